From an optimization exercise on the open Yosys and OpenROAD flow, aimed at small area; shortcuts taken in it are not production practice. At most, simulation tests tie the RTL to the original design; equivalence was not proved. The runs stand in the order in which they began. Some may have run side by side, so a run need not build on the results above it, and the first need not be the original design. Some runs may be left out. An edit can pass the tests and still lose a function that they never use. Only the layout flow was run in runs 6 to 13 and 16; the RTL was not checked for function there. The clock input has no modelled driver; a real chip could not lean on it and would need a root buffer or a full tree. Power is estimated from default activity; no workload was simulated.

==> flow/constraint.sdc <==
create_clock -name core_clock -period 15.0 [get_ports {in_clk}]
set_input_delay 3.0000 -clock core_clock [delete_from_list [all_inputs] [get_ports {in_clk}]]
set_output_delay 3.0000 -clock core_clock [all_outputs]
set_load 0.01 [all_outputs]
==> flow/run.sh <==
#!/bin/bash
# synth_recipe.tcl (not shown) runs the flow's synth.tcl, then flattens the netlist and writes it again
# the make line also repeats each setting of config.mk as NAME=value (left out here)
make -C /OpenROAD-flow-scripts/flow DESIGN_CONFIG=/design/flow/config.mk WORK_HOME=/design/flow/orfs CLKGATE_MAP_FILE= SYNTH_SCRIPT=/design/flow/synth_recipe.tcl finish
==> flow/config.mk <==
export PLATFORM = sky130hd
export DESIGN_NAME = DP_project
export DESIGN_NICKNAME = DP_project
export VERILOG_FILES = /design/flow/design.v
export SDC_FILE = /design/flow/constraint.sdc
export NUM_CORES = 4
export LEC_CHECK = 0
export CAP_MARGIN = 20
export CORE_MARGIN = 2
export CORE_UTILIZATION = 40
export PLACE_DENSITY = 0.6
export SLEW_MARGIN = 20
==> flow/design.v <==
module DP_project(
    input [1:0] mode,
    input start, cancel, door_close, fill_water, drain_water, in_clk,
    output reg door_lock, fill_valve, drain_valve, motor_bled,
    output reg [3:0] mode_led,
    output reg [2:0] status,
    output reg [4:0] ps_led,
    output reg [6:0] lcd_out,
    output reg [7:0] lcd_an
    );
    localparam DIV = 9;
    reg [17:0] clk_counter, lcd_counter;
    reg motor, clk;
    reg wash_up, rinse_up, spin_up;
    reg wash_done, rinse_done, spin_done;
    reg [16:0]  washcount, rinsecount, spincount;
    reg [2:0] ps, ns;
    reg [1:0] mode_r;
    reg [1:0] step, step_n;
    reg [1:0] digit_display;
    reg [6:0] display1 [1:0];
    reg [3:0] lcd_bit [1:0];
    reg [4:0] display;
    reg door_lock_n, fill_valve_n, drain_valve_n, motor_n;
    reg wash_up_n, rinse_up_n, spin_up_n;
    reg [3:0] mode_led_n;
    reg [2:0] status_n;
    reg [4:0] ps_led_n;
    parameter idle = 3'b000,
              ready = 3'b001,
              wash = 3'b010,
              rinse = 3'b011,
              spin = 3'b100;
    wire tick = (clk_counter > DIV) && !clk;
    always @(*) motor_bled = motor;
    always@(posedge in_clk)
        begin
            if(cancel)
                begin
                clk <= 1'b0;
                clk_counter <= 0;
                end
            else if(clk_counter <= DIV)
                clk_counter <= clk_counter + 1'b1;
            else
                begin
                clk <= ~clk;
                clk_counter <= 1'b1;
                end
        end
    always@(posedge in_clk)
        begin
            if(cancel)
                begin
                ps <= idle;
                step <= 2'b00;
                mode_r <= 2'b00;
                door_lock <= 1'b0;
                fill_valve <= 1'b0;
                drain_valve <= 1'b0;
                motor <= 1'b0;
                wash_up <= 1'b0;
                rinse_up <= 1'b0;
                spin_up <= 1'b0;
                mode_led <= 4'b0000;
                status <= 3'b000;
                ps_led <= 5'b00000;
                end
            else if(tick)
                begin
                ps <= ns;
                step <= step_n;
                if(ps == idle)
                    mode_r <= mode;
                door_lock <= door_lock_n;
                fill_valve <= fill_valve_n;
                drain_valve <= drain_valve_n;
                motor <= motor_n;
                wash_up <= wash_up_n;
                rinse_up <= rinse_up_n;
                spin_up <= spin_up_n;
                mode_led <= mode_led_n;
                status <= status_n;
                ps_led <= ps_led_n;
                end
        end
    always@(*)
        begin
            ns = ps;
            step_n = step;
            door_lock_n = door_lock;
            fill_valve_n = fill_valve;
            drain_valve_n = drain_valve;
            motor_n = motor;
            wash_up_n = wash_up;
            rinse_up_n = rinse_up;
            spin_up_n = spin_up;
            mode_led_n = mode_led;
            status_n = status;
            ps_led_n = ps_led;
            case(ps)
                idle:
                    if(start && door_close)
                        begin
                        door_lock_n = 1'b1;
                        status_n = 3'b010;   
                        ns = ready;
                        end
                    else if(start && !door_close)
                        begin
                        status_n = 3'b001;   
                        ns = idle;
                        end
                    else
                        begin
                        status_n = 3'b100;   
                        case(mode)
                            2'b00 : mode_led_n = 4'b0001;
                            2'b01 : mode_led_n = 4'b0010;
                            2'b10 : mode_led_n = 4'b0100;
                            2'b11 : mode_led_n = 4'b1000;
                        endcase
                        ps_led_n = 5'b00001;
                        door_lock_n = 1'b0;
                        fill_valve_n = 1'b0;
                        drain_valve_n = 1'b0;
                        ns = idle;
                        step_n = 2'b00;
                        end
                 ready:
                    if(mode_r == 2'b00)
                        begin
                        ps_led_n = 5'b00010;
                        mode_led_n = 4'b0001;
                        step_n = 2'b00;
                        ns = wash;
                        end
                    else if(mode_r == 2'b01)
                        begin
                        ps_led_n = 5'b00010;
                        mode_led_n = 4'b0010;
                        step_n = 2'b00;
                        ns = wash;
                        end
                    else if(mode_r == 2'b10)
                        begin
                        ps_led_n = 5'b00010;
                        mode_led_n = 4'b0100;
                        step_n = 2'b00;
                        ns = rinse;
                        end
                    else
                        begin
                        ps_led_n = 5'b00010;
                        mode_led_n = 4'b1000;
                        step_n = 2'b00;
                        ns = spin;
                        end
                  wash:
                    begin
                        if(step_n == 2'b00)
                            begin
                            ps_led_n = 5'b00100;
                            fill_valve_n = 1'b1;
                            step_n = {1'b0, fill_water};
                            ns = wash;
                            end
                        else if(step_n == 2'b01)
                            begin
                            ps_led_n = 5'b00100;
                            fill_valve_n = 1'b0;
                            wash_up_n = 1'b1;
                            motor_n = 1'b1;
                            step_n = step_n + wash_done;
                            ns = wash;
                            end
                        else if(step_n == 2'b10)
                            begin
                            ps_led_n = 5'b00100;
                            motor_n = 1'b0;
                            wash_up_n = 1'b0;
                            drain_valve_n = 1'b1;
                            step_n = step_n + drain_water;
                            ns = wash;
                            end
                        else
                            begin
                            ps_led_n = 5'b00100;
                            drain_valve_n = 1'b0;
                            ns = rinse;
                            end
                    end
                  rinse:
                    begin
                        if(step_n == 2'b11 && !rinse_done)
                            step_n = 2'b00;
                        else if(step_n == 2'b00)
                            begin
                            ps_led_n = 5'b01000;
                            fill_valve_n = 1'b1;
                            step_n = {1'b0, fill_water};
                            ns = rinse;
                            end
                        else if(step_n == 2'b01)
                            begin
                            fill_valve_n = 1'b0;
                            rinse_up_n = 1'b1;
                            motor_n = 1'b1;
                            step_n = step_n + rinse_done;
                            ns = rinse;
                            end
                        else if(step_n == 2'b10)
                            begin
                            motor_n = 1'b0;
                            rinse_up_n = 1'b0;
                            drain_valve_n = 1'b1;
                            step_n = step_n + drain_water;
                            ns = rinse;
                            end
                        else
                            begin
                            drain_valve_n = 1'b0;
                            ns = spin;
                            end
                    end
                  spin:
                    if(!spin_done)
                        begin
                        ps_led_n = 5'b10000;
                        spin_up_n = 1'b1;
                        motor_n = 1'b1;
                        ns = spin;
                        end
                    else
                        begin
                        ps_led_n = 5'b10000;
                        spin_up_n = 1'b0;
                        motor_n = 1'b0;
                        door_lock_n = 1'b0;
                        ns = idle;
                        end
                  default:
                        ns = ps;
            endcase
        end
    always@(*)
        begin
            if(mode_r == 2'b00)
                wash_done = (washcount == 1500) ? 1'b1 : 1'b0;   
            else if(mode_r == 2'b01)
                wash_done = (washcount == 1250) ? 1'b1 : 1'b0;   
            else
                wash_done = 1'b0;
        end
    always@(*)
        begin
            if(mode_r == 2'b00)
                rinse_done = (rinsecount == 1500) ? 1'b1 : 1'b0;   
            else if(mode_r == 2'b01)
                rinse_done = (rinsecount == 1000) ? 1'b1 : 1'b0;   
            else if(mode_r == 2'b10)
                rinse_done = (rinsecount == 1500) ? 1'b1 : 1'b0;   
            else
                rinse_done = 1'b0;
        end
    always@(*)
        begin
            if(mode_r == 2'b00)
                spin_done = (spincount == 1000) ? 1'b1 : 1'b0;   
            else if(mode_r == 2'b01)
                spin_done = (spincount == 750) ? 1'b1 : 1'b0;   
            else
                spin_done = (spincount == 1000) ? 1'b1 : 1'b0;   
        end
    always@(posedge in_clk)
        begin
            if(cancel)
                begin
                washcount <= 0;
                rinsecount <= 0;
                spincount <= 0;
                display <= 0;
                end
            else if(tick)
                begin
                if(wash_done && ps == 3'b010)
                    washcount <= washcount;
                else if(wash_up)
                    washcount <= washcount + 1'b1;
                else
                    washcount <= 0;
                if(rinse_done && ps == 3'b011)
                    rinsecount <= rinsecount;
                else if(rinse_up)
                    rinsecount <= rinsecount + 1'b1;
                else
                    rinsecount <= 0;
                if(spin_done && ps == 3'b100)
                    spincount <= spincount;
                else if(spin_up)
                    spincount <= spincount + 1'b1;
                else
                    spincount <= 0;
                if(ps == 3'b000)
                    begin
                    case(mode)
                        2'b00 : display <= 16;
                        2'b01 : display <= 12;
                        2'b10 : display <= 10;
                        2'b11 : display <= 4;
                    endcase
                    end
                else if(wash_up)
                    begin
                    if((washcount % 250) == 0)
                        display <= display - 1'b1;
                    end
                else if(rinse_up)
                    begin
                    if((rinsecount % 250) == 0)
                        display <= display - 1'b1;
                    end
                else if(spin_up)
                    begin
                    if((spincount % 250) == 0)
                        display <= display - 1'b1;
                    end
                end
        end
    always@(posedge in_clk)
        begin
            if(cancel)
                begin
                lcd_counter <= 0;
                digit_display <= 0;
                lcd_bit[0] <= 4'b0000;
                lcd_bit[1] <= 4'b0000;
                display1[0] <= 7'b1111111;
                display1[1] <= 7'b1111111;
                lcd_an <= 8'b11111111;
                lcd_out <= 7'b1111111;
                end
            else
                begin
                if(lcd_counter <= DIV)
                    lcd_counter <= lcd_counter + 1'b1;
                else
                    begin
                    digit_display <= digit_display + 1'b1;
                    lcd_counter <= 1'b1;
                    end
                case(display)
                    0 : begin lcd_bit[0] <= 4'b0000; lcd_bit[1] <= 4'b0000; end
                    1 : begin lcd_bit[0] <= 4'b0001; lcd_bit[1] <= 4'b0000; end
                    2 : begin lcd_bit[0] <= 4'b0010; lcd_bit[1] <= 4'b0000; end
                    3 : begin lcd_bit[0] <= 4'b0011; lcd_bit[1] <= 4'b0000; end
                    4 : begin lcd_bit[0] <= 4'b0100; lcd_bit[1] <= 4'b0000; end
                    5 : begin lcd_bit[0] <= 4'b0101; lcd_bit[1] <= 4'b0000; end
                    6 : begin lcd_bit[0] <= 4'b0110; lcd_bit[1] <= 4'b0000; end
                    7 : begin lcd_bit[0] <= 4'b0111; lcd_bit[1] <= 4'b0000; end
                    8 : begin lcd_bit[0] <= 4'b1000; lcd_bit[1] <= 4'b0000; end
                    9 : begin lcd_bit[0] <= 4'b1001; lcd_bit[1] <= 4'b0000; end
                   10 : begin lcd_bit[0] <= 4'b0000; lcd_bit[1] <= 4'b0001; end
                   11 : begin lcd_bit[0] <= 4'b0001; lcd_bit[1] <= 4'b0001; end
                   12 : begin lcd_bit[0] <= 4'b0010; lcd_bit[1] <= 4'b0001; end
                   13 : begin lcd_bit[0] <= 4'b0011; lcd_bit[1] <= 4'b0001; end
                   14 : begin lcd_bit[0] <= 4'b0100; lcd_bit[1] <= 4'b0001; end
                   15 : begin lcd_bit[0] <= 4'b0101; lcd_bit[1] <= 4'b0001; end
                   16 : begin lcd_bit[0] <= 4'b0110; lcd_bit[1] <= 4'b0001; end
              default : begin lcd_bit[0] <= 4'b0000; lcd_bit[1] <= 4'b0000; end
                endcase
                if(digit_display[1] == 1'b0)
                    begin
                    case(lcd_bit[digit_display[0]])
                        0 : display1[digit_display[0]] <= 7'b1000000;
                        1 : display1[digit_display[0]] <= 7'b1111001;
                        2 : display1[digit_display[0]] <= 7'b0100100;
                        3 : display1[digit_display[0]] <= 7'b0110000;
                        4 : display1[digit_display[0]] <= 7'b0011001;
                        5 : display1[digit_display[0]] <= 7'b0010010;
                        6 : display1[digit_display[0]] <= 7'b0000010;
                        7 : display1[digit_display[0]] <= 7'b1111000;
                        8 : display1[digit_display[0]] <= 7'b0000000;
                        9 : display1[digit_display[0]] <= 7'b0010000;
                  default : display1[digit_display[0]] <= 7'b1111111;
                    endcase
                    end
                case(digit_display)
                    0 : begin
                        lcd_an <= 8'b11111110;
                        lcd_out <= display1[0];
                        end
                    1 : begin
                        lcd_an <= 8'b11111101;
                        lcd_out <= display1[1];
                        end
                    default : ;
                endcase
                end
        end
endmodule
==> results of run 1 <==
-- cell usage in the layout, fill, tap and decap left out, drive strengths merged, types with 23 or more instances in the layout --
cell and n:
mux2i 37, nand3 79, a31oi 29, a21oi 130, inv 73, dfxtp 135, nand2 169, o211ai 35
a21o 34, nand4 25, o21ai 121, ha 34, or2 23, nor2 237, nor4 31, nor3 81
xnor2 67, conb 35, clkdlybuf4s50 31, and3 32, a211oi 40
-- critical path: stages, from the launching register on --
cell       delay [ns]
dfxtp_1          0.80
o211a_1          0.36
a31oi_1          0.15
nor3_1           0.64
a21oi_2          0.24
mux2i_4          0.29
nor3_2           0.34
xor2_1           0.68
nand2_1          0.16
mux2i_1          0.82
a21oi_1          0.16
o32ai_2          0.33
nand3_1          0.31
or3_1            0.49
a21oi_1          0.30
nand2_1          0.11
mux2i_1          0.41
mux2_2           0.42
a211oi_2         0.27
o211ai_2         0.14
a31oi_1          0.23
a2111oi_2        0.08
o32ai_2          0.42
o31ai_1          0.18
nor4_4           0.23
nand2b_4         0.22
o31ai_1          0.06
-- report_power, final --
| group | leakage [nW] | switching (mW) | internal, mW | total [mW] |
|---|---|---|---|---|
| combinational | 4.30 | 0.0491 | 0.0377 | 0.0868 |
| clock | 0.286 | 0.197 | 0.222 | 0.419 |
| sequential | 1.23 | 0.0151 | 0.420 | 0.435 |
-- logic make-up (layout without fill, tap and decap cells) --
logic type               Yosys count  after routing  share of synthesized area [%]
other                              2             36                         0.0491
buffers and inverters            192            136                           5.75
adder cells (fa/ha/maj)           43             43                           3.38
AND/OR/NAND/NOR                  817            817                           27.3
flip-flops                       149            149                           20.4
multiplexers                      54             54                           3.88
XOR/XNOR                          90             90                           5.34
AO/OA/AOI/OAI                    674            674                           33.9
-- state kept, by name, indices dropped and copies added (netlist names), 2 cells and up --
| register | cells |
|---|---|
| clk_counter | 18 |
| lcd_counter | 18 |
| step | 2 |
| ps | 3 |
| mode_r | 2 |
| display | 5 |
| digit_display | 2 |
| display1 | 14 |
| washcount | 17 |
| lcd_out | 7 |
| lcd_an | 2 |
| spincount | 17 |
| lcd_bit | 5 |
| status | 3 |
| rinsecount | 17 |
| ps_led | 5 |
| mode_led | 4 |
-- final cells by class --
| cell class | count | area, µm² | area share [%] |
|---|---|---|---|
| timing repair buffer | 37 | 353 | 2.15 |
| inverter | 67 | 251 | 1.53 |
| clock buffer | 17 | 425 | 2.59 |
| sequential | 149 | 3120 | 19.0 |
| clock inverter | 15 | 161 | 0.984 |
| antenna | 1 | 2.50 | 0.0153 |
| tap | 511 | 639 | 3.90 |
| multi-input combinational | 1713 | 11400 | 69.8 |
-- worst paths after layout --
check	slack, ns	endpoint	depth (start not counted)
max reg2reg	5.98	display[1]	26
min	0.46	lcd_out[6]	2
min reg2reg	0.46	lcd_out[6]	2
max	5.98	display[1]	26
-- layer usage --
metal | vias up | track usage (%)
met5 | - | 0
met4 | 2 | 6.04
met3 | 55 | 2.97
met2 | 421 | 32.0
met1 | 7159 | 27.8
li1 | 7548 | -
==> results by group, run 1 <==
Timing
  • Max Transition Viols Final: 0
  • Highest achievable clock rate: 0.111 GHz
  • RSZ-0062 raised after global routing: no
  • Tmin final: 9.02 ns
  • Worst Skew: 0.0157 ns
  • Rel. slew slack: a little under a third
  • Setup TNS: 0 ns
  • Setup violations, final: 0
  • Setup ws final: 5.98 ns
  • Period utilisation layout: 60.2%
  • Slew @ Worst Pin: 1.02 ns
  • Hold WS: about 0.46 ns
  • Final Hold Viols: 0

Routing
  • Met2 routed WL: approximately 18000 µm
  • DRC Markers: 0
  • Met3 wire len: about 1900 µm
  • Post-route ant nets: 0
  • Pre-Repair DR Iteration Count: 5
  • Post-DR vias/cell: 6.05
  • DR vias: 15200
  • DR iter-0 viols: between 1000 and 1500
  • WL per Instance: between 15 and 20 µm
  • Uppermost routed layer: met5
  • Detailed Route WL: ~40000 µm
  • WL met1: 19200 µm

Setup path
  • Startpoint types: flop
  • Reg2Reg Launch Point: spincount[9]
  • Worst Setup SP: spincount[9]
  • Critical path class: reg -> reg
  • Max FO, Critical Path: 22
  • Worst EP required: 15.29 ns
  • Nature of the critical path endpoint: flop
  • Critical Path AT: 9.32 ns

Flow run
  • Max-Cap Viols: 0

Synth
  • Avg Inst Size Synth: 7.57 µm²
  • Synth top cells by count: nor2_1 (234), nand2_1 (168), dfxtp_1 (135)
  • Syn Std Cell Area: between 15000 and 20000 µm²
  • Cell variety after synth: 136
  • Yosys warnings: 2
  • Area contributors post-synth: dfxtp_1 (18%), nor2_1 (5.7%), nand2_1 (4.1%), a21oi_1 (3.9%), xnor2_1 (3.7%)
  • Synth Instances: 2021
  • Synth Flop Type: dfxtp_1
  • Register area share after synthesis: 20.4%
  • Yosys reg bits: approximately 150
  • Async SR Flop Fraction: 0%
  • Post-synth EDFFs: 14
  • Synth area leader: dfxtp_1
  • Post-synth top area share: 17.7%
  • Most numerous cell in the Yosys netlist: nor2_1

Global route
  • Initial antenna violation count: 2
  • Largest net degree at the start of global routing: 46
  • Vias in the first global route: 13600
  • First-pass GRT wire length: 67200 µm
  • Total GRT Usage: 20.1%
  • Grt ovf: 0

Power
  • Peak VDD IR: 78.9 µV
  • Tot Pwr: 0.941 mW
  • Leak pwr: between 5 and 6 nW
  • Pwr per Cell Area: 57.3 nW/µm²

Clock tree
  • TritonCTS buffer count: 17
  • Clock Latency Late Sink: 0.43 ns
  • CTS Sinks: 149
  • CTS clk-pin slew, worst paths: 0.07 ns
  • Post-CTS Setup Repair Bufs: 0
  • Clk buf depth: 2
  • Root Buffer: clkbuf_16
  • CTS resizes: 0
  • CTS Hold Buffers Added: 0
  • CTS tree: built
  • H-tree depth: 4

Outcome
  • Outcome: complete, no violations

Die
  • Die span in x: around 200 µm
  • Cell Rows: 71
  • Die area: 39800 µm²
  • Height of the chip: 200 µm
  • I/O pin count: 39
  • Floorplan core area: 37700 µm²
  • Starting density of the core: 40.6%

Worst hold path
  • Hold path startpoint: display1[1][6]
  • Min-delay worst type: reg -> reg

Layout
  • Finished Layout Cells: 2510
  • Layout area overhead: 7.22%
  • # fillers: 3820
  • Final #Nets: just over 2000
  • Share of layout cells above drive strength 1: 8.76%
  • Design area: approximately 16000 µm²
  • Post-layout util: 43.6%

Placed design
  • Worst slack, placed: slightly above 6 ns
  • GPL Wtd Cong: 0.908
  • DP Wirelength: 30200 µm
  • DP Cell Count: 2477
  • Port bufs: 32
  • Dpl cell area: approximately 16000 µm²
==> run 2, diff against run 1 <==
==> flow/design.v (replaced) <==
module DP_project(
    input [1:0] mode,
    input start, cancel, door_close, fill_water, drain_water, in_clk,
    output door_lock, fill_valve, drain_valve, motor_bled,
    output [3:0] mode_led,
    output [2:0] status,
    output [4:0] ps_led,
    output [6:0] lcd_out,
    output [7:0] lcd_an
    );
    localparam IDLE = 3'd0, READY = 3'd1, WASH = 3'd2, RINSE = 3'd3, SPIN = 3'd4;
    reg [3:0] c;
    reg [1:0] dd;
    reg       fp;        
    wire c10  = (c == 4'd10);
    wire tick = c10 && !dd[0];
    always @(posedge in_clk) begin
        if (cancel) begin
            c  <= 4'd0;
            dd <= 2'd0;
        end else if (c10) begin
            c  <= 4'd1;
            dd <= dd + 1'b1;
        end else
            c  <= c + 1'b1;
    end
    reg [2:0]  ps;
    reg [1:0]  step;
    reg        e;        
    reg        z;        
    reg        rd;       
    reg        motor;
    reg [1:0]  ml;       
    reg [1:0]  mode_r;   
    reg [10:0] t;        
    reg [4:0]  d;        
    reg [10:0] target;
    always @(*) begin
        case (ps)
            WASH:    target = mode_r[0] ? 11'd1250 : 11'd1500;
            RINSE:   target = (mode_r == 2'd1) ? 11'd1000 : 11'd1500;
            default: target = (mode_r == 2'd1) ? 11'd750 : 11'd1000;
        endcase
    end
    wire done = (t == target);
    reg [4:0] dload;
    always @(*) begin
        case (mode)
            2'd0: dload = 5'd16;
            2'd1: dload = 5'd12;
            2'd2: dload = 5'd10;
            default: dload = 5'd4;
        endcase
    end
    wire t250 = (t == 11'd0) || (t == 11'd250) || (t == 11'd500) || (t == 11'd750) ||
                (t == 11'd1000) || (t == 11'd1250) || (t == 11'd1500);
    always @(posedge in_clk) begin
        if (cancel) begin
            ps <= IDLE;
            step <= 2'd0;
            e <= 1'b0;
            z <= 1'b1;
            rd <= 1'b0;
            motor <= 1'b0;
            ml <= 2'd0;
            mode_r <= 2'd0;
            t <= 11'd0;
            d <= 5'd0;
        end else if (tick) begin
            if (!motor)
                t <= 11'd0;
            else if (!done)
                t <= t + 1'b1;
            if (ps == IDLE)
                d <= dload;
            else if (motor && t250)
                d <= d - 1'b1;
            case (ps)
                IDLE: begin
                    mode_r <= mode;
                    if (start && door_close) begin
                        ps <= READY;
                        rd <= 1'b0;
                    end else if (start) begin
                        rd <= 1'b1;
                    end else begin
                        e <= 1'b1;
                        z <= 1'b0;
                        rd <= 1'b0;
                        ml <= mode;
                    end
                end
                READY: begin
                    e <= 1'b0;
                    z <= 1'b0;
                    ml <= mode_r;
                    step <= 2'd0;
                    ps <= (mode_r[1] == 1'b0) ? WASH : (mode_r[0] ? SPIN : RINSE);
                end
                WASH, RINSE: begin
                    case (step)
                        2'd0: begin
                            e <= 1'b1;
                            step <= {1'b0, fill_water};
                        end
                        2'd1: begin
                            motor <= 1'b1;
                            if (done) step <= 2'd2;
                        end
                        2'd2: begin
                            motor <= 1'b0;
                            if (drain_water) step <= 2'd3;
                        end
                        default: begin
                            if (!e)
                                step <= 2'd0;
                            else begin
                                e <= 1'b0;
                                ps <= (ps == WASH) ? RINSE : SPIN;
                            end
                        end
                    endcase
                end
                default: begin  
                    if (!done) begin
                        e <= 1'b1;
                        motor <= 1'b1;
                    end else begin
                        e <= 1'b0;
                        motor <= 1'b0;
                        ps <= IDLE;
                    end
                end
            endcase
        end
    end
    wire st_idle  = (ps == IDLE);
    wire st_ready = (ps == READY);
    wire st_wash  = (ps == WASH);
    wire st_rinse = (ps == RINSE);
    wire st_spin  = (ps == SPIN);
    wire st_wr    = st_wash || st_rinse;
    assign door_lock   = !st_idle;
    assign motor_bled  = motor;
    assign fill_valve  = st_wr && ((step == 2'd0 && e) || (step == 2'd1 && !motor));
    assign drain_valve = st_wr && ((step == 2'd2 && !motor) || (step == 2'd3 && e));
    assign mode_led    = z ? 4'b0000 : (4'b0001 << ml);
    assign status      = !st_idle ? 3'b010 :
                         rd ? 3'b001 : e ? 3'b100 : z ? 3'b000 : 3'b010;
    reg [4:0] psl;
    always @(*) begin
        if (st_idle || st_ready)
            psl = z ? 5'b00000 : e ? 5'b00001 : 5'b10000;
        else if (st_wash)
            psl = e ? 5'b00100 : 5'b00010;
        else if (st_rinse)
            psl = e ? 5'b01000 : (mode_r == 2'd2 ? 5'b00010 : 5'b00100);
        else
            psl = e ? 5'b10000 : (mode_r == 2'd3 ? 5'b00010 : 5'b01000);
    end
    assign ps_led = psl;
    wire       ten = (d >= 5'd10) && (d <= 5'd16);
    wire [3:0] unit = (d <= 5'd9) ? d[3:0] : ten ? (d[3:0] - 4'd10) : 4'd0;
    reg [3:0] ustore;    
    reg       tb;        
    reg       tstore;    
    always @(posedge in_clk) begin
        if (cancel) begin
            ustore <= 4'd0;
            tb <= 1'b0;
            tstore <= 1'b0;
            fp <= 1'b1;
        end else if (tick) begin
            if (!dd[1]) begin
                ustore <= unit;
                tb <= ten;
            end else begin
                tstore <= ten;
                fp <= 1'b0;
            end
        end
    end
    reg [3:0] dig;
    reg       blank;
    reg [1:0] an;
    always @(*) begin
        blank = 1'b0;
        dig = 4'd0;
        an = 2'b01;
        if (c == 4'd0) begin
            blank = 1'b1;
            an = 2'b11;
        end else case (dd)
            2'd0: begin
                an = 2'b10;
                if (c == 4'd1) begin
                    blank = fp;
                    dig = {3'b000, tstore};
                    an = fp ? 2'b10 : 2'b01;
                end else if (c == 4'd2)
                    dig = ustore;
                else
                    dig = unit;
            end
            2'd1: begin
                if (c == 4'd1) begin
                    dig = ustore;
                    an = 2'b10;
                end else if (c == 4'd2) begin
                    blank = fp;
                    dig = {3'b000, tstore};
                end else if (c == 4'd3)
                    dig = {3'b000, tb};
                else
                    dig = {3'b000, ten};
            end
            2'd2: dig = {3'b000, ten};
            default: dig = {3'b000, tstore};
        endcase
    end
    reg [6:0] seg;
    always @(*) begin
        case (dig)
            4'd0: seg = 7'b1000000;
            4'd1: seg = 7'b1111001;
            4'd2: seg = 7'b0100100;
            4'd3: seg = 7'b0110000;
            4'd4: seg = 7'b0011001;
            4'd5: seg = 7'b0010010;
            4'd6: seg = 7'b0000010;
            4'd7: seg = 7'b1111000;
            4'd8: seg = 7'b0000000;
            default: seg = 7'b0010000;
        endcase
    end
    assign lcd_out = blank ? 7'b1111111 : seg;
    assign lcd_an  = {6'b111111, an};
endmodule
==> run 2 against run 1 <==
- first-iteration DRC count shrank 87%
- via count shrank 78%
- sequential cell count shrank 107
- clock-buffer cell count shrank 10
- largest cell class unchanged
==> results by group, run 2 <==
Outcome
  • Outcome: complete, no violations

Layout
  • Regs by FF count: t x11, d x5
  • Layout area overhead: 11.3%
  • Final #Nets: 514 (-75%)
  • Number of flip-flops under the largest register name: 11
  • Post-layout util: 45.9% (+2.3 points)
  • Most common cell after layout, fill and taps aside: dfxtp_1
  • Design area: 4000 µm² (-76%)
  • Share of layout cells above drive strength 1: 5.24% (-3.5 points)
  • # diodes: 0 (-1)
  • Finished Layout Cells: 585 (-77%)
  • Most frequent cells in the layout: dfxtp_1 (42), nor2_1 (41), nand2_1 (40), a21oi_1 (37), clkdlybuf4s50_1 (32)
  • Top reg by flops: t

Setup path
  • Worst-path cell chain: inv_1 -> ha_1 -> a21bo_2 -> a31oi_2 -> a2111oi_0 -> o21ai_1 -> inv_1 -> ha_1 -> inv_1 -> nand2b_1 -> a41oi_1 -> clkdlybuf4s50_1
  • Worst EP required: 12.00 ns (-3.29 ns)
  • Worst path buffer plus inverter count: 4 (+4)
  • Startpoint types: flop
  • CP top delay family: compound AO/OA/AOI/OAI gates
  • Worst Setup SP: d[1]
  • Reg2Reg Launch Point: c[0]
  • Crit-path max cell delay: 0.56 ns (-0.26 ns)
  • Nature of the critical path endpoint: output pin
  • Max FO, Critical Path: 10 (-55%)
  • Cell mode on critical path: inv_1
  • R2R Setup Slk: 12.41 ns (+6.43 ns)
  • CP max stage cell: clkdlybuf4s50_1
  • Critical path class: reg -> out
  • Worst r2r dst: t[8]
  • FF-to-FF path depth: 8 (-69%)
  • Critical Path AT: 3.41 ns (-5.91 ns)

Global route
  • Grt ovf: 0 (unchanged)
  • Total GRT Usage: 18.8% (-1.2 points)
  • Vias in the first global route: 3237 (-76%)
  • First-pass GRT wire length: 15500 µm (-77%)
  • Largest net degree at the start of global routing: 41 (-11%)
  • Initial antenna violation count: 0 (-2)

Worst hold path
  • Worst Hold Depth: 2 (unchanged)
  • Hold Crit Endpoint: t[10]
  • Min-delay worst type: reg -> reg
  • Hold path startpoint: t[10]

Synth
  • Synth Area in Compound Gates: 27.7% (-6.2 points)
  • Synth Area in Simple Gates: 26.8% (-0.44 points)
  • Synth Flop Type: dfxtp_1
  • Synth Instances: 465 (-77%)
  • Mux cell area share after synthesis: 2.54% (-1.3 points)
  • Area contributors post-synth: dfxtp_1 (23%), ha_1 (10%), a21oi_1 (5.2%), nor2_1 (4.3%), nand2_1 (4.2%)
  • Avg Inst Size Synth: 7.73 µm² (+2.0%)
  • Adder-Cell Fraction of Synth Area: 10.4% (+7.1 points)
  • Largest family of logic cells by synthesized area: compound AO/OA/AOI/OAI gates
  • Synth area leader: dfxtp_1
  • Post-synth top area share: 23.4% (+5.7 points)
  • Yosys warnings: 1 (-1)
  • Syn Std Cell Area: 3590 µm² (-77%)
  • Async SR Flop Fraction: 0% (unchanged)
  • Post-synth EDFFs: 0 (-14)
  • Yosys reg bits: 42 (-72%)
  • Synth Area in XOR/XNOR: 0.488% (-4.9 points)
  • Most numerous cell in the Yosys netlist: dfxtp_1
  • Synth top cells by count: dfxtp_1 (42), nor2_1 (41), nand2_1 (40)
  • Cell variety after synth: 78 (-43%)
  • Register area share after synthesis: 23.4% (+3.0 points)

Routing
  • DR vias: 3375 (-78%)
  • DR iter-0 viols: 134 (-87%)
  • Post-DR vias/cell: 5.77 (-4.6%)
  • Post-route ant nets: 0 (unchanged)
  • Detailed Route WL: 8920 µm (-78%)
  • DRC Markers: 0 (unchanged)
  • WL per Instance: 15.2 µm (-5.1%)
  • Pre-Repair DR Iteration Count: 4 (-1)

Clock tree
  • Root Buffer: clkbuf_8
  • CTS Hold Buffers Added: 0 (unchanged)
  • CTS resizes: 0 (unchanged)
  • CTS tree: built
  • CTS clk-pin slew, worst paths: 0.08 ns (about the same)
  • Clock Latency Late Sink: 0.30 ns (-0.13 ns)
  • Post-CTS Setup Repair Bufs: 0 (unchanged)
  • TritonCTS buffer count: 5 (-12)
  • Clk buf depth: 2 (unchanged)
  • H-tree depth: 2 (-2)
  • CTS Sinks: 42 (-72%)

Placed design
  • DP Wirelength: 6640 µm (-78%)
  • Port bufs: 32 (unchanged)
  • DP Cell Count: 577 (-77%)
  • GPL Wtd Cong: 0.852 (-6.2%)
  • Dpl cell area: 3890 µm² (-75%)

Die
  • Die span in x: 98.8 µm (-51%)
  • Height of the chip: 98.8 µm (-51%)
  • Starting density of the core: 41.2% (+0.57 points)
  • I/O pin count: 39 (unchanged)
  • Floorplan core area: 8720 µm² (-77%)
  • Cell Rows: 34 (-52%)
  • Die area: 9750 µm² (-76%)

Timing
  • Period utilisation layout: 42.8% (-17 points)
  • Tmin final: 6.41 ns (-2.61 ns)
  • Final Hold Viols: 0 (unchanged)
  • Setup violations, final: 0 (unchanged)
  • Slew @ Worst Pin: 0.565 ns (-0.452 ns)
  • Max Transition Viols Final: 0 (unchanged)
  • Worst Skew: 0.0103 ns (-0.00539 ns)
  • Highest achievable clock rate: 0.156 GHz (+41%)
  • Hold WS: 0.490 ns (+0.0284 ns)
  • RSZ-0062 raised after global routing: no
  • Setup TNS: 0 ns (unchanged)
  • Rel. slew slack: 62.2% (+32 points)

Power
  • Peak VDD IR: 25.1 µV (-68%)
  • Pwr per Cell Area: 59.6 nW/µm² (+3.9%)
  • Leak pwr: 1.43 nW (-75%)

Flow run
  • Max-Cap Viols: 0 (unchanged)
==> run 2: cell types whose count changed in the layout (fill, tap and decap cells not counted), sizes merged, moves of 70 or more <==
| cell | before | now |
|---|---|---|
| dfxtp | 135 | 42 |
| nand2 | 169 | 40 |
| nor2 | 237 | 41 |
| a21oi | 130 | 38 |
| nor3 | 81 | 11 |
| o21ai | 121 | 26 |
==> run 2: area by class of cell <==
| type | instances | area [µm²] |
|---|---|---|
| Fill cell | 906 | 4720 |
| Multi-Input combinational cell | 363 | 2460 |
| Clock buffer | 7 | 76.3 |
| Sequential cell | 42 | 841 |
| Tap cell | 108 | 135 |
| Clock inverter | 1 | 30.0 |
| Timing Repair Buffer | 35 | 343 |
| Inverter | 29 | 109 |
==> run 2: report_power, final <==
part	total, mW	internal (mW)	switching (mW)
sequential	0.113	0.112	0.00107
combinational	0.0349	0.0158	0.0191
clock	0.0901	0.0499	0.0402
==> run 2: worst max-delay path by stage <==
stage,to,cells past startpoint
after floorplan,lcd_out[4],11
after global placement,lcd_out[4],12
after detailed placement,lcd_out[4],12
after CTS,lcd_out[4],12
after global routing,lcd_out[4],12
final,lcd_out[4],12
==> run 2: stage by stage <==
| stage | power (mW) | setup WS, ns |
|---|---|---|
| floorplan | 0.138 | 9.67 |
| global placement | 0.151 | 9.00 |
| detailed placement | 0.151 | 8.90 |
| CTS | 0.241 | 8.56 |
| global route | 0.249 | 8.20 |
| finish | 0.238 | 8.59 |
==> run 2: cell families (layout without fill, tap and decap cells) <==
kind of cell | count (synthesis) | count (layout)
flops | 42 | 42
fa+ha+maj | 30 | 30
compound gates | 139 | 139
simple gates | 177 | 177
other cells | 1 | 6
xor+xnor | 2 | 2
mux | 9 | 9
buf+inv | 65 | 72
==> run 2: per-layer routing <==
layer | GRT usage, % | wire length (µm)
met2 | 31.9 | 4220
met1 | 24.7 | 4170
met4 | 5.90 | 146
met5 | 0 | 0
met3 | 2.70 | 376
==> run 2: worst reg2reg max path: cells and delay by family (launching register included) <==
kind / cells / cell delay [ns]
buf+inv: 1 / 0.10
flops: 1 / 0.36
compound gates: 1 / 0.14
simple gates: 5 / 1.60
fa+ha+maj: 1 / 0.35
==> run 3, diff against run 2 <==
--- a/flow/design.v
+++ b/flow/design.v
@@ -27,75 +27,73 @@
     reg [2:0]  ps;
     reg [1:0]  step;
     reg        e;        
-    reg        z;        
-    reg        rd;       
     reg        motor;
     reg [1:0]  ml;       
-    reg [1:0]  mode_r;   
-    reg [10:0] t;        
-    reg [4:0]  d;        
-    reg [10:0] target;
+    reg [7:0]  r;        
+    reg [4:0]  d;
+    wire st_idle  = (ps == IDLE);
+    wire st_ready = (ps == READY);
+    wire st_wash  = (ps == WASH);
+    wire st_rinse = (ps == RINSE);
+    wire st_spin  = (ps == SPIN);
+    wire st_wr    = st_wash || st_rinse;
+    reg [4:0] dend;
     always @(*) begin
         case (ps)
-            WASH:    target = mode_r[0] ? 11'd1250 : 11'd1500;
-            RINSE:   target = (mode_r == 2'd1) ? 11'd1000 : 11'd1500;
-            default: target = (mode_r == 2'd1) ? 11'd750 : 11'd1000;
-        endcase
-    end
-    wire done = (t == target);
+            WASH:    dend = ml[0] ? 5'd7 : 5'd16;
+            RINSE:   dend = ml[1] ? 5'd4 : (ml[0] ? 5'd1 : 5'd2);
+            default: dend = (ml == 2'd3) ? 5'd0 : (ml == 2'd2) ? 5'd30 : 5'd28;
+        endcase
+    end
+    wire r0   = (r == 8'd0);
+    wire done = r0 && (d == dend);
     reg [4:0] dload;
     always @(*) begin
         case (mode)
-            2'd0: dload = 5'd16;
-            2'd1: dload = 5'd12;
-            2'd2: dload = 5'd10;
+            2'd0: dload = 5'd22;
+            2'd1: dload = 5'd18;
+            2'd2: dload = 5'd16;
             default: dload = 5'd4;
         endcase
     end
-    wire t250 = (t == 11'd0) || (t == 11'd250) || (t == 11'd500) || (t == 11'd750) ||
-                (t == 11'd1000) || (t == 11'd1250) || (t == 11'd1500);
+    wire [4:0] ddec = (d == 5'd16) ? 5'd9 : d - 1'b1;
+    wire [1:0] dmode = {~d[1], d[2] ^ d[1]};
     always @(posedge in_clk) begin
         if (cancel) begin
             ps <= IDLE;
-            step <= 2'd0;
+            step <= 2'b10;
             e <= 1'b0;
-            z <= 1'b1;
-            rd <= 1'b0;
             motor <= 1'b0;
             ml <= 2'd0;
-            mode_r <= 2'd0;
-            t <= 11'd0;
+            r <= 8'd0;
             d <= 5'd0;
         end else if (tick) begin
-            if (!motor)
-                t <= 11'd0;
-            else if (!done)
-                t <= t + 1'b1;
-            if (ps == IDLE)
+            if (!motor || done || r == 8'd249)
+                r <= 8'd0;
+            else
+                r <= r + 1'b1;
+            if (st_idle)
                 d <= dload;
-            else if (motor && t250)
-                d <= d - 1'b1;
+            else if (motor && r0)
+                d <= ddec;
             case (ps)
                 IDLE: begin
-                    mode_r <= mode;
                     if (start && door_close) begin
                         ps <= READY;
-                        rd <= 1'b0;
+                        step[0] <= 1'b0;
                     end else if (start) begin
-                        rd <= 1'b1;
+                        step[0] <= 1'b1;
                     end else begin
                         e <= 1'b1;
-                        z <= 1'b0;
-                        rd <= 1'b0;
+                        step <= 2'b00;
                         ml <= mode;
                     end
                 end
                 READY: begin
                     e <= 1'b0;
-                    z <= 1'b0;
-                    ml <= mode_r;
-                    step <= 2'd0;
-                    ps <= (mode_r[1] == 1'b0) ? WASH : (mode_r[0] ? SPIN : RINSE);
+                    step <= 2'b00;
+                    ml <= dmode;
+                    ps <= (dmode[1] == 1'b0) ? WASH : (dmode[0] ? SPIN : RINSE);
                 end
                 WASH, RINSE: begin
                     case (step)
@@ -116,7 +114,7 @@
                                 step <= 2'd0;
                             else begin
                                 e <= 1'b0;
-                                ps <= (ps == WASH) ? RINSE : SPIN;
+                                ps <= st_wash ? RINSE : SPIN;
                             end
                         end
                     endcase
@@ -128,18 +126,15 @@
                     end else begin
                         e <= 1'b0;
                         motor <= 1'b0;
+                        step <= 2'b00;
                         ps <= IDLE;
                     end
                 end
             endcase
         end
     end
-    wire st_idle  = (ps == IDLE);
-    wire st_ready = (ps == READY);
-    wire st_wash  = (ps == WASH);
-    wire st_rinse = (ps == RINSE);
-    wire st_spin  = (ps == SPIN);
-    wire st_wr    = st_wash || st_rinse;
+    wire z  = (st_idle || st_ready) && step[1];
+    wire rd = st_idle && step[0];
     assign door_lock   = !st_idle;
     assign motor_bled  = motor;
     assign fill_valve  = st_wr && ((step == 2'd0 && e) || (step == 2'd1 && !motor));
@@ -154,13 +149,13 @@
         else if (st_wash)
             psl = e ? 5'b00100 : 5'b00010;
         else if (st_rinse)
-            psl = e ? 5'b01000 : (mode_r == 2'd2 ? 5'b00010 : 5'b00100);
+            psl = e ? 5'b01000 : (ml == 2'd2 ? 5'b00010 : 5'b00100);
         else
-            psl = e ? 5'b10000 : (mode_r == 2'd3 ? 5'b00010 : 5'b01000);
+            psl = e ? 5'b10000 : (ml == 2'd3 ? 5'b00010 : 5'b01000);
     end
     assign ps_led = psl;
-    wire       ten = (d >= 5'd10) && (d <= 5'd16);
-    wire [3:0] unit = (d <= 5'd9) ? d[3:0] : ten ? (d[3:0] - 4'd10) : 4'd0;
+    wire       ten  = d[4] && !d[3];
+    wire [3:0] unit = {d[3] && !d[4], d[2:0] & {3{!(d[4] && d[3])}}};
     reg [3:0] ustore;    
     reg       tb;        
     reg       tstore;    
==> flow/flow/run.sh (new file) <==
#!/bin/bash
bash standard.sh > standard_sh.log 2>&1
==> flow/standard.sh (new file) <==
#!/bin/bash
# synth_recipe.tcl (not shown) runs the flow's synth.tcl, then flattens the netlist and writes it again
# the make line also repeats each setting of config.mk as NAME=value (left out here)
make -C /OpenROAD-flow-scripts/flow DESIGN_CONFIG=/design/flow/config.mk WORK_HOME=/design/flow/orfs CLKGATE_MAP_FILE= SYNTH_SCRIPT=/design/flow/synth_recipe.tcl "${@:-finish}"
removed: flow/run.sh
==> run 3 against run 2 <==
- first-iteration DRC count increased by 13%
- worst setup slack better by 0.21 ns
- clock skew shrank 0.0061 ns
- via count is 15% lower
- clock power down 3.8%
- fmax is 3.4% higher
- register-to-register slack better by 0.06 ns
- non-clock buffer count fell by 1
- cell count is 10% lower
- combinational power grew 19%
- global-route usage is 0.11 points lower
- highest routed layer unchanged
==> results by group, run 3 <==
Die
  • Height of the chip: 91.2 µm (-7.7%)
  • Starting density of the core: 41.7% (+0.47 points)
  • I/O pin count: 39 (unchanged)
  • Floorplan core area: 7290 µm² (-16%)
  • Cell Rows: 31 (-8.8%)
  • Die area: 8310 µm² (-15%)
  • Die span in x: 91.2 µm (-7.7%)

Placed design
  • Worst slack, placed: 9.14 ns (+0.240 ns)
  • DP Wirelength: 5600 µm (-16%)
  • DP Cell Count: 516 (-11%)
  • GPL Wtd Cong: 0.798 (-6.4%)
  • Port bufs: 32 (unchanged)

Clock tree
  • Post-CTS Setup Repair Bufs: 0 (unchanged)
  • H-tree depth: 2 (unchanged)
  • Root Buffer: clkbuf_8
  • Clock Latency Late Sink: 0.28 ns (-0.02 ns)
  • CTS resizes: 0 (unchanged)
  • CTS Hold Buffers Added: 0 (unchanged)
  • Clk buf depth: 2 (unchanged)
  • CTS Sinks: 35 (-17%)
  • TritonCTS buffer count: 5 (unchanged)
  • CTS tree: built
  • CTS clk-pin slew, worst paths: 0.07 ns (about the same)

Setup path
  • FF-to-FF path depth: 6 (-2)
  • Reg2Reg Launch Point: ps[1]
  • Startpoint types: flop
  • Worst EP required: 12.00 ns (about the same)
  • R2R Setup Slk: 12.47 ns (+0.06 ns)
  • Critical path class: reg -> out
  • Nature of the critical path endpoint: output pin
  • Critical Path AT: 3.20 ns (-0.21 ns)
  • Max FO, Critical Path: 12 (+2)
  • Worst r2r dst: ps[1]

Synth
  • Adder-Cell Fraction of Synth Area: 11.5% (+1.1 points)
  • Synth area leader: dfxtp_1
  • Most numerous cell in the Yosys netlist: nand2_1
  • Synth Area in Simple Gates: 24.5% (-2.4 points)
  • Syn Std Cell Area: 3040 µm² (-15%)
  • Async SR Flop Fraction: 0% (unchanged)
  • Cell variety after synth: 65 (-17%)
  • Post-synth EDFFs: 0 (unchanged)
  • Synth Instances: 406 (-13%)
  • Area contributors post-synth: dfxtp_1 (23%), ha_1 (12%), a21oi_1 (5.4%), nand2_1 (4.9%), o21ai_0 (4.9%)
  • Mux cell area share after synthesis: 1.98% (-0.57 points)
  • Register area share after synthesis: 23.1% (-0.34 points)
  • Post-synth top area share: 23.1% (-0.34 points)
  • Synth top cells by count: nand2_1 (40), dfxtp_1 (35), a21oi_1 (33), nor2_1 (33), o21ai_0 (30)
  • Largest family of logic cells by synthesized area: compound AO/OA/AOI/OAI gates
  • Yosys reg bits: 35 (-17%)
  • Synth Flop Type: dfxtp_1
  • Synth Area in XOR/XNOR: 2.02% (+1.5 points)
  • Yosys warnings: 1 (unchanged)
  • Synth Area in Compound Gates: 28.8% (+1.1 points)
  • Avg Inst Size Synth: 7.48 µm² (-3.1%)

Routing
  • WL per Instance: 14.7 µm (-3.3%)
  • DRC Markers: 0 (unchanged)
  • Pre-Repair DR Iteration Count: 5 (+1)
  • DR vias: 2864 (-15%)
  • Detailed Route WL: 7720 µm (-13%)
  • Post-route ant nets: 0 (unchanged)
  • DR iter-0 viols: 151 (+13%)
  • Post-DR vias/cell: 5.47 (-5.3%)

Layout
  • Regs by FF count: r x8, d x5
  • Post-layout util: 47.9% (+2.0 points)
  • Number of flip-flops under the largest register name: 8 (-3)
  • Most common cell after layout, fill and taps aside: nand2_1
  • Most frequent cells in the layout: nand2_1 (40), dfxtp_1 (35), nor2_1 (33), a21oi_1 (33), clkdlybuf4s50_1 (32)
  • Share of layout cells above drive strength 1: 5.65% (+0.41 points)
  • Top reg by flops: r
  • # diodes: 0 (unchanged)
  • Layout area overhead: 14.9%
  • Final #Nets: 460 (-11%)
  • Finished Layout Cells: 524 (-10%)

Timing
  • Period utilisation layout: 41.4% (-1.4 points)
  • Setup TNS: 0 ns (unchanged)
  • Slew @ Worst Pin: 0.778 ns (+0.212 ns)
  • Tmin final: 6.20 ns (-0.211 ns)
  • Setup ws final: 8.80 ns (+0.211 ns)
  • Highest achievable clock rate: 0.161 GHz (+3.4%)
  • Worst Skew: 0.00422 ns (-0.00607 ns)
  • Setup violations, final: 0 (unchanged)
  • Rel. slew slack: 48.1% (-14 points)
  • RSZ-0062 raised after global routing: no
  • Max Transition Viols Final: 0 (unchanged)
  • Final Hold Viols: 0 (unchanged)

Worst hold path
  • Hold Crit Endpoint: tb
  • Hold path startpoint: tb
  • Min-delay worst type: reg -> reg
  • Worst Hold Depth: 2 (unchanged)

Power
  • Peak VDD IR: 34.8 µV (+38%)
  • Tot Pwr: 0.224 mW (-6.0%)
  • Leak pwr: 1.26 nW (-12%)
  • Pwr per Cell Area: 64.1 nW/µm² (+7.7%)

Global route
  • Vias in the first global route: 2620 (-19%)
  • Grt ovf: 0 (unchanged)
  • Largest net degree at the start of global routing: 35 (-15%)
  • First-pass GRT wire length: 12800 µm (-17%)
  • Initial antenna violation count: 0 (unchanged)
  • Total GRT Usage: 18.7% (-0.11 points)

Outcome
  • Outcome: complete, no violations

Flow run
  • Max-Cap Viols: 0 (unchanged)
## run 3: changes by cell type after synthesis, sizes merged, moves of 6 or more
cell	before	now
buf	19	12
dfxtp	42	35
nor2	41	34
and3	2	8
nand2b	15	9
nor3b	8	2
## run 3: final cells by class
cell class                 count  area [µm²]
tap                           99         124
fill                         765        3800
timing repair buffer          34         335
clock buffer                   5        68.8
multi-input combinational    320        2110
sequential                    35         701
clock inverter                 3        43.8
inverter                      28         105
## run 3: stage by stage
| step | hold slack, ns | area [µm²] |
|---|---|---|
| after floorplan | 0.445 | 3060 |
| after global placement | 0.465 | 3380 |
| after detailed placement | 0.477 | 3380 |
| after CTS | 0.490 | 3490 |
| after global routing | 0.520 | 3490 |
| final | 0.487 | 3490 |
## run 3: worst max-delay path, cell delays in order (launching register included)
cell             delay [ns]
dfxtp_1                0.42
inv_1                  0.12
ha_1                   0.33
nand3b_1               0.18
a21oi_1                0.28
a32oi_1                0.09
nor2_1                 0.24
inv_1                  0.11
ha_1                   0.24
o22ai_1                0.17
a21oi_1                0.06
o21ai_0                0.14
clkdlybuf4s50_1        0.55
## run 3: worst max path at each step
stage / from / endpoint / slack, ns / cells past startpoint
after detailed placement: dd[1] / lcd_out[3] / 9.14 / 12
after floorplan: dd[1] / lcd_out[3] / 9.66 / 12
after CTS: dd[1] / lcd_out[3] / 8.81 / 12
final: dd[1] / lcd_out[4] / 8.80 / 12
after global placement: dd[1] / lcd_out[3] / 9.19 / 11
after global routing: dd[1] / lcd_out[4] / 8.41 / 12
## run 3: cells by family after synthesis
group / count (synthesis)
multiplexers: 6
other: 1
XOR/XNOR: 7
buffers and inverters: 56
AO/OA/AOI/OAI: 130
AND/OR/NAND/NOR: 143
flip-flops: 35
adder cells (fa/ha/maj): 28
## run 3: report_power, final
group / total (mW) / leakage [nW] / switching [mW] / internal, mW
Combinational: 0.0417 / 0.923 / 0.0233 / 0.0184
Sequential: 0.0955 / 0.283 / 0.00174 / 0.0938
Clock: 0.0867 / 0.0581 / 0.0372 / 0.0495
## run 3: layer usage
metal	vias to the layer above	global-route usage, %	share of wire (%)	wire [µm]
met5	-	0	0	0
met2	68	31.4	47	3660
met4	0	3.79	0.61	47
met1	1306	25.5	47	3640
li1	1486	-	-	-
met3	4	2.82	4.8	373
==> run 4, diff against run 3 <==
==> flow/run.sh (new file) <==
#!/bin/bash
# synth_recipe.tcl (not shown) runs the flow's synth.tcl, then flattens the netlist and writes it again
# the make line also repeats each setting of config.mk as NAME=value (left out here)
make -C /OpenROAD-flow-scripts/flow DESIGN_CONFIG=/design/flow/config.mk WORK_HOME=/design/flow/orfs CLKGATE_MAP_FILE= SYNTH_SCRIPT=/design/flow/synth_recipe.tcl finish
--- a/flow/config.mk
+++ b/flow/config.mk
@@ -5,6 +5,7 @@
 export SDC_FILE = /design/flow/constraint.sdc
 export NUM_CORES = 4
 export LEC_CHECK = 0
+export ABC_AREA = 1
 export CAP_MARGIN = 20
 export CORE_MARGIN = 2
 export CORE_UTILIZATION = 40
removed: flow/flow/run.sh
removed: flow/standard.sh
==> run 4 against run 3 <==
- still clean on timing, DRC and antenna
- area after synthesis down 9.4%
- combinational power down 43%
- clock-buffer cell count up 1
- fmax up 6.6%
- via count down 6.3%
- critical path type unchanged
- largest cell class unchanged
==> results by group, run 4 <==
Setup path
  • Nature of the critical path endpoint: output pin
  • Startpoint types: flop
  • Max FO, Critical Path: 5 (-7)
  • Crit-path max cell delay: 0.51 ns (-0.04 ns)
  • Critical path class: reg -> out
  • Worst-path cell chain: inv_1 -> ha_1 -> nand2_1 -> inv_1 -> nand2_1 -> nor2_1 -> nor4_1 -> nand3_1 -> nand2_1 -> inv_1 -> ha_1 -> o21ai_0 -> o21ai_0 -> clkdlybuf4s50_1
  • Worst EP required: 12.00 ns (about the same)
  • Reg2Reg Launch Point: ps[2]
  • Worst path buffer plus inverter count: 4 (+1)
  • CP max stage cell: clkdlybuf4s50_1
  • Worst Setup SP: dd[0]
  • CP top delay family: buffers and inverters
  • Critical Path AT: 2.82 ns (-0.38 ns)

Timing
  • Highest achievable clock rate: 0.172 GHz (+6.6%)
  • Max Transition Viols Final: 0 (unchanged)
  • Setup violations, final: 0 (unchanged)
  • RSZ-0062 raised after global routing: no
  • Period utilisation layout: 38.8% (-2.6 points)
  • Slew @ Worst Pin: 0.789 ns (+0.0114 ns)
  • Final Hold Viols: 0 (unchanged)
  • Worst Skew: 0.00518 ns (+0.000954 ns)
  • Tmin final: 5.82 ns (-0.387 ns)
  • Setup TNS: 0 ns (unchanged)
  • Rel. slew slack: 47.2% (-0.87 points)

Synth
  • Post-synth top area share: 25.5% (+2.4 points)
  • Most numerous cell in the Yosys netlist: nand2_1
  • Synth Flop Type: dfxtp_1
  • Register area share after synthesis: 25.5% (+2.4 points)
  • Avg Inst Size Synth: 6.55 µm² (-12%)
  • Synth top cells by count: nand2_1 (79), inv_1 (68), nor2_1 (46)
  • Area contributors post-synth: dfxtp_1 (25%), ha_1 (13%), nand2_1 (11%), inv_1 (9.3%), nor2_1 (6.3%)
  • Synth area leader: dfxtp_1
  • Syn Std Cell Area: 2750 µm² (-9.4%)
  • Async SR Flop Fraction: 0% (unchanged)
  • Cell variety after synth: 39 (-40%)
  • Yosys warnings: 1 (unchanged)
  • Synth Instances: 420 (+3.4%)
  • Post-synth EDFFs: 0 (unchanged)
  • Yosys reg bits: 35 (unchanged)

Routing
  • WL per Instance: 12.3 µm (-16%)
  • DR iter-0 viols: 129 (-15%)
  • Pre-Repair DR Iteration Count: 4 (-1)
  • Post-DR vias/cell: 5.03 (-8.0%)
  • DRC Markers: 0 (unchanged)
  • Detailed Route WL: 6590 µm (-15%)
  • Post-route ant nets: 0 (unchanged)
  • DR vias: 2685 (-6.3%)

Clock tree
  • CTS Hold Buffers Added: 0 (unchanged)
  • Post-CTS Setup Repair Bufs: 0 (unchanged)
  • CTS tree: built
  • CTS clk-pin slew, worst paths: 0.07 ns (about the same)
  • CTS resizes: 0 (unchanged)
  • Clk buf depth: 2 (unchanged)
  • TritonCTS buffer count: 5 (unchanged)
  • Clock Latency Late Sink: 0.29 ns (about the same)
  • Root Buffer: clkbuf_8
  • CTS Sinks: 35 (unchanged)
  • H-tree depth: 2 (unchanged)

Global route
  • First-pass GRT wire length: 11300 µm (-12%)
  • Grt ovf: 0 (unchanged)
  • Grt met1 use: 25.3% (-0.17 points)
  • Vias in the first global route: 2506 (-4.4%)
  • Initial antenna violation count: 0 (unchanged)
  • Largest net degree at the start of global routing: 18 (-49%)
  • Met3 GRT Util: 2.84% (+0.022 points)
  • GR peak layer: met2
  • Met2 GRT Util: 29.5% (-1.9 points)
  • Total GRT Usage: 18.3% (-0.40 points)

Die
  • Starting density of the core: 41.0% (-0.69 points)
  • I/O pin count: 39 (unchanged)
  • Floorplan core area: 6720 µm² (-7.9%)
  • Die area: 7560 µm² (-9.0%)
  • Height of the chip: 87.0 µm (-4.6%)
  • Die span in x: 87.0 µm (-4.6%)
  • Cell Rows: 30 (-3.2%)

Power
  • Switching share of power: 26.8% (-0.98 points)
  • Seq pwr share: 50.5% (+7.8 points)
  • Peak VDD IR: 47.5 µV (+36%)
  • Net Switching: 0.0501 mW (-19%)
  • Pwr per Cell Area: 58.2 nW/µm² (-9.2%)
  • Logic pwr share: 12.7% (-5.9 points)
  • Tot Pwr: 0.187 mW (-16%)
  • Internal: 0.137 mW (-15%)
  • Clock power share: 36.8% (-1.9 points)
  • Leak pwr: 1.42 nW (+13%)

Placed design
  • Port bufs: 32 (unchanged)
  • DP Wirelength: 5090 µm (-9.2%)
  • GPL Wtd Cong: 0.874 (+9.5%)
  • DP Cell Count: 526 (+1.9%)

Layout
  • Final #Nets: 489 (+6.3%)
  • Share of layout cells above drive strength 1: 5.95% (+0.30 points)
  • Finished Layout Cells: 534 (+1.9%)
  • Regs by FF count: r x8, d x5
  • Most frequent cells in the layout: nand2_1 (79), inv_1 (68), nor2_1 (46), dfxtp_1 (35), o21ai_0 (34)
  • Most common cell after layout, fill and taps aside: nand2_1
  • Layout area overhead: 16.6%
  • Top reg by flops: r
  • # diodes: 0 (unchanged)
  • Number of flip-flops under the largest register name: 8 (unchanged)

Outcome
  • Outcome: complete, no violations

Flow run
  • Max-Cap Viols: 0 (unchanged)

Worst hold path
  • Hold path startpoint: tb
  • Min-delay worst type: reg -> reg
-- run 4: power groups by stage --
stage	clock network [mW]	registers, mW	logic (mW)
2_1_floorplan	0	0.0964	0.0143
3_3_place_gp	0	0.0965	0.0237
3_5_place_dp	0	0.0966	0.0239
4_1_cts	0.0711	0.0944	0.0240
5_1_grt	0.0744	0.0945	0.0271
6_report	0.0689	0.0944	0.0237
-- run 4: metrics by stage --
stage	utilization [%]	worst slack [ns]	hold WS [ns]	area, µm²
after global routing	47.8	8.84	0.487	3210
after global placement	46.5	9.57	0.455	3130
final	47.8	9.18	0.464	3210
after floorplan	-	10.12	0.430	2770
after detailed placement	46.5	9.49	0.458	3130
after CTS	47.8	9.17	0.470	3210
-- run 4: worst paths after layout --
path           endpoint  slack [ns]  cells past startpoint
max          lcd_out[6]        9.18                     14
min                  tb        0.46                      2
max reg2reg       ml[1]       12.93                      9
min reg2reg          tb        0.46                      2
-- run 4: cell families (layout without fill, tap and decap cells) --
| logic type | after synthesis | count (layout) | synth area share [%] |
|---|---|---|---|
| fa+ha+maj | 28 | 28 | 12.7 |
| flops | 35 | 35 | 25.5 |
| simple gates | 175 | 175 | 28.6 |
| xor+xnor | 5 | 5 | 1.59 |
| other cells | 1 | 6 | 0.136 |
| compound gates | 93 | 93 | 19.2 |
| buf+inv | 83 | 112 | 12.3 |
-- run 4: layer usage --
layer / wire [µm] / vias to the layer above
li1: - / 1430
met1: 3420 / 1222
met2: 2940 / 26
met3: 160 / 7
met4: 63 / 0
met5: 0 / -
-- run 4: cell type report --
| type | count | area [µm²] |
|---|---|---|
| Inverter | 72 | 273 |
| Sequential cell | 35 | 701 |
| Clock inverter | 2 | 12.5 |
| Multi-Input combinational cell | 307 | 1730 |
| Timing Repair Buffer | 32 | 320 |
| Fill cell | 700 | 3510 |
| Tap cell | 80 | 100 |
| Clock buffer | 6 | 72.6 |
-- run 4: tightest hold or removal path, delay by kind of cell, from the launching register on --
family           cells  cell delay [ns]
AO/OA/AOI/OAI        1             0.05
flip-flops           1             0.31
AND/OR/NAND/NOR      1             0.06
==> run 5, diff against run 4 <==
==> flow/flow/run.sh (new file) <==
#!/bin/bash
set -euo pipefail
here=$(pwd)
export MY_ABC_SCRIPT=$here/flow/area.abc
bash standard.sh ADDER_MAP_FILE= SYNTH_SCRIPT=$here/flow/my_synth.tcl synth > synth.log 2>&1
bash standard.sh ADDER_MAP_FILE= SYNTH_SCRIPT=$here/flow/my_synth.tcl finish > finish.log 2>&1
==> flow/flow/area.abc (new file) <==
strash
&get -n
&deepsyn -T 30
&put
strash
dch -f
map -a
topo
==> flow/flow/my_synth.tcl (new file) <==
# The standard flow's synthesis (synth_recipe.tcl) with one change: the final abc
# mapping runs an area-oriented script (flow/area.abc) in place of the
# platform's.
proc synth {args} { yosys synth -nofsm -noshare {*}$args }
proc abc {args} {
  set i [lsearch -exact $args -script]
  if {$i >= 0} {
    set args [lreplace $args [expr {$i+1}] [expr {$i+1}] $::env(MY_ABC_SCRIPT)]
  }
  yosys abc {*}$args
}
source $::env(SCRIPTS_DIR)/synth.tcl
# left out here: clear keep_hierarchy, flatten, clean up, hide names made inside functions, write 1_2_yosys.v
==> flow/standard.sh (new file) <==
#!/bin/bash
# synth_recipe.tcl (not shown) runs the flow's synth.tcl, then flattens the netlist and writes it again
# the make line also repeats each setting of config.mk as NAME=value (left out here)
make -C /OpenROAD-flow-scripts/flow DESIGN_CONFIG=/design/flow/config.mk WORK_HOME=/design/flow/orfs CLKGATE_MAP_FILE= SYNTH_SCRIPT=/design/flow/synth_recipe.tcl "${@:-finish}"
removed: flow/run.sh
==> run 5 against run 4 <==
- still clean
- highest routed layer unchanged
- sequential share of layout area is 6.4 points higher
- sequential power barely moved
- fmax decreased by 3.9%
- clock-buffer cell count is 1 lower
- first-iteration DRC count fell by 33%
==> results by group, run 5 <==
Outcome
  • Outcome: complete, no violations

Layout
  • Most common cell after layout, fill and taps aside: nor2_1
  • # diodes: 0 (unchanged)
  • Share of layout cells above drive strength 1: 3.27% (-2.7 points)
  • Top reg by flops: r
  • Regs by FF count: r x8, d x5
  • Number of flip-flops under the largest register name: 8 (unchanged)
  • Final #Nets: 374 (-24%)
  • Layout area overhead: 22.8%
  • Most frequent cells in the layout: nor2_1 (70), clkinv_1 (54), nand2_1 (49), o21ai_0 (36), dfxtp_1 (35)

Timing
  • Setup ws final: 8.95 ns (-0.236 ns)
  • RSZ-0062 raised after global routing: no
  • Period utilisation layout: 40.4% (+1.6 points)
  • Setup TNS: 0 ns (unchanged)
  • Tmin final: 6.05 ns (+0.236 ns)
  • Highest achievable clock rate: 0.165 GHz (-3.9%)
  • Final Hold Viols: 0 (unchanged)
  • Setup violations, final: 0 (unchanged)
  • Hold WS: 0.462 ns (-0.00202 ns)
  • Worst Skew: 0.00489 ns (-0.000288 ns)
  • Max Transition Viols Final: 0 (unchanged)

Placed design
  • Worst slack, placed: 9.25 ns (-0.242 ns)
  • Port bufs: 32 (unchanged)
  • DP Wirelength: 4270 µm (-16%)
  • GPL Wtd Cong: 0.863 (-1.2%)

Routing
  • WL per Instance: 12.2 µm (-1.1%)
  • DRC Markers: 0 (unchanged)
  • DR iter-0 viols: 87 (-33%)
  • Detailed Route WL: 5290 µm (-20%)
  • Post-DR vias/cell: 4.99 (-0.79%)
  • DR vias: 2165 (-19%)
  • Pre-Repair DR Iteration Count: 4 (unchanged)
  • Post-route ant nets: 0 (unchanged)

Power
  • Clock power share: 36.7% (about the same)
  • Leak pwr: 0.933 nW (-34%)
  • Internal: 0.134 mW (-1.8%)
  • Seq pwr share: 52.1% (+1.6 points)
  • Logic pwr share: 11.2% (-1.5 points)
  • Tot Pwr: 0.181 mW (-3.3%)
  • Switching share of power: 25.6% (-1.2 points)
  • Net Switching: 0.0463 mW (-7.6%)
  • Pwr per Cell Area: 72.7 nW/µm² (+25%)
  • Peak VDD IR: 53.3 µV (+12%)

Synth
  • Register area share after synthesis: 34.6% (+9.2 points)
  • Post-synth top area share: 34.6% (+9.2 points)
  • Yosys reg bits: 35 (unchanged)
  • Area contributors post-synth: dfxtp_1 (35%), nor2_1 (13%), clkinv_1 (10%), nand2_1 (9.1%), o21ai_0 (8.9%)
  • Synth Instances: 328 (-22%)
  • Synth Flop Type: dfxtp_1
  • Cell variety after synth: 24 (-38%)
  • Synth top cells by count: nor2_1 (70), clkinv_1 (54), nand2_1 (49)
  • Post-synth EDFFs: 0 (unchanged)
  • Yosys warnings: 1 (unchanged)
  • Most numerous cell in the Yosys netlist: nor2_1
  • Syn Std Cell Area: 2020 µm² (-26%)
  • Avg Inst Size Synth: 6.17 µm² (-5.8%)
  • Async SR Flop Fraction: 0% (unchanged)
  • Synth area leader: dfxtp_1

Clock tree
  • Clk buf depth: 2 (unchanged)
  • Post-CTS Setup Repair Bufs: 0 (unchanged)
  • H-tree depth: 2 (unchanged)
  • CTS Hold Buffers Added: 0 (unchanged)
  • TritonCTS buffer count: 5 (unchanged)
  • CTS clk-pin slew, worst paths: 0.07 ns (about the same)
  • CTS Sinks: 35 (unchanged)
  • CTS resizes: 0 (unchanged)
  • Root Buffer: clkbuf_8
  • Clock Latency Late Sink: 0.29 ns (about the same)
  • CTS tree: built

Die
  • I/O pin count: 39 (unchanged)
  • Die span in x: 75.1 µm (-14%)
  • Die area: 5650 µm² (-25%)
  • Starting density of the core: 42.0% (+1.1 points)
  • Floorplan core area: 4820 µm² (-28%)
  • Cell Rows: 25 (-17%)
  • Height of the chip: 75.1 µm (-14%)

Global route
  • Total GRT Usage: 20.4% (+2.1 points)
  • Grt ovf: 0 (unchanged)
  • Initial antenna violation count: 0 (unchanged)
  • First-pass GRT wire length: 8830 µm (-22%)
  • Vias in the first global route: 1936 (-23%)
  • Largest net degree at the start of global routing: 13 (-5)

Setup path
  • Critical path class: reg -> out
  • Reg2Reg Launch Point: c[1]
  • Worst path buffer plus inverter count: 6 (+2)
  • Critical Path AT: 3.05 ns (+0.23 ns)
  • Nature of the critical path endpoint: output pin
  • Worst Setup SP: c[1]
  • Crit-path max cell delay: 0.55 ns (+0.04 ns)
  • Max FO, Critical Path: 5 (unchanged)
  • Worst EP required: 12.00 ns (about the same)
  • CP top delay family: buffers and inverters
  • Worst-path cell chain: nand2_1 -> clkinv_1 -> nor2_1 -> clkinv_1 -> nor3_1 -> clkinv_1 -> o22ai_1 -> clkinv_1 -> nand2_1 -> a21oi_1 -> nor2_1 -> clkinv_1 -> o21ai_0 -> clkdlybuf4s50_1
  • CP max stage cell: clkdlybuf4s50_1
  • Cell mode on critical path: clkinv_1
  • Startpoint types: flop

Flow run
  • Max-Cap Viols: 0 (unchanged)

Worst hold path
  • Hold path startpoint: c[0]
  • Min-delay worst type: reg -> reg
run 5: cell type report:
cell class / count / area, µm²
clock buffers: 5 / 68.8
clock inverters: 3 / 15.0
fillers: 520 / 2330
inverters: 54 / 203
multi-input cells: 238 / 1090
flip-flops and latches: 35 / 701
well taps: 67 / 83.8
repair buffers: 32 / 320
run 5: worst reg2reg max path, delay by kind of cell, from the launching register on:
family,cells,cell delay [ns]
compound gates,2,0.25
buf+inv,3,0.51
flops,1,0.35
simple gates,10,1.75
run 5: power by group through the flow:
stage / clock network (mW) / registers (mW) / logic, mW
floorplan: 0 / 0.0961 / 0.0121
global placement: 0 / 0.0962 / 0.0203
detailed placement: 0 / 0.0963 / 0.0205
CTS: 0.0676 / 0.0941 / 0.0205
global route: 0.0718 / 0.0942 / 0.0231
finish: 0.0663 / 0.0941 / 0.0203
run 5: per-stage QoR:
step                      cell area [µm²]  cells  util, %
final                                2490    434     51.6
after global routing                 2490    434     51.6
after CTS                            2490    434     51.6
after detailed placement             2400    426     49.9
after global placement               2400    426     49.9
after floorplan                      2040    333        -
run 5: logic make-up (layout without fill, tap and decap cells):
logic type,Yosys count,in the layout,share of synthesized area [%]
AO/OA/AOI/OAI,81,81,22.2
XOR/XNOR,1,1,0.433
buffers and inverters,60,94,12.2
flip-flops,35,35,34.6
other,1,6,0.185
AND/OR/NAND/NOR,150,150,30.3
run 5: routing by layer:
| layer | up-vias | global-route usage, % | routed length [µm] |
|---|---|---|---|
| li1 | 1158 | - | - |
| met1 | 967 | 26.8 | 2520 |
| met2 | 36 | 34.5 | 2570 |
| met3 | 4 | 3.61 | 159 |
| met4 | 0 | 5.85 | 43 |
| met5 | - | 0 | 0 |
run 5: worst paths after layout:
check / end / slack [ns] / cells past startpoint
setup / recovery: lcd_out[2] / 8.95 / 14
hold / removal: c[0] / 0.46 / 1
setup reg to reg: r[7] / 12.09 / 15
hold reg to reg: c[0] / 0.46 / 1
==> run 6, diff against run 5 <==
--- a/flow/design.v
+++ b/flow/design.v
@@ -9,20 +9,20 @@
     output [7:0] lcd_an
     );
     localparam IDLE = 3'd0, READY = 3'd1, WASH = 3'd2, RINSE = 3'd3, SPIN = 3'd4;
-    reg [3:0] c;
-    reg [1:0] dd;
+    reg [3:0] k;
+    reg [1:0] s;
     reg       fp;        
-    wire c10  = (c == 4'd10);
-    wire tick = c10 && !dd[0];
+    wire k9   = k[3] && k[0];
+    wire tick = k[3] && !k[0] && !s[0];
     always @(posedge in_clk) begin
         if (cancel) begin
-            c  <= 4'd0;
-            dd <= 2'd0;
-        end else if (c10) begin
-            c  <= 4'd1;
-            dd <= dd + 1'b1;
+            k <= 4'd8;
+            s <= 2'd3;
+        end else if (k9) begin
+            k <= 4'd0;
+            s <= s + 1'b1;
         end else
-            c  <= c + 1'b1;
+            k <= k + 1'b1;
     end
     reg [2:0]  ps;
     reg [1:0]  step;
@@ -68,10 +68,10 @@
             r <= 8'd0;
             d <= 5'd0;
         end else if (tick) begin
-            if (!motor || done || r == 8'd249)
+            if (!motor || done || r == 8'd236)
                 r <= 8'd0;
             else
-                r <= r + 1'b1;
+                r <= {r[6:0], ~(r[7] ^ r[5] ^ r[4] ^ r[3])};
             if (st_idle)
                 d <= dload;
             else if (motor && r0)
@@ -156,63 +156,33 @@
     assign ps_led = psl;
     wire       ten  = d[4] && !d[3];
     wire [3:0] unit = {d[3] && !d[4], d[2:0] & {3{!(d[4] && d[3])}}};
-    reg [3:0] ustore;    
+    reg [3:0] ur;        
     reg       tb;        
-    reg       tstore;    
+    reg       tr;        
+    wire s0 = (s == 2'd0);
+    wire at00 = s0 && (k == 4'd0);
+    wire at08 = tick && !s[1];
+    wire at11 = (s == 2'd1) && (k == 4'd1);
     always @(posedge in_clk) begin
         if (cancel) begin
-            ustore <= 4'd0;
+            ur <= 4'd0;
             tb <= 1'b0;
-            tstore <= 1'b0;
+            tr <= 1'b0;
             fp <= 1'b1;
-        end else if (tick) begin
-            if (!dd[1]) begin
-                ustore <= unit;
+        end else begin
+            if (at00)
+                ur <= unit;
+            if (at08)
                 tb <= ten;
-            end else begin
-                tstore <= ten;
+            if (at11) begin
+                tr <= ten;
                 fp <= 1'b0;
             end
         end
     end
-    reg [3:0] dig;
-    reg       blank;
-    reg [1:0] an;
-    always @(*) begin
-        blank = 1'b0;
-        dig = 4'd0;
-        an = 2'b01;
-        if (c == 4'd0) begin
-            blank = 1'b1;
-            an = 2'b11;
-        end else case (dd)
-            2'd0: begin
-                an = 2'b10;
-                if (c == 4'd1) begin
-                    blank = fp;
-                    dig = {3'b000, tstore};
-                    an = fp ? 2'b10 : 2'b01;
-                end else if (c == 4'd2)
-                    dig = ustore;
-                else
-                    dig = unit;
-            end
-            2'd1: begin
-                if (c == 4'd1) begin
-                    dig = ustore;
-                    an = 2'b10;
-                end else if (c == 4'd2) begin
-                    blank = fp;
-                    dig = {3'b000, tstore};
-                end else if (c == 4'd3)
-                    dig = {3'b000, tb};
-                else
-                    dig = {3'b000, ten};
-            end
-            2'd2: dig = {3'b000, ten};
-            default: dig = {3'b000, tstore};
-        endcase
-    end
+    wire       blank = fp && ((s == 2'd3) || ((s == 2'd1) && (k == 4'd0)));
+    wire [3:0] dig = s0 ? ur : {3'b000, at11 ? tb : tr};
+    wire [1:0] an = {s0 || (fp && s == 2'd3), !(s0 || (fp && s == 2'd3 && k[0]))};
     reg [6:0] seg;
     always @(*) begin
         case (dig)
==> flow/flow/run.sh (replaced) <==
#!/bin/bash
set -euo pipefail
here=$(pwd)
export MY_ABC_SCRIPT=$here/flow/area.abc
args=(ADDER_MAP_FILE= SYNTH_SCRIPT=$here/flow/my_synth.tcl "BUFFER_PORTS_ARGS=-buffer_cell sky130_fd_sc_hd__buf_1")
bash standard.sh "${args[@]}" synth > synth.log 2>&1
bash standard.sh "${args[@]}" finish > finish.log 2>&1
==> flow/flow/area.abc (replaced) <==
strash
&get -n
&deepsyn -T 30
&put
strash
dch -f
amap
topo
==> run 6 against run 5 <==
- register-to-register slack got worse by 0.03 ns
- total power increased by 4.9%
- via count decreased by 7.7%
- area after synthesis decreased by 6.4%
- critical endpoint is now drain_valve
- first-iteration DRC count increased by 56%
- largest cell class unchanged
- worst hold slack improved by 0.017 ns
- clock power increased by 3.9%
- cell count decreased by 15%
- wire length decreased by 12%
- sequential cell count unchanged
- clock-buffer cell count increased by 1
- worst setup slack improved by 0.70 ns
==> results by group, run 6 <==
Timing
  • Rel. slew slack: 45.3%
  • Setup TNS: 0 ns (unchanged)
  • Worst Skew: 0.00540 ns (+0.000507 ns)
  • Tmin final: 5.35 ns (-0.704 ns)
  • Hold WS: 0.478 ns (+0.0167 ns)
  • Setup violations, final: 0 (unchanged)
  • Period utilisation layout: 35.7% (-4.7 points)
  • Highest achievable clock rate: 0.187 GHz (+13%)
  • Final Hold Viols: 0 (unchanged)
  • RSZ-0062 raised after global routing: no
  • Setup ws final: 9.65 ns (+0.704 ns)
  • Max Transition Viols Final: 0 (unchanged)
  • Slew @ Worst Pin: about 0.81 ns

Clock tree
  • Root Buffer: clkbuf_8
  • TritonCTS buffer count: 5 (unchanged)
  • CTS resizes: 0 (unchanged)
  • CTS clk-pin slew, worst paths: 0.07 ns (about the same)
  • Clk buf depth: 2 (unchanged)
  • CTS Sinks: 35 (unchanged)
  • CTS Hold Buffers Added: 0 (unchanged)
  • CTS tree: built
  • Clock Latency Late Sink: 0.28 ns (about the same)
  • H-tree depth: 2 (unchanged)
  • Post-CTS Setup Repair Bufs: 0 (unchanged)

Die
  • Die span in x: 72.8 µm (-3.1%)
  • Cell Rows: 25 (unchanged)
  • Floorplan core area: 4660 µm² (-3.2%)
  • I/O pin count: 39 (unchanged)
  • Die area: 5310 µm² (-6.0%)
  • Starting density of the core: 40.7% (-1.4 points)
  • Height of the chip: 72.8 µm (-3.1%)

Global route
  • Vias in the first global route: 1831 (-5.4%)
  • Grt ovf: 0 (unchanged)
  • Total GRT Usage: 19.1% (-1.3 points)
  • Largest net degree at the start of global routing: 13 (unchanged)
  • Initial antenna violation count: 0 (unchanged)
  • First-pass GRT wire length: 8020 µm (-9.1%)

Setup path
  • Critical Path AT: 2.35 ns (-0.70 ns)
  • Worst EP required: 12.00 ns (about the same)
  • Max FO, Critical Path: 6 (+1)
  • FF-to-FF path depth: 9 (-6)
  • Nature of the critical path endpoint: output pin
  • Startpoint types: flop
  • Critical path class: reg -> out

Layout
  • Final #Nets: 321 (-14%)
  • Most frequent cells in the layout: nor2_1 (51), clkinv_1 (49), dfxtp_1 (35), buf_1 (32), nand2_1 (27)
  • Layout area overhead: 13.1%
  • # diodes: 0 (unchanged)
  • Top reg by flops: r
  • Regs by FF count: r x8, d x5
  • Number of flip-flops under the largest register name: 8 (unchanged)
  • Most common cell after layout, fill and taps aside: nor2_1
  • Share of layout cells above drive strength 1: 2.24% (-1.0 points)
  • # fillers: 468 (-10%)
  • Post-layout util: 46.0% (-5.6 points)

Power
  • Peak VDD IR: 47.7 µV (-11%)
  • Leak pwr: 0.732 nW (-22%)
  • Pwr per Cell Area: 88.5 nW/µm² (+22%)

Synth
  • Cell variety after synth: 32 (+33%)
  • Post-synth EDFFs: 0 (unchanged)
  • Avg Inst Size Synth: 6.89 µm² (+12%)
  • Synth Flop Type: dfxtp_1
  • Syn Std Cell Area: 1900 µm² (-6.4%)
  • Most numerous cell in the Yosys netlist: nor2_1
  • Async SR Flop Fraction: 0% (unchanged)
  • Synth area leader: dfxtp_1
  • Synth Instances: 275 (-16%)
  • Register area share after synthesis: 37.0% (+2.4 points)
  • Yosys warnings: 1 (unchanged)
  • Synth top cells by count: nor2_1 (51), clkinv_1 (49), dfxtp_1 (35)
  • Post-synth top area share: 37.0% (+2.4 points)
  • Yosys reg bits: 35 (unchanged)
  • Area contributors post-synth: dfxtp_1 (37%), nor2_1 (10%), clkinv_1 (9.7%), o22ai_1 (5.9%), nand2_1 (5.3%)

Worst hold path
  • Worst Hold Depth: 2 (+1)
  • Min-delay worst type: reg -> reg

Outcome
  • Outcome: complete, no violations

Routing
  • DR vias: 1998 (-7.7%)
  • WL per Instance: 12.7 µm (+4.5%)
  • DR iter-0 viols: 136 (+56%)
  • Pre-Repair DR Iteration Count: 4 (unchanged)
  • Detailed Route WL: 4680 µm (-12%)
  • Post-route ant nets: 0 (unchanged)
  • Post-DR vias/cell: 5.44 (+9.1%)
  • DRC Markers: 0 (unchanged)

Flow run
  • Max-Cap Viols: 0 (unchanged)

Placed design
  • GPL Wtd Cong: 0.853 (-1.2%)
  • Port bufs: 32 (unchanged)
  • DP Wirelength: 3670 µm (-14%)
  • Worst slack, placed: 9.98 ns (+0.730 ns)
-- run 6: cell count changes after synthesis, sizes merged, moves of 3 or more --
cell,change
o21a,+6
o22ai,+8
o221ai,+4
a21oi,-11
nor2,-19
nand2,-22
nand3,-6
o21ai,-21
o32ai,+3
clkinv,-5
or3,+3
-- run 6: cell families (layout without fill, tap and decap cells) --
group | Yosys count | count (layout) | synth area share, %
compound gates | 75 | 75 | 26.3
simple gates | 109 | 109 | 24.4
buf+inv | 55 | 88 | 12.1
other cells | 1 | 6 | 0.198
flops | 35 | 35 | 37.0
-- run 6: final timing paths --
kind,from,endpoint,slack [ns]
worst max register to register,k[3],d[2],12.06
worst max-delay path,ps[1],drain_valve,9.65
worst min-delay path,r[1],r[1],0.48
worst min register to register,r[1],r[1],0.48
-- run 6: final cells by class --
cell class / instances / area [µm²] / area share (%)
clock buffers: 6 / 82.6 / 3.85
clock inverters: 1 / 5.00 / 0.233
inverters: 49 / 184 / 8.58
multi-input cells: 190 / 985 / 45.9
flip-flops and latches: 35 / 701 / 32.7
well taps: 54 / 67.6 / 3.15
repair buffers: 32 / 120 / 5.60
-- run 6: per-stage QoR --
step | cells | total power [mW] | cell area, µm²
after CTS | 367 | 0.191 | 2140
after floorplan | 280 | 0.116 | 1910
after global routing | 367 | 0.199 | 2140
after detailed placement | 360 | 0.123 | 2060
final | 367 | 0.190 | 2140
after global placement | 360 | 0.123 | 2060
-- run 6: where the power goes --
| group | switching, mW | internal, mW | total, mW |
|---|---|---|---|
| registers | 0.00245 | 0.0949 | 0.0974 |
| logic | 0.0155 | 0.00794 | 0.0234 |
| clock network | 0.0329 | 0.0360 | 0.0689 |
| total | 0.0508 | 0.139 | 0.190 |
-- run 6: metal layers --
| layer | global-route usage (%) | wire, µm | share of wire, % |
|---|---|---|---|
| met5 | 0 | 0 | 0 |
| met1 | 25.3 | 2260 | 48 |
| met3 | 5.11 | 254 | 5.4 |
| met4 | 7.41 | 53 | 1.1 |
| met2 | 29.7 | 2110 | 45 |
-- run 6: critical path: stages, from the launching register on --
cell and delay (ns):
dfxtp_1 0.33, clkinv_1 0.11, nor2_1 0.32, clkinv_1 0.26, nor3_1 0.53, clkinv_1 0.17
o22ai_1 0.18, buf_1 0.16
==> run 7, diff against run 6 <==
--- a/flow/config.mk
+++ b/flow/config.mk
@@ -9,5 +9,6 @@
 export CAP_MARGIN = 20
 export CORE_MARGIN = 2
 export CORE_UTILIZATION = 40
+export CTS_BUF_LIST = sky130_fd_sc_hd__clkbuf_4
 export PLACE_DENSITY = 0.6
 export SLEW_MARGIN = 20
==> run 7 against run 6 <==
- still clean
- clock power fell by 31%
- area after synthesis unchanged
- highest routed layer unchanged
- sequential power about the same
- die area did not move
==> results by group, run 7 <==
Clock tree
  • H-tree depth: 2 (unchanged)
  • Post-CTS Setup Repair Bufs: 0 (unchanged)
  • CTS clk-pin slew, worst paths: 0.11 ns (+0.04 ns)
  • CTS Hold Buffers Added: 0 (unchanged)
  • TritonCTS buffer count: 5 (unchanged)
  • Root Buffer: clkbuf_4
  • CTS resizes: 0 (unchanged)
  • CTS tree: built
  • Clock Latency Late Sink: 0.33 ns (+0.05 ns)
  • Clk buf depth: 2 (unchanged)
  • CTS Sinks: 35 (unchanged)

Layout
  • Most common cell after layout, fill and taps aside: nor2_1
  • Top reg by flops: r
  • Layout area overhead: 11.0%
  • Number of flip-flops under the largest register name: 8 (unchanged)
  • Regs by FF count: r x8, d x5
  • Final #Nets: 321 (unchanged)
  • Share of layout cells above drive strength 1: 1.92% (-0.32 points)
  • # diodes: 0 (unchanged)
  • Most frequent cells in the layout: nor2_1 (51), clkinv_1 (50), dfxtp_1 (35), buf_1 (32), nand2_1 (27)

Routing
  • Detailed Route WL: 4650 µm (-0.62%)
  • DRC Markers: 0 (unchanged)
  • DR vias: 1989 (-0.45%)
  • DR iter-0 viols: 113 (-17%)
  • Post-route ant nets: 0 (unchanged)
  • Pre-Repair DR Iteration Count: 4 (unchanged)
  • Post-DR vias/cell: 5.42 (-0.45%)
  • WL per Instance: 12.7 µm (-0.62%)

Die
  • Die span in x: 72.8 µm (unchanged)
  • Cell Rows: 25 (unchanged)
  • Die area: 5310 µm² (unchanged)
  • I/O pin count: 39 (unchanged)
  • Floorplan core area: 4660 µm² (unchanged)
  • Height of the chip: 72.8 µm (unchanged)
  • Starting density of the core: 40.7% (unchanged)

Flow run
  • Max-Cap Viols: 0 (unchanged)

Global route
  • Largest net degree at the start of global routing: 13 (unchanged)
  • Vias in the first global route: 1831 (unchanged)
  • Initial antenna violation count: 0 (unchanged)
  • First-pass GRT wire length: 8030 µm (about the same)
  • Total GRT Usage: 19.2% (+0.087 points)
  • Grt ovf: 0 (unchanged)

Synth
  • Async SR Flop Fraction: 0% (unchanged)
  • Syn Std Cell Area: 1900 µm² (unchanged)
  • Post-synth top area share: 37.0% (unchanged)
  • Synth top cells by count: nor2_1 (51), clkinv_1 (49), dfxtp_1 (35)
  • Area contributors post-synth: dfxtp_1 (37%), nor2_1 (10%), clkinv_1 (9.7%), o22ai_1 (5.9%), nand2_1 (5.3%)
  • Yosys reg bits: 35 (unchanged)
  • Post-synth EDFFs: 0 (unchanged)
  • Most numerous cell in the Yosys netlist: nor2_1
  • Register area share after synthesis: 37.0% (unchanged)
  • Yosys warnings: 1 (unchanged)
  • Synth Instances: 275 (unchanged)
  • Avg Inst Size Synth: 6.89 µm² (unchanged)
  • Cell variety after synth: 32 (unchanged)
  • Synth area leader: dfxtp_1
  • Synth Flop Type: dfxtp_1

Setup path
  • Nature of the critical path endpoint: output pin
  • Cell mode on critical path: clkinv_1
  • Critical path class: reg -> out
  • Crit-path max cell delay: 0.54 ns (about the same)
  • CP top delay family: simple AND/OR/NAND/NOR gates
  • CP max stage cell: nor3_1
  • Worst EP required: 12.00 ns (about the same)
  • Reg2Reg Launch Point: k[3]
  • Worst Setup SP: ps[1]
  • Max FO, Critical Path: 6 (unchanged)
  • Worst-path cell chain: clkinv_1 -> nor2_1 -> clkinv_1 -> nor3_1 -> clkinv_1 -> o22ai_1 -> buf_1
  • Startpoint types: flop
  • Critical Path AT: 2.42 ns (+0.07 ns)
  • Worst path buffer plus inverter count: 4 (unchanged)

Timing
  • Slew @ Worst Pin: 0.803 ns (-0.0107 ns)
  • Tmin final: 5.42 ns (+0.0734 ns)
  • Max Transition Viols Final: 0 (unchanged)
  • Final Hold Viols: 0 (unchanged)
  • Rel. slew slack: 46.0% (+0.72 points)
  • Hold WS: 0.484 ns (+0.00536 ns)
  • Highest achievable clock rate: 0.184 GHz (-1.4%)
  • Setup TNS: 0 ns (unchanged)
  • Setup violations, final: 0 (unchanged)
  • RSZ-0062 raised after global routing: no
  • Period utilisation layout: 36.1% (+0.49 points)
  • Worst Skew: 0.00613 ns (+0.000728 ns)

Worst hold path
  • Hold path startpoint: r[1]
  • Min-delay worst type: reg -> reg

Outcome
  • Outcome: complete, no violations

Placed design
  • GPL Wtd Cong: 0.853 (unchanged)
  • DP Wirelength: 3670 µm (unchanged)
  • Port bufs: 32 (unchanged)

Power
  • Peak VDD IR: 37.1 µV (-22%)
  • Pwr per Cell Area: 80.0 nW/µm² (-9.5%)
  • Leak pwr: 0.714 nW (-2.5%)
run 7: logic make-up after synthesis:
logic type	after synthesis	share of synthesized area, %
AOI/OAI and AO/OA	75	26.3
other	1	0.198
and+or+nand+nor	109	24.4
DFF	35	37.0
buffers and inverters	55	12.1
run 7: final timing paths:
path	slack [ns]	end	cells past startpoint
max	9.58	drain_valve	7
min	0.48	r[1]	2
max reg2reg	12.06	d[2]	9
min reg2reg	0.48	r[1]	2
run 7: metrics by stage:
step / setup WS [ns] / util [%] / total power [mW] / cells / area [µm²]
after floorplan: 10.18 / - / 0.116 / 280 / 1910
after global placement: 10.02 / 44.1 / 0.123 / 360 / 2060
after detailed placement: 9.98 / 44.1 / 0.123 / 360 / 2060
after CTS: 9.58 / 45.1 / 0.171 / 367 / 2100
after global routing: 9.31 / 45.1 / 0.178 / 367 / 2100
final: 9.58 / 45.1 / 0.168 / 367 / 2100
run 7: tightest hold or removal path, cell delays in order, from the launching register on:
cell	delay (ns)
dfxtp_1	0.32
clkinv_1	0.06
o22ai_1	0.07
run 7: metal layers:
layer  track usage (%)  routed length (µm)
met3              5.11                 275
met1              25.2                2200
met2              29.8                2100
met5                 0                   0
met4              8.02                  70
run 7: layout make-up:
type / count / area, µm²
repair buffers: 32 / 120
well taps: 54 / 67.6
fillers: 476 / 2560
flip-flops and latches: 35 / 701
clock buffers: 5 / 37.5
clock inverters: 2 / 8.76
multi-input cells: 190 / 985
inverters: 49 / 184
run 7: power breakdown:
group	switching [mW]	internal [mW]	leakage [nW]
clock	0.0309	0.0166	0.0285
combinational	0.0155	0.00794	0.402
sequential	0.00246	0.0949	0.283
==> run 8, diff against run 7 <==
--- a/flow/config.mk
+++ b/flow/config.mk
@@ -9,6 +9,8 @@
 export CAP_MARGIN = 20
 export CORE_MARGIN = 2
 export CORE_UTILIZATION = 40
-export CTS_BUF_LIST = sky130_fd_sc_hd__clkbuf_4
+export CTS_BUF_LIST = sky130_fd_sc_hd__clkbuf_16
+export CTS_CLUSTER_DIAMETER = 200
+export CTS_CLUSTER_SIZE = 50
 export PLACE_DENSITY = 0.6
 export SLEW_MARGIN = 20
==> run 8 against run 7 <==
- worst setup slack better by 0.013 ns
- total power increased by 29%
- first-iteration DRC count up 16%
- clock power grew 100%
- clock skew about the same
- area after synthesis did not move
- wire length increased by 1.1%
- still clean
- largest cell class unchanged
- fmax up 0.23%
- core utilization up 1.9 points
- cell count did not move
- sequential share of layout area fell by 1.3 points
==> results by group, run 8 <==
Global route
  • Vias in the first global route: 1832 (+0.055%)
  • Total GRT Usage: 19.4% (+0.17 points)
  • Grt ovf: 0 (unchanged)
  • Largest net degree at the start of global routing: 13 (unchanged)
  • First-pass GRT wire length: 8090 µm (+0.77%)
  • Initial antenna violation count: 0 (unchanged)

Setup path
  • Nature of the critical path endpoint: output pin
  • FF-to-FF path depth: 9 (unchanged)
  • Worst r2r dst: d[1]
  • Critical path class: reg -> out
  • Startpoint types: flop
  • Reg2Reg Launch Point: k[3]
  • Worst-path cell chain: clkinv_1 -> nor2_1 -> clkinv_1 -> nor3_1 -> clkinv_1 -> o22ai_1 -> buf_1
  • Worst Setup SP: ps[1]
  • R2R Setup Slk: 12.05 ns (about the same)
  • Cell mode on critical path: clkinv_1
  • Worst path buffer plus inverter count: 4 (unchanged)
  • CP max stage cell: nor3_1
  • Critical Path AT: 2.41 ns (about the same)
  • CP Depth: 7 (unchanged)
  • End of the critical path: drain_valve
  • CP top delay family: simple AND/OR/NAND/NOR gates
  • Max FO, Critical Path: 6 (unchanged)
  • Crit-path max cell delay: 0.58 ns (+0.04 ns)
  • Worst EP required: 12.00 ns (about the same)

Timing
  • Period utilisation layout: 36.1% (-0.084 points)
  • Hold WS: 0.477 ns (-0.00631 ns)
  • Max Transition Viols Final: 0 (unchanged)
  • Tmin final: 5.41 ns (-0.0127 ns)
  • Slew @ Worst Pin: 0.797 ns (-0.00638 ns)
  • RSZ-0062 raised after global routing: no
  • Setup violations, final: 0 (unchanged)
  • Setup ws final: 9.59 ns (+0.0127 ns)
  • Highest achievable clock rate: 0.185 GHz (+0.23%)
  • Rel. slew slack: 46.5% (+0.43 points)
  • Worst Skew: 0.00572 ns (-0.000404 ns)
  • Final Hold Viols: 0 (unchanged)
  • Setup TNS: 0 ns (unchanged)

Routing
  • WL per Instance: 12.8 µm (+1.1%)
  • DR vias: 1999 (+0.50%)
  • Post-route ant nets: 0 (unchanged)
  • Detailed Route WL: 4700 µm (+1.1%)
  • DRC Markers: 0 (unchanged)
  • DR iter-0 viols: 131 (+16%)
  • Post-DR vias/cell: 5.45 (+0.50%)
  • Pre-Repair DR Iteration Count: 4 (unchanged)

Clock tree
  • TritonCTS buffer count: 5 (unchanged)
  • Root Buffer: clkbuf_16
  • H-tree depth: 2 (unchanged)
  • Post-CTS Setup Repair Bufs: 0 (unchanged)
  • CTS tree: built
  • CTS Sinks: 35 (unchanged)
  • CTS clk-pin slew, worst paths: 0.05 ns (-0.06 ns)
  • CTS resizes: 0 (unchanged)
  • Clock Latency Late Sink: 0.28 ns (-0.05 ns)
  • Clk buf depth: 2 (unchanged)
  • CTS Hold Buffers Added: 0 (unchanged)

Die
  • Cell Rows: 25 (unchanged)
  • Die span in x: 72.8 µm (unchanged)
  • Height of the chip: 72.8 µm (unchanged)
  • I/O pin count: 39 (unchanged)
  • Starting density of the core: 40.7% (unchanged)
  • Die area: 5310 µm² (unchanged)
  • Floorplan core area: 4660 µm² (unchanged)

Synth
  • Mux cell area share after synthesis: 0% (unchanged)
  • Avg Inst Size Synth: 6.89 µm² (unchanged)
  • Yosys reg bits: 35 (unchanged)
  • Synth area leader: dfxtp_1
  • Adder-Cell Fraction of Synth Area: 0% (unchanged)
  • Largest family of logic cells by synthesized area: compound AO/OA/AOI/OAI gates
  • Synth Area in Simple Gates: 24.4% (unchanged)
  • Synth Flop Type: dfxtp_1
  • Syn Std Cell Area: 1900 µm² (unchanged)
  • Yosys warnings: 1 (unchanged)
  • Cell variety after synth: 32 (unchanged)
  • Async SR Flop Fraction: 0% (unchanged)
  • Synth Instances: 275 (unchanged)
  • Most numerous cell in the Yosys netlist: nor2_1
  • Area contributors post-synth: dfxtp_1 (37%), nor2_1 (10%), clkinv_1 (9.7%), o22ai_1 (5.9%), nand2_1 (5.3%)
  • Post-synth EDFFs: 0 (unchanged)
  • Synth Area in XOR/XNOR: 0% (unchanged)
  • Synth top cells by count: nor2_1 (51), clkinv_1 (49), dfxtp_1 (35)
  • Post-synth top area share: 37.0% (unchanged)
  • Synth Area in Compound Gates: 26.3% (unchanged)
  • Register area share after synthesis: 37.0% (unchanged)

Layout
  • Most common cell after layout, fill and taps aside: nor2_1
  • # diodes: 0 (unchanged)
  • Regs by FF count: r x8, d x5
  • Area taken by flip-flops and latches: 701 µm² (unchanged)
  • # fillers: 467 (-1.9%)
  • Final #Nets: 321 (unchanged)
  • Most frequent cells in the layout: nor2_1 (51), clkinv_1 (50), dfxtp_1 (35), buf_1 (32), nand2_1 (27)
  • Layout area overhead: 15.6%
  • Top reg by flops: r
  • Post-layout util: 47.0% (+1.9 points)
  • Number of flip-flops under the largest register name: 8 (unchanged)
  • Area of the multi-input gates: 985 µm² (unchanged)
  • Share of layout cells above drive strength 1: 1.92% (unchanged)

Power
  • Peak VDD IR: 72.9 µV (+96%)
  • Pwr per Cell Area: 98.8 nW/µm² (+23%)
  • Leak pwr: 0.752 nW (+5.4%)

Placed design
  • Port bufs: 32 (unchanged)
  • Worst slack, placed: 9.98 ns (unchanged)
  • DP Wirelength: 3670 µm (unchanged)
  • GPL Wtd Cong: 0.853 (unchanged)

Flow run
  • Max-Cap Viols: 0 (unchanged)

Worst hold path
  • Min-delay worst type: reg -> reg

Outcome
  • Outcome: complete, no violations
==> run 8: changes by cell type in the layout (fill, tap and decap cells not counted) <==
| cell | delta |
|---|---|
| clkbuf_4 | -5 |
| clkbuf_16 | +5 |
==> run 8: layout make-up <==
type | instances | area share, %
inverter | 49 | 8.40
sequential | 35 | 32.0
clock buffer | 5 | 5.71
timing repair buffer | 32 | 5.48
tap | 54 | 3.08
clock inverter | 2 | 0.400
multi-input combinational | 190 | 44.9
==> run 8: kinds of logic (layout without fill, tap and decap cells) <==
| family | count (synthesis) | after routing |
|---|---|---|
| simple gates | 109 | 109 |
| compound gates | 75 | 75 |
| buf+inv | 55 | 88 |
| flops | 35 | 35 |
| other cells | 1 | 6 |
==> run 8: worst min-delay path by stage <==
stage	startpoint	endpoint	slack, ns	cells past startpoint
after floorplan	tb	tb	0.44	2
after global placement	r[1]	r[1]	0.47	2
after detailed placement	r[1]	r[1]	0.47	2
after CTS	r[1]	r[1]	0.48	2
after global routing	r[7]	r[7]	0.51	2
final	r[1]	r[1]	0.48	2
==> run 8: power by group <==
part	total, mW	internal, mW	switching [mW]
clock	0.0956	0.0596	0.0360
combinational	0.0233	0.00794	0.0154
sequential	0.0975	0.0951	0.00242
total	0.216	0.163	0.0538
==> run 8: per-stage QoR <==
step                      area [µm²]  power, mW  std cells
final                           2190      0.216        367
after global routing            2190      0.227        367
after CTS                       2190      0.219        367
after detailed placement        2060      0.123        360
after global placement          2060      0.123        360
after floorplan                 1910      0.116        280
==> run 8: worst register-to-register path: cells and delay by family (launching register included) <==
family,cells,cell delay (ns)
AO/OA/AOI/OAI,2,0.45
buffers and inverters,3,0.61
flip-flops,1,0.32
AND/OR/NAND/NOR,4,1.43
==> run 8: layer usage <==
metal / up-vias / wire length, µm / global-route usage (%)
met2: 59 / 2140 / 30.0
met5: - / 0 / 0
met1: 908 / 2270 / 25.8
li1: 1026 / - / -
met3: 6 / 233 / 4.14
met4: 0 / 63 / 8.85
==> run 9, diff against run 8 <==
==> flow/flow/run.sh (replaced) <==
#!/bin/bash
set -euo pipefail
here=$(pwd)
export MY_ABC_SCRIPT=$here/flow/area.abc
args=(ADDER_MAP_FILE= SYNTH_SCRIPT=$here/flow/my_synth.tcl "BUFFER_PORTS_ARGS=-buffer_cell sky130_fd_sc_hd__buf_1" "CTS_ARGS=-sink_clustering_enable -repair_clock_nets -buf_list sky130_fd_sc_hd__clkbuf_4 -dont_use_dummy_load")
bash standard.sh "${args[@]}" synth > synth.log 2>&1
bash standard.sh "${args[@]}" finish > finish.log 2>&1
--- a/flow/config.mk
+++ b/flow/config.mk
@@ -9,8 +9,5 @@
 export CAP_MARGIN = 20
 export CORE_MARGIN = 2
 export CORE_UTILIZATION = 40
-export CTS_BUF_LIST = sky130_fd_sc_hd__clkbuf_16
-export CTS_CLUSTER_DIAMETER = 200
-export CTS_CLUSTER_SIZE = 50
 export PLACE_DENSITY = 0.6
 export SLEW_MARGIN = 20
==> run 9 against run 8 <==
- sequential cell count unchanged
- clock power decreased by 53%
- clock-buffer cell count unchanged
- die area unchanged
- non-clock buffer count unchanged
- register-to-register slack got worse by 0.03 ns
- total power decreased by 23%
- worst setup slack got worse by 0.012 ns
- sequential power about the same
- global-route usage decreased by 0.23 points
- critical path depth unchanged
- fmax decreased by 0.22%
==> results by group, run 9 <==
Outcome
  • Outcome: complete, no violations

Flow run
  • Max-Cap Viols: 0 (unchanged)

Synth
  • Synth top cells by count: nor2_1 (51), clkinv_1 (49), dfxtp_1 (35)
  • Synth Instances: 275 (unchanged)
  • Register area share after synthesis: 37.0% (unchanged)
  • Cell variety after synth: 32 (unchanged)
  • Area contributors post-synth: dfxtp_1 (37%), nor2_1 (10%), clkinv_1 (9.7%), o22ai_1 (5.9%), nand2_1 (5.3%)
  • Synth Area in Compound Gates: 26.3% (unchanged)
  • Yosys warnings: 1 (unchanged)
  • Most numerous cell in the Yosys netlist: nor2_1
  • Synth Area in Simple Gates: 24.4% (unchanged)
  • Post-synth EDFFs: 0 (unchanged)
  • Synth Flop Type: dfxtp_1
  • Adder-Cell Fraction of Synth Area: 0% (unchanged)
  • Largest family of logic cells by synthesized area: compound AO/OA/AOI/OAI gates
  • Yosys reg bits: 35 (unchanged)
  • Syn Std Cell Area: 1900 µm² (unchanged)
  • Mux cell area share after synthesis: 0% (unchanged)
  • Synth area leader: dfxtp_1
  • Post-synth top area share: 37.0% (unchanged)
  • Avg Inst Size Synth: 6.89 µm² (unchanged)
  • Async SR Flop Fraction: 0% (unchanged)
  • Synth Area in XOR/XNOR: 0% (unchanged)

Worst hold path
  • Hold path startpoint: r[1]
  • Worst Hold Depth: 2 (unchanged)
  • Hold Crit Endpoint: r[1]
  • Min-delay worst type: reg -> reg

Die
  • Height of the chip: 72.8 µm (unchanged)
  • Die area: 5310 µm² (unchanged)
  • Die span in x: 72.8 µm (unchanged)
  • Floorplan core area: 4660 µm² (unchanged)
  • Starting density of the core: 40.7% (unchanged)
  • Cell Rows: 25 (unchanged)
  • I/O pin count: 39 (unchanged)

Placed design
  • Port bufs: 32 (unchanged)
  • GPL Wtd Cong: 0.853 (unchanged)
  • DP Cell Count: 360 (unchanged)
  • DP Wirelength: 3670 µm (unchanged)

Timing
  • Slew @ Worst Pin: 0.840 ns (+0.0431 ns)
  • Max Transition Viols Final: 0 (unchanged)
  • Highest achievable clock rate: 0.184 GHz (-0.22%)
  • Worst Skew: 0.0148 ns (+0.00903 ns)
  • Rel. slew slack: 43.6% (-2.9 points)
  • Period utilisation layout: 36.1% (+0.080 points)
  • Setup violations, final: 0 (unchanged)
  • RSZ-0062 raised after global routing: no
  • Final Hold Viols: 0 (unchanged)
  • Tmin final: 5.42 ns (+0.0120 ns)
  • Setup TNS: 0 ns (unchanged)

Routing
  • Uppermost routed layer: met4
  • WL per Instance: 12.9 µm (+0.85%)
  • WL met1: 2270 µm (unchanged)
  • Met2 routed WL: 2170 µm (+1.6%)
  • DR vias: 1985 (-0.70%)
  • DR iter-0 viols: 136 (+3.8%)
  • Post-route ant nets: 0 (unchanged)
  • Pre-Repair DR Iteration Count: 4 (unchanged)
  • DRC Markers: 0 (unchanged)
  • Post-DR vias/cell: 5.44 (-0.16%)
  • Detailed Route WL: 4710 µm (+0.30%)
  • Met3 wire len: 250 µm (+7.3%)

Clock tree
  • CTS Hold Buffers Added: 0 (unchanged)
  • Clk buf depth: 2 (unchanged)
  • CTS resizes: 0 (unchanged)
  • Root Buffer: clkbuf_4
  • Clock Latency Late Sink: 0.34 ns (+0.06 ns)
  • CTS tree: built
  • CTS Sinks: 35 (unchanged)
  • H-tree depth: 2 (unchanged)
  • TritonCTS buffer count: 5 (unchanged)
  • Post-CTS Setup Repair Bufs: 0 (unchanged)
  • CTS clk-pin slew, worst paths: 0.11 ns (+0.06 ns)

Global route
  • Initial antenna violation count: 0 (unchanged)
  • First-pass GRT wire length: 8020 µm (-0.85%)
  • Vias in the first global route: 1829 (-0.16%)
  • Total GRT Usage: 19.1% (-0.23 points)
  • Largest net degree at the start of global routing: 13 (unchanged)
  • Grt ovf: 0 (unchanged)

Setup path
  • Cell mode on critical path: clkinv_1
  • Critical path class: reg -> out
  • Reg2Reg Launch Point: k[3]
  • FF-to-FF path depth: 9 (unchanged)
  • Crit-path max cell delay: 0.54 ns (-0.04 ns)
  • Nature of the critical path endpoint: output pin
  • Startpoint types: flop
  • Max FO, Critical Path: 6 (unchanged)
  • CP top delay family: simple AND/OR/NAND/NOR gates
  • Worst EP required: 12.00 ns (about the same)
  • Worst-path cell chain: clkinv_1 -> nor2_1 -> clkinv_1 -> nor3_1 -> clkinv_1 -> o22ai_1 -> buf_1
  • R2R Setup Slk: 12.02 ns (-0.03 ns)
  • Critical Path AT: 2.42 ns (about the same)
  • Worst r2r dst: d[1]
  • CP max stage cell: nor3_1
  • Worst path buffer plus inverter count: 4 (unchanged)

Layout
  • Final #Nets: 321 (unchanged)
  • Regs by FF count: r x8, d x5
  • Top reg by flops: r
  • # fillers: 478 (+2.4%)
  • Layout area overhead: 10.5%
  • Share of layout cells above drive strength 1: 1.61% (-0.31 points)
  • Most common cell after layout, fill and taps aside: nor2_1
  • Area taken by flip-flops and latches: 701 µm² (unchanged)
  • Number of flip-flops under the largest register name: 8 (unchanged)
  • Finished Layout Cells: 365 (-0.54%)
  • # diodes: 0 (unchanged)
  • Area of the multi-input gates: 985 µm² (unchanged)
  • Most frequent cells in the layout: nor2_1 (51), clkinv_1 (49), dfxtp_1 (35), buf_1 (32), nand2_1 (27)

Power
  • Peak VDD IR: 36.8 µV (-49%)
  • Pwr per Cell Area: 79.1 nW/µm² (-20%)
  • Leak pwr: 0.708 nW (-5.9%)
[run 9: changes by cell type in the layout (fill, tap and decap cells not counted)]
cell,before,now
clkinv_1,50,49
clkinv_2,1,0
clkbuf_16,5,0
clkbuf_4,0,5
[run 9: final cells by class]
cell class	count	share of cell area (%)
clock buffers	5	1.79
inverters	49	8.78
multi-input cells	190	47.0
flip-flops and latches	35	33.5
well taps	54	3.23
repair buffers	32	5.73
[run 9: worst min-delay path, cell delays in order (launching register included)]
cell	delay, ns
dfxtp_1	0.32
clkinv_1	0.06
o22ai_1	0.07
[run 9: stage by stage]
step	cell area [µm²]	hold slack, ns	worst slack, ns	power, mW	utilization [%]
floorplan	1910	0.444	10.18	0.116	-
global placement	2060	0.468	10.02	0.123	44.1
detailed placement	2060	0.471	9.98	0.123	44.1
CTS	2090	0.488	9.60	0.167	44.9
global route	2090	0.520	9.33	0.174	44.9
finish	2090	0.484	9.58	0.166	44.9
[run 9: report_power, final]
| part | leakage (nW) | total (mW) | internal [mW] | switching (mW) |
|---|---|---|---|---|
| clock | 0.0230 | 0.0449 | 0.0157 | 0.0292 |
| sequential | 0.283 | 0.0973 | 0.0949 | 0.00245 |
| combinational | 0.402 | 0.0234 | 0.00794 | 0.0155 |
| total | 0.708 | 0.166 | 0.118 | 0.0471 |
[run 9: cells by family (layout without fill, tap and decap cells)]
family                 Yosys count  in the layout
AO/OA/AOI/OAI                   75             75
buffers and inverters           55             86
flip-flops                      35             35
other                            1              6
AND/OR/NAND/NOR                109            109
[run 9: how the worst max path moves through the flow]
stage	startpoint	to	cells past startpoint
after floorplan	k[3]	lcd_out[0]	8
after global placement	ps[1]	drain_valve	7
after detailed placement	ps[1]	drain_valve	7
after CTS	ps[1]	drain_valve	7
after global routing	ps[1]	drain_valve	7
final	ps[1]	drain_valve	7
[run 9: routing by layer]
layer | up-vias | global-route usage (%)
li1 | 1023 | -
met1 | 910 | 25.0
met2 | 50 | 30.0
met3 | 2 | 5.25
met4 | 0 | 7.41
met5 | - | 0
==> run 10, diff against run 9 <==
==> flow/flow/run.sh (replaced) <==
#!/bin/bash
set -euo pipefail
here=$(pwd)
export MY_ABC_SCRIPT=$here/flow/area.abc
args=(ADDER_MAP_FILE= SYNTH_SCRIPT=$here/flow/my_synth.tcl "BUFFER_PORTS_ARGS=-buffer_cell sky130_fd_sc_hd__buf_1" "CTS_ARGS=-sink_clustering_enable -repair_clock_nets -buf_list sky130_fd_sc_hd__clkbuf_4 -sink_clustering_size 20 -sink_clustering_max_diameter 300 -dont_use_dummy_load")
bash standard.sh "${args[@]}" synth > synth.log 2>&1
bash standard.sh "${args[@]}" finish > finish.log 2>&1
==> run 10 against run 9 <==
- still clean on timing, DRC and antenna
- synthesized cell count is the same
- clock skew is the same
- critical path depth is the same
- via count is the same
- wire length is the same
- total power is the same
- register-to-register slack is essentially flat
- critical path type unchanged
- largest power group unchanged
==> results by group, run 10 <==
Synth
  • Synth top cells by count: nor2_1 (51), clkinv_1 (49), dfxtp_1 (35)
  • Yosys warnings: 1 (unchanged)
  • Yosys reg bits: 35 (unchanged)
  • Post-synth top area share: 37.0% (unchanged)
  • Cell variety after synth: 32 (unchanged)
  • Avg Inst Size Synth: 6.89 µm² (unchanged)
  • Register area share after synthesis: 37.0% (unchanged)
  • Post-synth EDFFs: 0 (unchanged)
  • Synth Flop Type: dfxtp_1
  • Synth Instances: 275 (unchanged)
  • Area contributors post-synth: dfxtp_1 (37%), nor2_1 (10%), clkinv_1 (9.7%), o22ai_1 (5.9%), nand2_1 (5.3%)
  • Synth area leader: dfxtp_1
  • Most numerous cell in the Yosys netlist: nor2_1
  • Syn Std Cell Area: 1900 µm² (unchanged)
  • Async SR Flop Fraction: 0% (unchanged)

Timing
  • Setup ws final: 9.58 ns (unchanged)
  • Max Transition Viols Final: 0 (unchanged)
  • Highest achievable clock rate: 0.184 GHz (unchanged)
  • Tmin final: 5.42 ns (unchanged)
  • Setup violations, final: 0 (unchanged)
  • Period utilisation layout: 36.1% (unchanged)
  • Final Hold Viols: 0 (unchanged)
  • Setup TNS: 0 ns (unchanged)
  • RSZ-0062 raised after global routing: no
  • Worst Skew: 0.0148 ns (unchanged)
  • Hold WS: 0.484 ns (unchanged)
  • Rel. slew slack: 43.6% (unchanged)
  • Slew @ Worst Pin: 0.840 ns (unchanged)

Clock tree
  • Clock Latency Late Sink: 0.34 ns (about the same)
  • CTS clk-pin slew, worst paths: 0.11 ns (about the same)
  • CTS Sinks: 35 (unchanged)
  • H-tree depth: 2 (unchanged)
  • Clk buf depth: 2 (unchanged)
  • Post-CTS Setup Repair Bufs: 0 (unchanged)
  • CTS resizes: 0 (unchanged)
  • CTS Hold Buffers Added: 0 (unchanged)
  • TritonCTS buffer count: 5 (unchanged)
  • CTS tree: built
  • Root Buffer: clkbuf_4

Layout
  • Layout area overhead: 10.5% (unchanged)
  • Post-layout util: 44.9% (unchanged)
  • # diodes: 0 (unchanged)
  • Number of flip-flops under the largest register name: 8 (unchanged)
  • Most common cell after layout, fill and taps aside: nor2_1
  • Design area: 2090 µm² (unchanged)
  • # fillers: 478 (unchanged)
  • Most frequent cells in the layout: nor2_1 (51), clkinv_1 (49), dfxtp_1 (35), buf_1 (32), nand2_1 (27)
  • Top reg by flops: r
  • Final #Nets: 321 (unchanged)
  • Share of layout cells above drive strength 1: 1.61% (unchanged)
  • Regs by FF count: r x8, d x5

Routing
  • Detailed Route WL: 4710 µm (unchanged)
  • WL per Instance: 12.9 µm (unchanged)
  • Pre-Repair DR Iteration Count: 4 (unchanged)
  • Post-DR vias/cell: 5.44 (unchanged)
  • DRC Markers: 0 (unchanged)
  • DR vias: 1985 (unchanged)
  • DR iter-0 viols: 136 (unchanged)
  • Post-route ant nets: 0 (unchanged)

Power
  • Leak pwr: 0.708 nW (unchanged)
  • Pwr per Cell Area: 79.1 nW/µm² (unchanged)
  • Peak VDD IR: 36.8 µV (unchanged)

Global route
  • First-pass GRT wire length: 8020 µm (unchanged)
  • Total GRT Usage: 19.1% (unchanged)
  • Vias in the first global route: 1829 (unchanged)
  • Grt ovf: 0 (unchanged)
  • Largest net degree at the start of global routing: 13 (unchanged)
  • Initial antenna violation count: 0 (unchanged)

Flow run
  • Max-Cap Viols: 0 (unchanged)

Die
  • Cell Rows: 25 (unchanged)
  • Height of the chip: 72.8 µm (unchanged)
  • Die span in x: 72.8 µm (unchanged)
  • Die area: 5310 µm² (unchanged)
  • Starting density of the core: 40.7% (unchanged)
  • Floorplan core area: 4660 µm² (unchanged)
  • I/O pin count: 39 (unchanged)

Placed design
  • DP Wirelength: 3670 µm (unchanged)
  • GPL Wtd Cong: 0.853 (unchanged)
  • Port bufs: 32 (unchanged)
  • Dpl cell area: 2060 µm² (unchanged)
  • Worst slack, placed: 9.98 ns (unchanged)

Worst hold path
  • Min-delay worst type: reg -> reg

Setup path
  • Nature of the critical path endpoint: output pin
  • Startpoint types: flop
  • Worst EP required: 12.00 ns (about the same)
  • Critical Path AT: 2.42 ns (about the same)
  • Max FO, Critical Path: 6 (unchanged)
  • R2R Setup Slk: 12.02 ns (about the same)
  • Critical path class: reg -> out

Outcome
  • Outcome: complete, no violations
[run 10: cell counts after synthesis]
Identical to the previous run, type by type.
[run 10: critical path, stage by stage, from the launching register on]
cell and delay, ns:
dfxtp_1 0.34, clkinv_1 0.10, nor2_1 0.32, clkinv_1 0.26, nor3_1 0.54, clkinv_1 0.19, o22ai_1 0.18, buf_1 0.16
[run 10: logic make-up (layout without fill, tap and decap cells)]
logic type	after synthesis	count (layout)	synth area share (%)
buffers and inverters	55	86	12.1
DFF	35	35	37.0
AOI/OAI and AO/OA	75	75	26.3
and+or+nand+nor	109	109	24.4
other	1	6	0.198
[run 10: final timing paths]
kind / startpoint / to / cells after the start
worst max-delay path: ps[1] / drain_valve / 7
worst min-delay path: r[1] / r[1] / 2
worst max register to register: k[3] / d[1] / 9
worst min register to register: r[1] / r[1] / 2
[run 10: layer usage]
| metal | track usage, % | up-vias | routed length [µm] |
|---|---|---|---|
| met5 | 0 | - | 0 |
| met1 | 25.0 | 910 | 2270 |
| li1 | - | 1023 | - |
| met2 | 30.0 | 50 | 2170 |
| met4 | 7.41 | 0 | 26 |
| met3 | 5.25 | 2 | 250 |
[run 10: area by class of cell]
type	instances	area (µm²)	area share (%)
Sequential cell	35	701	33.5
Clock buffer	5	37.5	1.79
Timing Repair Buffer	32	120	5.73
Multi-Input combinational cell	190	985	47.0
Inverter	49	184	8.78
Tap cell	54	67.6	3.23
[run 10: through the flow]
step                      std cells  power, mW
after floorplan                 280      0.116
after global placement          360      0.123
after detailed placement        360      0.123
after CTS                       365      0.167
after global routing            365      0.174
final                           365      0.166
[run 10: power breakdown]
group          switching (mW)  internal, mW
logic                  0.0155       0.00794
registers             0.00245        0.0949
clock network          0.0292        0.0157
total                  0.0471         0.118
==> run 11, diff against run 10 <==
==> flow/flow/run.sh (replaced) <==
#!/bin/bash
set -euo pipefail
here=$(pwd)
export MY_ABC_SCRIPT=$here/flow/area.abc
args=(ADDER_MAP_FILE= SYNTH_SCRIPT=$here/flow/my_synth.tcl "BUFFER_PORTS_ARGS=-buffer_cell sky130_fd_sc_hd__buf_1" "CTS_ARGS=-sink_clustering_enable -repair_clock_nets -buf_list sky130_fd_sc_hd__clkbuf_2 -root_buf sky130_fd_sc_hd__clkbuf_4 -sink_clustering_size 12 -sink_clustering_max_diameter 100 -dont_use_dummy_load")
bash standard.sh "${args[@]}" synth > synth.log 2>&1
bash standard.sh "${args[@]}" finish > finish.log 2>&1
==> run 11 against run 10 <==
- still clean
- sequential power is 0.6% higher
- cell area is 0.42% higher
- wire length is 0.51% higher
- sequential cell count stayed put
- worst hold slack worse by 0.019 ns
- largest cell class unchanged
- highest routed layer unchanged
==> results by group, run 11 <==
Global route
  • Grt ovf: 0 (unchanged)
  • Total GRT Usage: 19.2% (+0.073 points)
  • First-pass GRT wire length: 8030 µm (about the same)
  • Met3 GRT Util: 3.87% (-1.4 points)
  • Initial antenna violation count: 0 (unchanged)
  • Vias in the first global route: 1805 (-1.3%)
  • GR peak layer: met2
  • Largest net degree at the start of global routing: 15 (+2)
  • Grt met1 use: 25.0% (about the same)
  • Met2 GRT Util: 31.2% (+1.2 points)

Power
  • Pwr per Cell Area: 79.5 nW/µm² (+0.60%)
  • Peak VDD IR: 45.0 µV (+22%)
  • Leak pwr: 0.700 nW (-1.2%)
  • Tot Pwr: 0.167 mW (+1.0%)

Layout
  • Area of the multi-input gates: 982 µm² (-0.25%)
  • # fillers: 511 (+6.9%)
  • Regs by FF count: r x8, d x5
  • Final #Nets: 323 (+0.62%)
  • # diodes: 0 (unchanged)
  • Most frequent cells in the layout: clkinv_1 (52), nor2_1 (48), dfxtp_1 (35), buf_1 (32), nand2_1 (23)
  • Design area: 2100 µm² (+0.42%)
  • Share of layout cells above drive strength 1: 1.60% (-0.010 points)
  • Area taken by flip-flops and latches: 701 µm² (unchanged)
  • Most common cell after layout, fill and taps aside: clkinv_1
  • Number of flip-flops under the largest register name: 8 (unchanged)
  • Top reg by flops: r
  • Layout area overhead: 10.4% (about the same)

Synth
  • Yosys reg bits: 35 (unchanged)
  • Cell variety after synth: 34 (+6.3%)
  • Post-synth top area share: 36.8% (-0.17 points)
  • Adder-Cell Fraction of Synth Area: 0% (unchanged)
  • Synth Area in Compound Gates: 28.4% (+2.0 points)
  • Synth top cells by count: clkinv_1 (52), nor2_1 (48), dfxtp_1 (35)
  • Syn Std Cell Area: 1900 µm² (+0.46%)
  • Synth Flop Type: dfxtp_1
  • Async SR Flop Fraction: 0% (unchanged)
  • Register area share after synthesis: 36.8% (-0.17 points)
  • Synth Area in Simple Gates: 22.0% (-2.4 points)
  • Synth area leader: dfxtp_1
  • Mux cell area share after synthesis: 0% (unchanged)
  • Most numerous cell in the Yosys netlist: clkinv_1
  • Avg Inst Size Synth: 6.87 µm² (-0.26%)
  • Post-synth EDFFs: 0 (unchanged)
  • Synth Area in XOR/XNOR: 0% (unchanged)
  • Area contributors post-synth: dfxtp_1 (37%), clkinv_1 (10%), nor2_1 (9.5%), o21ai_0 (5.5%), o22ai_1 (5.3%)
  • Yosys warnings: 1 (unchanged)
  • Largest family of logic cells by synthesized area: compound AO/OA/AOI/OAI gates
  • Synth Instances: 277 (+0.73%)

Setup path
  • Worst EP required: 12.00 ns (about the same)
  • Critical path class: reg -> out
  • Reg2Reg Launch Point: d[2]
  • Max FO, Critical Path: 6 (unchanged)
  • R2R Setup Slk: 11.76 ns (-0.26 ns)
  • Critical Path AT: 2.46 ns (+0.04 ns)
  • Worst Setup SP: k[3]
  • Startpoint types: flop
  • Nature of the critical path endpoint: output pin

Timing
  • Setup TNS: 0 ns (unchanged)
  • Max Transition Viols Final: 0 (unchanged)
  • Setup violations, final: 0 (unchanged)
  • Tmin final: 5.46 ns (+0.0430 ns)
  • Final Hold Viols: 0 (unchanged)
  • Slew @ Worst Pin: 0.775 ns (-0.0648 ns)
  • Setup ws final: 9.54 ns (-0.0430 ns)
  • Worst Skew: 0.0193 ns (+0.00458 ns)
  • Highest achievable clock rate: 0.183 GHz (-0.79%)
  • Rel. slew slack: 47.9% (+4.4 points)
  • Period utilisation layout: 36.4% (+0.29 points)
  • RSZ-0062 raised after global routing: no

Clock tree
  • Clk buf depth: 2 (unchanged)
  • CTS tree: built
  • H-tree depth: 2 (unchanged)
  • Clock Latency Late Sink: 0.33 ns (about the same)
  • TritonCTS buffer count: 5 (unchanged)
  • Root Buffer: clkbuf_4
  • Post-CTS Setup Repair Bufs: 0 (unchanged)
  • CTS Hold Buffers Added: 0 (unchanged)
  • CTS Sinks: 35 (unchanged)
  • CTS clk-pin slew, worst paths: 0.11 ns (about the same)
  • CTS resizes: 0 (unchanged)

Routing
  • DR iter-0 viols: 71 (-48%)
  • WL per Instance: 12.9 µm (about the same)
  • DRC Markers: 0 (unchanged)
  • Post-DR vias/cell: 5.46 (+0.46%)
  • Post-route ant nets: 0 (unchanged)
  • Pre-Repair DR Iteration Count: 5 (+1)
  • DR vias: 2005 (+1.0%)
  • Detailed Route WL: 4740 µm (+0.51%)

Die
  • Starting density of the core: 40.9% (+0.19 points)
  • Height of the chip: 73 µm (+0.22%)
  • I/O pin count: 39 (unchanged)
  • Floorplan core area: 4660 µm² (unchanged)
  • Die span in x: 73 µm (+0.22%)
  • Cell Rows: 25 (unchanged)
  • Die area: 5330 µm² (+0.44%)

Placed design
  • DP Wirelength: 3660 µm (-0.20%)
  • Port bufs: 32 (unchanged)
  • Dpl cell area: 2070 µm² (+0.43%)
  • Worst slack, placed: 9.90 ns (-0.0769 ns)
  • GPL Wtd Cong: 0.837 (-1.8%)

Worst hold path
  • Min-delay worst type: reg -> reg
  • Hold path startpoint: ur[0]

Outcome
  • Outcome: complete, no violations

Flow run
  • Max-Cap Viols: 0 (unchanged)
## run 11: cell types whose count changed in the layout (fill, tap and decap cells not counted), sizes merged, moves of 3 or more
cell    before  now
clkinv      49   52
nand2       27   23
a21oi       10   15
nor2        51   48
o21ai       15   21
## run 11: cells by family after synthesis
| logic type | count (synthesis) |
|---|---|
| buffers and inverters | 58 |
| and+or+nand+nor | 99 |
| other | 1 |
| DFF | 35 |
| AOI/OAI and AO/OA | 84 |
## run 11: final timing paths
| check | to | depth (start not counted) |
|---|---|---|
| max reg2reg | ps[2] | 14 |
| min reg2reg | ur[0] | 2 |
| max | lcd_out[0] | 8 |
| min | ur[0] | 2 |
## run 11: area by class of cell
| class | count | share of cell area (%) |
|---|---|---|
| multi-input cells | 189 | 46.7 |
| repair buffers | 32 | 5.71 |
| inverters | 52 | 9.28 |
| well taps | 54 | 3.21 |
| flip-flops and latches | 35 | 33.3 |
| clock buffers | 5 | 1.78 |
## run 11: metal layers
metal	wire length, µm	part of all wire, %
met3	213	4.5
met4	92	1.9
met5	0	0
met2	2150	45
met1	2280	48
## run 11: worst max-delay path, stage by stage, from the launching register on
cell and delay [ns]:
dfxtp_1 0.37, or3_1 0.40, nor4_1 0.50, nor2_1 0.13, a31oi_1 0.24, nand2_1 0.10, o21ai_0 0.11, o21a_1 0.15
buf_1 0.15
## run 11: metrics by stage
step | util (%) | instances | hold WS (ns)
floorplan | - | 282 | 0.436
finish | 45.1 | 367 | 0.465
global route | 45.1 | 367 | 0.491
CTS | 45.1 | 367 | 0.466
global placement | 44.3 | 362 | 0.453
detailed placement | 44.3 | 362 | 0.452
## run 11: report_power, final
part,total (mW),leakage (nW),switching [mW],internal (mW)
clock,0.0440,0.0230,0.0283,0.0157
sequential,0.0979,0.284,0.00271,0.0951
combinational,0.0254,0.393,0.0171,0.00826
total,0.167,0.700,0.0482,0.119
==> run 12, diff against run 11 <==
==> flow/flow/run.sh (replaced) <==
#!/bin/bash
set -euo pipefail
here=$(pwd)
export MY_ABC_SCRIPT=$here/flow/area.abc
args=(ADDER_MAP_FILE= SYNTH_SCRIPT=$here/flow/my_synth.tcl "BUFFER_PORTS_ARGS=-buffer_cell sky130_fd_sc_hd__buf_1" "CTS_ARGS=-sink_clustering_enable -repair_clock_nets -buf_list sky130_fd_sc_hd__clkbuf_8 -sink_clustering_size 40 -sink_clustering_max_diameter 500 -dont_use_dummy_load")
bash standard.sh "${args[@]}" synth > synth.log 2>&1
bash standard.sh "${args[@]}" finish > finish.log 2>&1
==> run 12 against run 11 <==
- via count is 1.4% lower
- worst hold slack better by 0.0064 ns
- cell area is 0.59% higher
- critical path depth is 2 higher
- largest power group unchanged
==> results by group, run 12 <==
Global route
  • Grt ovf: 0 (unchanged)
  • Total GRT Usage: 19.5% (+0.28 points)
  • Initial antenna violation count: 0 (unchanged)
  • Largest net degree at the start of global routing: 16 (+1)
  • Vias in the first global route: 1808 (+0.17%)
  • First-pass GRT wire length: 8100 µm (+0.86%)

Clock tree
  • TritonCTS buffer count: 5 (unchanged)
  • CTS clk-pin slew, worst paths: 0.07 ns (-0.04 ns)
  • Clk buf depth: 2 (unchanged)
  • H-tree depth: 2 (unchanged)
  • CTS resizes: 0 (unchanged)
  • Clock Latency Late Sink: 0.29 ns (-0.04 ns)
  • CTS tree: built
  • CTS Sinks: 35 (unchanged)
  • Post-CTS Setup Repair Bufs: 0 (unchanged)
  • Root Buffer: clkbuf_8
  • CTS Hold Buffers Added: 0 (unchanged)

Setup path
  • Worst EP required: 12.00 ns (about the same)
  • R2R Setup Slk: 12.13 ns (+0.37 ns)
  • Worst-path cell chain: nor2_1 -> clkinv_1 -> nor4_1 -> a21oi_1 -> o41ai_1 -> a31oi_1 -> nand2b_1 -> o21ai_0 -> o21a_1 -> buf_1
  • CP max stage cell: nor4_1
  • Nature of the critical path endpoint: output pin
  • Critical path class: reg -> out
  • Worst path buffer plus inverter count: 2 (+1)
  • Max FO, Critical Path: 6 (unchanged)
  • Reg2Reg Launch Point: ps[1]
  • FF-to-FF path depth: 12 (-2)
  • Crit-path max cell delay: 0.49 ns (about the same)
  • Worst r2r dst: ps[2]
  • Critical Path AT: 2.38 ns (-0.08 ns)
  • Startpoint types: flop
  • CP top delay family: simple AND/OR/NAND/NOR gates

Synth
  • Avg Inst Size Synth: 6.84 µm² (-0.49%)
  • Syn Std Cell Area: 1890 µm² (-0.85%)
  • Post-synth EDFFs: 0 (unchanged)
  • Synth area leader: dfxtp_1
  • Synth Instances: 276 (-0.36%)
  • Synth top cells by count: clkinv_1 (47), nor2_1 (47), dfxtp_1 (35)
  • Register area share after synthesis: 37.1% (+0.32 points)
  • Yosys warnings: 1 (unchanged)
  • Synth Flop Type: dfxtp_1
  • Post-synth top area share: 37.1% (+0.32 points)
  • Async SR Flop Fraction: 0% (unchanged)
  • Yosys reg bits: 35 (unchanged)
  • Area contributors post-synth: dfxtp_1 (37%), clkinv_1 (9.3%), nor2_1 (9.3%), o22ai_1 (6.0%), nand2_1 (5.6%)
  • Cell variety after synth: 31 (-8.8%)

Worst hold path
  • Hold path startpoint: r[1]
  • Hold Crit Endpoint: r[2]
  • Worst Hold Depth: 2 (unchanged)
  • Min-delay worst type: reg -> reg

Routing
  • DRC Markers: 0 (unchanged)
  • Post-DR vias/cell: 5.43 (-0.63%)
  • DR iter-0 viols: 114 (+61%)
  • WL per Instance: 13.0 µm (+0.82%)
  • Post-route ant nets: 0 (unchanged)
  • Pre-Repair DR Iteration Count: 4 (-1)
  • Detailed Route WL: 4740 µm (unchanged)
  • DR vias: 1976 (-1.4%)

Power
  • Pwr per Cell Area: 92.5 nW/µm² (+16%)
  • Leak pwr: 0.727 nW (+3.9%)
  • Tot Pwr: 0.196 mW (+17%)
  • Peak VDD IR: 40.7 µV (-9.5%)

Layout
  • # diodes: 0 (unchanged)
  • Top reg by flops: r
  • Share of layout cells above drive strength 1: 1.60% (+0.0051 points)
  • Number of flip-flops under the largest register name: 8 (unchanged)
  • Layout area overhead: 12.1%
  • Most frequent cells in the layout: clkinv_1 (47), nor2_1 (47), dfxtp_1 (35), buf_1 (32), nand2_1 (28)
  • Design area: 2120 µm² (+0.59%)
  • # fillers: 495 (-3.1%)
  • Regs by FF count: r x8, d x5
  • Final #Nets: 322 (-0.31%)
  • Finished Layout Cells: 364 (-0.82%)
  • Post-layout util: 47.6% (+2.5 points)

Die
  • Height of the chip: 72.7 µm (-0.40%)
  • Starting density of the core: 42.5% (+1.6 points)
  • Cell Rows: 24 (-4.0%)
  • Floorplan core area: 4440 µm² (-4.6%)
  • I/O pin count: 39 (unchanged)
  • Die span in x: 72.7 µm (-0.40%)
  • Die area: 5290 µm² (-0.81%)

Timing
  • Final Hold Viols: 0 (unchanged)
  • Worst Skew: 0.00775 ns (-0.0116 ns)
  • Highest achievable clock rate: 0.186 GHz (+1.6%)
  • RSZ-0062 raised after global routing: no
  • Rel. slew slack: 58.8% (+11 points)
  • Setup ws final: 9.62 ns (+0.0874 ns)
  • Period utilisation layout: 35.8% (-0.58 points)
  • Setup violations, final: 0 (unchanged)
  • Tmin final: 5.38 ns (-0.0874 ns)
  • Setup TNS: 0 ns (unchanged)
  • Max Transition Viols Final: 0 (unchanged)
  • Hold WS: 0.471 ns (+0.00637 ns)
  • Slew @ Worst Pin: 0.612 ns (-0.163 ns)

Placed design
  • Port bufs: 32 (unchanged)
  • DP Cell Count: 359 (-0.83%)
  • DP Wirelength: 3630 µm (-0.78%)
  • Dpl cell area: 2050 µm² (-0.91%)
  • GPL Wtd Cong: 0.868 (+3.6%)
  • Worst slack, placed: 9.92 ns (+0.0163 ns)

Flow run
  • Max-Cap Viols: 0 (unchanged)

Outcome
  • Outcome: complete, no violations
run 12: cell families after synthesis:
family	count (synthesis)	synth area share, %
AOI/OAI and AO/OA	77	25.8
buffers and inverters	53	11.7
DFF	35	37.1
other	1	0.199
and+or+nand+nor	110	25.1
run 12: worst max-delay path by stage:
| stage | start | end | cells past startpoint |
|---|---|---|---|
| final | s[1] | lcd_out[0] | 10 |
| after detailed placement | s[1] | lcd_out[0] | 10 |
| after floorplan | s[1] | lcd_out[0] | 9 |
| after global routing | s[1] | lcd_out[0] | 10 |
| after CTS | s[1] | lcd_out[0] | 10 |
| after global placement | k[1] | lcd_out[0] | 10 |
run 12: area by class of cell:
class	instances	area [µm²]	share of cell area, %
repair buffers	32	120	5.68
well taps	52	65.1	3.08
flip-flops and latches	35	701	33.1
clock buffers	5	68.8	3.25
inverters	47	176	8.34
multi-input cells	193	985	46.5
run 12: tightest hold or removal path: stages, from the launching register on:
cell	delay, ns
dfxtp_1	0.30
clkinv_1	0.06
o22ai_1	0.07
run 12: routing by layer:
metal,vias up,wire (µm),GRT usage [%]
li1,1032,-,-
met1,871,2320,25.5
met2,63,2080,30.4
met3,10,258,4.70
met4,0,85,8.85
met5,-,0,0
run 12: where the power goes:
part           internal, mW  switching (mW)  leakage, nW  total, mW
Sequential           0.0959         0.00373        0.284     0.0996
Clock                0.0299          0.0312       0.0359     0.0611
Combinational        0.0113          0.0237        0.407     0.0351
Total                 0.137          0.0587        0.727      0.196
==> run 13, diff against run 12 <==
==> flow/flow/run.sh (replaced) <==
#!/bin/bash
set -euo pipefail
here=$(pwd)
export MY_ABC_SCRIPT=$here/flow/area.abc
args=(ADDER_MAP_FILE= SYNTH_SCRIPT=$here/flow/my_synth.tcl "BUFFER_PORTS_ARGS=-buffer_cell sky130_fd_sc_hd__buf_1" "CTS_ARGS=-sink_clustering_enable -repair_clock_nets -buf_list sky130_fd_sc_hd__clkbuf_4 -sink_clustering_size 40 -sink_clustering_max_diameter 500 -dont_use_dummy_load")
bash standard.sh "${args[@]}" synth > synth.log 2>&1
bash standard.sh "${args[@]}" finish > finish.log 2>&1
==> run 13 against run 12 <==
- still clean on timing, DRC and antenna
- total power is 15% lower
- sequential power is 2.3% lower
- wire length is 0.51% lower
- register-to-register slack worse by 0.11 ns
- first-iteration DRC count is 19% higher
- highest routed layer unchanged
==> results by group, run 13 <==
Outcome
  • Outcome: complete, no violations

Placed design
  • Dpl cell area: 2060 µm² (+0.49%)
  • DP Wirelength: 3670 µm (+0.99%)
  • GPL Wtd Cong: 0.853 (-1.7%)
  • Port bufs: 32 (unchanged)
  • Worst slack, placed: 9.98 ns (+0.0606 ns)

Routing
  • DR iter-0 viols: 136 (+19%)
  • Post-DR vias/cell: 5.44 (+0.18%)
  • Post-route ant nets: 0 (unchanged)
  • WL per Instance: 12.9 µm (-0.78%)
  • DRC Markers: 0 (unchanged)
  • DR vias: 1985 (+0.46%)
  • Detailed Route WL: 4710 µm (-0.51%)
  • Pre-Repair DR Iteration Count: 4 (unchanged)

Clock tree
  • Clock Latency Late Sink: 0.34 ns (+0.05 ns)
  • Root Buffer: clkbuf_4
  • TritonCTS buffer count: 5 (unchanged)
  • CTS tree: built
  • Post-CTS Setup Repair Bufs: 0 (unchanged)
  • Clk buf depth: 2 (unchanged)
  • CTS Hold Buffers Added: 0 (unchanged)
  • CTS clk-pin slew, worst paths: 0.11 ns (+0.04 ns)
  • CTS resizes: 0 (unchanged)
  • H-tree depth: 2 (unchanged)
  • CTS Sinks: 35 (unchanged)

Timing
  • Setup violations, final: 0 (unchanged)
  • Tmin final: 5.42 ns (+0.0444 ns)
  • Setup ws final: 9.58 ns (-0.0444 ns)
  • Max Transition Viols Final: 0 (unchanged)
  • Highest achievable clock rate: 0.184 GHz (-0.82%)
  • Period utilisation layout: 36.1% (+0.30 points)
  • Worst Skew: 0.0148 ns (+0.00700 ns)
  • Slew @ Worst Pin: 0.840 ns (+0.228 ns)
  • RSZ-0062 raised after global routing: no
  • Rel. slew slack: 43.6% (-15 points)
  • Setup TNS: 0 ns (unchanged)
  • Final Hold Viols: 0 (unchanged)

Synth
  • Area contributors post-synth: dfxtp_1 (37%), nor2_1 (10%), clkinv_1 (9.7%), o22ai_1 (5.9%), nand2_1 (5.3%)
  • Avg Inst Size Synth: 6.89 µm² (+0.76%)
  • Synth Flop Type: dfxtp_1
  • Post-synth EDFFs: 0 (unchanged)
  • Register area share after synthesis: 37.0% (-0.15 points)
  • Syn Std Cell Area: 1900 µm² (+0.40%)
  • Yosys reg bits: 35 (unchanged)
  • Post-synth top area share: 37.0% (-0.15 points)
  • Cell variety after synth: 32 (+3.2%)
  • Most numerous cell in the Yosys netlist: nor2_1
  • Synth top cells by count: nor2_1 (51), clkinv_1 (49), dfxtp_1 (35)
  • Async SR Flop Fraction: 0% (unchanged)
  • Synth Instances: 275 (-0.36%)
  • Yosys warnings: 1 (unchanged)
  • Synth area leader: dfxtp_1

Layout
  • Layout area overhead: 10.5%
  • # diodes: 0 (unchanged)
  • Regs by FF count: r x8, d x5
  • Share of layout cells above drive strength 1: 1.61% (+0.0052 points)
  • Design area: 2090 µm² (-1.0%)
  • Most common cell after layout, fill and taps aside: nor2_1
  • Most frequent cells in the layout: nor2_1 (51), clkinv_1 (49), dfxtp_1 (35), buf_1 (32), nand2_1 (27)
  • Area taken by flip-flops and latches: 701 µm² (unchanged)
  • Final #Nets: 321 (-0.31%)
  • Number of flip-flops under the largest register name: 8 (unchanged)
  • Top reg by flops: r
  • # fillers: 478 (-3.4%)
  • Area of the multi-input gates: 985 µm² (unchanged)

Die
  • Cell Rows: 25 (+4.2%)
  • Floorplan core area: 4660 µm² (+4.9%)
  • Die span in x: 72.8 µm (+0.19%)
  • Height of the chip: 72.8 µm (+0.19%)
  • Starting density of the core: 40.7% (-1.8 points)
  • Die area: 5310 µm² (+0.37%)
  • I/O pin count: 39 (unchanged)

Power
  • Peak VDD IR: 36.8 µV (-9.6%)
  • Seq pwr share: 58.8% (+7.9 points)
  • Tot Pwr: 0.166 mW (-15%)
  • Logic pwr share: 14.1% (-3.8 points)
  • Net Switching: 0.0471 mW (-20%)
  • Clock power share: 27.1% (-4.1 points)
  • Switching share of power: 28.4% (-1.5 points)
  • Leak pwr: 0.708 nW (-2.5%)
  • Internal: 0.118 mW (-14%)
  • Pwr per Cell Area: 79.1 nW/µm² (-15%)

Global route
  • Grt ovf: 0 (unchanged)
  • Total GRT Usage: 19.1% (-0.36 points)
  • Initial antenna violation count: 0 (unchanged)
  • Vias in the first global route: 1829 (+1.2%)
  • Largest net degree at the start of global routing: 13 (-3)
  • First-pass GRT wire length: 8020 µm (-0.94%)

Setup path
  • Nature of the critical path endpoint: output pin
  • Critical Path AT: 2.42 ns (+0.04 ns)
  • Max FO, Critical Path: 6 (unchanged)
  • Critical path class: reg -> out
  • Worst EP required: 12.00 ns (about the same)
  • Startpoint types: flop

Flow run
  • Max-Cap Viols: 0 (unchanged)

Worst hold path
  • Min-delay worst type: reg -> reg
run 13: changes by cell type in the layout (fill, tap and decap cells not counted), moves of 3 or more:
cell / previous run / this run
a21oi_1: 13 / 10
o21ai_0: 18 / 15
clkbuf_8: 5 / 0
nor2_1: 47 / 51
clkbuf_4: 0 / 5
run 13: metal layers:
layer | up-vias | part of all wire (%) | GRT usage [%]
met4 | 0 | 0.55 | 7.41
met1 | 910 | 48 | 25.0
met2 | 50 | 46 | 30.0
li1 | 1023 | - | -
met5 | - | 0 | 0
met3 | 2 | 5.3 | 5.25
run 13: critical path, cell delays in order (launching register included):
cell and delay (ns):
dfxtp_1 0.34, clkinv_1 0.10, nor2_1 0.32, clkinv_1 0.26, nor3_1 0.54, clkinv_1 0.19, o22ai_1 0.18, buf_1 0.16
run 13: layout make-up:
type,instances,share of cell area [%]
Sequential cell,35,33.5
Tap cell,54,3.23
Inverter,49,8.78
Multi-Input combinational cell,190,47.0
Clock buffer,5,1.79
Timing Repair Buffer,32,5.73
run 13: kinds of logic after synthesis:
logic type             Yosys count  synth area share, %
AO/OA/AOI/OAI                   75                 26.3
flip-flops                      35                 37.0
buffers and inverters           55                 12.1
AND/OR/NAND/NOR                109                 24.4
other                            1                0.198
run 13: power by group through the flow:
stage | Clock (mW) | Sequential, mW | Combinational, mW
finish | 0.0449 | 0.0973 | 0.0234
global route | 0.0499 | 0.0978 | 0.0267
CTS | 0.0465 | 0.0973 | 0.0234
detailed placement | 0 | 0.0994 | 0.0233
global placement | 0 | 0.0995 | 0.0233
floorplan | 0 | 0.0988 | 0.0173
run 13: worst paths after layout:
kind | slack (ns) | cells after the start | to | startpoint
setup / recovery | 9.58 | 7 | drain_valve | ps[1]
hold / removal | 0.48 | 2 | r[1] | r[1]
setup reg to reg | 12.02 | 9 | d[1] | k[3]
hold reg to reg | 0.48 | 2 | r[1] | r[1]
run 13: stage by stage:
step	instances	utilization, %	hold slack, ns
2_1_floorplan	280	-	0.444
3_3_place_gp	360	44.1	0.468
3_5_place_dp	360	44.1	0.471
4_1_cts	365	44.9	0.488
5_1_grt	365	44.9	0.520
6_report	365	44.9	0.484
==> run 14, diff against run 13 <==
--- a/flow/design.v
+++ b/flow/design.v
@@ -26,8 +26,7 @@
     end
     reg [2:0]  ps;
     reg [1:0]  step;
-    reg        e;        
-    reg        motor;
+    reg        x;
     reg [1:0]  ml;       
     reg [7:0]  r;        
     reg [4:0]  d;
@@ -37,6 +36,9 @@
     wire st_rinse = (ps == RINSE);
     wire st_spin  = (ps == SPIN);
     wire st_wr    = st_wash || st_rinse;
+    wire motor    = ((st_wr && (step[1] ^ step[0])) || st_spin) && x;
+    wire e        = st_wash  ? !(step == 2'd0 && !x) :
+                    st_rinse ? !(!x && (step[1] == step[0])) : x;
     reg [4:0] dend;
     always @(*) begin
         case (ps)
@@ -62,8 +64,7 @@
         if (cancel) begin
             ps <= IDLE;
             step <= 2'b10;
-            e <= 1'b0;
-            motor <= 1'b0;
+            x <= 1'b0;
             ml <= 2'd0;
             r <= 8'd0;
             d <= 5'd0;
@@ -84,13 +85,13 @@
                     end else if (start) begin
                         step[0] <= 1'b1;
                     end else begin
-                        e <= 1'b1;
+                        x <= 1'b1;
                         step <= 2'b00;
                         ml <= mode;
                     end
                 end
                 READY: begin
-                    e <= 1'b0;
+                    x <= 1'b0;
                     step <= 2'b00;
                     ml <= dmode;
                     ps <= (dmode[1] == 1'b0) ? WASH : (dmode[0] ? SPIN : RINSE);
@@ -98,22 +99,22 @@
                 WASH, RINSE: begin
                     case (step)
                         2'd0: begin
-                            e <= 1'b1;
+                            x <= !fill_water;
                             step <= {1'b0, fill_water};
                         end
                         2'd1: begin
-                            motor <= 1'b1;
+                            x <= 1'b1;
                             if (done) step <= 2'd2;
                         end
                         2'd2: begin
-                            motor <= 1'b0;
+                            x <= drain_water;
                             if (drain_water) step <= 2'd3;
                         end
                         default: begin
-                            if (!e)
+                            if (!x)
                                 step <= 2'd0;
                             else begin
-                                e <= 1'b0;
+                                x <= 1'b0;
                                 ps <= st_wash ? RINSE : SPIN;
                             end
                         end
@@ -121,11 +122,9 @@
                 end
                 default: begin  
                     if (!done) begin
-                        e <= 1'b1;
-                        motor <= 1'b1;
+                        x <= 1'b1;
                     end else begin
-                        e <= 1'b0;
-                        motor <= 1'b0;
+                        x <= 1'b0;
                         step <= 2'b00;
                         ps <= IDLE;
                     end
@@ -137,8 +136,8 @@
     wire rd = st_idle && step[0];
     assign door_lock   = !st_idle;
     assign motor_bled  = motor;
-    assign fill_valve  = st_wr && ((step == 2'd0 && e) || (step == 2'd1 && !motor));
-    assign drain_valve = st_wr && ((step == 2'd2 && !motor) || (step == 2'd3 && e));
+    assign fill_valve  = st_wr && ((step == 2'd0 && x) || (step == 2'd1 && !x));
+    assign drain_valve = st_wr && ((step == 2'd2 && !x) || (step == 2'd3 && x));
     assign mode_led    = z ? 4'b0000 : (4'b0001 << ml);
     assign status      = !st_idle ? 3'b010 :
                          rd ? 3'b001 : e ? 3'b100 : z ? 3'b000 : 3'b010;
==> flow/flow/run.sh (replaced) <==
#!/bin/bash
# The standard layout (standard.sh) with these changes:
#  - synthesis: no adder-cell extraction, and the final abc mapping uses an
#    area script, tried with several seeds, keeping the smallest netlist
#    (flow/my_synth.tcl, flow/area.abc); registers are untouched;
#  - every port still gets a buffer, of the smallest buffer cell (buf_1);
#  - clock tree of clkbuf_4 cells, without dummy loads.
# Each step writes its full output to its own log in this folder.
set -euo pipefail
here=$(pwd)
export MY_ABC_SCRIPT=$here/flow/area.abc
export MY_ABC_SEEDS="1 2 3 4"
args=(ADDER_MAP_FILE=
      SYNTH_SCRIPT=$here/flow/my_synth.tcl
      "BUFFER_PORTS_ARGS=-buffer_cell sky130_fd_sc_hd__buf_1"
      "CTS_ARGS=-sink_clustering_enable -repair_clock_nets -buf_list sky130_fd_sc_hd__clkbuf_4 -dont_use_dummy_load")
bash standard.sh "${args[@]}" synth > synth.log 2>&1
bash standard.sh "${args[@]}" finish > finish.log 2>&1
==> flow/flow/area.abc (replaced) <==
strash
&get -n
&deepsyn -T 25 -S @SEED@
&put
strash
dch -f
amap
topo
==> flow/flow/my_synth.tcl (replaced) <==
# The standard flow's synthesis (synth_recipe.tcl) with one change: the final abc
# mapping runs an area-oriented script (flow/area.abc) several times with
# different random seeds for its &deepsyn step, and keeps the smallest
# result by liberty cell area.
proc synth {args} { yosys synth -nofsm -noshare {*}$args }
proc abc {args} {
  set i [lsearch -exact $args -script]
  set lib [lindex $args [expr {[lsearch -exact $args -liberty] + 1}]]
  set seeds $::env(MY_ABC_SEEDS)
  set tmpl [read [open $::env(MY_ABC_SCRIPT)]]
  yosys design -save preabc
  set best -1
  set bestseed [lindex $seeds 0]
  foreach seed $seeds {
    set f $::env(OBJECTS_DIR)/area_s$seed.abc
    set fh [open $f w]
    puts $fh [string map [list @SEED@ $seed] $tmpl]
    close $fh
    set a [lreplace $args [expr {$i+1}] [expr {$i+1}] $f]
    yosys design -load preabc
    yosys abc {*}$a
    yosys tee -q -o $::env(OBJECTS_DIR)/area_s$seed.txt stat -liberty $lib
    set fh [open $::env(OBJECTS_DIR)/area_s$seed.txt r]
    set txt [read $fh]
    close $fh
    regexp {Chip area for module[^:]*:\s*([0-9.]+)} $txt -> area
    puts "abc seed $seed: area $area"
    if {$best < 0 || $area < $best} {
      set best $area
      set bestseed $seed
      yosys design -save bestabc
    }
  }
  puts "abc: keeping seed $bestseed, area $best"
  yosys design -load bestabc
}
source $::env(SCRIPTS_DIR)/synth.tcl
# left out here: clear keep_hierarchy, flatten, clean up, hide names made inside functions, write 1_2_yosys.v
==> run 14 against run 13 <==
- still clean on timing, DRC and antenna
- area after synthesis down 1.2%
- fmax rose by 3.9%
- core utilization increased by 1.6 points
- register-to-register slack improved by 0.09 ns
- critical path depth up 4
- total power is 1.4% higher
- critical path type unchanged
- largest cell class unchanged
==> results by group, run 14 <==
Outcome
  • Outcome: complete, no violations

Layout
  • Number of flip-flops under the largest register name: 8 (unchanged)
  • Layout area overhead: 10.5% (about the same)
  • Top reg by flops: r
  • Finished Layout Cells: 364 (-0.27%)
  • Regs by FF count: r x8, d x5
  • Most common cell after layout, fill and taps aside: clkinv_1
  • # fillers: 503 (+5.2%)
  • Share of layout cells above drive strength 1: 1.60% (-0.0052 points)
  • Final #Nets: 322 (+0.31%)
  • # diodes: 0 (unchanged)
  • Design area: 2070 µm² (-1.2%)
  • Most frequent cells in the layout: clkinv_1 (47), nor2_1 (46), dfxtp_1 (34), buf_1 (32), nand2_1 (29)
  • Post-layout util: 46.6% (+1.6 points)

Placed design
  • DP Cell Count: 359 (-0.28%)
  • GPL Wtd Cong: 0.843 (-1.1%)
  • Port bufs: 32 (unchanged)
  • Dpl cell area: 2030 µm² (-1.2%)
  • DP Wirelength: 3530 µm (-3.7%)

Clock tree
  • Root Buffer: clkbuf_4
  • CTS clk-pin slew, worst paths: 0.11 ns (about the same)
  • Post-CTS Setup Repair Bufs: 0 (unchanged)
  • CTS Hold Buffers Added: 0 (unchanged)
  • TritonCTS buffer count: 5 (unchanged)
  • Clk buf depth: 2 (unchanged)
  • H-tree depth: 2 (unchanged)
  • CTS tree: built
  • Clock Latency Late Sink: 0.34 ns (about the same)
  • CTS Sinks: 34 (-2.9%)
  • CTS resizes: 0 (unchanged)

Synth
  • Post-synth EDFFs: 0 (unchanged)
  • Area contributors post-synth: dfxtp_1 (36%), clkinv_1 (9.4%), nor2_1 (9.2%), o21ai_0 (5.9%), nand2_1 (5.8%)
  • Yosys reg bits: 34 (-2.9%)
  • Most numerous cell in the Yosys netlist: clkinv_1
  • Synth area leader: dfxtp_1
  • Yosys warnings: 1 (unchanged)
  • Syn Std Cell Area: 1870 µm² (-1.2%)
  • Post-synth top area share: 36.3% (-0.62 points)
  • Synth Instances: 276 (+0.36%)
  • Avg Inst Size Synth: 6.79 µm² (-1.5%)
  • Synth top cells by count: clkinv_1 (47), nor2_1 (46), dfxtp_1 (34)
  • Async SR Flop Fraction: 0% (unchanged)
  • Register area share after synthesis: 36.3% (-0.62 points)
  • Cell variety after synth: 32 (unchanged)
  • Synth Flop Type: dfxtp_1

Die
  • Die span in x: 72.4 µm (-0.56%)
  • Height of the chip: 72.4 µm (-0.56%)
  • Die area: 5250 µm² (-1.1%)
  • Cell Rows: 24 (-4.0%)
  • Floorplan core area: 4440 µm² (-4.6%)
  • Starting density of the core: 42.1% (+1.5 points)
  • I/O pin count: 39 (unchanged)

Power
  • Logic pwr share: 16.9% (+2.8 points)
  • Tot Pwr: 0.168 mW (+1.4%)
  • Switching share of power: 29.7% (+1.3 points)
  • Leak pwr: 0.711 nW (+0.36%)
  • Seq pwr share: 57.1% (-1.7 points)
  • Internal: 0.118 mW (-0.46%)
  • Peak VDD IR: 42.1 µV (+14%)
  • Net Switching: 0.0499 mW (+6.0%)
  • Clock power share: 26.0% (-1.1 points)
  • Pwr per Cell Area: 81.1 nW/µm² (+2.6%)

Setup path
  • Critical Path AT: 2.22 ns (-0.20 ns)
  • Worst EP required: 12.00 ns (about the same)
  • Nature of the critical path endpoint: output pin
  • Startpoint types: flop
  • Critical path class: reg -> out
  • Max FO, Critical Path: 4 (-2)

Timing
  • Final Hold Viols: 0 (unchanged)
  • Worst Skew: 0.0226 ns (+0.00782 ns)
  • Rel. slew slack: 57.7% (+14 points)
  • Max Transition Viols Final: 0 (unchanged)
  • Tmin final: 5.22 ns (-0.203 ns)
  • Setup violations, final: 0 (unchanged)
  • RSZ-0062 raised after global routing: no
  • Period utilisation layout: 34.8% (-1.4 points)
  • Highest achievable clock rate: 0.192 GHz (+3.9%)
  • Setup TNS: 0 ns (unchanged)
  • Slew @ Worst Pin: 0.635 ns (-0.205 ns)

Global route
  • Initial antenna violation count: 0 (unchanged)
  • Vias in the first global route: 1753 (-4.2%)
  • Largest net degree at the start of global routing: 14 (+1)
  • Grt ovf: 0 (unchanged)
  • First-pass GRT wire length: 7870 µm (-1.9%)
  • Total GRT Usage: 18.5% (-0.63 points)

Routing
  • WL per Instance: 12.4 µm (-3.6%)
  • Detailed Route WL: 4530 µm (-3.8%)
  • DR vias: 1960 (-1.3%)
  • Post-route ant nets: 0 (unchanged)
  • Post-DR vias/cell: 5.38 (-0.99%)
  • DR iter-0 viols: 92 (-32%)
  • DRC Markers: 0 (unchanged)
  • Pre-Repair DR Iteration Count: 4 (unchanged)

Flow run
  • Max-Cap Viols: 0 (unchanged)

Worst hold path
  • Min-delay worst type: reg -> reg
==> run 14: logic make-up (layout without fill, tap and decap cells) <==
kind of cell | count (synthesis) | in the layout | share of synthesized area, %
simple gates | 105 | 105 | 23.6
other cells | 1 | 6 | 0.200
compound gates | 83 | 83 | 28.0
buf+inv | 53 | 84 | 11.8
flops | 34 | 34 | 36.3
==> run 14: layout make-up <==
cell class | instances | area (µm²) | share of cell area [%]
clock buffers | 5 | 37.5 | 1.81
inverters | 47 | 176 | 8.52
multi-input cells | 194 | 990 | 47.8
flip-flops and latches | 34 | 681 | 32.9
well taps | 52 | 65.1 | 3.14
repair buffers | 32 | 120 | 5.80
==> run 14: routing by layer <==
| metal | up-vias | track usage [%] | wire length (µm) |
|---|---|---|---|
| met4 | 0 | 4.94 | 50 |
| met1 | 904 | 25.8 | 2270 |
| li1 | 1028 | - | - |
| met2 | 21 | 29.2 | 2090 |
| met3 | 7 | 3.75 | 117 |
| met5 | - | 0 | 0 |
==> run 14: path summary, 6_finish.rpt <==
check	startpoint	endpoint	slack, ns	cells past startpoint
setup / recovery	k[3]	lcd_out[0]	9.78	11
hold / removal	r[0]	r[1]	0.47	2
setup reg to reg	ps[0]	ps[0]	12.11	13
hold reg to reg	r[0]	r[1]	0.47	2
==> run 14: worst max-delay path, stage by stage, from the launching register on <==
cell and delay [ns]:
dfxtp_1 0.34, or2_0 0.24, nor3_1 0.22, nor2_1 0.09, nand3_1 0.14, clkinv_1 0.11
a22oi_1 0.17, nor2_1 0.06, nor2_1 0.18, o31ai_1 0.12, o21a_1 0.12, buf_1 0.12
==> run 14: power by group through the flow <==
| stage | clock, mW | combinational [mW] | sequential [mW] |
|---|---|---|---|
| after floorplan | 0 | 0.0213 | 0.0971 |
| after detailed placement | 0 | 0.0283 | 0.0979 |
| after CTS | 0.0456 | 0.0284 | 0.0958 |
| final | 0.0436 | 0.0284 | 0.0958 |
| after global routing | 0.0502 | 0.0322 | 0.0964 |
| after global placement | 0 | 0.0284 | 0.0979 |
==> run 14: per-stage QoR <==
step,hold slack [ns],setup slack [ns]
6_report,0.470,9.78
5_1_grt,0.499,9.53
4_1_cts,0.467,9.77
3_5_place_dp,0.466,10.10
3_3_place_gp,0.464,10.14
2_1_floorplan,0.442,10.22
==> run 15, diff against run 14 <==
--- a/flow/design.v
+++ b/flow/design.v
@@ -12,17 +12,20 @@
     reg [3:0] k;
     reg [1:0] s;
     reg       fp;        
-    wire k9   = k[3] && k[0];
-    wire tick = k[3] && !k[0] && !s[0];
+    wire k0   = !k[0] && !k[2];
+    wire k1   = !k[1] && !k[3];
+    wire k8   = !k[0] && !k[3];
+    wire k9   = !k[0] && !k[1] && k[2];
+    wire tick = k8 && !s[0];
     always @(posedge in_clk) begin
         if (cancel) begin
-            k <= 4'd8;
+            k <= 4'b0110;
             s <= 2'd3;
-        end else if (k9) begin
-            k <= 4'd0;
-            s <= s + 1'b1;
-        end else
-            k <= k + 1'b1;
+        end else begin
+            k <= {k[2:0], k[0] ^ k[3] ^ (!k[1] && k[2])};
+            if (k9)
+                s <= s + 1'b1;
+        end
     end
     reg [2:0]  ps;
     reg [1:0]  step;
@@ -39,16 +42,16 @@
     wire motor    = ((st_wr && (step[1] ^ step[0])) || st_spin) && x;
     wire e        = st_wash  ? !(step == 2'd0 && !x) :
                     st_rinse ? !(!x && (step[1] == step[0])) : x;
-    reg [4:0] dend;
+    reg [2:0] dend;
     always @(*) begin
         case (ps)
-            WASH:    dend = ml[0] ? 5'd7 : 5'd16;
-            RINSE:   dend = ml[1] ? 5'd4 : (ml[0] ? 5'd1 : 5'd2);
-            default: dend = (ml == 2'd3) ? 5'd0 : (ml == 2'd2) ? 5'd30 : 5'd28;
+            WASH:    dend = ml[0] ? 3'b111 : 3'b000;
+            RINSE:   dend = ml[1] ? 3'b100 : (ml[0] ? 3'b001 : 3'b010);
+            default: dend = (ml == 2'd3) ? 3'b000 : (ml == 2'd2) ? 3'b110 : 3'b100;
         endcase
     end
     wire r0   = (r == 8'd0);
-    wire done = r0 && (d == dend);
+    wire done = r0 && (d[2:0] == dend);
     reg [4:0] dload;
     always @(*) begin
         case (mode)
@@ -69,10 +72,10 @@
             r <= 8'd0;
             d <= 5'd0;
         end else if (tick) begin
-            if (!motor || done || r == 8'd236)
+            if (!motor || done)
                 r <= 8'd0;
             else
-                r <= {r[6:0], ~(r[7] ^ r[5] ^ r[4] ^ r[3])};
+                r <= {r[6:0], ~(r[7] ^ r[5] ^ r[0] ^ (r[4] & r[3]))};
             if (st_idle)
                 d <= dload;
             else if (motor && r0)
@@ -159,9 +162,9 @@
     reg       tb;        
     reg       tr;        
     wire s0 = (s == 2'd0);
-    wire at00 = s0 && (k == 4'd0);
+    wire at00 = s0 && k0;
     wire at08 = tick && !s[1];
-    wire at11 = (s == 2'd1) && (k == 4'd1);
+    wire at11 = (s == 2'd1) && k1;
     always @(posedge in_clk) begin
         if (cancel) begin
             ur <= 4'd0;
@@ -179,24 +182,18 @@
             end
         end
     end
-    wire       blank = fp && ((s == 2'd3) || ((s == 2'd1) && (k == 4'd0)));
+    wire       blank = fp && ((s == 2'd3) || ((s == 2'd1) && k0));
     wire [3:0] dig = s0 ? ur : {3'b000, at11 ? tb : tr};
-    wire [1:0] an = {s0 || (fp && s == 2'd3), !(s0 || (fp && s == 2'd3 && k[0]))};
-    reg [6:0] seg;
-    always @(*) begin
-        case (dig)
-            4'd0: seg = 7'b1000000;
-            4'd1: seg = 7'b1111001;
-            4'd2: seg = 7'b0100100;
-            4'd3: seg = 7'b0110000;
-            4'd4: seg = 7'b0011001;
-            4'd5: seg = 7'b0010010;
-            4'd6: seg = 7'b0000010;
-            4'd7: seg = 7'b1111000;
-            4'd8: seg = 7'b0000000;
-            default: seg = 7'b0010000;
-        endcase
-    end
+    wire [1:0] an = {s0 || (fp && s == 2'd3), !(s0 || (fp && s == 2'd3 && k[3]))};
+    wire A = dig[3], B = dig[2], C = dig[1], D = dig[0];
+    wire sa = A | C | (B & D) | (!B & !D);
+    wire sb = !B | (!C & !D) | (C & D);
+    wire sc = B | !C | D;
+    wire sd = A | (!B & !D) | (!B & C) | (C & !D) | (B & !C & D);
+    wire se = (!B & !D) | (C & !D);
+    wire sf = A | (!C & !D) | (B & !C) | (B & !D);
+    wire sg = A | (!B & C) | (B & !C) | (C & !D);
+    wire [6:0] seg = ~{sg, sf, se, sd, sc, sb, sa};
     assign lcd_out = blank ? 7'b1111111 : seg;
     assign lcd_an  = {6'b111111, an};
 endmodule
--- a/flow/flow/run.sh
+++ b/flow/flow/run.sh
@@ -9,7 +9,7 @@
 set -euo pipefail
 here=$(pwd)
 export MY_ABC_SCRIPT=$here/flow/area.abc
-export MY_ABC_SEEDS="1 2 3 4"
+export MY_ABC_SEEDS="1 2 3 4 5 6"
 args=(ADDER_MAP_FILE=
       SYNTH_SCRIPT=$here/flow/my_synth.tcl
       "BUFFER_PORTS_ARGS=-buffer_cell sky130_fd_sc_hd__buf_1"
==> run 15 against run 14 <==
- fmax decreased by 0.24%
- worst setup slack got worse by 0.012 ns
- combinational power about the same
- total power about the same
- clock power about the same
- wire length increased by 1.4%
- clock-buffer cell count unchanged
- global-route usage increased by 0.28 points
- cell area decreased by 2.4%
==> results by group, run 15 <==
Outcome
  • Outcome: complete, no violations

Setup path
  • Max FO, Critical Path: 6 (+2)
  • Worst r2r dst: ps[0]
  • Crit-path max cell delay: 0.51 ns (+0.17 ns)
  • Critical path class: reg -> out
  • Reg2Reg Launch Point: d[2]
  • Cell mode on critical path: nor2_1
  • Worst Setup SP: s[0]
  • R2R Setup Slk: 12.18 ns (+0.07 ns)
  • FF-to-FF path depth: 12 (-1)
  • Worst-path cell chain: nor2_1 -> nor4_1 -> nand2_1 -> a41oi_1 -> clkinv_1 -> nor2_1 -> o21a_1 -> buf_1
  • Startpoint types: flop
  • Critical Path AT: 2.23 ns (about the same)
  • Worst EP required: 12.00 ns (about the same)
  • End of the critical path: lcd_out[0]
  • Nature of the critical path endpoint: output pin
  • CP max stage cell: nor4_1

Routing
  • WL per Instance: 13.1 µm (+5.1%)
  • Pre-Repair DR Iteration Count: 4 (unchanged)
  • Post-route ant nets: 0 (unchanged)
  • DR iter-0 viols: 103 (+12%)
  • Detailed Route WL: 4590 µm (+1.4%)
  • Post-DR vias/cell: 5.48 (+1.8%)
  • DRC Markers: 0 (unchanged)
  • DR vias: 1924 (-1.8%)

Layout
  • Most common cell after layout, fill and taps aside: nor2_1
  • Final #Nets: 309 (-4.0%)
  • # fillers: 469 (-6.8%)
  • Most frequent cells in the layout: nor2_1 (52), clkinv_1 (42), dfxtp_1 (34), buf_1 (32), nand2_1 (22)
  • Regs by FF count: r x8, d x5
  • Top reg by flops: r
  • Number of flip-flops under the largest register name: 8 (unchanged)
  • Layout area overhead: 10.8%
  • Design area: 2020 µm² (-2.4%)
  • Share of layout cells above drive strength 1: 1.67% (+0.070 points)
  • Finished Layout Cells: 351 (-3.6%)
  • # diodes: 0 (unchanged)

Worst hold path
  • Worst Hold Depth: 2 (unchanged)
  • Min-delay worst type: reg -> reg

Power
  • Leak pwr: 0.711 nW (about the same)
  • Pwr per Cell Area: 83.1 nW/µm² (+2.5%)
  • Peak VDD IR: 34.1 µV (-19%)
  • Tot Pwr: 0.168 mW (about the same)

Clock tree
  • H-tree depth: 2 (unchanged)
  • TritonCTS buffer count: 5 (unchanged)
  • CTS Hold Buffers Added: 0 (unchanged)
  • Clk buf depth: 2 (unchanged)
  • CTS tree: built
  • CTS resizes: 0 (unchanged)
  • Root Buffer: clkbuf_4
  • CTS Sinks: 34 (unchanged)
  • Clock Latency Late Sink: 0.33 ns (about the same)
  • CTS clk-pin slew, worst paths: 0.10 ns (about the same)
  • Post-CTS Setup Repair Bufs: 0 (unchanged)

Synth
  • Synth Instances: 263 (-4.7%)
  • Area contributors post-synth: dfxtp_1 (37%), nor2_1 (11%), clkinv_1 (8.6%), o22ai_1 (5.5%), a21oi_1 (4.7%)
  • Yosys reg bits: 34 (unchanged)
  • Most numerous cell in the Yosys netlist: nor2_1
  • Register area share after synthesis: 37.3% (+1.0 points)
  • Yosys warnings: 1 (unchanged)
  • Post-synth top area share: 37.3% (+1.0 points)
  • Syn Std Cell Area: 1820 µm² (-2.7%)
  • Async SR Flop Fraction: 0% (unchanged)
  • Synth Flop Type: dfxtp_1
  • Synth area leader: dfxtp_1
  • Avg Inst Size Synth: 6.93 µm² (+2.1%)
  • Post-synth EDFFs: 0 (unchanged)
  • Cell variety after synth: 34 (+6.3%)
  • Synth top cells by count: nor2_1 (52), clkinv_1 (42), dfxtp_1 (34)

Timing
  • Final Hold Viols: 0 (unchanged)
  • Rel. slew slack: 45.3% (-12 points)
  • Slew @ Worst Pin: 0.814 ns (+0.179 ns)
  • Worst Skew: 0.0189 ns (-0.00366 ns)
  • Setup TNS: 0 ns (unchanged)
  • Setup violations, final: 0 (unchanged)
  • Tmin final: 5.23 ns (+0.0124 ns)
  • Period utilisation layout: 34.9% (+0.082 points)
  • Hold WS: 0.448 ns (-0.0213 ns)
  • RSZ-0062 raised after global routing: no
  • Max Transition Viols Final: 0 (unchanged)
  • Highest achievable clock rate: 0.191 GHz (-0.24%)

Global route
  • Grt ovf: 0 (unchanged)
  • First-pass GRT wire length: 7760 µm (-1.4%)
  • Total GRT Usage: 18.8% (+0.28 points)
  • Vias in the first global route: 1755 (+0.11%)
  • Initial antenna violation count: 0 (unchanged)
  • Largest net degree at the start of global routing: 13 (-1)

Die
  • Die span in x: 71.5 µm (-1.3%)
  • Cell Rows: 24 (unchanged)
  • Floorplan core area: 4380 µm² (-1.4%)
  • Starting density of the core: 41.6% (-0.56 points)
  • Height of the chip: 71.5 µm (-1.3%)
  • Die area: 5110 µm² (-2.5%)
  • I/O pin count: 39 (unchanged)

Placed design
  • Port bufs: 32 (unchanged)
  • Dpl cell area: 1980 µm² (-2.5%)
  • DP Wirelength: 3520 µm (-0.32%)
  • GPL Wtd Cong: 0.853 (+1.2%)
  • DP Cell Count: 346 (-3.6%)

Flow run
  • Max-Cap Viols: 0 (unchanged)
==> run 15: cell count changes after synthesis, moves of 3 or more <==
| cell | before | now |
|---|---|---|
| nand2_1 | 29 | 22 |
| a31o_1 | 4 | 1 |
| nor4_1 | 0 | 4 |
| o31ai_1 | 4 | 0 |
| nor2_1 | 46 | 52 |
| nand3_1 | 7 | 2 |
| o21ai_0 | 22 | 15 |
| nor3_1 | 16 | 13 |
| clkinv_1 | 47 | 42 |
| o21a_1 | 1 | 4 |
| and3_1 | 0 | 3 |
==> run 15: through the flow <==
stage	utilization (%)	worst slack [ns]
floorplan	-	10.07
global placement	45.2	10.14
detailed placement	45.2	10.09
CTS	46.1	9.73
global route	46.1	9.56
finish	46.1	9.77
==> run 15: final cells by class <==
cell class / count / area (µm²) / share of cell area (%)
Sequential cell: 34 / 681 / 33.7
Timing Repair Buffer: 32 / 120 / 5.95
Inverter: 42 / 158 / 7.81
Multi-Input combinational cell: 186 / 958 / 47.5
Tap cell: 52 / 65.1 / 3.22
Clock buffer: 5 / 37.5 / 1.86
==> run 15: logic make-up after synthesis <==
| group | count (synthesis) | share of synthesized area [%] |
|---|---|---|
| flops | 34 | 37.3 |
| simple gates | 104 | 24.6 |
| buf+inv | 48 | 11.1 |
| other cells | 1 | 0.206 |
| compound gates | 76 | 26.8 |
==> run 15: report_power, final <==
part | leakage [nW] | switching, mW | internal, mW | total [mW]
Clock | 0.0230 | 0.0279 | 0.0156 | 0.0436
Sequential | 0.276 | 0.00265 | 0.0930 | 0.0956
Combinational | 0.412 | 0.0194 | 0.00931 | 0.0287
Total | 0.711 | 0.0500 | 0.118 | 0.168
==> run 15: critical path: cells and delay by family (launching register included) <==
| kind | cells | cell delay (ns) |
|---|---|---|
| DFF | 1 | 0.38 |
| AOI/OAI and AO/OA | 2 | 0.40 |
| and+or+nand+nor | 4 | 0.88 |
| buffers and inverters | 2 | 0.26 |
==> run 15: how the worst min path moves through the flow <==
stage	from	end	slack, ns
after global placement	k[2]	k[3]	0.44
after detailed placement	k[2]	k[3]	0.44
after CTS	k[2]	k[3]	0.45
final	k[2]	k[3]	0.45
after floorplan	k[2]	k[3]	0.41
after global routing	k[2]	k[3]	0.49
==> run 15: layer usage <==
layer  share of wire [%]  up-vias  GRT usage (%)
met5                   0        -              0
met4                 1.9        0           7.34
met3                 5.0        9           3.80
met2                  46       52           29.7
met1                  47      862           25.2
li1                    -     1001              -
==> run 16, diff against run 15 <==
--- a/flow/design.v
+++ b/flow/design.v
@@ -31,7 +31,7 @@
     reg [1:0]  step;
     reg        x;
     reg [1:0]  ml;       
-    reg [7:0]  r;        
+    reg [7:0]  rn;       
     reg [4:0]  d;
     wire st_idle  = (ps == IDLE);
     wire st_ready = (ps == READY);
@@ -50,6 +50,7 @@
             default: dend = (ml == 2'd3) ? 3'b000 : (ml == 2'd2) ? 3'b110 : 3'b100;
         endcase
     end
+    wire [7:0] r = ~rn;
     wire r0   = (r == 8'd0);
     wire done = r0 && (d[2:0] == dend);
     reg [4:0] dload;
@@ -69,13 +70,13 @@
             step <= 2'b10;
             x <= 1'b0;
             ml <= 2'd0;
-            r <= 8'd0;
+            rn <= 8'hff;
             d <= 5'd0;
         end else if (tick) begin
             if (!motor || done)
-                r <= 8'd0;
+                rn <= 8'hff;
             else
-                r <= {r[6:0], ~(r[7] ^ r[5] ^ r[0] ^ (r[4] & r[3]))};
+                rn <= ~{r[6:0], ~(r[7] ^ r[5] ^ r[0] ^ (r[4] & r[3]))};
             if (st_idle)
                 d <= dload;
             else if (motor && r0)
@@ -84,7 +85,6 @@
                 IDLE: begin
                     if (start && door_close) begin
                         ps <= READY;
-                        step[0] <= 1'b0;
                     end else if (start) begin
                         step[0] <= 1'b1;
                     end else begin
--- a/flow/flow/run.sh
+++ b/flow/flow/run.sh
@@ -12,6 +12,7 @@
 export MY_ABC_SEEDS="1 2 3 4 5 6"
 args=(ADDER_MAP_FILE=
       SYNTH_SCRIPT=$here/flow/my_synth.tcl
+      SKIP_REPAIR_TIE_FANOUT=1
       "BUFFER_PORTS_ARGS=-buffer_cell sky130_fd_sc_hd__buf_1"
       "CTS_ARGS=-sink_clustering_enable -repair_clock_nets -buf_list sky130_fd_sc_hd__clkbuf_4 -dont_use_dummy_load")
 bash standard.sh "${args[@]}" synth > synth.log 2>&1
==> run 16 against run 15 <==
- sequential power rose by 0.7%
- die area decreased by 0.91%
- area after synthesis down 0.96%
- register-to-register slack worse by 0.33 ns
- core utilization fell by 0.52 points
- wire length down 6.2%
- worst hold slack hardly changed
- global-route usage shrank 0.64 points
- cell count shrank 3.7%
- non-clock buffer count stayed put
- highest routed layer unchanged
==> results by group, run 16 <==
Outcome
  • Outcome: complete, no violations

Die
  • Starting density of the core: 41.5% (-0.12 points)
  • I/O pin count: 39 (unchanged)
  • Die span in x: 71.2 µm (-0.45%)
  • Cell Rows: 24 (unchanged)
  • Die area: 5070 µm² (-0.91%)
  • Floorplan core area: 4350 µm² (-0.68%)
  • Height of the chip: 71.2 µm (-0.45%)

Setup path
  • Nature of the critical path endpoint: output pin
  • Cell mode on critical path: nor2_1
  • Startpoint types: flop
  • Critical path class: reg -> out
  • Crit-path max cell delay: 0.36 ns (-0.15 ns)
  • Worst EP required: 12.00 ns (about the same)
  • Worst-path cell chain: clkinv_1 -> nor2_1 -> clkinv_1 -> a21oi_1 -> o21ai_0 -> o211ai_1 -> nor2_1 -> nor2_1 -> a211oi_1 -> or2_0 -> nor2_1 -> buf_1
  • Critical Path AT: 2.51 ns (+0.28 ns)
  • Max FO, Critical Path: 4 (-2)
  • CP max stage cell: dfxtp_1

Layout
  • # fillers: 448 (-4.5%)
  • Final #Nets: 296 (-4.2%)
  • Regs by FF count: rn x8, d x5
  • Layout area overhead: 9.84%
  • Most frequent cells in the layout: nor2_1 (50), clkinv_1 (37), dfxtp_1 (34), buf_1 (32), o21ai_0 (24)
  • # diodes: 0 (unchanged)
  • Top reg by flops: rn
  • Share of layout cells above drive strength 1: 1.75% (+0.076 points)
  • Area of the multi-input gates: 941 µm² (-1.8%)
  • Number of flip-flops under the largest register name: 8 (unchanged)
  • Area taken by flip-flops and latches: 681 µm² (unchanged)
  • Finished Layout Cells: 338 (-3.7%)
  • Most common cell after layout, fill and taps aside: nor2_1

Clock tree
  • Root Buffer: clkbuf_4
  • CTS Sinks: 34 (unchanged)
  • Post-CTS Setup Repair Bufs: 0 (unchanged)
  • CTS Hold Buffers Added: 0 (unchanged)
  • TritonCTS buffer count: 5 (unchanged)
  • Clk buf depth: 2 (unchanged)
  • CTS resizes: 0 (unchanged)
  • CTS tree: built
  • CTS clk-pin slew, worst paths: 0.10 ns (about the same)
  • Clock Latency Late Sink: 0.34 ns (about the same)
  • H-tree depth: 2 (unchanged)

Synth
  • Synth Flop Type: dfxtp_1
  • Yosys reg bits: 34 (unchanged)
  • Area contributors post-synth: dfxtp_1 (38%), nor2_1 (10%), clkinv_1 (7.7%), o21ai_0 (6.7%), nand2_1 (4.4%)
  • Async SR Flop Fraction: 0% (unchanged)
  • Cell variety after synth: 32 (-5.9%)
  • Avg Inst Size Synth: 7.08 µm² (+2.1%)
  • Yosys warnings: 1 (unchanged)
  • Most numerous cell in the Yosys netlist: nor2_1
  • Synth Instances: 255 (-3.0%)
  • Register area share after synthesis: 37.7% (+0.36 points)
  • Post-synth top area share: 37.7% (+0.36 points)
  • Synth area leader: dfxtp_1
  • Syn Std Cell Area: 1810 µm² (-0.96%)
  • Post-synth EDFFs: 0 (unchanged)
  • Synth top cells by count: nor2_1 (50), clkinv_1 (37), dfxtp_1 (34)

Routing
  • Detailed Route WL: 4310 µm (-6.2%)
  • WL per Instance: 12.7 µm (-2.6%)
  • Pre-Repair DR Iteration Count: 4 (unchanged)
  • Post-DR vias/cell: 5.37 (-2.0%)
  • Post-route ant nets: 0 (unchanged)
  • DRC Markers: 0 (unchanged)
  • DR vias: 1815 (-5.7%)
  • DR iter-0 viols: 106 (+2.9%)

Timing
  • Worst Skew: 0.0222 ns (+0.00327 ns)
  • Period utilisation layout: 36.7% (+1.8 points)
  • Max Transition Viols Final: 0 (unchanged)
  • RSZ-0062 raised after global routing: no
  • Slew @ Worst Pin: 0.796 ns (-0.0181 ns)
  • Setup TNS: 0 ns (unchanged)
  • Setup violations, final: 0 (unchanged)
  • Tmin final: 5.51 ns (+0.275 ns)
  • Final Hold Viols: 0 (unchanged)
  • Highest achievable clock rate: 0.182 GHz (-5.0%)
  • Rel. slew slack: 46.5% (+1.2 points)

Placed design
  • Port bufs: 32 (unchanged)
  • GPL Wtd Cong: 0.847 (-0.76%)
  • DP Cell Count: 333 (-3.8%)
  • DP Wirelength: 3260 µm (-7.3%)

Global route
  • Vias in the first global route: 1662 (-5.3%)
  • First-pass GRT wire length: 7420 µm (-4.4%)
  • Initial antenna violation count: 0 (unchanged)
  • Largest net degree at the start of global routing: 16 (+3)
  • Total GRT Usage: 18.1% (-0.64 points)
  • Grt ovf: 0 (unchanged)

Power
  • Peak VDD IR: 40.6 µV (+19%)
  • Leak pwr: 0.666 nW (-6.3%)
  • Pwr per Cell Area: 85.0 nW/µm² (+2.2%)

Worst hold path
  • Min-delay worst type: reg -> reg

Flow run
  • Max-Cap Viols: 0 (unchanged)
[run 16: changes by cell type in the layout (fill, tap and decap cells not counted), sizes merged, moves of 3 or more]
cell    previous run  this run
conb               6         1
a211oi             2         6
a21oi             17        11
o22a               1         8
o21a               4         1
o22ai             16         6
o21ai             15        24
clkinv            42        37
[run 16: cells by family after synthesis]
group	after synthesis	synth area share, %
compound gates	76	27.7
flops	34	37.7
buf+inv	43	10.2
simple gates	101	24.2
other cells	1	0.208
[run 16: routing by layer]
metal | vias up | share of wire [%] | global-route usage (%)
li1 | 957 | - | -
met1 | 820 | 50 | 24.4
met2 | 33 | 44 | 28.8
met3 | 5 | 4.4 | 4.42
met4 | 0 | 0.91 | 5.45
met5 | - | 0 | 0
[run 16: metrics by stage]
step           setup slack, ns  hold slack (ns)  area, µm²  total power, mW  util (%)
3_5_place_dp              9.89            0.437       1950            0.127      44.7
4_1_cts                   9.52            0.451       1980            0.170      45.5
5_1_grt                   9.24            0.480       1980            0.177      45.5
6_report                  9.49            0.448       1980            0.169      45.5
3_3_place_gp              9.99            0.435       1950            0.127      44.7
2_1_floorplan            10.18            0.415       1810            0.119         -
[run 16: path summary, 6_finish.rpt]
check                            from        end  slack, ns  cells after the start
worst max-delay path            ps[1]  ps_led[1]       9.49                     12
worst min-delay path             k[2]       k[3]       0.45                      2
worst max register to register   s[0]    step[0]      11.85                      8
worst min register to register   k[2]       k[3]       0.45                      2
[run 16: where the power goes]
| group | leakage (nW) | switching [mW] | internal (mW) |
|---|---|---|---|
| clock | 0.0230 | 0.0280 | 0.0157 |
| combinational | 0.367 | 0.0193 | 0.00923 |
| sequential | 0.276 | 0.00315 | 0.0932 |
[run 16: final cells by class]
| type | count | area share (%) |
|---|---|---|
| Inverter | 37 | 7.00 |
| Multi-Input combinational cell | 178 | 47.4 |
| Clock buffer | 5 | 1.89 |
| Tap cell | 52 | 3.28 |
| Sequential cell | 34 | 34.3 |
| Timing Repair Buffer | 32 | 6.06 |
[run 16: worst max-delay path, delay by kind of cell, from the launching register on]
kind | cells | cell delay [ns]
flops | 1 | 0.36
compound gates | 4 | 0.61
simple gates | 5 | 0.75
buf+inv | 3 | 0.48
==> run 17, diff against run 16 <==
--- a/flow/design.v
+++ b/flow/design.v
@@ -8,7 +8,7 @@
     output [6:0] lcd_out,
     output [7:0] lcd_an
     );
-    localparam IDLE = 3'd0, READY = 3'd1, WASH = 3'd2, RINSE = 3'd3, SPIN = 3'd4;
+    localparam IDLE = 2'd0, SPIN = 2'd1, WASH = 2'd2, RINSE = 2'd3;
     reg [3:0] k;
     reg [1:0] s;
     reg       fp;        
@@ -27,17 +27,17 @@
                 s <= s + 1'b1;
         end
     end
-    reg [2:0]  ps;
+    reg [1:0]  ps;
     reg [1:0]  step;
     reg        x;
     reg [1:0]  ml;       
     reg [7:0]  rn;       
     reg [4:0]  d;
     wire st_idle  = (ps == IDLE);
-    wire st_ready = (ps == READY);
+    wire st_ready = (ps == SPIN) && step[0];
     wire st_wash  = (ps == WASH);
     wire st_rinse = (ps == RINSE);
-    wire st_spin  = (ps == SPIN);
+    wire st_spin  = (ps == SPIN) && !step[0];
     wire st_wr    = st_wash || st_rinse;
     wire motor    = ((st_wr && (step[1] ^ step[0])) || st_spin) && x;
     wire e        = st_wash  ? !(step == 2'd0 && !x) :
@@ -84,7 +84,8 @@
             case (ps)
                 IDLE: begin
                     if (start && door_close) begin
-                        ps <= READY;
+                        ps <= SPIN;
+                        step[0] <= 1'b1;
                     end else if (start) begin
                         step[0] <= 1'b1;
                     end else begin
@@ -93,44 +94,47 @@
                         ml <= mode;
                     end
                 end
-                READY: begin
-                    x <= 1'b0;
-                    step <= 2'b00;
-                    ml <= dmode;
-                    ps <= (dmode[1] == 1'b0) ? WASH : (dmode[0] ? SPIN : RINSE);
-                end
-                WASH, RINSE: begin
-                    case (step)
-                        2'd0: begin
-                            x <= !fill_water;
-                            step <= {1'b0, fill_water};
-                        end
-                        2'd1: begin
-                            x <= 1'b1;
-                            if (done) step <= 2'd2;
-                        end
-                        2'd2: begin
-                            x <= drain_water;
-                            if (drain_water) step <= 2'd3;
-                        end
-                        default: begin
-                            if (!x)
-                                step <= 2'd0;
-                            else begin
-                                x <= 1'b0;
-                                ps <= st_wash ? RINSE : SPIN;
-                            end
-                        end
-                    endcase
-                end
-                default: begin  
-                    if (!done) begin
+                SPIN: begin
+                    if (step[0]) begin  
+                        x <= 1'b0;
+                        step <= 2'b00;
+                        ml <= dmode;
+                        ps <= (dmode[1] == 1'b0) ? WASH : (dmode[0] ? SPIN : RINSE);
+                    end else if (!done) begin
                         x <= 1'b1;
                     end else begin
                         x <= 1'b0;
                         step <= 2'b00;
                         ps <= IDLE;
                     end
+                end
+                default: begin  
+                    case (step)
+                        2'd0: begin
+                            x <= !fill_water;
+                            step <= {1'b0, fill_water};
+                        end
+                        2'd1: begin
+                            x <= 1'b1;
+                            if (done) step <= 2'd2;
+                        end
+                        2'd2: begin
+                            x <= drain_water;
+                            if (drain_water) step <= 2'd3;
+                        end
+                        default: begin
+                            if (!x)
+                                step <= 2'd0;
+                            else if (st_wash) begin
+                                x <= 1'b0;
+                                ps <= RINSE;
+                            end else begin
+                                x <= 1'b0;
+                                step <= 2'b00;
+                                ps <= SPIN;
+                            end
+                        end
+                    endcase
                 end
             endcase
         end
--- a/flow/flow/run.sh
+++ b/flow/flow/run.sh
@@ -4,7 +4,8 @@
 #    area script, tried with several seeds, keeping the smallest netlist
 #    (flow/my_synth.tcl, flow/area.abc); registers are untouched;
 #  - every port still gets a buffer, of the smallest buffer cell (buf_1);
-#  - clock tree of clkbuf_4 cells, without dummy loads.
+#  - clock tree of clkbuf_4 cells, without dummy loads;
+#  - the constant outputs share one tie cell (no tie fanout repair).
 # Each step writes its full output to its own log in this folder.
 set -euo pipefail
 here=$(pwd)
==> run 17 against run 16 <==
- still clean on timing, DRC and antenna
- combinational power is 3% higher
- sequential share of layout area is 0.32 points lower
- clock-buffer cell count stayed put
- total power is 1.7% lower
- cell area is 2.0% lower
- clock skew is 0.0088 ns lower
- critical path depth is 4 lower
- register-to-register slack better by 0.30 ns
- largest cell class unchanged
- highest routed layer unchanged
==> results by group, run 17 <==
Die
  • Die span in x: 70.4 µm (-1.1%)
  • I/O pin count: 39 (unchanged)
  • Floorplan core area: 4290 µm² (-1.4%)
  • Height of the chip: 70.4 µm (-1.1%)
  • Die area: 4960 µm² (-2.1%)
  • Starting density of the core: 41.1% (-0.35 points)
  • Cell Rows: 24 (unchanged)

Synth
  • Post-synth top area share: 37.4% (-0.28 points)
  • Async SR Flop Fraction: 0% (unchanged)
  • Synth area leader: dfxtp_1
  • Avg Inst Size Synth: 7.24 µm² (+2.2%)
  • Yosys warnings: 1 (unchanged)
  • Syn Std Cell Area: 1770 µm² (-2.2%)
  • Yosys reg bits: 33 (-2.9%)
  • Synth Instances: 244 (-4.3%)
  • Synth Flop Type: dfxtp_1
  • Register area share after synthesis: 37.4% (-0.28 points)
  • Post-synth EDFFs: 0 (unchanged)
  • Most numerous cell in the Yosys netlist: nor2_1
  • Cell variety after synth: 31 (-3.1%)
  • Synth top cells by count: nor2_1 (39), clkinv_1 (38), dfxtp_1 (33)
  • Area contributors post-synth: dfxtp_1 (37%), nor2_1 (8.3%), clkinv_1 (8.1%), o21ai_0 (6.2%), nand2_1 (4.5%)

Routing
  • DRC Markers: 0 (unchanged)
  • DR vias: 1766 (-2.7%)
  • DR iter-0 viols: 65 (-39%)
  • WL per Instance: 12.7 µm (-0.74%)
  • Post-DR vias/cell: 5.40 (+0.57%)
  • Detailed Route WL: 4140 µm (-4.0%)
  • Post-route ant nets: 0 (unchanged)
  • Pre-Repair DR Iteration Count: 4 (unchanged)

Clock tree
  • Post-CTS Setup Repair Bufs: 0 (unchanged)
  • CTS tree: built
  • H-tree depth: 2 (unchanged)
  • Root Buffer: clkbuf_4
  • CTS clk-pin slew, worst paths: 0.09 ns (about the same)
  • Clock Latency Late Sink: 0.33 ns (about the same)
  • CTS Hold Buffers Added: 0 (unchanged)
  • CTS resizes: 0 (unchanged)
  • TritonCTS buffer count: 5 (unchanged)
  • CTS Sinks: 33 (-2.9%)
  • Clk buf depth: 2 (unchanged)

Placed design
  • GPL Wtd Cong: 0.867 (+2.4%)
  • Port bufs: 32 (unchanged)
  • DP Wirelength: 3160 µm (-3.1%)
  • Worst slack, placed: 9.90 ns (+0.0120 ns)
  • DP Cell Count: 322 (-3.3%)

Global route
  • Total GRT Usage: 18.0% (-0.18 points)
  • Initial antenna violation count: 0 (unchanged)
  • First-pass GRT wire length: 7250 µm (-2.3%)
  • Grt ovf: 0 (unchanged)
  • Vias in the first global route: 1607 (-3.3%)
  • Largest net degree at the start of global routing: 14 (-2)

Timing
  • RSZ-0062 raised after global routing: no
  • Highest achievable clock rate: 0.182 GHz (+0.18%)
  • Setup TNS: 0 ns (unchanged)
  • Period utilisation layout: 36.6% (-0.068 points)
  • Setup ws final: 9.50 ns (+0.0102 ns)
  • Setup violations, final: 0 (unchanged)
  • Worst Skew: 0.0133 ns (-0.00885 ns)
  • Slew @ Worst Pin: 0.613 ns (-0.183 ns)
  • Max Transition Viols Final: 0 (unchanged)
  • Rel. slew slack: 58.7% (+12 points)
  • Final Hold Viols: 0 (unchanged)
  • Tmin final: 5.50 ns (-0.0102 ns)

Power
  • Leak pwr: 0.644 nW (-3.4%)
  • Pwr per Cell Area: 85.3 nW/µm² (+0.36%)
  • Peak VDD IR: 48.3 µV (+19%)
  • Tot Pwr: 0.166 mW (-1.7%)
  • Seq pwr share: 56.4% (-0.8 points)
  • Clock power share: 25.9% (about the same)
  • Net Switching: 0.0496 mW (-1.7%)
  • Switching share of power: 29.9% (about the same)
  • Logic pwr share: 17.7% (+0.8 points)
  • Internal: 0.116 mW (-1.6%)

Layout
  • Share of layout cells above drive strength 1: 1.82% (+0.070 points)
  • Finished Layout Cells: 327 (-3.3%)
  • Post-layout util: 45.3% (-0.30 points)
  • Number of flip-flops under the largest register name: 8 (unchanged)
  • Regs by FF count: rn x8, d x5
  • Layout area overhead: 10.1%
  • Final #Nets: 285 (-3.7%)
  • Most common cell after layout, fill and taps aside: nor2_1
  • Top reg by flops: rn
  • # diodes: 0 (unchanged)
  • Most frequent cells in the layout: nor2_1 (39), clkinv_1 (38), dfxtp_1 (33), buf_1 (32), o21ai_0 (22)

Worst hold path
  • Worst Hold Depth: 2 (unchanged)
  • Min-delay worst type: reg -> reg
  • Hold path startpoint: k[2]

Setup path
  • Startpoint types: flop
  • FF-to-FF path depth: 12 (+4)
  • Max FO, Critical Path: 9 (+5)
  • Critical Path AT: 2.50 ns (about the same)
  • R2R Setup Slk: 12.15 ns (+0.30 ns)
  • Nature of the critical path endpoint: output pin
  • Worst EP required: 12.00 ns (about the same)
  • Reg2Reg Launch Point: ps[1]
  • Critical path class: reg -> out
  • Worst Setup SP: s[1]

Outcome
  • Outcome: complete, no violations

Flow run
  • Max-Cap Viols: 0 (unchanged)
-- run 17: cell count changes after synthesis, moves of 3 or more --
cell / change
a211oi_1: -3
nor2_1: -11
o221ai_1: +3
o21a_1: +4
o31ai_1: +4
o22ai_1: +3
nor3_1: -5
-- run 17: logic make-up (layout without fill, tap and decap cells) --
group | count (synthesis) | in the layout | share of synthesized area (%)
and+or+nand+nor | 84 | 84 | 20.8
AOI/OAI and AO/OA | 82 | 82 | 30.9
buffers and inverters | 44 | 75 | 10.6
DFF | 33 | 33 | 37.4
other | 1 | 1 | 0.212
-- run 17: path summary, 6_finish.rpt --
check,endpoint
worst max-delay path,lcd_out[0]
worst min-delay path,k[3]
worst max register to register,ps[0]
worst min register to register,k[3]
-- run 17: per-layer routing --
metal  GRT usage [%]  vias to the layer above  share of wire [%]
met5               0                        -                  0
met4            5.13                        0                1.3
met3            4.62                        6                5.2
met2            26.9                       47                 44
met1            25.3                      788                 50
li1                -                      925                  -
-- run 17: power groups by stage --
stage | sequential (mW) | clock (mW) | combinational, mW
CTS | 0.0935 | 0.0444 | 0.0294
floorplan | 0.0947 | 0 | 0.0219
global placement | 0.0954 | 0 | 0.0294
finish | 0.0935 | 0.0429 | 0.0294
detailed placement | 0.0955 | 0 | 0.0293
global route | 0.0941 | 0.0481 | 0.0334
-- run 17: layout make-up --
cell class | count | area [µm²]
Clock buffer | 5 | 37.5
Fill cell | 448 | 2350
Inverter | 38 | 143
Multi-Input combinational cell | 167 | 917
Sequential cell | 33 | 661
Tap cell | 52 | 65.1
Timing Repair Buffer | 32 | 120
-- run 17: worst max-delay path, stage by stage, from the launching register on --
cell and delay (ns):
dfxtp_1 0.41, nor2_1 0.16, nor4_1 0.51, nor2b_1 0.11, a2111oi_0 0.47, a31oi_1 0.13, o21a_1 0.16, o21a_1 0.10
buf_1 0.12
-- run 17: through the flow --
stage	hold WS (ns)	cell area, µm²
2_1_floorplan	0.410	1770
3_3_place_gp	0.438	1910
3_5_place_dp	0.433	1910
4_1_cts	0.450	1940
5_1_grt	0.478	1940
6_report	0.448	1940
==> run 18, diff against run 17 <==
==> flow/flow/run.sh (replaced) <==
#!/bin/bash
# The standard layout (standard.sh) with these changes:
#  - synthesis: no adder-cell extraction, and the final abc mapping uses an
#    area script, tried with several seeds, keeping the smallest netlist
#    (flow/my_synth.tcl, flow/area.abc); registers are untouched;
#  - every port still gets a buffer, of the smallest buffer cell (buf_1);
#  - clock tree of clkbuf_4 cells, without dummy loads.
# Each step writes its full output to its own log in this folder.
set -euo pipefail
here=$(pwd)
export MY_ABC_SCRIPT=$here/flow/area.abc
export MY_ABC_SEEDS="1 2 3 4 5 6"
args=(ADDER_MAP_FILE=
      SYNTH_SCRIPT=$here/flow/my_synth.tcl
      "BUFFER_PORTS_ARGS=-buffer_cell sky130_fd_sc_hd__buf_1"
      "CTS_ARGS=-sink_clustering_enable -repair_clock_nets -buf_list sky130_fd_sc_hd__clkbuf_4 -dont_use_dummy_load")
bash standard.sh "${args[@]}" synth > synth.log 2>&1
bash standard.sh "${args[@]}" finish > finish.log 2>&1
==> run 18 against run 17 <==
- sequential cell count did not move
- largest cell class unchanged
- sequential power barely moved
- still clean on timing, DRC and antenna
- core utilization rose by 0.44 points
- highest routed layer unchanged
- cell count rose by 1.5%
- largest power group unchanged
==> results by group, run 18 <==
Clock tree
  • CTS resizes: 0 (unchanged)
  • Post-CTS Setup Repair Bufs: 0 (unchanged)
  • CTS Hold Buffers Added: 0 (unchanged)
  • CTS Sinks: 33 (unchanged)
  • H-tree depth: 2 (unchanged)
  • Root Buffer: clkbuf_4
  • TritonCTS buffer count: 5 (unchanged)
  • CTS tree: built
  • CTS clk-pin slew, worst paths: 0.09 ns (about the same)
  • Clock Latency Late Sink: 0.33 ns (about the same)
  • Clk buf depth: 2 (unchanged)

Timing
  • Setup violations, final: 0 (unchanged)
  • Slew @ Worst Pin: 0.578 ns (-0.0350 ns)
  • Period utilisation layout: 36.9% (+0.30 points)
  • Highest achievable clock rate: 0.181 GHz (-0.80%)
  • Final Hold Viols: 0 (unchanged)
  • Worst Skew: 0.0108 ns (-0.00253 ns)
  • Setup TNS: 0 ns (unchanged)
  • Tmin final: 5.54 ns (+0.0446 ns)
  • Max Transition Viols Final: 0 (unchanged)
  • RSZ-0062 raised after global routing: no
  • Rel. slew slack: 60.5% (+1.8 points)

Setup path
  • Max FO, Critical Path: 9 (unchanged)
  • Startpoint types: flop
  • Reg2Reg Launch Point: ps[0]
  • Critical path class: reg -> out
  • Nature of the critical path endpoint: output pin
  • Worst EP required: 12.00 ns (about the same)
  • Worst Setup SP: s[1]
  • Critical Path AT: 2.54 ns (+0.04 ns)

Placed design
  • DP Cell Count: 327 (+1.6%)
  • DP Wirelength: 3150 µm (-0.48%)
  • GPL Wtd Cong: 0.792 (-8.7%)
  • Port bufs: 32 (unchanged)

Global route
  • Met3 GRT Util: 3.90% (-0.72 points)
  • Grt ovf: 0 (unchanged)
  • Total GRT Usage: 17.4% (-0.54 points)
  • Vias in the first global route: 1571 (-2.2%)
  • Grt met1 use: 23.9% (-1.4 points)
  • Initial antenna violation count: 0 (unchanged)
  • Met2 GRT Util: 27.6% (+0.63 points)
  • First-pass GRT wire length: 7130 µm (-1.6%)
  • Largest net degree at the start of global routing: 14 (unchanged)
  • GR peak layer: met2

Layout
  • Area of the multi-input gates: 936 µm² (+2.0%)
  • Area taken by flip-flops and latches: 661 µm² (unchanged)
  • Most common cell after layout, fill and taps aside: nor2_1
  • Final #Nets: 290 (+1.8%)
  • # diodes: 0 (unchanged)
  • Top reg by flops: rn
  • Layout area overhead: 11.1%
  • Finished Layout Cells: 332 (+1.5%)
  • Most frequent cells in the layout: nor2_1 (39), clkinv_1 (38), dfxtp_1 (33), buf_1 (32), o21ai_0 (22)
  • # fillers: 474 (+5.8%)
  • Regs by FF count: rn x8, d x5
  • Share of layout cells above drive strength 1: 1.79% (-0.032 points)
  • Number of flip-flops under the largest register name: 8 (unchanged)

Synth
  • Post-synth EDFFs: 0 (unchanged)
  • Yosys warnings: 1 (unchanged)
  • Area contributors post-synth: dfxtp_1 (37%), nor2_1 (8.3%), clkinv_1 (8.1%), o21ai_0 (6.2%), nand2_1 (4.5%)
  • Yosys reg bits: 33 (unchanged)
  • Avg Inst Size Synth: 7.24 µm² (unchanged)
  • Post-synth top area share: 37.4% (unchanged)
  • Synth top cells by count: nor2_1 (39), clkinv_1 (38), dfxtp_1 (33)
  • Cell variety after synth: 31 (unchanged)
  • Synth area leader: dfxtp_1
  • Register area share after synthesis: 37.4% (unchanged)
  • Synth Instances: 244 (unchanged)
  • Most numerous cell in the Yosys netlist: nor2_1
  • Syn Std Cell Area: 1770 µm² (unchanged)
  • Async SR Flop Fraction: 0% (unchanged)
  • Synth Flop Type: dfxtp_1

Die
  • Floorplan core area: 4290 µm² (unchanged)
  • Starting density of the core: 41.1% (unchanged)
  • Die span in x: 70.4 µm (unchanged)
  • I/O pin count: 39 (unchanged)
  • Die area: 4960 µm² (unchanged)
  • Cell Rows: 24 (unchanged)
  • Height of the chip: 70.4 µm (unchanged)

Outcome
  • Outcome: complete, no violations

Flow run
  • Max-Cap Viols: 0 (unchanged)

Power
  • Peak VDD IR: 40.5 µV (-16%)
  • Leak pwr: 0.660 nW (+2.5%)
  • Pwr per Cell Area: 84.3 nW/µm² (-1.2%)

Worst hold path
  • Min-delay worst type: reg -> reg
  • Hold path startpoint: k[2]

Routing
  • Post-DR vias/cell: 5.27 (-2.5%)
  • Detailed Route WL: 4080 µm (-1.3%)
  • DR iter-0 viols: 54 (-17%)
  • DRC Markers: 0 (unchanged)
  • DR vias: 1749 (-0.96%)
  • Pre-Repair DR Iteration Count: 4 (unchanged)
  • WL per Instance: 12.3 µm (-2.8%)
  • Post-route ant nets: 0 (unchanged)
-- run 18: final timing paths --
path	end	slack, ns	cells past startpoint
setup / recovery	lcd_out[0]	9.46	8
hold / removal	k[3]	0.44	2
setup reg to reg	d[4]	12.14	13
hold reg to reg	k[3]	0.44	2
-- run 18: per-stage QoR --
step / hold WS, ns / area (µm²) / power [mW] / utilization, % / setup slack (ns)
2_1_floorplan: 0.410 / 1780 / 0.117 / - / 10.10
3_3_place_gp: 0.440 / 1920 / 0.125 / 44.8 / 9.95
3_5_place_dp: 0.427 / 1920 / 0.125 / 44.8 / 9.85
4_1_cts: 0.443 / 1960 / 0.168 / 45.7 / 9.48
5_1_grt: 0.486 / 1960 / 0.175 / 45.7 / 9.19
6_report: 0.440 / 1960 / 0.165 / 45.7 / 9.46
-- run 18: critical path, cell delays in order (launching register included) --
cell and delay, ns:
dfxtp_1 0.41, nor2_1 0.17, nor4_1 0.54, nor2b_1 0.12, a2111oi_0 0.47, a31oi_1 0.12
o21a_1 0.16, o21a_1 0.11, buf_1 0.12
-- run 18: cell type report --
| cell class | instances | share of cell area, % |
|---|---|---|
| well taps | 52 | 3.32 |
| flip-flops and latches | 33 | 33.7 |
| clock buffers | 5 | 1.91 |
| inverters | 38 | 7.27 |
| multi-input cells | 172 | 47.7 |
| repair buffers | 32 | 6.12 |
-- run 18: cells by family after synthesis --
kind of cell	count (synthesis)	share of synthesized area, %
AND/OR/NAND/NOR	84	20.8
AO/OA/AOI/OAI	82	30.9
buffers and inverters	44	10.6
flip-flops	33	37.4
other	1	0.212
-- run 18: power by group --
group	internal, mW	switching, mW
registers	0.0905	0.00295
logic	0.00998	0.0194
clock network	0.0156	0.0269
-- run 18: routing by layer --
layer / vias up / share of wire (%)
met2: 40 / 44
met4: 0 / 1.2
met1: 773 / 50
met5: - / 0
met3: 6 / 4.4
li1: 930 / -
==> run 19, diff against run 18 <==
--- a/flow/design.v
+++ b/flow/design.v
@@ -39,9 +39,9 @@
     wire st_rinse = (ps == RINSE);
     wire st_spin  = (ps == SPIN) && !step[0];
     wire st_wr    = st_wash || st_rinse;
-    wire motor    = ((st_wr && (step[1] ^ step[0])) || st_spin) && x;
-    wire e        = st_wash  ? !(step == 2'd0 && !x) :
-                    st_rinse ? !(!x && (step[1] == step[0])) : x;
+    wire motor    = ((st_wr && step[0]) || st_spin) && x;
+    wire e        = st_wash  ? !(step == 2'b00 && !x) :
+                    st_rinse ? !(!x && !step[0]) : x;
     reg [2:0] dend;
     always @(*) begin
         case (ps)
@@ -114,17 +114,17 @@
                             x <= !fill_water;
                             step <= {1'b0, fill_water};
                         end
-                        2'd1: begin
+                        2'b01: begin
                             x <= 1'b1;
-                            if (done) step <= 2'd2;
-                        end
-                        2'd2: begin
+                            if (done) step <= 2'b11;
+                        end
+                        2'b11: begin
                             x <= drain_water;
-                            if (drain_water) step <= 2'd3;
+                            if (drain_water) step <= 2'b10;
                         end
                         default: begin
                             if (!x)
-                                step <= 2'd0;
+                                step <= 2'b00;
                             else if (st_wash) begin
                                 x <= 1'b0;
                                 ps <= RINSE;
@@ -143,8 +143,8 @@
     wire rd = st_idle && step[0];
     assign door_lock   = !st_idle;
     assign motor_bled  = motor;
-    assign fill_valve  = st_wr && ((step == 2'd0 && x) || (step == 2'd1 && !x));
-    assign drain_valve = st_wr && ((step == 2'd2 && !x) || (step == 2'd3 && x));
+    assign fill_valve  = st_wr && !step[1] && (step[0] ^ x);
+    assign drain_valve = st_wr && step[1] && (step[0] ^ x);
     assign mode_led    = z ? 4'b0000 : (4'b0001 << ml);
     assign status      = !st_idle ? 3'b010 :
                          rd ? 3'b001 : e ? 3'b100 : z ? 3'b000 : 3'b010;
@@ -155,7 +155,7 @@
         else if (st_wash)
             psl = e ? 5'b00100 : 5'b00010;
         else if (st_rinse)
-            psl = e ? 5'b01000 : (ml == 2'd2 ? 5'b00010 : 5'b00100);
+            psl = e ? 5'b01000 : (ml[1] ? 5'b00010 : 5'b00100);   
         else
             psl = e ? 5'b10000 : (ml == 2'd3 ? 5'b00010 : 5'b01000);
     end
--- a/flow/flow/run.sh
+++ b/flow/flow/run.sh
@@ -4,7 +4,8 @@
 #    area script, tried with several seeds, keeping the smallest netlist
 #    (flow/my_synth.tcl, flow/area.abc); registers are untouched;
 #  - every port still gets a buffer, of the smallest buffer cell (buf_1);
-#  - clock tree of clkbuf_4 cells, without dummy loads.
+#  - clock tree of clkbuf_4 cells, without dummy loads;
+#  - the constant outputs share one tie cell (no tie fanout repair).
 # Each step writes its full output to its own log in this folder.
 set -euo pipefail
 here=$(pwd)
@@ -12,6 +13,7 @@
 export MY_ABC_SEEDS="1 2 3 4 5 6"
 args=(ADDER_MAP_FILE=
       SYNTH_SCRIPT=$here/flow/my_synth.tcl
+      SKIP_REPAIR_TIE_FANOUT=1
       "BUFFER_PORTS_ARGS=-buffer_cell sky130_fd_sc_hd__buf_1"
       "CTS_ARGS=-sink_clustering_enable -repair_clock_nets -buf_list sky130_fd_sc_hd__clkbuf_4 -dont_use_dummy_load")
 bash standard.sh "${args[@]}" synth > synth.log 2>&1
==> run 19 against run 18 <==
- worst setup slack gained 0.22 ns
- fmax grew 4.1%
- die area shrank 2.7%
- cell area shrank 3.3%
- sequential cell count is the same
- clock-buffer cell count is the same
- first-iteration DRC count grew 130%
- critical path type unchanged
==> results by group, run 19 <==
Outcome
  • Outcome: complete, no violations

Timing
  • Hold WS: 0.447 ns (+0.00643 ns)
  • Tmin final: 5.32 ns (-0.219 ns)
  • Final Hold Viols: 0 (unchanged)
  • Slew @ Worst Pin: 0.803 ns (+0.226 ns)
  • RSZ-0062 raised after global routing: no
  • Highest achievable clock rate: 0.188 GHz (+4.1%)
  • Worst Skew: 0.0158 ns (+0.00497 ns)
  • Rel. slew slack: 46.5% (-14 points)
  • Max Transition Viols Final: 0 (unchanged)
  • Setup TNS: 0 ns (unchanged)
  • Period utilisation layout: 35.5% (-1.5 points)
  • Setup violations, final: 0 (unchanged)

Setup path
  • Worst EP required: 12.00 ns (about the same)
  • Worst r2r dst: d[2]
  • Startpoint types: flop
  • FF-to-FF path depth: 13 (unchanged)
  • Reg2Reg Launch Point: ps[0]
  • Critical path class: reg -> out
  • R2R Setup Slk: 11.66 ns (-0.48 ns)
  • Critical Path AT: 2.32 ns (-0.22 ns)
  • Nature of the critical path endpoint: output pin
  • Max FO, Critical Path: 6 (-3)

Layout
  • Most common cell after layout, fill and taps aside: nor2_1
  • Most frequent cells in the layout: nor2_1 (44), clkinv_1 (33), dfxtp_1 (33), buf_1 (32)
  • # fillers: 439 (-7.4%)
  • Final #Nets: 283 (-2.4%)
  • Finished Layout Cells: 323 (-2.7%)
  • Post-layout util: 46.8% (+1.1 points)
  • # diodes: 0 (unchanged)
  • Area taken by flip-flops and latches: 661 µm² (unchanged)
  • Area of the multi-input gates: 886 µm² (-5.3%)
  • Regs by FF count: rn x8, d x5
  • Number of flip-flops under the largest register name: 8 (unchanged)
  • Top reg by flops: rn
  • Layout area overhead: 10.6%
  • Share of layout cells above drive strength 1: 2.20% (+0.41 points)

Routing
  • Met2 routed WL: 1800 µm (unchanged)
  • DR iter-0 viols: 125 (+130%)
  • WL met1: 1970 µm (-4.3%)
  • WL per Instance: 12.4 µm (+0.87%)
  • Post-DR vias/cell: 5.36 (+1.7%)
  • DRC Markers: 0 (unchanged)
  • Post-route ant nets: 0 (unchanged)
  • DR vias: 1731 (-1.0%)
  • Uppermost routed layer: met4
  • Detailed Route WL: 4010 µm (-1.9%)
  • Pre-Repair DR Iteration Count: 4 (unchanged)
  • Met3 wire len: 212 µm (+19%)

Clock tree
  • CTS clk-pin slew, worst paths: 0.08 ns (about the same)
  • CTS Sinks: 33 (unchanged)
  • CTS resizes: 0 (unchanged)
  • CTS tree: built
  • Root Buffer: clkbuf_4
  • CTS Hold Buffers Added: 0 (unchanged)
  • Post-CTS Setup Repair Bufs: 0 (unchanged)
  • Clk buf depth: 2 (unchanged)
  • Clock Latency Late Sink: 0.33 ns (about the same)
  • H-tree depth: 2 (unchanged)
  • TritonCTS buffer count: 5 (unchanged)

Die
  • Floorplan core area: 4060 µm² (-5.5%)
  • Height of the chip: 69.5 µm (-1.3%)
  • Die area: 4830 µm² (-2.7%)
  • Starting density of the core: 42.3% (+1.2 points)
  • Die span in x: 69.5 µm (-1.3%)
  • I/O pin count: 39 (unchanged)
  • Cell Rows: 23 (-4.2%)

Global route
  • First-pass GRT wire length: 6820 µm (-4.3%)
  • Total GRT Usage: 17.1% (-0.30 points)
  • Grt ovf: 0 (unchanged)
  • Vias in the first global route: 1548 (-1.5%)
  • Largest net degree at the start of global routing: 19 (+5)
  • Initial antenna violation count: 0 (unchanged)

Power
  • Peak VDD IR: 59.7 µV (+48%)
  • Leak pwr: 0.656 nW (-0.52%)
  • Pwr per Cell Area: 91.2 nW/µm² (+8.2%)
  • Tot Pwr: 0.173 mW (+4.7%)

Synth
  • Async SR Flop Fraction: 0% (unchanged)
  • Post-synth top area share: 38.5% (+1.1 points)
  • Synth Flop Type: dfxtp_1
  • Cell variety after synth: 31 (unchanged)
  • Synth top cells by count: nor2_1 (44), clkinv_1 (33), dfxtp_1 (33)
  • Yosys reg bits: 33 (unchanged)
  • Post-synth EDFFs: 0 (unchanged)
  • Synth Instances: 241 (-1.2%)
  • Synth area leader: dfxtp_1
  • Syn Std Cell Area: 1720 µm² (-2.8%)
  • Register area share after synthesis: 38.5% (+1.1 points)
  • Yosys warnings: 1 (unchanged)
  • Area contributors post-synth: dfxtp_1 (39%), nor2_1 (9.6%), clkinv_1 (7.2%), a21oi_1 (6.1%), nor3_1 (5.3%)
  • Avg Inst Size Synth: 7.12 µm² (-1.6%)
  • Most numerous cell in the Yosys netlist: nor2_1

Worst hold path
  • Min-delay worst type: reg -> reg
  • Worst Hold Depth: 2 (unchanged)
  • Hold path startpoint: k[2]
  • Hold Crit Endpoint: k[3]

Placed design
  • Port bufs: 32 (unchanged)
  • DP Cell Count: 318 (-2.8%)
  • DP Wirelength: 3100 µm (-1.4%)
  • GPL Wtd Cong: 0.929 (+17%)

Flow run
  • Max-Cap Viols: 0 (unchanged)
-- run 19: cell count changes in the layout (fill, tap and decap cells not counted), moves of 3 or more --
cell	delta
a21oi_1	+9
a221oi_1	+4
a22oi_1	-3
clkinv_1	-5
conb_1	-5
nor2_1	+5
nor3_1	+10
o21ai_0	-11
o221ai_1	-3
o31ai_1	-5
-- run 19: worst max path at each step --
stage | end | depth (start not counted) | startpoint | slack [ns]
after detailed placement | lcd_out[0] | 8 | s[0] | 10.04
final | lcd_out[0] | 8 | s[0] | 9.68
after CTS | lcd_out[0] | 8 | s[0] | 9.67
after global placement | lcd_out[0] | 8 | s[0] | 10.13
after floorplan | lcd_out[0] | 7 | s[0] | 10.08
after global routing | lcd_out[0] | 8 | s[0] | 9.28
-- run 19: routing by layer --
layer	vias to the layer above	GRT usage [%]
met5	-	0
met4	0	4.79
met3	2	5.52
met2	31	26.4
met1	774	23.0
li1	924	-
-- run 19: worst max-delay path, cell delays in order (launching register included) --
cell	delay (ns)
dfxtp_1	0.36
clkinv_1	0.15
nor4_1	0.52
nand2_1	0.11
a41oi_1	0.31
clkinv_1	0.13
nor2_1	0.15
o21a_1	0.13
buf_1	0.14
-- run 19: kinds of logic after synthesis --
group | count (synthesis) | synth area share, %
buffers and inverters | 39 | 9.85
AO/OA/AOI/OAI | 68 | 26.0
flip-flops | 33 | 38.5
other | 1 | 0.219
AND/OR/NAND/NOR | 100 | 25.5
-- run 19: cell type report --
| cell class | count | area share [%] |
|---|---|---|
| Multi-Input combinational cell | 169 | 46.7 |
| Sequential cell | 33 | 34.8 |
| Timing Repair Buffer | 33 | 6.72 |
| Inverter | 33 | 6.53 |
| Tap cell | 50 | 3.30 |
| Clock buffer | 5 | 1.98 |
-- run 19: power by group --
| part | internal [mW] | switching, mW |
|---|---|---|
| registers | 0.0912 | 0.00395 |
| clock network | 0.0156 | 0.0255 |
| logic | 0.0123 | 0.0245 |
-- run 19: through the flow --
| step | area [µm²] | worst slack (ns) |
|---|---|---|
| finish | 1900 | 9.68 |
| global placement | 1860 | 10.13 |
| floorplan | 1720 | 10.08 |
| CTS | 1900 | 9.67 |
| global route | 1900 | 9.28 |
| detailed placement | 1860 | 10.04 |
==> run 20, diff against run 19 <==
--- a/flow/flow/run.sh
+++ b/flow/flow/run.sh
@@ -10,11 +10,11 @@
 set -euo pipefail
 here=$(pwd)
 export MY_ABC_SCRIPT=$here/flow/area.abc
-export MY_ABC_SEEDS="1 2 3 4 5 6"
+export MY_ABC_SEEDS="3"
 args=(ADDER_MAP_FILE=
       SYNTH_SCRIPT=$here/flow/my_synth.tcl
       SKIP_REPAIR_TIE_FANOUT=1
       "BUFFER_PORTS_ARGS=-buffer_cell sky130_fd_sc_hd__buf_1"
-      "CTS_ARGS=-sink_clustering_enable -repair_clock_nets -buf_list sky130_fd_sc_hd__clkbuf_4 -dont_use_dummy_load")
+      "CTS_ARGS=-sink_clustering_enable -repair_clock_nets -buf_list sky130_fd_sc_hd__clkbuf_4 -dont_use_dummy_load -sink_clustering_size 16 -sink_clustering_max_diameter 1000 -sink_clustering_levels 1")
 bash standard.sh "${args[@]}" synth > synth.log 2>&1
 bash standard.sh "${args[@]}" finish > finish.log 2>&1
==> run 20 against run 19 <==
- sequential share of layout area down 0.32 points
- combinational power up 7.9%
- fmax up 0.28%
- register-to-register slack better by 0.44 ns
- synthesized cell count up 0.83%
- cell count up 0.31%
- worst hold slack better by 0.0069 ns
- clock skew up 0.0017 ns
- via count up 1.6%
- sequential power up 0.6%
- non-clock buffer count down 1
- wire length up 3.2%
- highest routed layer unchanged
==> results by group, run 20 <==
Clock tree
  • Clk buf depth: 2 (unchanged)
  • CTS Hold Buffers Added: 0 (unchanged)
  • CTS clk-pin slew, worst paths: 0.10 ns (+0.02 ns)
  • CTS Sinks: 33 (unchanged)
  • TritonCTS buffer count: 5 (unchanged)
  • Post-CTS Setup Repair Bufs: 0 (unchanged)
  • Root Buffer: clkbuf_4
  • CTS tree: built
  • H-tree depth: 2 (unchanged)
  • Clock Latency Late Sink: 0.33 ns (about the same)
  • CTS resizes: 0 (unchanged)

Power
  • Tot Pwr: 0.178 mW (+2.6%)
  • Internal: 0.120 mW (+0.31%)
  • Leak pwr: 0.658 nW (+0.25%)
  • Net Switching: 0.0581 mW (+7.6%)
  • Clock power share: 23.7% (about the same)
  • Peak VDD IR: 37.1 µV (-38%)
  • Switching share of power: 32.7% (+1.5 points)
  • Pwr per Cell Area: 92.7 nW/µm² (+1.6%)
  • Logic pwr share: 22.4% (+1.1 points)
  • Seq pwr share: 53.9% (-1.1 points)

Synth
  • Synth Flop Type: dfxtp_1
  • Area contributors post-synth: dfxtp_1 (38%), nor2_1 (8.4%), clkinv_1 (7.3%), o21ai_0 (6.3%), nand2_1 (5.2%)
  • Synth area leader: dfxtp_1
  • Synth top cells by count: nor2_1 (39), clkinv_1 (34), dfxtp_1 (33)
  • Avg Inst Size Synth: 7.16 µm² (+0.62%)
  • Register area share after synthesis: 38.0% (-0.55 points)
  • Cell variety after synth: 32 (+3.2%)
  • Synth Instances: 243 (+0.83%)
  • Post-synth EDFFs: 0 (unchanged)
  • Yosys warnings: 1 (unchanged)
  • Async SR Flop Fraction: 0% (unchanged)
  • Most numerous cell in the Yosys netlist: nor2_1
  • Post-synth top area share: 38.0% (-0.55 points)
  • Syn Std Cell Area: 1740 µm² (+1.5%)
  • Yosys reg bits: 33 (unchanged)

Die
  • Die span in x: 70.0 µm (+0.68%)
  • Starting density of the core: 42.6% (+0.31 points)
  • Die area: 4890 µm² (+1.4%)
  • Cell Rows: 23 (unchanged)
  • Floorplan core area: 4090 µm² (+0.71%)
  • I/O pin count: 39 (unchanged)
  • Height of the chip: 70.0 µm (+0.68%)

Placed design
  • Dpl cell area: 1880 µm² (+0.94%)
  • GPL Wtd Cong: 0.920 (-0.95%)
  • Port bufs: 32 (unchanged)
  • DP Wirelength: 3100 µm (about the same)
  • Worst slack, placed: 9.99 ns (-0.0530 ns)

Layout
  • Design area: 1920 µm² (+0.92%)
  • Regs by FF count: rn x8, d x5
  • # diodes: 0 (unchanged)
  • Final #Nets: 284 (+0.35%)
  • Share of layout cells above drive strength 1: 1.82% (-0.37 points)
  • Layout area overhead: 10.1%
  • Most common cell after layout, fill and taps aside: nor2_1
  • Post-layout util: 46.9% (+0.099 points)
  • Most frequent cells in the layout: nor2_1 (39), clkinv_1 (34), dfxtp_1 (33), buf_1 (32), nand2_1 (24)
  • Number of flip-flops under the largest register name: 8 (unchanged)
  • Top reg by flops: rn

Flow run
  • Max-Cap Viols: 0 (unchanged)

Outcome
  • Outcome: complete, no violations

Global route
  • Vias in the first global route: 1612 (+4.1%)
  • GR peak layer: met2
  • Total GRT Usage: 17.9% (+0.78 points)
  • Initial antenna violation count: 0 (unchanged)
  • Grt met1 use: 23.2% (+0.27 points)
  • Grt ovf: 0 (unchanged)
  • Met2 GRT Util: 28.5% (+2.1 points)
  • First-pass GRT wire length: 7160 µm (+4.9%)
  • Met3 GRT Util: 3.61% (-1.9 points)
  • Largest net degree at the start of global routing: 15 (-4)

Worst hold path
  • Worst Hold Depth: 2 (unchanged)
  • Min-delay worst type: reg -> reg

Routing
  • Post-DR vias/cell: 5.43 (+1.3%)
  • Pre-Repair DR Iteration Count: 4 (unchanged)
  • DR iter-0 viols: 134 (+7.2%)
  • WL per Instance: 12.8 µm (+2.9%)
  • Detailed Route WL: 4140 µm (+3.2%)
  • DRC Markers: 0 (unchanged)
  • Post-route ant nets: 0 (unchanged)
  • DR vias: 1759 (+1.6%)

Timing
  • Setup violations, final: 0 (unchanged)
  • RSZ-0062 raised after global routing: no
  • Period utilisation layout: 35.4% (-0.099 points)
  • Setup ws final: 9.69 ns (+0.0148 ns)
  • Final Hold Viols: 0 (unchanged)
  • Max Transition Viols Final: 0 (unchanged)
  • Tmin final: 5.31 ns (-0.0148 ns)
  • Worst Skew: 0.0175 ns (+0.00172 ns)
  • Rel. slew slack: 59.1% (+13 points)
  • Setup TNS: 0 ns (unchanged)
  • Slew @ Worst Pin: 0.613 ns (-0.190 ns)
  • Highest achievable clock rate: 0.188 GHz (+0.28%)

Setup path
  • Nature of the critical path endpoint: output pin
  • Critical Path AT: 2.31 ns (about the same)
  • FF-to-FF path depth: 12 (-1)
  • Startpoint types: flop
  • Worst EP required: 12.00 ns (about the same)
  • Max FO, Critical Path: 5 (-1)
  • Critical path class: reg -> out
-- run 20: cell count changes after synthesis, sizes merged, moves of 4 or more --
cell,before,now
a21oi,21,17
a31oi,2,7
nor2,44,39
nor3,18,10
a221oi,4,0
o21a,5,1
a22oi,0,4
o21ai,11,22
-- run 20: logic make-up (layout without fill, tap and decap cells) --
family	after synthesis	count (layout)	synth area share (%)
AND/OR/NAND/NOR	88	88	21.8
AO/OA/AOI/OAI	81	81	30.1
buffers and inverters	40	71	9.92
flip-flops	33	33	38.0
other	1	1	0.215
-- run 20: per-stage QoR --
stage	cells	hold slack, ns
5_1_grt	324	0.475
3_3_place_gp	319	0.444
6_report	324	0.454
2_1_floorplan	243	0.415
4_1_cts	324	0.458
3_5_place_dp	319	0.443
-- run 20: final timing paths --
check / start / endpoint / slack, ns
max: s[0] / lcd_out[3] / 9.69
min: k[2] / k[3] / 0.45
max reg2reg: ps[0] / d[1] / 12.10
min reg2reg: k[2] / k[3] / 0.45
-- run 20: layout make-up --
class | instances | area, µm²
Clock buffer | 5 | 37.5
Fill cell | 443 | 2170
Inverter | 34 | 128
Multi-Input combinational cell | 170 | 907
Sequential cell | 33 | 661
Tap cell | 50 | 62.6
Timing Repair Buffer | 32 | 120
-- run 20: layer usage --
| metal | vias up | share of wire [%] |
|---|---|---|
| met4 | 0 | 0.80 |
| met1 | 770 | 47 |
| met3 | 5 | 6.6 |
| li1 | 926 | - |
| met2 | 58 | 45 |
| met5 | - | 0 |
-- run 20: power groups by stage --
stage                     clock (mW)  combinational [mW]  sequential (mW)
after detailed placement           0              0.0397           0.0975
final                         0.0422              0.0397           0.0957
after floorplan                    0              0.0295           0.0964
after global placement             0              0.0398           0.0977
after CTS                     0.0457              0.0398           0.0956
after global routing          0.0492              0.0458           0.0966
-- run 20: critical path, stage by stage (launching register included) --
cell and delay (ns):
dfxtp_1 0.39, clkinv_1 0.15, nor4_1 0.52, nand2b_1 0.20, a31oi_1 0.12, nor2_1 0.15, clkinv_1 0.09, o21ai_0 0.11
o21ai_0 0.12, buf_1 0.14
==> run 21, diff against run 20 <==
--- a/flow/flow/run.sh
+++ b/flow/flow/run.sh
@@ -15,6 +15,6 @@
       SYNTH_SCRIPT=$here/flow/my_synth.tcl
       SKIP_REPAIR_TIE_FANOUT=1
       "BUFFER_PORTS_ARGS=-buffer_cell sky130_fd_sc_hd__buf_1"
-      "CTS_ARGS=-sink_clustering_enable -repair_clock_nets -buf_list sky130_fd_sc_hd__clkbuf_4 -dont_use_dummy_load -sink_clustering_size 16 -sink_clustering_max_diameter 1000 -sink_clustering_levels 1")
+      "CTS_ARGS=-repair_clock_nets -buf_list sky130_fd_sc_hd__clkbuf_4 -dont_use_dummy_load")
 bash standard.sh "${args[@]}" synth > synth.log 2>&1
 bash standard.sh "${args[@]}" finish > finish.log 2>&1
==> run 21 against run 20 <==
- fmax unchanged
- first-iteration DRC count did not move
- area after synthesis did not move
- register-to-register slack hardly changed
- sequential power about the same
- synthesized cell count unchanged
- wire length did not move
- still clean on timing, DRC and antenna
- total power stayed put
- combinational power about the same
- sequential cell count unchanged
- die area did not move
==> results by group, run 21 <==
Synth
  • Async SR Flop Fraction: 0% (unchanged)
  • Post-synth EDFFs: 0 (unchanged)
  • Post-synth top area share: 38.0% (unchanged)
  • Register area share after synthesis: 38.0% (unchanged)
  • Avg Inst Size Synth: 7.16 µm² (unchanged)
  • Area contributors post-synth: dfxtp_1 (38%), nor2_1 (8.4%), clkinv_1 (7.3%), o21ai_0 (6.3%), nand2_1 (5.2%)
  • Most numerous cell in the Yosys netlist: nor2_1
  • Synth area leader: dfxtp_1
  • Synth Flop Type: dfxtp_1
  • Syn Std Cell Area: 1740 µm² (unchanged)
  • Cell variety after synth: 32 (unchanged)
  • Synth Instances: 243 (unchanged)
  • Yosys warnings: 1 (unchanged)
  • Synth top cells by count: nor2_1 (39), clkinv_1 (34), dfxtp_1 (33)
  • Yosys reg bits: 33 (unchanged)

Power
  • Clock power share: 23.7% (about the same)
  • Peak VDD IR: 37.1 µV (unchanged)
  • Logic pwr share: 22.4% (about the same)
  • Internal: 0.120 mW (unchanged)
  • Pwr per Cell Area: 92.7 nW/µm² (unchanged)
  • Net Switching: 0.0581 mW (unchanged)
  • Seq pwr share: 53.9% (about the same)
  • Leak pwr: 0.658 nW (unchanged)
  • Switching share of power: 32.7% (unchanged)

Timing
  • Worst Skew: 0.0175 ns (unchanged)
  • Final Hold Viols: 0 (unchanged)
  • Setup TNS: 0 ns (unchanged)
  • Highest achievable clock rate: 0.188 GHz (unchanged)
  • Setup violations, final: 0 (unchanged)
  • Slew @ Worst Pin: 0.613 ns (unchanged)
  • Rel. slew slack: 59.1% (unchanged)
  • Tmin final: 5.31 ns (unchanged)
  • Hold WS: 0.454 ns (unchanged)
  • Max Transition Viols Final: 0 (unchanged)
  • Period utilisation layout: 35.4% (unchanged)
  • RSZ-0062 raised after global routing: no

Routing
  • DR vias: 1759 (unchanged)
  • Post-route ant nets: 0 (unchanged)
  • Detailed Route WL: 4140 µm (unchanged)
  • Post-DR vias/cell: 5.43 (unchanged)
  • DR iter-0 viols: 134 (unchanged)
  • WL per Instance: 12.8 µm (unchanged)
  • DRC Markers: 0 (unchanged)
  • Pre-Repair DR Iteration Count: 4 (unchanged)

Layout
  • Most common cell after layout, fill and taps aside: nor2_1
  • Top reg by flops: rn
  • # diodes: 0 (unchanged)
  • Share of layout cells above drive strength 1: 1.82% (unchanged)
  • Finished Layout Cells: 324 (unchanged)
  • Post-layout util: 46.9% (unchanged)
  • Number of flip-flops under the largest register name: 8 (unchanged)
  • Most frequent cells in the layout: nor2_1 (39), clkinv_1 (34), dfxtp_1 (33), buf_1 (32), nand2_1 (24)
  • Final #Nets: 284 (unchanged)
  • Layout area overhead: 10.1% (unchanged)
  • Regs by FF count: rn x8, d x5

Global route
  • Grt ovf: 0 (unchanged)
  • First-pass GRT wire length: 7160 µm (unchanged)
  • Vias in the first global route: 1612 (unchanged)
  • Initial antenna violation count: 0 (unchanged)
  • Largest net degree at the start of global routing: 15 (unchanged)
  • Total GRT Usage: 17.9% (unchanged)

Setup path
  • Nature of the critical path endpoint: output pin
  • Critical path class: reg -> out
  • FF-to-FF path depth: 12 (unchanged)
  • Max FO, Critical Path: 5 (unchanged)
  • Startpoint types: flop
  • Worst EP required: 12.00 ns (about the same)
  • Critical Path AT: 2.31 ns (about the same)

Die
  • Die area: 4890 µm² (unchanged)
  • Floorplan core area: 4090 µm² (unchanged)
  • Die span in x: 70.0 µm (unchanged)
  • Height of the chip: 70.0 µm (unchanged)
  • I/O pin count: 39 (unchanged)
  • Cell Rows: 23 (unchanged)
  • Starting density of the core: 42.6% (unchanged)

Placed design
  • DP Cell Count: 319 (unchanged)
  • GPL Wtd Cong: 0.920 (unchanged)
  • DP Wirelength: 3100 µm (unchanged)
  • Port bufs: 32 (unchanged)

Clock tree
  • TritonCTS buffer count: 5 (unchanged)
  • CTS Hold Buffers Added: 0 (unchanged)
  • CTS clk-pin slew, worst paths: 0.10 ns (about the same)
  • H-tree depth: 2 (unchanged)
  • CTS resizes: 0 (unchanged)
  • CTS tree: built
  • Clk buf depth: 2 (unchanged)
  • Root Buffer: clkbuf_4
  • Clock Latency Late Sink: 0.33 ns (about the same)
  • Post-CTS Setup Repair Bufs: 0 (unchanged)
  • CTS Sinks: 33 (unchanged)

Flow run
  • Max-Cap Viols: 0 (unchanged)

Worst hold path
  • Min-delay worst type: reg -> reg
  • Worst Hold Depth: 2 (unchanged)

Outcome
  • Outcome: complete, no violations
## run 21: metal layers
layer | part of all wire [%] | track usage, % | wire [µm] | vias up
li1 | - | - | - | 926
met1 | 47 | 23.2 | 1950 | 770
met2 | 45 | 28.5 | 1880 | 58
met3 | 6.6 | 3.61 | 271 | 5
met4 | 0.80 | 8.33 | 33 | 0
met5 | 0 | 0 | 0 | -
## run 21: worst paths after layout
kind | from | to | slack (ns)
worst max register to register | ps[0] | d[1] | 12.10
worst min register to register | k[2] | k[3] | 0.45
worst min-delay path | k[2] | k[3] | 0.45
worst max-delay path | s[0] | lcd_out[3] | 9.69
## run 21: kinds of logic (layout without fill, tap and decap cells)
family | count (synthesis) | in the layout | synth area share [%]
AND/OR/NAND/NOR | 88 | 88 | 21.8
AO/OA/AOI/OAI | 81 | 81 | 30.1
buffers and inverters | 40 | 71 | 9.92
flip-flops | 33 | 33 | 38.0
other | 1 | 1 | 0.215
## run 21: cell type report
type	instances	area, µm²
inverters	34	128
repair buffers	32	120
multi-input cells	170	907
clock buffers	5	37.5
fillers	443	2170
well taps	50	62.6
flip-flops and latches	33	661
## run 21: metrics by stage
stage	cell area, µm²	worst slack [ns]	total power [mW]
2_1_floorplan	1740	10.14	0.126
3_3_place_gp	1880	9.98	0.138
3_5_place_dp	1880	9.99	0.137
4_1_cts	1920	9.66	0.181
5_1_grt	1920	9.37	0.192
6_report	1920	9.69	0.178
## run 21: critical path: stages, from the launching register on
cell	delay (ns)
dfxtp_1	0.39
clkinv_1	0.15
nor4_1	0.52
nand2b_1	0.20
a31oi_1	0.12
nor2_1	0.15
clkinv_1	0.09
o21ai_0	0.11
o21ai_0	0.12
buf_1	0.14
## run 21: power by group through the flow
stage	Combinational (mW)	Clock (mW)	Sequential, mW
after floorplan	0.0295	0	0.0964
after global placement	0.0398	0	0.0977
after detailed placement	0.0397	0	0.0975
after CTS	0.0398	0.0457	0.0956
after global routing	0.0458	0.0492	0.0966
final	0.0397	0.0422	0.0957
==> run 22, diff against run 21 <==
--- a/flow/flow/run.sh
+++ b/flow/flow/run.sh
@@ -14,7 +14,8 @@
 args=(ADDER_MAP_FILE=
       SYNTH_SCRIPT=$here/flow/my_synth.tcl
       SKIP_REPAIR_TIE_FANOUT=1
+      POST_CTS_TCL=$here/flow/post_cts.tcl
       "BUFFER_PORTS_ARGS=-buffer_cell sky130_fd_sc_hd__buf_1"
-      "CTS_ARGS=-repair_clock_nets -buf_list sky130_fd_sc_hd__clkbuf_4 -dont_use_dummy_load")
+      "CTS_ARGS=-sink_clustering_enable -repair_clock_nets -buf_list sky130_fd_sc_hd__clkbuf_4 -dont_use_dummy_load")
 bash standard.sh "${args[@]}" synth > synth.log 2>&1
 bash standard.sh "${args[@]}" finish > finish.log 2>&1
==> flow/flow/post_cts.tcl (new file) <==
set block [ord::get_db_block]
set port_net [[$block findBTerm in_clk] getNet]
set loads [$port_net getITerms]
if { [llength $loads] == 1 } {
  set root [[lindex $loads 0] getInst]
  set root_out ""
  foreach it [$root getITerms] {
    if { [$it isOutputSignal] } { set root_out [$it getNet] }
  }
  if { $root_out ne "" } {
    set sinks [$root_out getITerms]
    set ok 1
    set bufs {}
    foreach it $sinks {
      if { [$it isOutputSignal] } { continue }
      set inst [$it getInst]
      if { ![string match "sky130_fd_sc_hd__clkbuf_*" [[$inst getMaster] getName]] } { set ok 0 }
      lappend bufs $it
    }
    if { $ok && [llength $bufs] > 0 && [llength $bufs] <= 4 && [llength [$root_out getBTerms]] == 0 } {
      foreach it $bufs {
        $it disconnect
        $it connect $port_net
      }
      [lindex $loads 0] disconnect
      odb::dbInst_destroy $root
      odb::dbNet_destroy $root_out
      puts "post_cts: removed root clock buffer, clock port drives [llength $bufs] clock buffers"
    } else {
      puts "post_cts: clock tree left as built"
    }
  }
}
==> run 22 against run 21 <==
- critical endpoint unchanged
- cell count increased by 1.5%
- clock power fell by 18%
- still clean on timing, DRC and antenna
- critical path type unchanged
- sequential power is 1% lower
- cell area grew 0.52%
- non-clock buffer count unchanged
==> results by group, run 22 <==
Timing
  • Highest achievable clock rate: 0.193 GHz (+2.3%)
  • RSZ-0062 raised after global routing: no
  • Setup TNS: 0 ns (unchanged)
  • Worst Skew: 0.0227 ns (+0.00516 ns)
  • Slew @ Worst Pin: 0.875 ns (+0.262 ns)
  • Period utilisation layout: 34.6% (-0.79 points)
  • Rel. slew slack: 41.2% (-18 points)
  • Setup violations, final: 0 (unchanged)
  • Tmin final: 5.19 ns (-0.119 ns)
  • Max Transition Viols Final: 0 (unchanged)
  • Final Hold Viols: 0 (unchanged)
  • Hold WS: 0.455 ns (+0.00167 ns)

Worst hold path
  • Min-delay worst type: reg -> reg

Setup path
  • Cell mode on critical path: o21ai_0
  • Nature of the critical path endpoint: output pin
  • Startpoint types: flop
  • Crit-path max cell delay: 0.35 ns (-0.17 ns)
  • Critical path class: reg -> out
  • Worst-path cell chain: nor2_1 -> clkinv_1 -> o31ai_1 -> o21ai_0 -> o21ai_0 -> o21bai_1 -> o21ai_0 -> buf_1
  • CP max stage cell: dfxtp_1
  • Worst EP required: 12.00 ns (about the same)
  • Critical Path AT: 2.19 ns (-0.12 ns)
  • Max FO, Critical Path: 7 (+2)

Routing
  • Pre-Repair DR Iteration Count: 4 (unchanged)
  • Post-route ant nets: 0 (unchanged)
  • WL per Instance: 12.6 µm (-1.2%)
  • DR vias: 1757 (-0.11%)
  • DRC Markers: 0 (unchanged)
  • Detailed Route WL: 4150 µm (+0.29%)
  • DR iter-0 viols: 101 (-25%)
  • Post-DR vias/cell: 5.34 (-1.6%)

Synth
  • Yosys warnings: 1 (unchanged)
  • Yosys reg bits: 33 (unchanged)
  • Synth Area in Compound Gates: 30.4% (+0.31 points)
  • Adder-Cell Fraction of Synth Area: 0% (unchanged)
  • Area contributors post-synth: dfxtp_1 (38%), nor2_1 (9.4%), o21ai_0 (8.0%), clkinv_1 (7.5%), a21oi_1 (4.0%)
  • Most numerous cell in the Yosys netlist: nor2_1
  • Largest family of logic cells by synthesized area: compound AO/OA/AOI/OAI gates
  • Cell variety after synth: 34 (+6.3%)
  • Register area share after synthesis: 37.6% (-0.32 points)
  • Avg Inst Size Synth: 7.11 µm² (-0.77%)
  • Synth area leader: dfxtp_1
  • Synth top cells by count: nor2_1 (44), clkinv_1 (35), dfxtp_1 (33)
  • Post-synth top area share: 37.6% (-0.32 points)
  • Synth Area in XOR/XNOR: 0% (unchanged)
  • Synth Area in Simple Gates: 21.7% (-0.12 points)
  • Synth Instances: 247 (+1.6%)
  • Syn Std Cell Area: 1760 µm² (+0.86%)
  • Post-synth EDFFs: 0 (unchanged)
  • Synth Flop Type: dfxtp_1
  • Async SR Flop Fraction: 0% (unchanged)
  • Mux cell area share after synthesis: 0% (unchanged)

Die
  • Height of the chip: 70.2 µm (+0.41%)
  • I/O pin count: 39 (unchanged)
  • Cell Rows: 24 (+4.3%)
  • Floorplan core area: 4290 µm² (+5.1%)
  • Die area: 4930 µm² (+0.82%)
  • Starting density of the core: 40.9% (-1.7 points)
  • Die span in x: 70.2 µm (+0.41%)

Power
  • Clock power share: 20.5% (-3.2 points)
  • Internal: 0.116 mW (-2.9%)
  • Switching share of power: 30.9% (-1.8 points)
  • Seq pwr share: 56.3% (+2.4 points)
  • Peak VDD IR: 30.9 µV (-17%)
  • Logic pwr share: 23.1% (+0.7 points)
  • Net Switching: 0.0519 mW (-11%)
  • Pwr per Cell Area: 87.2 nW/µm² (-5.9%)
  • Leak pwr: 0.651 nW (-1.1%)

Clock tree
  • CTS Sinks: 33 (unchanged)
  • Clock Latency Late Sink: 0.16 ns (-0.17 ns)
  • CTS clk-pin slew, worst paths: 0.10 ns (about the same)

Placed design
  • DP Wirelength: 3160 µm (+1.8%)
  • Port bufs: 32 (unchanged)
  • GPL Wtd Cong: 0.867 (-5.8%)

Layout
  • Layout area overhead: 9.69%
  • Number of flip-flops under the largest register name: 8 (unchanged)
  • Share of layout cells above drive strength 1: 1.44% (-0.38 points)
  • Most common cell after layout, fill and taps aside: nor2_1
  • Most frequent cells in the layout: nor2_1 (44), clkinv_1 (35), dfxtp_1 (33), buf_1 (32), o21ai_0 (28)
  • Final #Nets: 287 (+1.1%)
  • # diodes: 0 (unchanged)
  • Regs by FF count: rn x8, d x5
  • Top reg by flops: rn

Outcome
  • Outcome: complete, no violations

Global route
  • Largest net degree at the start of global routing: 14 (-1)
  • First-pass GRT wire length: 6930 µm (-3.1%)
  • GR peak layer: met2
  • Met2 GRT Util: 27.0% (-1.4 points)
  • Grt ovf: 0 (unchanged)
  • Grt met1 use: 23.0% (-0.25 points)
  • Met3 GRT Util: 4.33% (+0.72 points)
  • Initial antenna violation count: 0 (unchanged)
  • Vias in the first global route: 1549 (-3.9%)
  • Total GRT Usage: 17.1% (-0.79 points)

Flow run
  • Max-Cap Viols: 0 (unchanged)
==> run 22: worst paths after layout <==
check | end | slack (ns) | from | depth (start not counted)
min reg2reg | k[3] | 0.46 | k[2] | 2
min | k[3] | 0.46 | k[2] | 2
max | lcd_out[3] | 9.81 | s[1] | 8
max reg2reg | d[1] | 12.24 | ps[1] | 11
==> run 22: metal layers <==
metal / vias to the layer above / routed length (µm)
met4: 0 / 52
li1: 929 / -
met1: 765 / 1980
met5: - / 0
met2: 57 / 1840
met3: 6 / 275
==> run 22: cells by family after synthesis <==
family,Yosys count
flip-flops,33
AO/OA/AOI/OAI,84
buffers and inverters,41
AND/OR/NAND/NOR,88
other,1
==> run 22: through the flow <==
stage / total power, mW / instance area, µm² / worst slack, ns / instances / util [%]
2_1_floorplan: 0.125 / 1760 / 10.06 / 247 / -
3_5_place_dp: 0.135 / 1900 / 10.03 / 325 / 44.1
3_3_place_gp: 0.135 / 1900 / 10.07 / 325 / 44.1
6_report: 0.168 / 1930 / 9.81 / 329 / 44.8
5_1_grt: 0.179 / 1930 / 9.44 / 329 / 44.8
==> run 22: critical path: cells and delay by family, from the launching register on <==
family | cells | cell delay [ns]
flops | 1 | 0.35
buf+inv | 2 | 0.38
compound gates | 5 | 0.97
simple gates | 1 | 0.33
==> run 22: layout make-up <==
| class | count | area [µm²] |
|---|---|---|
| Fill cell | 462 | 2370 |
| Multi-Input combinational cell | 173 | 918 |
| Sequential cell | 33 | 661 |
| Inverter | 35 | 131 |
| Timing Repair Buffer | 32 | 120 |
| Tap cell | 52 | 65.1 |
| Clock buffer | 4 | 30.0 |
==> run 22: power groups by stage <==
stage | Combinational [mW] | Clock (mW) | Sequential (mW)
after floorplan | 0.0290 | 0 | 0.0955
after global placement | 0.0387 | 0 | 0.0967
after detailed placement | 0.0387 | 0 | 0.0967
after global routing | 0.0442 | 0.0394 | 0.0953
final | 0.0389 | 0.0345 | 0.0946
==> run 23, diff against run 22 <==
--- a/flow/flow/run.sh
+++ b/flow/flow/run.sh
@@ -5,12 +5,11 @@
 #    (flow/my_synth.tcl, flow/area.abc); registers are untouched;
 #  - every port still gets a buffer, of the smallest buffer cell (buf_1);
 #  - clock tree of clkbuf_4 cells, without dummy loads;
-#  - the constant outputs share one tie cell (no tie fanout repair).
-# Each step writes its full output to its own log in this folder.
+#  - the constant outputs share one tie cell (no tie fanout repair);
 set -euo pipefail
 here=$(pwd)
 export MY_ABC_SCRIPT=$here/flow/area.abc
-export MY_ABC_SEEDS="3"
+export MY_ABC_SEEDS="1 2 3 4 5 6 7 8"
 args=(ADDER_MAP_FILE=
       SYNTH_SCRIPT=$here/flow/my_synth.tcl
       SKIP_REPAIR_TIE_FANOUT=1
==> flow/flow/area.abc (replaced) <==
strash
&get -n
&deepsyn -T 30 -S @SEED@
&put
strash
dch -f
amap
topo
==> run 23 against run 22 <==
- sequential cell count is the same
- sequential share of layout area rose by 0.64 points
- via count decreased by 1.9%
- cell area is 1.8% lower
- clock skew shrank 0.0092 ns
- wire length decreased by 4.4%
- core utilization increased by 1.7 points
- clock-buffer cell count is the same
- combinational power fell by 5%
- critical endpoint is now lcd_out[0]
- highest routed layer unchanged
==> results by group, run 23 <==
Global route
  • First-pass GRT wire length: 6790 µm (-2.1%)
  • GR peak layer: met2
  • Grt ovf: 0 (unchanged)
  • Vias in the first global route: 1548 (-0.065%)
  • Met2 GRT Util: 26.3% (-0.76 points)
  • Met3 GRT Util: 5.09% (+0.76 points)
  • Total GRT Usage: 16.9% (-0.17 points)
  • Grt met1 use: 23.0% (about the same)
  • Largest net degree at the start of global routing: 19 (+5)
  • Initial antenna violation count: 0 (unchanged)

Setup path
  • Crit-path max cell delay: 0.52 ns (+0.17 ns)
  • Worst-path cell chain: clkinv_1 -> nor4_1 -> nand2_1 -> a41oi_1 -> clkinv_1 -> nor2_1 -> o21a_1 -> buf_1
  • Startpoint types: flop
  • Worst EP required: 12.00 ns (about the same)
  • FF-to-FF path depth: 13 (+2)
  • Cell mode on critical path: clkinv_1
  • Critical Path AT: 2.15 ns (-0.04 ns)
  • CP max stage cell: nor4_1
  • Worst r2r dst: d[2]
  • R2R Setup Slk: 11.66 ns (-0.58 ns)
  • Critical path class: reg -> out
  • Nature of the critical path endpoint: output pin
  • Reg2Reg Launch Point: ps[0]
  • Max FO, Critical Path: 6 (-1)

Clock tree
  • CTS clk-pin slew, worst paths: 0.08 ns (-0.02 ns)
  • CTS Sinks: 33 (unchanged)
  • Clock Latency Late Sink: 0.16 ns (about the same)

Synth
  • Post-synth EDFFs: 0 (unchanged)
  • Yosys warnings: 1 (unchanged)
  • Most numerous cell in the Yosys netlist: nor2_1
  • Area contributors post-synth: dfxtp_1 (39%), nor2_1 (9.6%), clkinv_1 (7.2%), a21oi_1 (6.1%), nor3_1 (5.3%)
  • Synth Flop Type: dfxtp_1
  • Post-synth top area share: 38.5% (+0.88 points)
  • Cell variety after synth: 31 (-8.8%)
  • Syn Std Cell Area: 1720 µm² (-2.3%)
  • Yosys reg bits: 33 (unchanged)
  • Async SR Flop Fraction: 0% (unchanged)
  • Avg Inst Size Synth: 7.12 µm² (+0.15%)
  • Synth Instances: 241 (-2.4%)
  • Synth area leader: dfxtp_1
  • Synth top cells by count: nor2_1 (44), clkinv_1 (33), dfxtp_1 (33)
  • Register area share after synthesis: 38.5% (+0.88 points)

Outcome
  • Outcome: complete, no violations

Die
  • Floorplan core area: 4060 µm² (-5.5%)
  • Cell Rows: 23 (-4.2%)
  • Height of the chip: 69.5 µm (-1.1%)
  • Die area: 4830 µm² (-2.2%)
  • Die span in x: 69.5 µm (-1.1%)
  • I/O pin count: 39 (unchanged)
  • Starting density of the core: 42.3% (+1.4 points)

Timing
  • RSZ-0062 raised after global routing: no
  • Setup TNS: 0 ns (unchanged)
  • Hold WS: 0.447 ns (-0.00855 ns)
  • Period utilisation layout: 34.3% (-0.25 points)
  • Setup violations, final: 0 (unchanged)
  • Worst Skew: 0.0135 ns (-0.00915 ns)
  • Rel. slew slack: 46.0% (+4.8 points)
  • Final Hold Viols: 0 (unchanged)
  • Max Transition Viols Final: 0 (unchanged)
  • Tmin final: 5.15 ns (-0.0378 ns)
  • Slew @ Worst Pin: 0.810 ns (-0.0648 ns)
  • Highest achievable clock rate: 0.194 GHz (+0.74%)

Layout
  • Final #Nets: 282 (-1.7%)
  • Number of flip-flops under the largest register name: 8 (unchanged)
  • Design area: 1890 µm² (-1.8%)
  • Layout area overhead: 10.2%
  • # diodes: 0 (unchanged)
  • Share of layout cells above drive strength 1: 1.84% (+0.39 points)
  • Regs by FF count: rn x8, d x5
  • Most frequent cells in the layout: nor2_1 (44), clkinv_1 (33), dfxtp_1 (33), buf_1 (32)
  • Most common cell after layout, fill and taps aside: nor2_1
  • Top reg by flops: rn

Worst hold path
  • Hold path startpoint: k[2]
  • Worst Hold Depth: 2 (unchanged)
  • Min-delay worst type: reg -> reg
  • Hold Crit Endpoint: k[3]

Routing
  • Detailed Route WL: 3960 µm (-4.4%)
  • Post-DR vias/cell: 5.35 (+0.20%)
  • DR iter-0 viols: 106 (+5.0%)
  • Pre-Repair DR Iteration Count: 4 (unchanged)
  • DR vias: 1723 (-1.9%)
  • WL per Instance: 12.3 µm (-2.3%)
  • Post-route ant nets: 0 (unchanged)
  • DRC Markers: 0 (unchanged)

Placed design
  • GPL Wtd Cong: 0.929 (+7.1%)
  • Dpl cell area: 1860 µm² (-1.8%)
  • Port bufs: 32 (unchanged)
  • DP Wirelength: 3100 µm (-1.7%)

Flow run
  • Max-Cap Viols: 0 (unchanged)

Power
  • Peak VDD IR: 58.9 µV (+90%)
  • Leak pwr: 0.652 nW (+0.18%)
  • Pwr per Cell Area: 87.4 nW/µm² (+0.20%)
==> run 23: changes by cell type after synthesis, moves of 4 or more <==
cell / previous run / this run
a21oi_1: 14 / 21
nor3_1: 8 / 18
nand3_1: 8 / 4
nand2_1: 17 / 21
a31oi_1: 7 / 2
o21ai_0: 28 / 11
==> run 23: critical path: cells and delay by family, from the launching register on <==
family	cells	cell delay (ns)
compound gates	2	0.44
flops	1	0.36
buf+inv	3	0.42
simple gates	3	0.78
==> run 23: routing by layer <==
layer / vias up / part of all wire [%]
met1: 770 / 49
met3: 3 / 4.5
met4: 0 / 0.91
met2: 28 / 45
met5: - / 0
li1: 922 / -
==> run 23: area by class of cell <==
cell class                 instances  area (µm²)
clock buffer                       4        30.0
fill                             440        2170
inverter                          33         124
multi-input combinational        169         886
sequential                        33         661
tap                               50        62.6
timing repair buffer              33         128
==> run 23: cells by family (layout without fill, tap and decap cells) <==
kind of cell | after synthesis | after routing | synth area share (%)
AOI/OAI and AO/OA | 68 | 68 | 26.0
buffers and inverters | 39 | 70 | 9.85
DFF | 33 | 33 | 38.5
other | 1 | 1 | 0.219
and+or+nand+nor | 100 | 100 | 25.5
==> run 23: stage by stage <==
step           utilization [%]  cells  power (mW)  worst slack (ns)
2_1_floorplan                -    241       0.123             10.08
3_3_place_gp              45.9    318       0.134             10.13
3_5_place_dp              45.9    318       0.134             10.04
5_1_grt                   46.6    322       0.176              9.46
6_report                  46.6    322       0.165              9.85
==> run 23: worst max-delay path by stage <==
stage	start	endpoint	slack, ns
after floorplan	s[0]	lcd_out[0]	10.08
after global placement	s[0]	lcd_out[0]	10.13
after detailed placement	s[0]	lcd_out[0]	10.04
after global routing	s[0]	lcd_out[0]	9.46
final	s[0]	lcd_out[0]	9.85
==> run 23: where the power goes <==
part	total (mW)	internal, mW	switching, mW	leakage (nW)
Combinational	0.0369	0.0123	0.0245	0.365
Sequential	0.0951	0.0912	0.00395	0.269
Clock	0.0333	0.0127	0.0205	0.0184
Total	0.165	0.116	0.0490	0.652
==> run 24, diff against run 23 <==
--- a/flow/flow/run.sh
+++ b/flow/flow/run.sh
@@ -9,7 +9,7 @@
 set -euo pipefail
 here=$(pwd)
 export MY_ABC_SCRIPT=$here/flow/area.abc
-export MY_ABC_SEEDS="1 2 3 4 5 6 7 8"
+export MY_ABC_SEEDS="3"
 args=(ADDER_MAP_FILE=
       SYNTH_SCRIPT=$here/flow/my_synth.tcl
       SKIP_REPAIR_TIE_FANOUT=1
==> flow/flow/post_cts.tcl (replaced) <==
# After clock tree synthesis:
# 2. Then, while a leaf clock buffer's registers can be shared among the
#    other leaf buffers with each driving at most 12 registers, move each
#    of its registers to the nearest other leaf buffer and remove it.
# Every register still gets its clock through exactly one clock buffer.
set block [ord::get_db_block]
set port_net [[$block findBTerm in_clk] getNet]

proc out_net {inst} {
  foreach it [$inst getITerms] {
    if { [$it isOutputSignal] } { return [$it getNet] }
  }
  return ""
}
proc is_clkbuf {inst} {
  return [string match "sky130_fd_sc_hd__clkbuf_*" [[$inst getMaster] getName]]
}
proc sinks_of {net} {
  set r {}
  foreach it [$net getITerms] {
    if { ![$it isOutputSignal] } { lappend r $it }
  }
  return $r
}

set loads [sinks_of $port_net]
if { [llength $loads] == 1 && [is_clkbuf [[lindex $loads 0] getInst]] } {
  set root [[lindex $loads 0] getInst]
  set root_out [out_net $root]
  set bufs [sinks_of $root_out]
  set ok [expr {[llength [$root_out getBTerms]] == 0 && [llength $bufs] <= 4}]
  foreach it $bufs { if { ![is_clkbuf [$it getInst]] } { set ok 0 } }
  if { $ok } {
    foreach it $bufs { $it disconnect; $it connect $port_net }
    [lindex $loads 0] disconnect
    odb::dbInst_destroy $root
    odb::dbNet_destroy $root_out
    puts "post_cts: removed root clock buffer"
  }
}

set maxload 12
while {1} {
  set leaves {}
  set total 0
  foreach it [sinks_of $port_net] {
    set inst [$it getInst]
    if { ![is_clkbuf $inst] } { set leaves {}; break }
    set n [out_net $inst]
    foreach s [sinks_of $n] {
      if { [is_clkbuf [$s getInst]] } { set leaves {}; break }
    }
    lappend leaves $inst
    incr total [llength [sinks_of $n]]
  }
  if { [llength $leaves] < 2 } { break }
  if { $total > $maxload * ([llength $leaves] - 1) } { break }
  # remove the leaf with the fewest registers
  set victim ""
  set vn 1000000
  foreach l $leaves {
    set c [llength [sinks_of [out_net $l]]]
    if { $c < $vn } { set vn $c; set victim $l }
  }
  set others {}
  foreach l $leaves { if { $l ne $victim } { lappend others $l } }
  set count [dict create]
  foreach l $others { dict set count [$l getName] [llength [sinks_of [out_net $l]]] }
  set vnet [out_net $victim]
  set moved 1
  foreach s [sinks_of $vnet] {
    set loc [[$s getInst] getLocation]
    set best ""
    set bd 1e18
    foreach l $others {
      if { [dict get $count [$l getName]] >= $maxload } { continue }
      set ll [$l getLocation]
      set dd [expr {abs([lindex $ll 0]-[lindex $loc 0]) + abs([lindex $ll 1]-[lindex $loc 1])}]
      if { $dd < $bd } { set bd $dd; set best $l }
    }
    if { $best eq "" } { set moved 0; break }
    $s disconnect
    $s connect [out_net $best]
    dict incr count [$best getName]
  }
  if { !$moved } { puts "post_cts: could not share a leaf's registers"; break }
  foreach it [$victim getITerms] { if { [$it getNet] ne "NULL" } { $it disconnect } }
  odb::dbInst_destroy $victim
  odb::dbNet_destroy $vnet
  puts "post_cts: removed leaf clock buffer, [llength $others] left"
}
==> run 24 against run 23 <==
- clock-buffer cell count decreased by 1
- still clean on timing, DRC and antenna
- total power grew 1.7%
- worst setup slack worse by 0.0070 ns
- die area up 1.4%
- wire length rose by 3.3%
- register-to-register slack gained 0.43 ns
- sequential cell count unchanged
- critical path type unchanged
- first-iteration DRC count is 29% higher
- cell count did not move
- area after synthesis increased by 1.5%
- worst hold slack improved by 0.010 ns
==> results by group, run 24 <==
Routing
  • Post-DR vias/cell: 5.47 (+2.1%)
  • DR vias: 1760 (+2.1%)
  • Pre-Repair DR Iteration Count: 4 (unchanged)
  • Detailed Route WL: 4090 µm (+3.3%)
  • DRC Markers: 0 (unchanged)
  • WL per Instance: 12.7 µm (+3.3%)
  • DR iter-0 viols: 137 (+29%)
  • Post-route ant nets: 0 (unchanged)

Timing
  • Setup violations, final: 0 (unchanged)
  • Rel. slew slack: 59.3% (+13 points)
  • Setup ws final: 9.84 ns (-0.00702 ns)
  • RSZ-0062 raised after global routing: no
  • Max Transition Viols Final: 0 (unchanged)
  • Period utilisation layout: 34.4% (+0.047 points)
  • Worst Skew: 0.0124 ns (-0.00107 ns)
  • Setup TNS: 0 ns (unchanged)
  • Highest achievable clock rate: 0.194 GHz (-0.14%)
  • Slew @ Worst Pin: 0.611 ns (-0.199 ns)
  • Tmin final: 5.16 ns (+0.00702 ns)
  • Final Hold Viols: 0 (unchanged)

Layout
  • Post-layout util: 46.5% (-0.083 points)
  • Top reg by flops: rn
  • # diodes: 0 (unchanged)
  • Most common cell after layout, fill and taps aside: nor2_1
  • Number of flip-flops under the largest register name: 8 (unchanged)
  • Most frequent cells in the layout: nor2_1 (39), clkinv_1 (34), dfxtp_1 (33), buf_1 (32), nand2_1 (24)
  • Layout area overhead: 9.20%
  • Regs by FF count: rn x8, d x5
  • Share of layout cells above drive strength 1: 1.10% (-0.74 points)
  • Final #Nets: 282 (unchanged)
  • Design area: 1900 µm² (+0.53%)

Setup path
  • Critical Path AT: 2.16 ns (about the same)
  • Nature of the critical path endpoint: output pin
  • CP top delay family: simple AND/OR/NAND/NOR gates
  • Worst path buffer plus inverter count: 3 (unchanged)
  • R2R Setup Slk: 12.09 ns (+0.43 ns)
  • Startpoint types: flop
  • Critical path class: reg -> out
  • CP max stage cell: nor4_1
  • Crit-path max cell delay: 0.52 ns (about the same)
  • Max FO, Critical Path: 5 (-1)
  • Worst EP required: 12.00 ns (about the same)
  • Worst-path cell chain: clkinv_1 -> nor4_1 -> nand2b_1 -> a31oi_1 -> nor2_1 -> clkinv_1 -> o21ai_0 -> o21ai_0 -> buf_1

Synth
  • Area contributors post-synth: dfxtp_1 (38%), nor2_1 (8.4%), clkinv_1 (7.3%), o21ai_0 (6.3%), nand2_1 (5.2%)
  • Post-synth EDFFs: 0 (unchanged)
  • Synth top cells by count: nor2_1 (39), clkinv_1 (34), dfxtp_1 (33)
  • Synth Flop Type: dfxtp_1
  • Yosys reg bits: 33 (unchanged)
  • Synth Instances: 243 (+0.83%)
  • Post-synth top area share: 38.0% (-0.55 points)
  • Async SR Flop Fraction: 0% (unchanged)
  • Synth area leader: dfxtp_1
  • Most numerous cell in the Yosys netlist: nor2_1
  • Register area share after synthesis: 38.0% (-0.55 points)
  • Syn Std Cell Area: 1740 µm² (+1.5%)
  • Cell variety after synth: 32 (+3.2%)
  • Avg Inst Size Synth: 7.16 µm² (+0.62%)
  • Yosys warnings: 1 (unchanged)

Global route
  • Largest net degree at the start of global routing: 15 (-4)
  • Total GRT Usage: 17.4% (+0.51 points)
  • Initial antenna violation count: 0 (unchanged)
  • First-pass GRT wire length: 7130 µm (+5.1%)
  • Vias in the first global route: 1605 (+3.7%)
  • Grt ovf: 0 (unchanged)

Power
  • Tot Pwr: 0.168 mW (+1.7%)
  • Peak VDD IR: 31.9 µV (-46%)
  • Leak pwr: 0.649 nW (-0.45%)
  • Pwr per Cell Area: 88.4 nW/µm² (+1.2%)

Die
  • Cell Rows: 23 (unchanged)
  • Die area: 4890 µm² (+1.4%)
  • Floorplan core area: 4090 µm² (+0.71%)
  • Starting density of the core: 42.6% (+0.31 points)
  • Height of the chip: 70.0 µm (+0.68%)
  • Die span in x: 70.0 µm (+0.68%)
  • I/O pin count: 39 (unchanged)

Worst hold path
  • Min-delay worst type: reg -> reg

Placed design
  • Worst slack, placed: 9.99 ns (-0.0530 ns)
  • Port bufs: 32 (unchanged)
  • DP Wirelength: 3100 µm (about the same)
  • Dpl cell area: 1880 µm² (+0.94%)
  • GPL Wtd Cong: 0.920 (-0.95%)

Clock tree
  • CTS Sinks: 33 (unchanged)
  • CTS clk-pin slew, worst paths: 0.12 ns (+0.04 ns)
  • Clock Latency Late Sink: 0.18 ns (+0.02 ns)

Outcome
  • Outcome: complete, no violations

Flow run
  • Max-Cap Viols: 0 (unchanged)
## run 24: metrics by stage
stage | cells | hold slack [ns]
2_1_floorplan | 243 | 0.415
3_3_place_gp | 319 | 0.444
3_5_place_dp | 319 | 0.443
5_1_grt | 322 | 0.476
6_report | 322 | 0.457
## run 24: logic make-up after synthesis
| group | after synthesis | synth area share (%) |
|---|---|---|
| buffers and inverters | 40 | 9.92 |
| AND/OR/NAND/NOR | 88 | 21.8 |
| flip-flops | 33 | 38.0 |
| other | 1 | 0.215 |
| AO/OA/AOI/OAI | 81 | 30.1 |
## run 24: routing by layer
layer | wire length [µm] | part of all wire [%] | global-route usage (%) | vias up
li1 | - | - | - | 916
met4 | 19 | 0.46 | 6.41 | 0
met2 | 1870 | 46 | 27.8 | 52
met1 | 2010 | 49 | 23.8 | 790
met5 | 0 | 0 | 0 | -
met3 | 201 | 4.9 | 2.74 | 2
## run 24: power breakdown
part / total [mW] / internal (mW) / switching [mW]
clock: 0.0326 / 0.00963 / 0.0230
combinational: 0.0397 / 0.0128 / 0.0269
sequential: 0.0957 / 0.0911 / 0.00465
## run 24: worst register-to-register path, delay by kind of cell (launching register included)
| kind | cells | cell delay (ns) |
|---|---|---|
| buffers and inverters | 3 | 0.56 |
| flip-flops | 1 | 0.58 |
| AND/OR/NAND/NOR | 7 | 1.34 |
| AO/OA/AOI/OAI | 2 | 0.30 |
## run 24: layout make-up
cell class	count	area, µm²
Clock buffer	3	22.5
Fill cell	445	2190
Inverter	34	128
Multi-Input combinational cell	170	907
Sequential cell	33	661
Tap cell	50	62.6
Timing Repair Buffer	32	120
## run 24: worst paths after layout
kind / startpoint / endpoint / cells past startpoint
setup / recovery: s[0] / lcd_out[3] / 9
hold / removal: k[2] / k[3] / 2
setup reg to reg: ps[0] / d[1] / 12
hold reg to reg: k[2] / k[3] / 2

## separate check: timing with driven ports
No port has a modelled driver above. Below, the same layouts with a new extraction and two added sets of constraints. Step 1: set_driving_cell puts a clkbuf_16 on in_clk and a buf_2 on each other input, an assumption about the parent block. Step 2, shift: input delay + t, output delay - t, t = (earliest + latest rising clock arrival at the registers) / 2. This alone moves slack from input paths to output paths. a / b / c = ideal / step 1 / step 2; a / b = the first two.
| run | t (ns) | setup slack, ns | hold WS [ns] | slew at the worst register clock pin (ns) |
|---|---|---|---|---|
| run 1 | 0.468 | 5.975 / 5.975 / 5.975 | 0.462 / 0.462 / 0.462 | 0.08 / 0.08 |
| run 2 | 0.323 | 8.586 / 8.555 / 8.878 | 0.490 / 0.490 / 0.490 | 0.08 / 0.08 |
| run 3 | 0.311 | 8.796 / 8.767 / 9.078 | 0.487 / 0.487 / 0.487 | 0.08 / 0.08 |
| run 4 | 0.318 | 9.183 / 9.154 / 9.471 | 0.464 / 0.464 / 0.464 | 0.08 / 0.08 |
| run 5 | 0.309 | 8.947 / 8.923 / 9.232 | 0.462 / 0.462 / 0.462 | 0.07 / 0.07 |
| run 6 | 0.307 | 9.652 / 9.625 / 9.932 | 0.478 / 0.478 / 0.478 | 0.07 / 0.07 |
| run 7 | 0.357 | 9.578 / 9.553 / 9.910 | 0.484 / 0.484 / 0.484 | 0.11 / 0.11 |
| run 8 | 0.305 | 9.591 / 9.559 / 9.864 | 0.477 / 0.477 / 0.477 | 0.05 / 0.05 |
| run 9 | 0.354 | 9.579 / 9.554 / 9.909 | 0.484 / 0.484 / 0.484 | 0.11 / 0.11 |
| run 10 | 0.354 | 9.579 / 9.554 / 9.909 | 0.484 / 0.484 / 0.484 | 0.11 / 0.11 |
| run 11 | 0.345 | 9.536 / 9.509 / 9.853 | 0.465 / 0.465 / 0.465 | 0.11 / 0.11 |
| run 12 | 0.310 | 9.623 / 9.595 / 9.905 | 0.471 / 0.471 / 0.471 | 0.07 / 0.07 |
| run 13 | 0.354 | 9.579 / 9.554 / 9.909 | 0.484 / 0.484 / 0.484 | 0.11 / 0.11 |
| run 14 | 0.351 | 9.782 / 9.757 / 10.102 | 0.470 / 0.470 / 0.470 | 0.11 / 0.11 |
| run 15 | 0.352 | 9.770 / 9.742 / 10.093 | 0.448 / 0.448 / 0.448 | 0.10 / 0.10 |
| run 16 | 0.351 | 9.494 / 9.469 / 9.820 | 0.448 / 0.448 / 0.448 | 0.11 / 0.11 |
| run 17 | 0.345 | 9.504 / 9.481 / 9.826 | 0.448 / 0.448 / 0.448 | 0.10 / 0.10 |
| run 18 | 0.346 | 9.460 / 9.436 / 9.782 | 0.440 / 0.440 / 0.440 | 0.10 / 0.10 |
| run 19 | 0.345 | 9.679 / 9.653 / 9.998 | 0.447 / 0.447 / 0.447 | 0.10 / 0.10 |
| run 20 | 0.343 | 9.694 / 9.669 / 9.991 | 0.454 / 0.454 / 0.454 | 0.10 / 0.10 |
| run 21 | 0.343 | 9.694 / 9.669 / 9.991 | 0.454 / 0.454 / 0.454 | 0.10 / 0.10 |
| run 22 | 0.195 | 9.812 / 9.768 / 9.962 | 0.455 / 0.455 / 0.455 | 0.10 / 0.10 |
| run 23 | 0.194 | 9.850 / 9.806 / 10.000 | 0.447 / 0.447 / 0.447 | 0.09 / 0.09 |
| run 24 | 0.208 | 9.843 / 9.808 / 9.991 | 0.457 / 0.457 / 0.457 | 0.12 / 0.12 |
After both steps setup and hold are still met in every run listed.
